Context: an optimization exercise on an open-source flow, tuned for small area, a short achievable clock period and few clock cycles. The choices shown serve that exercise and are no tape-out recipe. RTL that was checked went through simulation tests only; none was proved equivalent to the original. Order is by start time. A run may have started before the one above it ended, and the first run may already hold edits. The series may have gaps, and a smaller design here may also do less where the tests do not look. Function not checked in runs 3 to 9 and 13: the RTL went through the layout flow alone. The clock cells of runs 14 to 26 come from the design's own scripts or RTL, not from TritonCTS. No driver is modelled on the clock port, so clock power and skew are understated where the tree is cut down; a real chip needs a root buffer or a tree.

==> design/flow/design.v <==
module Histogram(clk, dataIn, histAddr, reset, enable, histOut, resetm);
parameter numBins = 8;
input clk;
input reset, enable, resetm;
input [7:0] dataIn;
input [$clog2(numBins) - 1:0] histAddr;
output [15:0] histOut;
integer i;
reg [15:0] data [numBins - 1: 0];
localparam integer inc = 256 / numBins;
always @(posedge clk)
begin
	if (reset | resetm)
	begin
		for(i = 0; i < numBins; i = i + 1)
		begin
			data[i] <= 0;
		end
	end
	else if(enable)
	begin
		for(i = 0; i < numBins; i = i  + 1) begin
			if(dataIn >= (i * inc) && dataIn < ((i + 1) * inc)) begin
				data[i]  <= data[i] + 1;
			end
		end
	end
end
assign histOut = data[histAddr];
endmodule
module simd_histogram
#(parameter numLanes = 4)
(
	input             clk,
	input             rst_n,            
	input             img_ready,        
	output     [11:0] img_addr,         
	input      [31:0] img_data,         
	output            hist_we,          
	output      [2:0] hist_addr,        
	output     [15:0] hist_data,        
	output reg        hist_transmit     
);
parameter IDLE = 0;
parameter SEND_DATA_DISTRIBUTER = 5;
parameter PREPARE_HISTOGRAM = 6;
parameter COMPUTE_HIST_SUM = 8;
reg [3:0] currState;
reg [3:0] nextState;
reg [13:0] image_data_addr;
reg [13:0] next_image_data_addr;
reg histogram_write_enable;
reg next_histogram_write_enable;
reg resetm;
reg [numLanes:0] histSumCounter;
reg [numLanes:0] nextHistSumCounter;
wire [15:0] histOut [numLanes];
reg [15:0] histSum;
reg [15:0] nextHistSum;
reg [3:0] histAddr;
reg [3:0] nextHistAddr;
reg enable;
reg nextEnable;
assign img_addr  = image_data_addr[11:0];
assign hist_we   = histogram_write_enable;
assign hist_addr = histAddr[2:0];
assign hist_data = histSum;
genvar j;
generate
	for (j = 0; j < numLanes; j = j + 1) begin : HIST
		Histogram H(clk, img_data[(j + 1) * 8 - 1: j * 8], histAddr[2:0], ~rst_n, enable, histOut[j], resetm);
	end
endgenerate
always @ (posedge clk)
begin
if(~rst_n)
	begin
	currState <= IDLE;
	enable <= 0;
	histAddr <= 0;
	histogram_write_enable <= 0;
	image_data_addr <= 0;
	histSum <= 0;
	histSumCounter <= 0;
	end
else
	begin
	currState <= nextState;
	enable <= nextEnable;
	histAddr <= nextHistAddr;
	histogram_write_enable <= next_histogram_write_enable;
	image_data_addr <= next_image_data_addr;
	histSum <= nextHistSum;
	histSumCounter <= nextHistSumCounter;
	end
end
always @(*)
begin
nextState = currState;
nextHistAddr = histAddr;
nextEnable = enable;
next_histogram_write_enable = histogram_write_enable;
next_image_data_addr = image_data_addr;
nextHistSum = histSum;
nextHistSumCounter = histSumCounter;
hist_transmit = 0;
resetm = 0;
case(currState)
IDLE:
begin
	resetm = 1;
	nextEnable = 0;
	next_histogram_write_enable = 0;
	next_image_data_addr = 0;
	nextHistAddr = 0;
	nextHistSum = 0;
	nextHistSumCounter = 0;
	if(img_ready)
	begin
		nextState = SEND_DATA_DISTRIBUTER;
	end
end
SEND_DATA_DISTRIBUTER:
begin
	if(image_data_addr == 4096)
	begin
		nextState = COMPUTE_HIST_SUM;
		nextHistAddr = 0;
		next_histogram_write_enable = 0;
		nextEnable = 0;
		nextHistSum = 0;
		nextHistSumCounter = 0;
	end
	else begin
		nextEnable = 1;
		next_image_data_addr = image_data_addr + 1;
		nextState = SEND_DATA_DISTRIBUTER;
	end
end
PREPARE_HISTOGRAM:
begin
	nextEnable = 0;
	next_histogram_write_enable = 0;
	if(histAddr == 7)
	begin
		hist_transmit = 1;
		nextState = IDLE;
	end
	else begin
		nextHistSumCounter = 0;
		nextHistSum = 0;
		nextState = COMPUTE_HIST_SUM;
		nextHistAddr = histAddr + 1;
	end
end
COMPUTE_HIST_SUM:
begin
	if(histSumCounter < numLanes)
	begin
		nextHistSum = histSum + histOut[histSumCounter[1:0]];
		nextState = COMPUTE_HIST_SUM;
		nextHistSumCounter = histSumCounter + 1;
	end
	else
	begin
		nextState = PREPARE_HISTOGRAM;
		next_histogram_write_enable = 1;
	end
end
default: nextState = IDLE;
endcase
end
endmodule
==> design/flow/run.sh <==
#!/bin/bash
# synth_recipe.tcl (not shown) runs the flow's synth.tcl, then flattens the netlist and writes it again
# the make line also repeats each setting of config.mk as NAME=value (left out here)
make -C /OpenROAD-flow-scripts/flow DESIGN_CONFIG=/design/flow/config.mk WORK_HOME=/design/flow/orfs CLKGATE_MAP_FILE= SYNTH_SCRIPT=/design/flow/synth_recipe.tcl finish
==> design/flow/config.mk <==
export PLATFORM = sky130hd
export DESIGN_NAME = simd_histogram
export DESIGN_NICKNAME = simd_histogram
export VERILOG_FILES = /design/flow/design.v
export SDC_FILE = /design/flow/constraint.sdc
export NUM_CORES = 4
export LEC_CHECK = 0
export CAP_MARGIN = 20
export CORE_MARGIN = 2
export CORE_UTILIZATION = 40
export PLACE_DENSITY = 0.6
export SLEW_MARGIN = 20
==> design/flow/constraint.sdc <==
create_clock -name core_clock -period 6.0 [get_ports {clk}]
set_input_delay 1.2000 -clock core_clock [delete_from_list [all_inputs] [get_ports {clk}]]
set_output_delay 1.2000 -clock core_clock [all_outputs]
set_load 0.01 [all_outputs]
==> flow_summary.yaml, run 1 <==
outcome:
  status: "finished clean"
worst_setup_path:
  critical_path_class: "reg -> reg"
  cp_max_fo: 32
  critPathTopFamily: "compound AO/OA/AOI/OAI gates"
  critical_path_buf_inv_count: 4
  start_kind: "register"
  crit_slowest_cell: "and2_2"
  crit_chain: "inv_1 -> ha_1 -> buf_4 -> and2_2 -> buf_4 -> a222oi_1 -> nand3_1 -> a22o_1 -> a2111oi_0 -> buf_4 -> a21oi_1 -> ha_1 -> nand3b_1 -> a21oi_1 -> o211ai_1 -> a21oi_1 -> o21ai_0 -> o2bb2ai_1 -> o311a_1 -> a221oi_1"
  crit_path_max_incr_delay_ps: 470
  cp_data_arrival_time_ps: 5800
  endpoint_kind: "register"
  crit_required_ps: 6500
cts:
  cts-hold-fix-buffers: 0
  clock_latency_ps: 630
  post_cts_buffers: 0
  clock-sinks: 557
  ctsLongestPathBuffers: 3
  cts_tree: "yes"
  htreeDepth: 3
  clk_pin_slew_worst_paths_ps: 60
  cts_buffers: 66
  root_buffer: "clkbuf_16"
  cts_resized: 0
logic_synthesis:
  synth_top_family_by_area: "simple AND/OR/NAND/NOR gates"
  synth-simple-area-share_pct: 24.9
  post_synth_num_cell_types: 55
  syn_area_per_cell_um2: 8.50
  async_flop_share_pct: 0
  synth_area_leaders: "dfxtp_1 40%, xor2_1 11%, nor2_1 8.0%, nand2_1 4.3%, mux2_2 4.0%"
  synth_edf_count: 0
  synth_top_area_share_pct: 40.2
  synth_commonest_cells: "589 x nor2_1, 557 x dfxtp_1, 341 x xor2_1, 321 x nand2_1, 188 x nand3_1"
  synth_top_cell_by_area: "dfxtp_1"
  synth_xor_area_share_pct: 14.3
  synth_nets: 3365
  synthAdderAreaFrac_pct: 2.87
  synth.most_common_cell: "nor2_1"
  ys_seq_area_share_pct: 40.2
  synth_seq_cells: 557
  yosys_warnings: 3
  synth_top_flop_cell: "dfxtp_1"
  synth_compound_area_share_pct: 9.02
  synth_cells: 3267
  syn_area_um2: 27800
  synth_mux_area_share_pct: 5.38
timing:
  skew_ps: 33.5
  slew_violations: 0
  setup_tns_ps: 0
  slew-limit-headroom_pct: 31.8
  hold_violations: 0
  rsz0062_at_grt: "false"
  timing.final.crit_share_pct: 88.3
  whs_ps: 484
  timing.final.ws_setup_ps: 703
  tightest_slew_ps: 1010
  finalSetupViolCount: 0
  timing.fmax_mhz: 189
  post-route-min-period_ps: 5300
routing:
  wl_um: 73300
  drc: 0
  routed_wire_length_per_instance_um: 17.4
  vias_per_cell: 5.38
  vias: 22700
  drtIter0Drc: 1680
  drtPass1Iterations: 7
  drtAntennaViolNets: 0
final_layout:
  nets: 3333
  syn_to_final_growth_pct: 12.3
  layout-drive-gt1-share_pct: 7.59
  fin_util_pct: 45.4
  diodes: 0
place:
  pre_cts_slack_ps: 699
  port_buffers: 47
  post-dp-hpwl_um: 51400
  gp_congestion: 0.846
die:
  initial_utilization_pct: 40.4
  row_count: 96
  die_w_um: 267
  core_um2: 68700
  fp.dieArea_um2: 71500
  ios: 68
  die_y_um: 267
global_route:
  grt_max_degree: 106
  grt_usage_pct: 20.4
  grt_pass1_wl_um: 117000
  antenna_found_initial: 1
  overflow: 0
  grt_pass1_vias: 21100
job:
  cap_viol_max_count: 0
min_path:
  hold_path.class: "reg -> reg"
==> logic make-up after synthesis <==
logic type,after synthesis
AOI/OAI and AO/OA,341
adders and majority gates,63
DFF,557
and+or+nand+nor,1486
buffers and inverters,230
muxes,137
xor gates and xnor gates,453
==> worst register-to-register path, cell delays in order, from the launching register on <==
cell and delay (ps):
dfxtp_1 430, inv_1 120, ha_1 200, buf_4 180
and2_2 470, buf_4 350, a222oi_1 330, nand3_1 210
a22o_1 290, a2111oi_0 380, buf_4 210, a21oi_1 50
ha_1 370, nand3b_1 130, a21oi_1 200, o211ai_1 150
a21oi_1 170, o21ai_0 140, o2bb2ai_1 210, o311a_1 350
a221oi_1 240
==> layer usage <==
layer | GRT usage [%] | vias up | wire, µm
met4 | 6.48 | 0 | 2200
met1 | 28.7 | 10800 | 34800
met2 | 32.3 | 486 | 32700
met3 | 2.89 | 117 | 3590
met5 | 0 | - | 0
li1 | - | 11300 | -
==> cell type report <==
cell class                 instances  area [µm²]
fill                            6806       37500
multi-input combinational       2480       15700
sequential                       557       11200
clock buffer                      93        1910
tap                              931        1160
timing repair buffer              84         811
clock inverter                    19         265
inverter                          46         173
==> state kept, by name (all words and copies together) (netlist names) <==
register,flops
HIST.H.data,512
currState,4
enable,1
histAddr,4
histSum,16
histSumCounter,5
histogram_write_enable,1
image_data_addr,14
==> cells in the final DEF, fill, tap and decap left out, types with 6 or more instances in the layout <==
master,netlist,final
o211ai_1,6,6
and4_1,56,56
and3_1,93,93
xnor2_1,112,112
clkdlybuf4s50_1,0,47
and2_1,10,9
clkbuf_8,0,14
a2111oi_0,7,7
nor2b_1,11,10
nand2_1,321,320
xor2_1,341,341
ha_1,62,58
a22o_1,10,10
a221o_1,20,20
a21oi_1,85,85
or3_1,51,51
mux2_2,98,98
nor2_1,589,589
inv_1,45,45
nand2b_1,18,18
buf_4,15,32
clkbuf_16,0,67
dfxtp_1,557,556
a222oi_1,77,77
mux2i_1,39,39
nand4_1,108,108
nand3_1,188,188
clkinv_2,0,7
a221oi_1,24,24
clkbuf_1,139,12
nor3_1,25,25
a22oi_1,27,27
o21ai_0,60,60
==> final timing paths <==
path | from | end | slack (ps) | cells after the start
min | histSumCounter[4]$_SDFFE_PN0P_ | histSumCounter[4]$_SDFFE_PN0P_ | 480 | 2
max | histAddr[0]$_SDFFE_PN0P_ | histSum[14]$_SDFFE_PN0P_ | 700 | 20
min reg2reg | histSumCounter[4]$_SDFFE_PN0P_ | histSumCounter[4]$_SDFFE_PN0P_ | 480 | 2
max reg2reg | histAddr[0]$_SDFFE_PN0P_ | histSum[14]$_SDFFE_PN0P_ | 700 | 20
==> through the flow <==
step | cell area [µm²] | cells
floorplan | 27800 | 3267
global placement | 29000 | 4098
detailed placement | 29000 | 4098
CTS | 31200 | 4210
global route | 31200 | 4210
finish | 31200 | 4210
Testbench counts, summed over its fixed seeds: cycles 132,672.
Power of run 1 is not shown: the default activity estimate is doubtful for this run.
==> inputs of run 2 (changes only) <==
==> design/flow/design.v (replaced) <==
module Histogram (
	input         clk,
	input   [3:0] match,     
	input         shift,     
	input  [14:0] countIn,   
	output [14:0] count      
);
reg  [1:0]  lo;
reg         cy;
reg  [12:0] hi;
wire [2:0]  d   = match[0] + match[1] + match[2] + match[3];
wire [1:0]  sum = lo + d[1:0];
wire        c   = d[2] | (d[1] & d[0] & (lo != 2'd0)) | (d[1] & lo[1]) | (d[0] & lo[1] & lo[0]);
always @(posedge clk) begin
	lo <= shift ? countIn[1:0] : sum;
	cy <= c;
	hi <= (shift ? countIn[14:2] : hi) + cy;
end
assign count = {hi, lo};
endmodule
module simd_histogram (
	input             clk,
	input             rst_n,
	input             img_ready,
	output     [11:0] img_addr,
	input      [31:0] img_data,
	output            hist_we,
	output      [2:0] hist_addr,
	output     [15:0] hist_data,
	output reg        hist_transmit
);
reg        busy;       
reg        rd;         
reg [11:0] addr;
reg        v1;         
reg        v2;         
reg        v3;         
reg        clr;        
reg        ow;         
reg  [2:0] k;          
reg [11:0] px;         
wire go = (~busy & ~ow & ~clr & img_ready) | rd;
always @(posedge clk) begin
	px <= {img_data[31:29], img_data[23:21], img_data[15:13], img_data[7:5]};
	if (~rst_n) begin
		busy <= 1'b0;
		rd   <= 1'b0;
		addr <= 12'd0;
		v1   <= 1'b0;
		v2   <= 1'b0;
		v3   <= 1'b0;
		clr  <= 1'b1;
		ow   <= 1'b0;
		k    <= 3'd0;
		hist_transmit <= 1'b0;
	end else begin
		busy <= (busy & ~hist_transmit) | go;
		rd   <= go & (addr != 12'd4095);
		if (go) addr <= addr + 12'd1;
		v1   <= go;
		v2   <= v1;
		v3   <= v2;
		clr  <= 1'b0;
		ow   <= clr | (v3 & ~v2) | (ow & (k != 3'd7));
		if (ow) k <= k + 3'd1;
		hist_transmit <= busy & ow & (k == 3'd6);
	end
end
assign img_addr  = addr;
assign hist_we   = ow;
assign hist_addr = k;
wire [14:0] count [0:8];
assign count[8] = 15'd0;
genvar b, l;
generate
	for (b = 0; b < 8; b = b + 1) begin : HIST
		wire [3:0] match;
		for (l = 0; l < 4; l = l + 1) begin : PIX
			assign match[l] = v2 & (px[3*l+2:3*l] == b);
		end
		Histogram H (.clk(clk), .match(match), .shift(ow), .countIn(count[b+1]), .count(count[b]));
	end
endgenerate
assign hist_data = {1'b0, count[0]};
endmodule
==> flow_summary.yaml, run 2 <==
job:
  cap_viol_max_count: 0
final_layout:
  diodes: 0
  final_cell_mix: "162 x dfxtp_1, 71 x nand2_1, 67 x mux2i_1"
  biggestRegsByFlops: "HIST.H.hi (104), HIST.H.lo (16)"
  layout-drive-gt1-share_pct: 7.96
  syn_to_final_growth_pct: 15.0
  largest_register: "HIST.H.hi"
  fillers: 2034
  nets: 986
  largest_reg_flops: 104
  final_common_cell: "dfxtp_1"
logic_synthesis:
  syn_area_um2: 8430
  synth_top_area_share_pct: 38.7
  synth_area_leaders: "dfxtp_1 39%, mux2i_1 8.0%, ha_1 7.7%, xor2_1 6.4%, xnor2_1 5.7%"
  synth_nets: 950
  async_flop_share_pct: 0
  synth_seq_cells: 163
  synth_edf_count: 0
  ys_seq_area_share_pct: 38.7
  synth_top_flop_cell: "dfxtp_1"
  synth_cells: 855
  synth.most_common_cell: "dfxtp_1"
  synth_commonest_cells: "163 x dfxtp_1, 71 x nand2_1, 67 x mux2i_1, 62 x nor2_1, 62 x xor2_1"
  yosys_warnings: 2
  post_synth_num_cell_types: 57
  syn_area_per_cell_um2: 9.86
  synth_top_cell_by_area: "dfxtp_1"
routing:
  drtAntennaViolNets: 0
  vias_per_cell: 5.06
  drtIter0Drc: 267
  drc: 0
  drtPass1Iterations: 4
  vias: 5967
  routed_wire_length_per_instance_um: 13.0
  wl_um: 15400
outcome:
  status: "finished clean"
place:
  port_buffers: 46
  post-dp-hpwl_um: 10900
  gp_congestion: 0.826
cts:
  clk_pin_slew_worst_paths_ps: 70
  htreeDepth: 4
  post_cts_buffers: 0
  clock-sinks: 163
  clock_latency_ps: 420
  cts_tree: "yes"
  cts_resized: 0
  root_buffer: "clkbuf_16"
  ctsLongestPathBuffers: 2
  cts-hold-fix-buffers: 0
  cts_buffers: 17
worst_setup_path:
  crit_chain: "buf_4 -> clkdlybuf4s50_1"
  critical_path_buf_inv_count: 2
  crit_slowest_cell: "dfxtp_4"
  endpoint_kind: "primary output"
  start_kind: "register"
  crit_required_ps: 4800
  crit_path_max_incr_delay_ps: 710
  cp_data_arrival_time_ps: 2400
  cp_max_fo: 50
  critPathTopFamily: "buffers and inverters"
  critical_path_class: "reg -> out"
global_route:
  grt_usage_pct: 14.5
  grt_pass1_vias: 5684
  antenna_found_initial: 0
  overflow: 0
  grt_max_degree: 59
  grt_pass1_wl_um: 26600
timing:
  slew_violations: 0
  timing.final.crit_share_pct: 60.0
  post-route-min-period_ps: 3600
  finalSetupViolCount: 0
  setup_tns_ps: 0
  skew_ps: 9.71
  tightest_slew_ps: 694
  slew-limit-headroom_pct: 53.7
  rsz0062_at_grt: "false"
  timing.fmax_mhz: 278
  hold_violations: 0
die:
  ios: 68
  die_w_um: 149
  core_um2: 20800
  die_y_um: 149
  initial_utilization_pct: 40.5
  fp.dieArea_um2: 22200
  row_count: 53
min_path:
  hold_path.class: "reg -> reg"
[run 2: cell types whose count changed after synthesis, moves of 82 or more]
cell,delta
dfxtp_1,-394
nand2_1,-250
and3_1,-82
xor2_1,-279
nand4_1,-85
nor2_1,-527
clkbuf_1,-132
nand3_1,-142
[run 2: stage by stage]
| step | instances | setup WS (ps) | cell area [µm²] | util [%] | hold WS, ps |
|---|---|---|---|---|---|
| detailed placement | 1147 | 2830 | 9080 | 43.6 | 423 |
| finish | 1179 | 2400 | 9700 | 46.6 | 437 |
| global route | 1179 | 2250 | 9700 | 46.6 | 464 |
| CTS | 1179 | 2360 | 9700 | 46.6 | 441 |
| floorplan | 855 | 3140 | 8430 | - | 412 |
| global placement | 1147 | 2810 | 9080 | 43.6 | 421 |
[run 2: final cells by class]
class | instances | area (µm²) | share of cell area (%)
tap | 275 | 344 | 3.55
inverter | 8 | 30.0 | 0.310
timing repair buffer | 50 | 490 | 5.06
multi-input combinational | 651 | 4950 | 51.0
clock inverter | 15 | 191 | 1.97
clock buffer | 17 | 425 | 4.39
sequential | 163 | 3270 | 33.7
[run 2: worst register-to-register path: stages (launching register included)]
cell and delay, ps:
dfxtp_4 710, buf_4 640, mux2_2 280, ha_1 160, ha_1 210, nand4_1 140, a21oi_2 390, nand3_1 150
xor2_1 150, mux2i_1 80
[run 2: metal layers]
| layer | wire length [µm] | GRT usage (%) | vias up |
|---|---|---|---|
| met5 | 0 | 0 | - |
| met4 | 165 | 5.00 | 0 |
| met3 | 291 | 2.60 | 11 |
| met2 | 7050 | 22.7 | 53 |
| met1 | 7870 | 20.3 | 2798 |
| li1 | - | - | 3105 |
[run 2: kinds of logic (layout without fill, tap and decap cells)]
family | after synthesis | after routing | synth area share (%)
AND/OR/NAND/NOR | 298 | 298 | 18.6
flip-flops | 163 | 163 | 38.7
XOR/XNOR | 117 | 117 | 12.2
multiplexers | 94 | 94 | 11.6
AO/OA/AOI/OAI | 73 | 73 | 5.75
adder cells (fa/ha/maj) | 68 | 68 | 10.6
buffers and inverters | 41 | 90 | 2.58
other | 1 | 1 | 0.0445
[run 2: worst paths after layout]
path	startpoint	end	slack (ps)	cells after the start
hold / removal	v1$_SDFF_PN0_	v2$_SDFF_PN0_	440	1
setup / recovery	ow$_SDFF_PN0_	hist_we	2400	2
hold reg to reg	v1$_SDFF_PN0_	v2$_SDFF_PN0_	440	1
setup reg to reg	ow$_SDFF_PN0_	HIST[3].H.hi[10]$_DFF_P_	2970	9
Testbench counts for the RTL of run 2, summed over its fixed seeds: cycles 131,472.
Power of run 2 is not shown: the default activity estimate is doubtful for this run.
==> inputs of run 3 (changes only) <==
==> design/flow/design.v (replaced) <==
module Histogram #(parameter HA = 6, parameter HB = 7) (
	input              clk,
	input        [3:0] match,      
	input              clear,
	input  [HA+HB+3:0] stateIn,    
	output [HA+HB+3:0] stateOut    
);
reg  [1:0]    lo;
reg           cy;
reg  [HA-1:0] hiA;
reg           c2;
reg  [HB-1:0] hiB;
wire [1:0]    loI  = stateIn[1:0];
wire          cyI  = stateIn[2];
wire [HA-1:0] hiAI = stateIn[HA+2:3];
wire          c2I  = stateIn[HA+3];
wire [HB-1:0] hiBI = stateIn[HA+HB+3:HA+4];
wire [2:0]    d    = match[0] + match[1] + match[2] + match[3];
wire          c    = d[2] | (d[1] & d[0] & (loI != 2'd0)) | (d[1] & loI[1]) | (d[0] & loI[1] & loI[0]);
wire [HA:0]   sumA = hiAI + cyI;
always @(posedge clk) begin
	if (clear) begin
		lo  <= 2'd0;
		cy  <= 1'b0;
		hiA <= {HA{1'b0}};
		c2  <= 1'b0;
		hiB <= {HB{1'b0}};
	end else begin
		lo  <= loI + d[1:0];
		cy  <= c;
		hiA <= sumA[HA-1:0];
		c2  <= sumA[HA];
		hiB <= hiBI + c2I;
	end
end
assign stateOut = {hiB, c2, hiA, cy, lo};
endmodule
module simd_histogram (
	input             clk,
	input             rst_n,
	input             img_ready,
	output     [11:0] img_addr,
	input      [31:0] img_data,
	output            hist_we,
	output      [2:0] hist_addr,
	output     [15:0] hist_data,
	output reg        hist_transmit
);
localparam HA = 6, HB = 7, SW = HA + HB + 4;
localparam [2:0] U0 = 3'd5;
reg        busy;       
reg        rd;         
reg [11:0] addr;
reg        v1;         
reg        v2;         
reg        v3, v4;     
reg        ow;         
reg  [2:0] u;          
reg [11:0] px;         
wire go = (~busy & ~ow & img_ready) | rd;
wire [2:0] nu = 3'd2 - u;    
always @(posedge clk) begin
	px <= {img_data[31:29] + nu, img_data[23:21] + nu, img_data[15:13] + nu, img_data[7:5] + nu};
	if (~rst_n) begin
		busy <= 1'b0;
		rd   <= 1'b0;
		addr <= 12'd0;
		v1   <= 1'b0;
		v2   <= 1'b0;
		v3   <= 1'b0;
		v4   <= 1'b0;
		ow   <= 1'b1;
		u    <= U0;
		hist_transmit <= 1'b0;
	end else begin
		busy <= (busy & ~hist_transmit) | go;
		rd   <= go & (addr != 12'd4095);
		if (go) addr <= addr + 12'd1;
		v1   <= go;
		v2   <= v1;
		v3   <= v2;
		v4   <= v3;
		ow   <= (v4 & ~v3) | (ow & (u != U0 + 3'd1));
		u    <= (busy | ow) ? u - 3'd1 : 3'd0;
		hist_transmit <= busy & ow & (u == U0 + 3'd2);
	end
end
assign img_addr  = addr;
assign hist_we   = ow;
assign hist_addr = u;
wire [SW-1:0] st [0:7];
genvar s, l;
generate
	for (s = 0; s < 8; s = s + 1) begin : SLOT
		wire [3:0] match;
		for (l = 0; l < 4; l = l + 1) begin : PIX
			assign match[l] = v2 & (px[3*l+2:3*l] == s);
		end
		Histogram #(.HA(HA), .HB(HB)) H (
			.clk(clk), .match(match), .clear(s == 1 ? ow : 1'b0),
			.stateIn(st[(s + 7) % 8]), .stateOut(st[s]));
	end
endgenerate
assign hist_data = {1'b0, st[0][SW-1:HA+4], st[0][HA+2:3], st[0][1:0]};
endmodule
==> flow_summary.yaml, run 3 <==
logic_synthesis:
  synth_cells: 587
  synth_nets: 707
  synth_top_family_by_area: "adder cells"
  synth_seq_cells: 171
  synth_mux_area_share_pct: 0
  synth_edf_count: 0
  synth_commonest_cells: "171 x dfxtp_1, 73 x ha_1, 61 x xnor2_1, 47 x nand3_1, 43 x nor2_1"
  post_synth_num_cell_types: 38
  synth_top_cell_by_area: "dfxtp_1"
  syn_area_per_cell_um2: 11.5
  synth-simple-area-share_pct: 14.2
  synthAdderAreaFrac_pct: 18.3
  synth_top_flop_cell: "dfxtp_1"
  synth.most_common_cell: "dfxtp_1"
  synth_area_leaders: "dfxtp_1 51%, ha_1 14%, xnor2_1 7.9%, xor2_1 4.6%, fa_1 3.6%"
  yosys_warnings: 2
  async_flop_share_pct: 0
  syn_area_um2: 6720
  synth_xor_area_share_pct: 12.5
  synth_compound_area_share_pct: 3.42
  synth_top_area_share_pct: 50.9
  ys_seq_area_share_pct: 50.9
worst_setup_path:
  crit_required_ps: 4800
  r2r_start: "v2$_SDFF_PN0_"
  crit_path_max_incr_delay_ps: 920
  r2r_cells: 7
  cp_max_fo: 22
  crit_chain: "clkdlybuf4s50_1"
  r2r_end: "SLOT[0].H.cy$_DFF_P_"
  rrSetupSlack_ps: 3310
  start_kind: "register"
  endpoint_kind: "primary output"
  critical_path_buf_inv_count: 1
  cp_data_arrival_time_ps: 2050
  critical_path_class: "reg -> out"
  critPathTopFamily: "flip-flops"
  crit_slowest_cell: "dfxtp_1"
place:
  post-dp-hpwl_um: 8150
  port_buffers: 46
  gp_congestion: 0.853
min_path:
  hold_path.class: "reg -> reg"
  hold_path_end: "SLOT[3].H.hiB[6]$_DFF_P_"
  min_from: "SLOT[2].H.hiB[6]$_DFF_P_"
  whs_path_depth: 1
routing:
  drc: 0
  drtPass1Iterations: 5
  vias_per_cell: 4.66
  drtAntennaViolNets: 0
  wl_um: 11100
  drtIter0Drc: 215
  routed_wire_length_per_instance_um: 12.6
  vias: 4099
global_route:
  grt_max_degree: 23
  overflow: 0
  grt_pass1_vias: 4262
  antenna_found_initial: 0
  grt_usage_pct: 13.5
  grt_pass1_wl_um: 18900
timing:
  setup_tns_ps: 0
  timing.fmax_mhz: 308
  whs_ps: 422
  slew-limit-headroom_pct: 38.5
  post-route-min-period_ps: 3250
  skew_ps: 7.66
  finalSetupViolCount: 0
  hold_violations: 0
  slew_violations: 0
  timing.final.crit_share_pct: 54.1
  tightest_slew_ps: 921
  rsz0062_at_grt: "false"
die:
  initial_utilization_pct: 40.7
  row_count: 47
  core_um2: 16500
  die_y_um: 134
  ios: 68
  fp.dieArea_um2: 17900
  die_w_um: 134
final_layout:
  final_common_cell: "dfxtp_1"
  diodes: 0
  biggestRegsByFlops: "SLOT.H.hiB (56), SLOT.H.hiA (48), SLOT.H.lo (16)"
  syn_to_final_growth_pct: 19.4
  largest_register: "SLOT.H.hiB"
  layout-drive-gt1-share_pct: 5.77
  final_cell_mix: "171 x dfxtp_1, 73 x ha_1, 61 x xnor2_1"
  fin_util_pct: 48.6
  largest_reg_flops: 56
  fillers: 1448
  nets: 766
cts:
  ctsLongestPathBuffers: 2
  clock_latency_ps: 430
  cts_tree: "yes"
  root_buffer: "clkbuf_16"
  htreeDepth: 4
  clock-sinks: 171
  cts-hold-fix-buffers: 0
  cts_resized: 0
  cts_buffers: 17
  post_cts_buffers: 0
  clk_pin_slew_worst_paths_ps: 70
job:
  cap_viol_max_count: 0
outcome:
  status: "finished clean"
-- run 3: cell types whose count changed after synthesis, moves of 10 or more --
| cell | previous run | this run |
|---|---|---|
| a21oi_1 | 16 | 2 |
| and2_1 | 1 | 12 |
| and3_1 | 11 | 21 |
| buf_2 | 17 | 0 |
| ha_1 | 52 | 73 |
| mux2_2 | 27 | 0 |
| mux2i_1 | 67 | 0 |
| nand2_1 | 71 | 23 |
| nand3b_1 | 12 | 0 |
| nand4_1 | 23 | 0 |
| nand4b_1 | 10 | 0 |
| nor2_1 | 62 | 43 |
| o21ai_0 | 20 | 7 |
| xor2_1 | 62 | 35 |
-- run 3: metrics by stage --
step	worst slack (ps)	instances	instance area, µm²
finish	2750	879	8030
global route	2600	879	8030
global placement	3180	847	7430
floorplan	3640	587	6720
detailed placement	3130	847	7430
CTS	2700	879	8030
-- run 3: worst max-delay path by stage --
stage,end,from,slack [ps],cells past startpoint
after floorplan,SLOT[4].H.cy$_DFF_P_,v2$_SDFF_PN0_,3640,7
after global placement,addr[11]$_SDFFE_PN0P_,img_ready,3180,5
after detailed placement,addr[11]$_SDFFE_PN0P_,img_ready,3130,5
after CTS,hist_we,ow$_SDFF_PN1_,2700,1
after global routing,hist_we,ow$_SDFF_PN1_,2600,1
final,hist_we,ow$_SDFF_PN1_,2750,1
-- run 3: metal layers --
layer  share of wire, %  wire length [µm]  global-route usage [%]
met5                  0                 0                       0
met4                2.7               302                    6.97
met3                3.9               435                    4.11
met2                 48              5380                    22.9
met1                 45              4990                    15.4
-- run 3: kinds of logic after synthesis --
group,Yosys count
xor+xnor,96
fa+ha+maj,93
compound gates,32
flops,171
buf+inv,9
simple gates,185
other cells,1
-- run 3: area by class of cell --
type / instances / area (µm²) / area share [%]
Clock inverter: 15 / 166 / 2.07
Clock buffer: 17 / 425 / 5.30
Sequential cell: 171 / 3420 / 42.7
Timing Repair Buffer: 46 / 460 / 5.74
Tap cell: 220 / 275 / 3.43
Multi-Input combinational cell: 407 / 3260 / 40.7
Inverter: 3 / 11.3 / 0.140
Power of run 3 is not shown: the default activity estimate is doubtful for this run.
==> inputs of run 4 (changes only) <==
==> design/flow/design.v (replaced) <==
module Histogram #(parameter INC = 0) (
	input        clk,
	input  [3:0] match,     
	input        clear,
	input  [4:0] loIn,      
	input        pIn,
	input  [9:0] hiIn,
	output reg [4:0] lo,    
	output       p,
	output reg [9:0] hi
);
wire [2:0] d  = match[0] + match[1] + match[2] + match[3];
wire       c2 = d[2] | (d[1] & d[0] & (loIn[1:0] != 2'd0)) | (d[1] & loIn[1]) | (d[0] & loIn[1] & loIn[0]);
wire       ovf = c2 & (&loIn[4:2]);
always @(posedge clk) begin
	if (clear) lo <= 5'd0;
	else       lo <= loIn + d;
end
generate
	if (INC) begin : G_INC
		always @(posedge clk) hi <= hiIn + (pIn | ovf);
		assign p = 1'b0;
	end else begin : G_MOVE
		reg pr;
		always @(posedge clk) begin
			if (clear) begin
				pr <= 1'b0;
				hi <= 10'd0;
			end else begin
				pr <= pIn | ovf;
				hi <= hiIn;
			end
		end
		assign p = pr;
	end
endgenerate
endmodule
module simd_histogram (
	input             clk,
	input             rst_n,
	input             img_ready,
	output     [11:0] img_addr,
	input      [31:0] img_data,
	output reg        hist_we,
	output      [2:0] hist_addr,
	output     [15:0] hist_data,
	output reg        hist_transmit
);
localparam [2:0] U0 = 3'd7;
reg        busy;       
reg        rd;         
reg [11:0] addr;
reg        v1;         
reg        v2;         
reg        ow;         
reg  [2:0] u;          
reg [11:0] px;         
wire go    = (~busy & ~ow & img_ready) | rd;
wire start = v2 & ~v1;
wire [2:0] nu = 3'd2 - u;    
always @(posedge clk) begin
	px <= {img_data[31:29] + nu, img_data[23:21] + nu, img_data[15:13] + nu, img_data[7:5] + nu};
	if (~rst_n) begin
		busy <= 1'b0;
		rd   <= 1'b0;
		addr <= 12'd0;
		v1   <= 1'b0;
		v2   <= 1'b0;
		ow   <= 1'b1;
		hist_we <= 1'b0;
		u    <= U0;
		hist_transmit <= 1'b0;
	end else begin
		busy <= (busy & ~hist_transmit) | go;
		rd   <= go & (addr != 12'd4095);
		if (go) addr <= addr + 12'd1;
		v1   <= go;
		v2   <= v1;
		ow   <= start | (ow & (u != U0 + 3'd1));
		hist_we <= start | (hist_we & (u != U0 + 3'd1));
		u    <= (busy | ow) ? u - 3'd1 : 3'd0;
		hist_transmit <= busy & ow & (u == U0 + 3'd2);
	end
end
assign img_addr  = addr;
assign hist_addr = u;
wire [4:0] lo [0:7];
wire       p  [0:7];
wire [9:0] hi [0:7];
genvar s, l;
generate
	for (s = 0; s < 8; s = s + 1) begin : SLOT
		wire [3:0] match;
		for (l = 0; l < 4; l = l + 1) begin : PIX
			assign match[l] = v2 & (px[3*l+2:3*l] == s);
		end
		Histogram #(.INC(s == 0)) H (
			.clk(clk), .match(match), .clear(s == 1 ? ow : 1'b0),
			.loIn(lo[(s + 7) % 8]), .pIn(p[(s + 7) % 8]), .hiIn(hi[(s + 7) % 8]),
			.lo(lo[s]), .p(p[s]), .hi(hi[s]));
	end
endgenerate
assign hist_data = {1'b0, hi[0], lo[0]};
endmodule
==> flow_summary.yaml, run 4 <==
routing:
  vias_per_cell: 4.79
  drtIter0Drc: 101
  drc: 0
  drtPass1Iterations: 4
  vias: 3542
  wl_um: 10400
  routed_wire_length_per_instance_um: 14.0
  drtAntennaViolNets: 0
logic_synthesis:
  synthAdderAreaFrac_pct: 19.1
  syn_area_um2: 5860
  synth.most_common_cell: "dfxtp_1"
  synth_mux_area_share_pct: 0
  synth_xor_area_share_pct: 7.18
  synth_top_flop_cell: "dfxtp_1"
  ys_seq_area_share_pct: 55.0
  synth-simple-area-share_pct: 10.2
  synth_nets: 589
  synth_cells: 483
  synth_top_cell_by_area: "dfxtp_1"
  synth_compound_area_share_pct: 7.65
  syn_area_per_cell_um2: 12.1
  synth_seq_cells: 161
  yosys_warnings: 3
  synth_top_area_share_pct: 55.0
  async_flop_share_pct: 0
  synth_area_leaders: "dfxtp_1 55%, ha_1 11%, fa_1 6.8%, xnor2_1 4.5%, nor2_1 2.7%"
  synth_commonest_cells: "161 x dfxtp_1, 51 x ha_1, 42 x nor2_1, 30 x xnor2_1, 21 x nand2_1"
  post_synth_num_cell_types: 38
  synth_top_family_by_area: "adder cells"
  synth_edf_count: 0
timing:
  timing.final.crit_share_pct: 61.8
  post-route-min-period_ps: 3710
  tightest_slew_ps: 824
  setup_tns_ps: 0
  rsz0062_at_grt: "false"
  slew-limit-headroom_pct: 45.0
  slew_violations: 0
  skew_ps: 7.11
  hold_violations: 0
  finalSetupViolCount: 0
  timing.fmax_mhz: 270
global_route:
  antenna_found_initial: 0
  overflow: 0
  grt_usage_pct: 14.3
  grt_pass1_wl_um: 17500
  grt_max_degree: 21
  grt_pass1_vias: 3662
die:
  ios: 68
  fp.dieArea_um2: 15600
  initial_utilization_pct: 40.6
  die_y_um: 125
  die_w_um: 125
  core_um2: 14400
  row_count: 44
cts:
  cts_resized: 0
  htreeDepth: 4
  clk_pin_slew_worst_paths_ps: 60
  post_cts_buffers: 0
  root_buffer: "clkbuf_16"
  ctsLongestPathBuffers: 2
  clock-sinks: 161
  clock_latency_ps: 420
  cts_tree: "yes"
  cts_buffers: 17
  cts-hold-fix-buffers: 0
final_layout:
  syn_to_final_growth_pct: 21.3
  largest_register: "SLOT.H.hi"
  nets: 649
  biggestRegsByFlops: "SLOT.H.hi (80), SLOT.H.lo (40)"
  diodes: 0
  final_common_cell: "dfxtp_1"
  largest_reg_flops: 80
  final_cell_mix: "161 x dfxtp_1, 51 x ha_1, 46 x clkdlybuf4s50_1"
  layout-drive-gt1-share_pct: 5.94
worst_setup_path:
  start_kind: "register"
  critical_path_class: "reg -> reg"
  crit_required_ps: 6310
  endpoint_kind: "register"
  cp_max_fo: 9
  cp_data_arrival_time_ps: 4020
outcome:
  status: "finished clean"
place:
  port_buffers: 46
  gp_congestion: 0.807
  post-dp-hpwl_um: 7700
job:
  cap_viol_max_count: 0
min_path:
  hold_path.class: "reg -> reg"
## run 4: changes by cell type after synthesis, sizes merged, moves of 10 or more
cell   before  now
ha         73   51
xor2       35   18
a21oi       2   16
a21o        0   15
dfxtp     171  161
and2       12    1
and3       22    1
nand3      48    7
xnor2      61   30
## run 4: final timing paths
path	start	end	slack, ps	cells past startpoint
setup / recovery	v2$_SDFF_PN0_	SLOT[0].H.hi[6]$_DFF_P_	2290	13
setup reg to reg	v2$_SDFF_PN0_	SLOT[0].H.hi[6]$_DFF_P_	2290	13
hold reg to reg	SLOT[3].H.hi[0]$_DFF_P_	SLOT[4].H.hi[0]$_DFF_P_	320	0
hold / removal	SLOT[3].H.hi[0]$_DFF_P_	SLOT[4].H.hi[0]$_DFF_P_	320	0
## run 4: cell type report
cell class | count | area, µm²
clock buffer | 20 | 457
clock inverter | 12 | 120
fill | 1322 | 7320
inverter | 6 | 22.5
multi-input combinational | 311 | 2590
sequential | 161 | 3220
tap | 184 | 230
timing repair buffer | 46 | 460
## run 4: per-layer routing
metal	vias up	track usage (%)	part of all wire, %
li1	1784	-	-
met3	20	4.66	4.2
met5	-	0	0
met1	1681	16.7	44
met2	57	23.7	49
met4	0	7.25	2.1
## run 4: logic make-up (layout without fill, tap and decap cells)
family          count (synthesis)  count (layout)
compound gates                 63              63
xor+xnor                       48              48
fa+ha+maj                      79              79
buf+inv                        11              84
flops                         161             161
other cells                     1               1
simple gates                  120             120
## run 4: worst max-delay path, cell delays in order, from the launching register on
cell,delay (ps)
dfxtp_1,510
nand2b_1,170
nor3_1,180
ha_1,290
fa_1,410
ha_1,340
maj3_1,370
a211o_1,300
a41o_1,250
ha_1,220
ha_1,230
nand4_1,140
nor2_1,60
xor2_1,140
## run 4: per-stage QoR
stage,setup WS (ps),hold WS [ps],utilization (%),std cells,area (µm²)
after floorplan,2670,310,-,483,5860
after global placement,2350,310,45.2,708,6530
after detailed placement,2300,312,45.2,708,6530
after CTS,2290,324,49.2,740,7100
after global routing,2110,327,49.2,740,7100
final,2290,323,49.2,740,7100
Power of run 4 is not shown: the default activity estimate is doubtful for this run.
==> inputs of run 5 (changes only) <==
--- a/design/flow/config.mk
+++ b/design/flow/config.mk
@@ -9,4 +9,5 @@
 export CORE_MARGIN = 2
 export CORE_UTILIZATION = 40
 export PLACE_DENSITY = 0.6
+export SETUP_SLACK_MARGIN = 3.9
 export SLEW_MARGIN = 20
==> flow_summary.yaml, run 5 <==
cts:
  cts_tree: "yes"
  ctsLongestPathBuffers: 2
  htreeDepth: 4
  cts_buffers: 17
  clock_latency_ps: 420
  clock-sinks: 161
  root_buffer: "clkbuf_16"
  clk_pin_slew_worst_paths_ps: 70
timing:
  post-route-min-period_ps: 3030
  slew_violations: 0
  setup_tns_ps: 0
  rsz0062_at_grt: "true"
  skew_ps: 9.68
  tightest_slew_ps: 827
  timing.final.crit_share_pct: 50.5
  finalSetupViolCount: 0
  timing.fmax_mhz: 330
  slew-limit-headroom_pct: 44.8
  hold_violations: 0
die:
  row_count: 44
  initial_utilization_pct: 40.6
  ios: 68
  fp.dieArea_um2: 15600
  die_y_um: 125
  core_um2: 14400
  die_w_um: 125
global_route:
  grt_usage_pct: 15.8
  grt_pass1_vias: 3946
  overflow: 0
  grt_max_degree: 21
  antenna_found_initial: 0
  grt_pass1_wl_um: 19200
final_layout:
  fin_util_pct: 56.8
  biggestRegsByFlops: "SLOT.H.hi (80), SLOT.H.lo (40)"
  largest_reg_flops: 80
  final_cell_mix: "123 x dfxtp_1, 43 x buf_4, 35 x buf_6"
  largest_register: "SLOT.H.hi"
  nets: 696
  syn_to_final_growth_pct: 39.9
  final_common_cell: "dfxtp_1"
  layout-drive-gt1-share_pct: 41.0
  fillers: 1197
  diodes: 0
worst_setup_path:
  endpoint_kind: "register"
  cp_data_arrival_time_ps: 3340
  crit_required_ps: 6310
  critical_path_class: "reg -> reg"
  start_kind: "register"
  cp_max_fo: 2
logic_synthesis:
  ys_seq_area_share_pct: 55.0
  syn_area_um2: 5860
  synth_nets: 589
  synth_seq_cells: 161
  async_flop_share_pct: 0
  synth.most_common_cell: "dfxtp_1"
  synth_edf_count: 0
  synth_top_cell_by_area: "dfxtp_1"
  synth_top_area_share_pct: 55.0
  synth_top_flop_cell: "dfxtp_1"
  syn_area_per_cell_um2: 12.1
  synth_cells: 483
  synth_commonest_cells: "161 x dfxtp_1, 51 x ha_1, 42 x nor2_1, 30 x xnor2_1, 21 x nand2_1"
  synth_area_leaders: "dfxtp_1 55%, ha_1 11%, fa_1 6.8%, xnor2_1 4.5%, nor2_1 2.7%"
  yosys_warnings: 3
  post_synth_num_cell_types: 38
job:
  cap_viol_max_count: 0
routing:
  drtIter0Drc: 113
  wl_um: 11700
  drc: 0
  routed_wire_length_per_instance_um: 14.8
  drtAntennaViolNets: 0
  drtPass1Iterations: 4
  vias_per_cell: 4.75
  vias: 3736
min_path:
  hold_path.class: "reg -> reg"
place:
  port_buffers: 46
  post-dp-hpwl_um: 7770
  gp_congestion: 0.794
outcome:
  status: "finished clean"
## run 5: cell counts after synthesis
Identical to the previous run, type by type.
## run 5: routing by layer
layer / GRT usage (%) / share of wire, % / vias up
met5: 0 / 0 / -
met4: 5.29 / 1.2 / 0
met3: 5.09 / 3.7 / 12
met2: 26.9 / 50 / 58
met1: 18.9 / 45 / 1788
li1: - / - / 1878
## run 5: logic make-up (layout without fill, tap and decap cells)
logic type / Yosys count / in the layout / share of synthesized area [%]
AOI/OAI and AO/OA: 63 / 63 / 7.65
buffers and inverters: 11 / 131 / 0.769
xor gates and xnor gates: 48 / 48 / 7.18
other: 1 / 1 / 0.0640
and+or+nand+nor: 120 / 120 / 10.2
adders and majority gates: 79 / 79 / 19.1
DFF: 161 / 161 / 55.0
## run 5: area by class of cell
cell class | count | area, µm² | share of cell area [%]
clock inverters | 15 | 186 | 2.28
inverters | 6 | 26.3 | 0.321
multi-input cells | 311 | 3170 | 38.6
well taps | 184 | 230 | 2.81
clock buffers | 17 | 425 | 5.19
repair buffers | 93 | 862 | 10.5
flip-flops and latches | 161 | 3300 | 40.3
## run 5: timing repair
| item | 4_1_cts | 5_1_grt |
|---|---|---|
| pin swaps | 46 | 23 |
| hold endpoints to repair | 0 | 0 |
| gates cloned | 0 | 0 |
| setup buffers | 35 | 12 |
| setup endpoints to repair | 93 | 90 |
| hold buffers | 0 | 0 |
| gates resized for setup | 237 | 36 |
## run 5: critical path, cell delays in order (launching register included)
cell	delay [ps]
dfxtp_2	330
nand2b_4	150
nor3_4	110
ha_1	260
fa_2	400
ha_4	230
maj3_2	300
a211o_1	270
a41o_1	210
ha_4	180
ha_4	150
nand4_1	100
nor2_1	70
xor2_1	140
## run 5: path summary, 6_finish.rpt
path / start / end / slack [ps] / cells past startpoint
setup reg to reg: px[2]$_DFF_P_ / SLOT[0].H.hi[6]$_DFF_P_ / 2970 / 13
setup / recovery: px[2]$_DFF_P_ / SLOT[0].H.hi[6]$_DFF_P_ / 2970 / 13
hold reg to reg: SLOT[3].H.hi[2]$_DFF_P_ / SLOT[4].H.hi[2]$_DFF_P_ / 320 / 0
hold / removal: SLOT[3].H.hi[2]$_DFF_P_ / SLOT[4].H.hi[2]$_DFF_P_ / 320 / 0
## run 5: metrics by stage
stage | instances | setup WS, ps | hold slack (ps) | instance area [µm²]
floorplan | 483 | 3110 | 310 | 6140
global placement | 708 | 2900 | 310 | 6810
detailed placement | 708 | 2880 | 312 | 6810
CTS | 775 | 2920 | 326 | 7950
global route | 787 | 2870 | 331 | 8190
finish | 787 | 2970 | 322 | 8190
Power of run 5 is not shown: the default activity estimate is doubtful for this run.
==> inputs of run 6 (changes only) <==
==> design/flow/design.v (replaced) <==
module Histogram #(parameter INC = 0) (
	input        clk,
	input  [3:0] match,     
	input        clear,
	input  [4:0] loIn,      
	input        pIn,
	input  [9:0] hiIn,
	output reg [4:0] lo,    
	output       p,
	output reg [9:0] hi
);
wire s1 = match[0] ^ match[1] ^ match[2];
wire k1 = (match[0] & match[1]) | (match[2] & (match[0] | match[1]));
wire s0 = loIn[0] ^ match[3] ^ s1;
wire k2 = (loIn[0] & match[3]) | (s1 & (loIn[0] | match[3]));
wire s2 = loIn[1] ^ k1 ^ k2;
wire c2 = (k1 & k2) | (loIn[1] & (k1 | k2));    
wire [4:0] loN = {loIn[4] ^ (c2 & loIn[3] & loIn[2]), loIn[3] ^ (c2 & loIn[2]), loIn[2] ^ c2, s2, s0};
wire       ovf = c2 & loIn[4] & loIn[3] & loIn[2];
always @(posedge clk) begin
	if (clear) lo <= 5'd0;
	else       lo <= loN;
end
generate
	if (INC) begin : G_INC
		wire [9:0] ones;
		wire       inc = pIn | ovf;
		genvar i;
		assign ones[0] = 1'b1;
		for (i = 1; i < 10; i = i + 1) begin : ONES
			assign ones[i] = ones[i-1] & hiIn[i-1];
		end
		always @(posedge clk) hi <= hiIn ^ (ones & {10{inc}});
		assign p = 1'b0;
	end else begin : G_MOVE
		reg pr;
		always @(posedge clk) begin
			if (clear) begin
				pr <= 1'b0;
				hi <= 10'd0;
			end else begin
				pr <= pIn | ovf;
				hi <= hiIn;
			end
		end
		assign p = pr;
	end
endgenerate
endmodule
module simd_histogram (
	input             clk,
	input             rst_n,
	input             img_ready,
	output     [11:0] img_addr,
	input      [31:0] img_data,
	output            hist_we,
	output      [2:0] hist_addr,
	output     [15:0] hist_data,
	output reg        hist_transmit
);
localparam [2:0] U0 = 3'd7;
localparam [11:0] A_LAST = 12'h800;    
reg        busy;       
reg        rd;         
reg [11:0] addr;
reg        v1;         
reg        v2;         
reg        ow;         
reg  [2:0] u;          
reg [11:0] px;         
wire go    = rst_n & ((~busy & ~ow & img_ready) | rd);
wire start = v2 & ~v1;
wire [2:0] nu = 3'd2 - u;    
wire       fb = addr[11] ^ addr[5] ^ addr[3] ^ addr[0] ^ (addr[10:0] == 11'd0);
always @(posedge clk) begin
	px   <= v1 ? {img_data[31:29] + nu, img_data[23:21] + nu, img_data[15:13] + nu, img_data[7:5] + nu}
	           : 12'b001_001_001_001;
	addr <= go ? {addr[10:0], fb} : 12'd0;
	if (~rst_n) begin
		busy <= 1'b0;
		rd   <= 1'b0;
		v1   <= 1'b0;
		v2   <= 1'b0;
		ow   <= 1'b1;
		u    <= U0;
		hist_transmit <= 1'b0;
	end else begin
		busy <= (busy & ~hist_transmit) | go;
		rd   <= go & (addr != A_LAST);
		v1   <= go;
		v2   <= v1;
		ow   <= start | (ow & (u != U0 + 3'd1));
		u    <= (busy | ow) ? u - 3'd1 : 3'd0;
		hist_transmit <= busy & ow & (u == U0 + 3'd2);
	end
end
assign img_addr  = addr;
assign hist_we   = ow;
assign hist_addr = u;
wire [4:0] lo [0:7];
wire       p  [0:7];
wire [9:0] hi [0:7];
genvar s, l;
generate
	for (s = 0; s < 8; s = s + 1) begin : SLOT
		wire [3:0] match;
		for (l = 0; l < 4; l = l + 1) begin : PIX
			assign match[l] = (px[3*l+2:3*l] == s);
		end
		Histogram #(.INC(s == 0)) H (
			.clk(clk), .match(match), .clear(s == 1 ? ~v2 : 1'b0),
			.loIn(lo[(s + 7) % 8]), .pIn(p[(s + 7) % 8]), .hiIn(hi[(s + 7) % 8]),
			.lo(lo[s]), .p(p[s]), .hi(hi[s]));
	end
endgenerate
assign hist_data = {1'b0, hi[0], lo[0]};
endmodule
==> flow_summary.yaml, run 6 <==
timing:
  post-route-min-period_ps: 2650
  tightest_slew_ps: 578
  finalSetupViolCount: 0
  timing.final.crit_share_pct: 44.1
  timing.final.ws_setup_ps: 3350
  skew_ps: 12.8
  timing.fmax_mhz: 378
  hold_violations: 0
  setup_tns_ps: 0
  rsz0062_at_grt: "true"
  slew_violations: 0
  slew-limit-headroom_pct: 61.4
place:
  pre_cts_slack_ps: 3100
  post-dp-hpwl_um: 5950
  port_buffers: 46
  dpl-instance-area_um2: 6270
  gp_congestion: 0.787
logic_synthesis:
  synth_area_leaders: "dfxtp_1 59%, fa_1 10%, inv_1 4.0%, and2_1 3.9%, ha_1 3.9%"
  yosys_warnings: 3
  ys_seq_area_share_pct: 59.3
  synth_nets: 510
  synth_seq_cells: 160
  syn_area_per_cell_um2: 12.6
  synth_top_cell_by_area: "dfxtp_1"
  synth_top_area_share_pct: 59.3
  synth_top_flop_cell: "dfxtp_1"
  synth.most_common_cell: "dfxtp_1"
  synth_commonest_cells: "160 x dfxtp_1, 57 x inv_1, 34 x and2_1, 28 x fa_1"
  synth_cells: 430
  async_flop_share_pct: 0
  syn_area_um2: 5400
  post_synth_num_cell_types: 39
  synth_edf_count: 0
worst_setup_path:
  endpoint_kind: "register"
  crit_slowest_cell: "fa_1"
  rrSetupSlack_ps: 3350
  start_kind: "register"
  cp_max_fo: 8
  cp_common_cell: "fa_2"
  startpoint: "px[5]$_SDFF_PN0_"
  critPathCapture: "SLOT[0].H.hi[5]$_DFF_P_"
  r2r_start: "px[5]$_SDFF_PN0_"
  crit_required_ps: 6300
  r2r_cells: 9
  crit_path_max_incr_delay_ps: 500
  cp_data_arrival_time_ps: 2950
  critical_path_buf_inv_count: 1
  crit_chain: "nor3_4 -> fa_1 -> inv_1 -> fa_2 -> fa_2 -> and4b_2 -> o211a_4 -> nand3_2 -> xnor2_2"
  critPathTopFamily: "adder cells"
  r2r_end: "SLOT[0].H.hi[5]$_DFF_P_"
  cp.depth: 9
  critical_path_class: "reg -> reg"
final_layout:
  biggestRegsByFlops: "SLOT.H.hi (80), SLOT.H.lo (40)"
  diodes: 0
  final_cell_mix: "120 x dfxtp_1, 45 x inv_1, 33 x and2_1"
  final_common_cell: "dfxtp_1"
  finalInstanceArea_um2: 7370
  nets: 609
  largest_register: "SLOT.H.hi"
  largest_reg_flops: 80
  fillers: 1116
  layout-drive-gt1-share_pct: 41.9
  syn_to_final_growth_pct: 36.3
global_route:
  overflow: 0
  grt_pass1_vias: 3311
  grt_pass1_wl_um: 15600
  antenna_found_initial: 0
  grt_max_degree: 18
  grt_usage_pct: 14.2
cts:
  cts_tree: "yes"
  cts-hold-fix-buffers: 0
  htreeDepth: 4
  ctsLongestPathBuffers: 2
  root_buffer: "clkbuf_16"
  clk_pin_slew_worst_paths_ps: 60
  clock_latency_ps: 420
  cts_buffers: 17
  clock-sinks: 160
die:
  initial_utilization_pct: 40.8
  row_count: 42
  die_y_um: 120
  ios: 68
  fp.dieArea_um2: 14500
  die_w_um: 120
  core_um2: 13200
routing:
  drtAntennaViolNets: 0
  drtPass1Iterations: 4
  routed_wire_length_per_instance_um: 12.8
  vias: 3084
  wl_um: 9160
  vias_per_cell: 4.31
  drtIter0Drc: 72
  drc: 0
min_path:
  hold_path.class: "reg -> reg"
outcome:
  status: "finished clean"
job:
  cap_viol_max_count: 0
[run 6: kinds of logic after synthesis]
| kind of cell | count (synthesis) | share of synthesized area [%] |
|---|---|---|
| compound gates | 14 | 1.94 |
| xor+xnor | 39 | 6.74 |
| fa+ha+maj | 45 | 14.3 |
| buf+inv | 62 | 4.58 |
| flops | 160 | 59.3 |
| other cells | 1 | 0.0694 |
| simple gates | 109 | 13.1 |
[run 6: timing repair]
| item | 4_1_cts | 5_1_grt |
|---|---|---|
| resized for setup | 204 | 44 |
| pin swaps | 34 | 20 |
| endpoints found under the hold margin | 0 | 0 |
| buffers inserted | 25 | 14 |
| setup endpoints to repair | 87 | 94 |
[run 6: worst min path at each step]
| stage | from | end | slack (ps) | cells past startpoint |
|---|---|---|---|---|
| detailed placement | SLOT[5].H.hi[6]$_DFF_P_ | SLOT[6].H.hi[6]$_DFF_P_ | 310 | 0 |
| global placement | SLOT[6].H.hi[0]$_DFF_P_ | SLOT[7].H.hi[0]$_DFF_P_ | 310 | 0 |
| finish | SLOT[5].H.hi[9]$_DFF_P_ | SLOT[6].H.hi[9]$_DFF_P_ | 320 | 0 |
| floorplan | SLOT[1].H.hi[0]$_SDFF_PN0_ | SLOT[2].H.hi[0]$_DFF_P_ | 310 | 0 |
| global route | SLOT[2].H.hi[1]$_DFF_P_ | SLOT[3].H.hi[1]$_DFF_P_ | 330 | 0 |
| CTS | SLOT[4].H.hi[2]$_DFF_P_ | SLOT[5].H.hi[2]$_DFF_P_ | 330 | 0 |
[run 6: routing by layer]
| layer | routed length (µm) | GRT usage, % |
|---|---|---|
| met5 | 0 | 0 |
| met4 | 112 | 6.47 |
| met1 | 4020 | 16.8 |
| met3 | 404 | 4.62 |
| met2 | 4620 | 23.6 |
[run 6: area by class of cell]
| class | instances | area [µm²] | share of cell area [%] |
|---|---|---|---|
| Clock inverter | 10 | 101 | 1.38 |
| Inverter | 57 | 221 | 3.01 |
| Multi-Input combinational cell | 208 | 2310 | 31.3 |
| Tap cell | 176 | 220 | 2.99 |
| Sequential cell | 160 | 3290 | 44.6 |
| Timing Repair Buffer | 85 | 752 | 10.2 |
| Clock buffer | 20 | 478 | 6.49 |
[run 6: metrics by stage]
step                      instances  utilization [%]  hold WS [ps]
after global routing            716             55.6           328
after global placement          647             47.3           310
after detailed placement        647             47.3           312
after floorplan                 430                -           310
final                           716             55.6           322
after CTS                       702             53.8           326
[run 6: worst register-to-register path: stages (launching register included)]
cell and delay, ps:
dfxtp_4 380, nor3_4 50, fa_1 500, inv_1 50
fa_2 330, fa_2 360, and4b_2 310, o211a_4 270
nand3_2 120, xnor2_2 150
Power of run 6 is not shown: the default activity estimate is doubtful for this run.
==> inputs of run 7 (changes only) <==
--- a/design/flow/config.mk
+++ b/design/flow/config.mk
@@ -9,5 +9,4 @@
 export CORE_MARGIN = 2
 export CORE_UTILIZATION = 40
 export PLACE_DENSITY = 0.6
-export SETUP_SLACK_MARGIN = 3.9
 export SLEW_MARGIN = 20
==> flow_summary.yaml, run 7 <==
routing:
  vias_per_cell: 4.29
  drtAntennaViolNets: 0
  vias: 2913
  drtIter0Drc: 105
  wl_um: 8060
  drc: 0
  routed_wire_length_per_instance_um: 11.9
  drtPass1Iterations: 5
timing:
  setup_tns_ps: 0
  timing.final.ws_setup_ps: 2840
  slew_violations: 0
  rsz0062_at_grt: "false"
  timing.final.crit_share_pct: 52.7
  slew-limit-headroom_pct: 65.3
  tightest_slew_ps: 519
  hold_violations: 0
  finalSetupViolCount: 0
  timing.fmax_mhz: 316
  skew_ps: 5.68
  post-route-min-period_ps: 3160
global_route:
  met1_usage_pct: 16.0
  grtUsageMet2_pct: 19.7
  overflow: 0
  grt_pass1_vias: 3054
  grt_pass1_wl_um: 14100
  grt_usage_pct: 12.7
  top_usage_layer: "met2"
  grt_max_degree: 18
  antenna_found_initial: 0
  use_met3_pct: 5.05
logic_synthesis:
  synth.most_common_cell: "dfxtp_1"
  synth_commonest_cells: "160 x dfxtp_1, 57 x inv_1, 34 x and2_1, 28 x fa_1"
  syn_area_per_cell_um2: 12.6
  synth_nets: 510
  synth_top_area_share_pct: 59.3
  synth_top_cell_by_area: "dfxtp_1"
  async_flop_share_pct: 0
  ys_seq_area_share_pct: 59.3
  post_synth_num_cell_types: 39
  synth_area_leaders: "dfxtp_1 59%, fa_1 10%, inv_1 4.0%, and2_1 3.9%, ha_1 3.9%"
  synth_top_flop_cell: "dfxtp_1"
  synth_cells: 430
  yosys_warnings: 3
  synth_seq_cells: 160
  synth_edf_count: 0
  syn_area_um2: 5400
die:
  row_count: 42
  die_w_um: 120
  die_y_um: 120
  fp.dieArea_um2: 14500
  ios: 68
  initial_utilization_pct: 40.8
  core_um2: 13200
final_layout:
  diodes: 0
  fillers: 1208
  final_cell_mix: "160 x dfxtp_1, 57 x inv_1, 46 x clkdlybuf4s50_1"
  nets: 570
  finalNonFillerCells: 679
  biggestRegsByFlops: "SLOT.H.hi (80), SLOT.H.lo (40)"
  largest_register: "SLOT.H.hi"
  final_common_cell: "dfxtp_1"
  layout-drive-gt1-share_pct: 9.15
  largest_reg_flops: 80
  syn_to_final_growth_pct: 23.0
worst_setup_path:
  startpoint: "px[0]$_SDFF_PN1_"
  r2r_start: "px[0]$_SDFF_PN1_"
  crit_slowest_cell: "fa_1"
  crit_path_max_incr_delay_ps: 540
  critical_path_class: "reg -> reg"
  cp_data_arrival_time_ps: 3470
  crit_chain: "nor3_1 -> fa_1 -> inv_1 -> fa_1 -> fa_1 -> and4b_1 -> o211a_1 -> nand4_4 -> xnor2_2"
  crit_required_ps: 6310
  cp_max_fo: 8
  cp_common_cell: "fa_1"
  start_kind: "register"
  endpoint_kind: "register"
cts:
  root_buffer: "clkbuf_16"
  clock_latency_ps: 420
  cts-hold-fix-buffers: 0
  cts_resized: 0
  cts_tree: "yes"
  htreeDepth: 4
  clk_pin_slew_worst_paths_ps: 60
  clock-sinks: 160
  cts_buffers: 17
  post_cts_buffers: 0
  ctsLongestPathBuffers: 2
outcome:
  status: "finished clean"
job:
  cap_viol_max_count: 0
min_path:
  min_from: "SLOT[4].H.hi[8]$_DFF_P_"
  hold_path.class: "reg -> reg"
place:
  gp_congestion: 0.786
  post-dp-hpwl_um: 5580
  placed_cells: 647
  port_buffers: 46
  pre_cts_slack_ps: 2790
[run 7: cell types whose count changed in the layout (fill, tap and decap cells not counted), moves of 13 or more]
cell	before	now
buf_6	30	0
buf_4	31	0
dfxtp_2	27	0
clkdlybuf4s50_1	8	46
fa_2	20	0
dfxtp_4	13	0
fa_1	8	28
dfxtp_1	120	160
[run 7: cell families after synthesis]
kind of cell	count (synthesis)	share of synthesized area, %
other	1	0.0694
adders and majority gates	45	14.3
buffers and inverters	62	4.58
AOI/OAI and AO/OA	14	1.94
and+or+nand+nor	109	13.1
xor gates and xnor gates	39	6.74
DFF	160	59.3
[run 7: worst max-delay path, delay by kind of cell, from the launching register on]
kind,cells,cell delay (ps)
buffers and inverters,1,50
AOI/OAI and AO/OA,1,440
adders and majority gates,3,1410
xor gates and xnor gates,1,150
and+or+nand+nor,3,550
DFF,1,460
[run 7: layout make-up]
| type | instances | area [µm²] | area share [%] |
|---|---|---|---|
| Sequential cell | 160 | 3200 | 48.2 |
| Multi-Input combinational cell | 208 | 1950 | 29.4 |
| Timing Repair Buffer | 46 | 460 | 6.93 |
| Clock buffer | 19 | 443 | 6.66 |
| Tap cell | 176 | 220 | 3.31 |
| Inverter | 57 | 214 | 3.22 |
| Clock inverter | 13 | 154 | 2.32 |
[run 7: final timing paths]
check	to	slack, ps	cells past startpoint
max	SLOT[0].H.hi[9]$_DFF_P_	2840	9
max reg2reg	SLOT[0].H.hi[9]$_DFF_P_	2840	9
min	SLOT[5].H.hi[8]$_DFF_P_	320	0
min reg2reg	SLOT[5].H.hi[8]$_DFF_P_	320	0
[run 7: per-layer routing]
layer	vias up	wire length, µm
met5	-	0
met4	0	140
met3	11	369
met2	51	3830
met1	1395	3720
li1	1456	-
[run 7: stage by stage]
| stage | util [%] | cell area (µm²) | hold WS [ps] |
|---|---|---|---|
| 2_1_floorplan | - | 5400 | 310 |
| 3_3_place_gp | 45.7 | 6050 | 310 |
| 3_5_place_dp | 45.7 | 6050 | 312 |
| 4_1_cts | 50.2 | 6650 | 324 |
| 5_1_grt | 50.2 | 6650 | 329 |
| 6_report | 50.2 | 6650 | 323 |
Power of run 7 is not shown: the default activity estimate is doubtful for this run.
==> inputs of run 8 (changes only) <==
--- a/design/flow/design.v
+++ b/design/flow/design.v
@@ -3,9 +3,11 @@
 	input  [3:0] match,     
 	input        clear,
 	input  [4:0] loIn,      
+	input        cyIn,
 	input        pIn,
 	input  [9:0] hiIn,
 	output reg [4:0] lo,    
+	output       cy,
 	output       p,
 	output reg [9:0] hi
 );
@@ -14,13 +16,20 @@
 wire s0 = loIn[0] ^ match[3] ^ s1;
 wire k2 = (loIn[0] & match[3]) | (s1 & (loIn[0] | match[3]));
 wire s2 = loIn[1] ^ k1 ^ k2;
-wire c2 = (k1 & k2) | (loIn[1] & (k1 | k2));    
-wire [4:0] loN = {loIn[4] ^ (c2 & loIn[3] & loIn[2]), loIn[3] ^ (c2 & loIn[2]), loIn[2] ^ c2, s2, s0};
-wire       ovf = c2 & loIn[4] & loIn[3] & loIn[2];
+wire c2 = (k1 & k2) | (loIn[1] & (k1 | k2));
+wire [4:0] loN = {loIn[4] ^ (cyIn & loIn[3] & loIn[2]), loIn[3] ^ (cyIn & loIn[2]), loIn[2] ^ cyIn, s2, s0};
+wire       ovf = cyIn & loIn[4] & loIn[3] & loIn[2];
+reg cyr;
 always @(posedge clk) begin
-	if (clear) lo <= 5'd0;
-	else       lo <= loN;
+	if (clear) begin
+		lo  <= 5'd0;
+		cyr <= 1'b0;
+	end else begin
+		lo  <= loN;
+		cyr <= c2;
+	end
 end
+assign cy = cyr;
 generate
 	if (INC) begin : G_INC
 		wire [9:0] ones;
@@ -58,29 +67,30 @@
 	output     [15:0] hist_data,
 	output reg        hist_transmit
 );
-localparam [2:0] U0 = 3'd7;
+localparam [2:0] U0 = 3'd6;
 localparam [11:0] A_LAST = 12'h800;    
 reg        busy;       
 reg        rd;         
 reg [11:0] addr;
 reg        v1;         
 reg        v2;         
+reg        v3;         
 reg        ow;         
 reg  [2:0] u;          
 reg [11:0] px;         
 wire go    = rst_n & ((~busy & ~ow & img_ready) | rd);
-wire start = v2 & ~v1;
+wire start = v3 & ~v2;
 wire [2:0] nu = 3'd2 - u;    
 wire       fb = addr[11] ^ addr[5] ^ addr[3] ^ addr[0] ^ (addr[10:0] == 11'd0);
 always @(posedge clk) begin
-	px   <= v1 ? {img_data[31:29] + nu, img_data[23:21] + nu, img_data[15:13] + nu, img_data[7:5] + nu}
-	           : 12'b001_001_001_001;
+	px   <= {img_data[31:29] + nu, img_data[23:21] + nu, img_data[15:13] + nu, img_data[7:5] + nu};
 	addr <= go ? {addr[10:0], fb} : 12'd0;
 	if (~rst_n) begin
 		busy <= 1'b0;
 		rd   <= 1'b0;
 		v1   <= 1'b0;
 		v2   <= 1'b0;
+		v3   <= 1'b0;
 		ow   <= 1'b1;
 		u    <= U0;
 		hist_transmit <= 1'b0;
@@ -89,6 +99,7 @@
 		rd   <= go & (addr != A_LAST);
 		v1   <= go;
 		v2   <= v1;
+		v3   <= v2;
 		ow   <= start | (ow & (u != U0 + 3'd1));
 		u    <= (busy | ow) ? u - 3'd1 : 3'd0;
 		hist_transmit <= busy & ow & (u == U0 + 3'd2);
@@ -98,6 +109,7 @@
 assign hist_we   = ow;
 assign hist_addr = u;
 wire [4:0] lo [0:7];
+wire       cy [0:7];
 wire       p  [0:7];
 wire [9:0] hi [0:7];
 genvar s, l;
@@ -105,12 +117,12 @@
 	for (s = 0; s < 8; s = s + 1) begin : SLOT
 		wire [3:0] match;
 		for (l = 0; l < 4; l = l + 1) begin : PIX
-			assign match[l] = (px[3*l+2:3*l] == s);
+			assign match[l] = v2 & (px[3*l+2:3*l] == s);
 		end
 		Histogram #(.INC(s == 0)) H (
-			.clk(clk), .match(match), .clear(s == 1 ? ~v2 : 1'b0),
-			.loIn(lo[(s + 7) % 8]), .pIn(p[(s + 7) % 8]), .hiIn(hi[(s + 7) % 8]),
-			.lo(lo[s]), .p(p[s]), .hi(hi[s]));
+			.clk(clk), .match(match), .clear(s == 1 ? ow : 1'b0),
+			.loIn(lo[(s + 7) % 8]), .cyIn(cy[(s + 7) % 8]), .pIn(p[(s + 7) % 8]), .hiIn(hi[(s + 7) % 8]),
+			.lo(lo[s]), .cy(cy[s]), .p(p[s]), .hi(hi[s]));
 	end
 endgenerate
 assign hist_data = {1'b0, hi[0], lo[0]};
--- a/design/flow/config.mk
+++ b/design/flow/config.mk
@@ -9,4 +9,5 @@
 export CORE_MARGIN = 2
 export CORE_UTILIZATION = 40
 export PLACE_DENSITY = 0.6
+export SETUP_SLACK_MARGIN = 3.9
 export SLEW_MARGIN = 20
==> flow_summary.yaml, run 8 <==
logic_synthesis:
  synth-simple-area-share_pct: 11.3
  syn_area_um2: 5410
  synth_edf_count: 0
  synth_mux_area_share_pct: 0
  synth_xor_area_share_pct: 6.45
  synthAdderAreaFrac_pct: 14.3
  synth_top_family_by_area: "adder cells"
  synth_compound_area_share_pct: 1.87
  syn_area_per_cell_um2: 12.7
  synth_commonest_cells: "169 x dfxtp_1, 41 x inv_1, 28 x fa_1, 28 x nand3_1, 24 x xnor2_1"
  synth_area_leaders: "dfxtp_1 63%, fa_1 10%, ha_1 3.9%, xnor2_1 3.9%, inv_1 2.8%"
  post_synth_num_cell_types: 34
  synth_top_area_share_pct: 62.5
  synth_seq_cells: 169
  synth.most_common_cell: "dfxtp_1"
  async_flop_share_pct: 0
  synth_cells: 425
  synth_top_flop_cell: "dfxtp_1"
  ys_seq_area_share_pct: 62.5
  synth_nets: 505
  yosys_warnings: 3
  synth_top_cell_by_area: "dfxtp_1"
timing:
  slew-limit-headroom_pct: 64.6
  finalSetupViolCount: 0
  timing.final.crit_share_pct: 36.7
  tightest_slew_ps: 530
  hold_violations: 0
  skew_ps: 11.1
  setup_tns_ps: 0
  timing.fmax_mhz: 454
  slew_violations: 0
  rsz0062_at_grt: "true"
  post-route-min-period_ps: 2200
outcome:
  status: "finished clean"
final_layout:
  layout-drive-gt1-share_pct: 33.1
  syn_to_final_growth_pct: 30.5
  largest_reg_flops: 80
  fin_util_pct: 53.3
  nets: 584
  diodes: 0
  largest_register: "SLOT.H.hi"
  biggestRegsByFlops: "SLOT.H.hi (80), SLOT.H.lo (40)"
  final_cell_mix: "128 x dfxtp_1, 41 x inv_1, 32 x dfxtp_2"
  finalNonFillerCells: 693
  finalInstanceArea_um2: 7060
  final_common_cell: "dfxtp_1"
routing:
  drc: 0
  drtAntennaViolNets: 0
  routed_wire_length_per_instance_um: 12.8
  vias: 3030
  drtIter0Drc: 51
  wl_um: 8880
  vias_per_cell: 4.37
  drtPass1Iterations: 4
global_route:
  grt_usage_pct: 13.7
  overflow: 0
  grt_pass1_vias: 3162
  grt_max_degree: 17
  grt_pass1_wl_um: 14900
  antenna_found_initial: 0
die:
  die_w_um: 120
  initial_utilization_pct: 40.9
  die_y_um: 120
  row_count: 42
  core_um2: 13200
  fp.dieArea_um2: 14500
  ios: 68
place:
  post-dp-hpwl_um: 5770
  placed_cells: 641
  port_buffers: 46
  dpl-instance-area_um2: 6110
  gp_congestion: 0.851
cts:
  clock_latency_ps: 420
  clk_pin_slew_worst_paths_ps: 70
  ctsLongestPathBuffers: 2
  cts-hold-fix-buffers: 0
  clock-sinks: 169
  cts_buffers: 17
  htreeDepth: 4
  cts_tree: "yes"
  root_buffer: "clkbuf_16"
job:
  cap_viol_max_count: 0
worst_setup_path:
  crit_required_ps: 6310
  start_kind: "register"
  r2r_cells: 6
  endpoint_kind: "register"
  critPathCapture: "SLOT[5].H.lo[1]$_DFF_P_"
  cp_data_arrival_time_ps: 2520
  critical_path_class: "reg -> reg"
  cp_max_fo: 5
  startpoint: "px[2]$_DFF_P_"
  rrSetupSlack_ps: 3800
  r2r_end: "SLOT[5].H.lo[1]$_DFF_P_"
  r2r_start: "px[2]$_DFF_P_"
min_path:
  hold_path.class: "reg -> reg"
==> run 8: layout make-up <==
cell class,instances,area (µm²)
multi-input combinational,209,2020
clock inverter,13,144
fill,1172,6180
clock buffer,19,433
tap,176,220
inverter,41,154
timing repair buffer,66,634
sequential,169,3460
==> run 8: repair_timing <==
action / CTS / global route
pin swaps: 8 / 13
endpoints found under the hold margin: 0 / 0
gates cloned: 0 / 0
endpoints found under the setup margin: 56 / 48
buffers inserted: 15 / 5
gates resized for setup: 197 / 49
==> run 8: metal layers <==
metal | vias to the layer above | track usage, % | routed length [µm]
met5 | - | 0 | 0
li1 | 1498 | - | -
met3 | 16 | 4.91 | 448
met2 | 51 | 21.9 | 4260
met1 | 1465 | 16.3 | 3950
met4 | 0 | 6.98 | 217
==> run 8: cell families (layout without fill, tap and decap cells) <==
logic type               count (synthesis)  in the layout
AND/OR/NAND/NOR                        112            112
flip-flops                             169            169
buffers and inverters                   47            139
adder cells (fa/ha/maj)                 45             45
other                                    1              1
XOR/XNOR                                39             39
AO/OA/AOI/OAI                           12             12
==> run 8: worst min-delay path by stage <==
stage	depth (start not counted)	slack [ps]	to	from
2_1_floorplan	0	310	SLOT[2].H.hi[0]$_DFF_P_	SLOT[1].H.hi[0]$_SDFF_PP0_
3_3_place_gp	0	310	SLOT[7].H.hi[4]$_DFF_P_	SLOT[6].H.hi[4]$_DFF_P_
3_5_place_dp	0	310	SLOT[2].H.hi[0]$_DFF_P_	SLOT[1].H.hi[0]$_SDFF_PP0_
4_1_cts	0	320	SLOT[6].H.hi[2]$_DFF_P_	SLOT[5].H.hi[2]$_DFF_P_
5_1_grt	0	330	SLOT[7].H.hi[2]$_DFF_P_	SLOT[6].H.hi[2]$_DFF_P_
6_report	0	320	SLOT[7].H.hi[2]$_DFF_P_	SLOT[6].H.hi[2]$_DFF_P_
==> run 8: per-stage QoR <==
| step | hold slack (ps) | setup slack [ps] |
|---|---|---|
| 6_report | 320 | 3800 |
| 5_1_grt | 330 | 3700 |
| 4_1_cts | 324 | 3800 |
| 3_5_place_dp | 312 | 3180 |
| 3_3_place_gp | 310 | 3170 |
| 2_1_floorplan | 310 | 3840 |
==> run 8: critical path: stages, from the launching register on <==
cell and delay (ps):
dfxtp_2 400, nor2b_1 210, nand3_1 120, fa_1 480, fa_2 360, fa_1 500
inv_1 40
Power of run 8 is not shown: the default activity estimate is doubtful for this run.
==> inputs of run 9 (changes only) <==
--- a/design/flow/config.mk
+++ b/design/flow/config.mk
@@ -8,6 +8,8 @@
 export CAP_MARGIN = 20
 export CORE_MARGIN = 2
 export CORE_UTILIZATION = 40
+export CTS_BUF_LIST = sky130_fd_sc_hd__clkbuf_8
+export CTS_CLUSTER_SIZE = 40
 export PLACE_DENSITY = 0.6
 export SETUP_SLACK_MARGIN = 3.9
 export SLEW_MARGIN = 20
==> flow_summary.yaml, run 9 <==
timing:
  skew_ps: 15.1
  setup_tns_ps: 0
  timing.fmax_mhz: 450
  timing.final.crit_share_pct: 37.0
  rsz0062_at_grt: "true"
  finalSetupViolCount: 0
  whs_ps: 323
  post-route-min-period_ps: 2220
  hold_violations: 0
  slew-limit-headroom_pct: 64.6
  tightest_slew_ps: 530
  slew_violations: 0
die:
  core_um2: 13200
  die_y_um: 120
  row_count: 42
  ios: 68
  fp.dieArea_um2: 14500
  die_w_um: 120
  initial_utilization_pct: 40.9
worst_setup_path:
  endpoint_kind: "register"
  crit_path_max_incr_delay_ps: 540
  crit_slowest_cell: "fa_2"
  crit_required_ps: 6340
  cp_data_arrival_time_ps: 2560
  r2r_end: "SLOT[7].H.lo[1]$_DFF_P_"
  critical_path_buf_inv_count: 2
  startpoint: "v2$_SDFF_PN0_"
  rrSetupSlack_ps: 3780
  critPathTopFamily: "adder cells"
  critical_path_class: "reg -> reg"
  r2r_start: "v2$_SDFF_PN0_"
  r2r_cells: 6
  cp_common_cell: "fa_2"
  crit_chain: "buf_4 -> nand4_1 -> fa_1 -> fa_2 -> fa_2 -> inv_1"
  start_kind: "register"
  cp_max_fo: 6
place:
  gp_congestion: 0.851
  port_buffers: 46
  post-dp-hpwl_um: 5770
logic_synthesis:
  synth_area_leaders: "dfxtp_1 63%, fa_1 10%, ha_1 3.9%, xnor2_1 3.9%, inv_1 2.8%"
  synth.most_common_cell: "dfxtp_1"
  synth_commonest_cells: "169 x dfxtp_1, 41 x inv_1, 28 x fa_1, 28 x nand3_1, 24 x xnor2_1"
  syn_area_per_cell_um2: 12.7
  ys_seq_area_share_pct: 62.5
  async_flop_share_pct: 0
  synth_nets: 505
  synth_top_cell_by_area: "dfxtp_1"
  syn_area_um2: 5410
  synth_top_area_share_pct: 62.5
  synth_cells: 425
  post_synth_num_cell_types: 34
  synth_top_flop_cell: "dfxtp_1"
  yosys_warnings: 3
  synth_edf_count: 0
  synth_seq_cells: 169
routing:
  drtPass1Iterations: 4
  routed_wire_length_per_instance_um: 12.6
  drtAntennaViolNets: 0
  wl_um: 8760
  vias: 3031
  drtIter0Drc: 67
  drc: 0
  vias_per_cell: 4.34
job:
  cap_viol_max_count: 0
min_path:
  hold_path.class: "reg -> reg"
  hold_path_end: "SLOT[6].H.hi[2]$_DFF_P_"
  whs_path_depth: 0
  min_from: "SLOT[5].H.hi[2]$_DFF_P_"
final_layout:
  diodes: 0
  fillers: 1197
  largest_register: "SLOT.H.hi"
  final_cell_mix: "127 x dfxtp_1, 43 x inv_1, 36 x dfxtp_2"
  layout-drive-gt1-share_pct: 32.4
  nets: 589
  final_common_cell: "dfxtp_1"
  biggestRegsByFlops: "SLOT.H.hi (80), SLOT.H.lo (40)"
  syn_to_final_growth_pct: 27.1
  largest_reg_flops: 80
outcome:
  status: "finished clean"
cts:
  clock_latency_ps: 440
  cts_buffers: 17
  cts_tree: "yes"
  clk_pin_slew_worst_paths_ps: 80
  htreeDepth: 4
  root_buffer: "clkbuf_8"
  ctsLongestPathBuffers: 2
  clock-sinks: 169
  cts-hold-fix-buffers: 0
global_route:
  antenna_found_initial: 0
  overflow: 0
  grt_max_degree: 17
  grt_pass1_vias: 3215
  grt_pass1_wl_um: 15000
  grt_usage_pct: 13.8
==> run 9: how the worst max path moves through the flow <==
stage / cells after the start / endpoint / slack (ps)
2_1_floorplan: 7 / SLOT[3].H.lo[1]$_DFF_P_ / 3840
3_3_place_gp: 1 / hist_we / 3170
5_1_grt: 6 / SLOT[7].H.lo[1]$_DFF_P_ / 3710
4_1_cts: 6 / SLOT[0].H.lo[1]$_DFF_P_ / 3780
6_report: 6 / SLOT[7].H.lo[1]$_DFF_P_ / 3780
3_5_place_dp: 1 / hist_we / 3180
==> run 9: cell families (layout without fill, tap and decap cells) <==
group | after synthesis | count (layout) | synth area share (%)
other | 1 | 1 | 0.0693
DFF | 169 | 169 | 62.5
buffers and inverters | 47 | 144 | 3.45
AOI/OAI and AO/OA | 12 | 12 | 1.87
adders and majority gates | 45 | 45 | 14.3
and+or+nand+nor | 112 | 112 | 11.3
xor gates and xnor gates | 39 | 39 | 6.45
==> run 9: metal layers <==
metal	share of wire [%]	vias up	GRT usage, %	wire [µm]
met4	1.4	0	5.38	121
met1	46	1474	16.4	4010
met2	48	45	22.0	4250
met5	0	-	0	0
met3	4.4	11	5.85	389
li1	-	1501	-	-
==> run 9: timing repair <==
| action | CTS | global route |
|---|---|---|
| setup buffers | 24 | 1 |
| gates cloned | 0 | 0 |
| setup endpoints to repair | 52 | 52 |
| pin swaps | 5 | 5 |
| resized for setup | 212 | 21 |
==> run 9: final cells by class <==
type                       instances  area, µm²  area share, %
clock buffer                      17        234           3.40
clock inverter                    15        151           2.20
inverter                          41        154           2.24
multi-input combinational        209       1970           28.6
sequential                       169       3450           50.2
tap                              176        220           3.20
timing repair buffer              71        698           10.2
==> run 9: worst reg2reg max path: stages, from the launching register on <==
cell,delay (ps)
dfxtp_4,390
buf_4,150
nand4_1,140
fa_1,500
fa_2,370
fa_2,540
inv_1,30
==> run 9: through the flow <==
step	setup WS, ps	util (%)	instance area [µm²]	instances
after floorplan	3840	-	5490	425
after global placement	3170	46.2	6110	641
after detailed placement	3180	46.2	6110	641
after CTS	3780	51.3	6800	697
after global routing	3710	51.9	6870	698
final	3780	51.9	6870	698
Power of run 9 is not shown: the default activity estimate is doubtful for this run.
==> inputs of run 10 (changes only) <==
--- a/design/flow/design.v
+++ b/design/flow/design.v
@@ -1,6 +1,8 @@
 module Histogram #(parameter INC = 0) (
 	input        clk,
 	input  [3:0] match,     
+	input  [1:0] eq,        
+	input  [1:0] ne,        
 	input        clear,
 	input  [4:0] loIn,      
 	input        cyIn,
@@ -11,12 +13,16 @@
 	output       p,
 	output reg [9:0] hi
 );
-wire s1 = match[0] ^ match[1] ^ match[2];
-wire k1 = (match[0] & match[1]) | (match[2] & (match[0] | match[1]));
-wire s0 = loIn[0] ^ match[3] ^ s1;
-wire k2 = (loIn[0] & match[3]) | (s1 & (loIn[0] | match[3]));
-wire s2 = loIn[1] ^ k1 ^ k2;
-wire c2 = (k1 & k2) | (loIn[1] & (k1 | k2));
+wire a1 = match[0] & eq[0];
+wire a0 = (match[0] | match[1]) & ne[0];
+wire b1 = match[2] & eq[1];
+wire b0 = (match[2] | match[3]) & ne[1];
+wire s0 = loIn[0] ^ a0 ^ b0;
+wire k0 = (loIn[0] & a0) | (b0 & (loIn[0] | a0));
+wire t1 = loIn[1] ^ a1 ^ b1;
+wire k1 = (loIn[1] & a1) | (b1 & (loIn[1] | a1));
+wire s2 = t1 ^ k0;
+wire c2 = k1 | (t1 & k0);
 wire [4:0] loN = {loIn[4] ^ (cyIn & loIn[3] & loIn[2]), loIn[3] ^ (cyIn & loIn[2]), loIn[2] ^ cyIn, s2, s0};
 wire       ovf = cyIn & loIn[4] & loIn[3] & loIn[2];
 reg cyr;
@@ -78,12 +84,17 @@
 reg        ow;         
 reg  [2:0] u;          
 reg [11:0] px;         
+reg  [1:0] eq, ne;     
 wire go    = rst_n & ((~busy & ~ow & img_ready) | rd);
 wire start = v3 & ~v2;
 wire [2:0] nu = 3'd2 - u;    
 wire       fb = addr[11] ^ addr[5] ^ addr[3] ^ addr[0] ^ (addr[10:0] == 11'd0);
 always @(posedge clk) begin
 	px   <= {img_data[31:29] + nu, img_data[23:21] + nu, img_data[15:13] + nu, img_data[7:5] + nu};
+	eq[0] <= v1 & (img_data[15:13] == img_data[7:5]);
+	ne[0] <= v1 & (img_data[15:13] != img_data[7:5]);
+	eq[1] <= v1 & (img_data[31:29] == img_data[23:21]);
+	ne[1] <= v1 & (img_data[31:29] != img_data[23:21]);
 	addr <= go ? {addr[10:0], fb} : 12'd0;
 	if (~rst_n) begin
 		busy <= 1'b0;
@@ -117,10 +128,10 @@
 	for (s = 0; s < 8; s = s + 1) begin : SLOT
 		wire [3:0] match;
 		for (l = 0; l < 4; l = l + 1) begin : PIX
-			assign match[l] = v2 & (px[3*l+2:3*l] == s);
+			assign match[l] = (px[3*l+2:3*l] == s);
 		end
 		Histogram #(.INC(s == 0)) H (
-			.clk(clk), .match(match), .clear(s == 1 ? ow : 1'b0),
+			.clk(clk), .match(match), .eq(eq), .ne(ne), .clear(s == 1 ? ow : 1'b0),
 			.loIn(lo[(s + 7) % 8]), .cyIn(cy[(s + 7) % 8]), .pIn(p[(s + 7) % 8]), .hiIn(hi[(s + 7) % 8]),
 			.lo(lo[s]), .cy(cy[s]), .p(p[s]), .hi(hi[s]));
 	end
==> flow_summary.yaml, run 10 <==
outcome:
  status: "finished clean"
routing:
  vias_per_cell: 4.48
  drtAntennaViolNets: 0
  drtPass1Iterations: 4
  drtIter0Drc: 118
  vias: 3371
  routed_wire_length_per_instance_um: 12.5
  drc: 0
  wl_um: 9400
worst_setup_path:
  cp_max_fo: 2
  crit_slowest_cell: "dfxtp_4"
  critical_path_class: "reg -> out"
  rrSetupSlack_ps: 4030
  critPathTopFamily: "flip-flops"
  crit_path_max_incr_delay_ps: 360
  start_kind: "register"
  endpoint_kind: "primary output"
  critical_path_buf_inv_count: 1
  crit_required_ps: 4800
  cp_data_arrival_time_ps: 920
  crit_chain: "buf_6"
logic_synthesis:
  syn_area_per_cell_um2: 11.9
  synth_commonest_cells: "173 x dfxtp_1, 49 x inv_1, 31 x xnor2_1, 30 x nand2_1, 26 x nand3_1"
  synth_seq_cells: 173
  ys_seq_area_share_pct: 60.4
  synth_top_cell_by_area: "dfxtp_1"
  synth_cells: 482
  async_flop_share_pct: 0
  synth_area_leaders: "dfxtp_1 60%, fa_1 7.0%, ha_1 5.5%, xnor2_1 4.7%, inv_1 3.2%"
  synth_top_area_share_pct: 60.4
  synth_top_flop_cell: "dfxtp_1"
  synth_nets: 562
  post_synth_num_cell_types: 33
  yosys_warnings: 3
  syn_area_um2: 5730
  synth.most_common_cell: "dfxtp_1"
  synth_edf_count: 0
global_route:
  overflow: 0
  met1_usage_pct: 17.5
  use_met3_pct: 5.27
  grt_usage_pct: 13.8
  top_usage_layer: "met2"
  grt_pass1_wl_um: 15700
  antenna_found_initial: 0
  grt_max_degree: 17
  grtUsageMet2_pct: 20.6
  grt_pass1_vias: 3419
timing:
  tightest_slew_ps: 497
  slew_violations: 0
  whs_ps: 324
  setup_tns_ps: 0
  post-route-min-period_ps: 2120
  timing.final.crit_share_pct: 35.3
  skew_ps: 11.7
  rsz0062_at_grt: "true"
  finalSetupViolCount: 0
  timing.fmax_mhz: 473
  slew-limit-headroom_pct: 66.8
  hold_violations: 0
die:
  row_count: 43
  ios: 68
  initial_utilization_pct: 41.1
  fp.dieArea_um2: 15300
  die_y_um: 124
  core_um2: 13900
  die_w_um: 124
cts:
  ctsLongestPathBuffers: 2
  clock-sinks: 173
  cts_buffers: 17
  clk_pin_slew_worst_paths_ps: 90
  root_buffer: "clkbuf_8"
  cts_tree: "yes"
  clock_latency_ps: 450
  htreeDepth: 4
final_layout:
  largest_reg_flops: 80
  final_cell_mix: "141 x dfxtp_1, 49 x inv_1, 32 x buf_6"
  fin_util_pct: 50.7
  syn_to_final_growth_pct: 23.4
  final_common_cell: "dfxtp_1"
  diodes: 0
  largest_register: "SLOT.H.hi"
  nets: 641
  layout-drive-gt1-share_pct: 23.0
  fillers: 1256
  biggestRegsByFlops: "SLOT.H.hi (80), SLOT.H.lo (40)"
  finalNonFillerCells: 753
job:
  cap_viol_max_count: 0
place:
  port_buffers: 46
  gp_congestion: 0.846
  placed_cells: 701
  post-dp-hpwl_um: 6460
min_path:
  hold_path.class: "reg -> reg"
[run 10: changes by cell type after synthesis, sizes merged, moves of 2 or more]
cell,before,now
a31oi,0,2
a32o,0,4
and3,2,0
dfxtp,169,173
fa,28,20
ha,17,25
inv,41,49
nand2,19,30
nand2b,1,8
nor3,2,10
o21ai,2,10
o32ai,0,2
xnor2,24,31
[run 10: layout make-up]
class | instances | area [µm²] | area share [%]
inverters | 50 | 201 | 2.85
clock inverters | 13 | 133 | 1.88
repair buffers | 67 | 668 | 9.45
multi-input cells | 252 | 2080 | 29.5
well taps | 180 | 225 | 3.19
clock buffers | 18 | 248 | 3.50
flip-flops and latches | 173 | 3510 | 49.7
[run 10: repair_timing]
| action | 4_1_cts | 5_1_grt |
|---|---|---|
| setup buffers | 20 | 1 |
| cloned | 0 | 0 |
| endpoints found under the setup margin | 51 | 50 |
| hold buffers | 0 | 0 |
| pin swaps | 0 | 3 |
| endpoints found under the hold margin | 0 | 0 |
| gates resized for setup | 200 | 9 |
[run 10: cells by family (layout without fill, tap and decap cells)]
| kind of cell | Yosys count | count (layout) | synth area share [%] |
|---|---|---|---|
| buf+inv | 57 | 148 | 4.08 |
| xor+xnor | 45 | 45 | 6.88 |
| flops | 173 | 173 | 60.4 |
| simple gates | 132 | 132 | 12.4 |
| other cells | 1 | 1 | 0.0654 |
| fa+ha+maj | 45 | 45 | 12.4 |
| compound gates | 29 | 29 | 3.75 |
[run 10: metrics by stage]
stage / cell area (µm²) / setup slack [ps]
after floorplan: 5740 / 3900
after global placement: 6390 / 3230
after detailed placement: 6390 / 3210
after CTS: 7020 / 3830
after global routing: 7070 / 3830
final: 7070 / 3880
[run 10: final timing paths]
check	startpoint	end	depth (start not counted)
max	u[0]$_SDFF_PN0_	hist_addr[0]	1
max reg2reg	px[2]$_DFF_P_	SLOT[5].H.cyr$_DFF_P_	6
min reg2reg	SLOT[5].H.hi[9]$_DFF_P_	SLOT[6].H.hi[9]$_DFF_P_	0
min	SLOT[5].H.hi[9]$_DFF_P_	SLOT[6].H.hi[9]$_DFF_P_	0
[run 10: per-layer routing]
| metal | vias to the layer above | routed length, µm |
|---|---|---|
| li1 | 1697 | - |
| met1 | 1580 | 4400 |
| met2 | 72 | 4280 |
| met3 | 22 | 518 |
| met4 | 0 | 211 |
| met5 | - | 0 |
Testbench counts for the RTL of run 10, summed over its fixed seeds: cycles 131,464.
Power of run 10 is not shown: the default activity estimate is doubtful for this run.
==> inputs of run 11 (changes only) <==
--- a/design/flow/config.mk
+++ b/design/flow/config.mk
@@ -11,5 +11,5 @@
 export CTS_BUF_LIST = sky130_fd_sc_hd__clkbuf_8
 export CTS_CLUSTER_SIZE = 40
 export PLACE_DENSITY = 0.6
-export SETUP_SLACK_MARGIN = 3.9
+export SETUP_SLACK_MARGIN = 3.85
 export SLEW_MARGIN = 20
==> flow_summary.yaml, run 11 <==
outcome:
  status: "finished clean"
final_layout:
  layout-drive-gt1-share_pct: 22.5
  nets: 642
  largest_reg_flops: 80
  syn_to_final_growth_pct: 23.5
  biggestRegsByFlops: "SLOT.H.hi (80), SLOT.H.lo (40)"
  final_cell_mix: "141 x dfxtp_1, 49 x inv_1, 32 x buf_6"
  finalNonFillerCells: 754
  largest_register: "SLOT.H.hi"
  final_common_cell: "dfxtp_1"
  diodes: 0
  fillers: 1224
logic_synthesis:
  synth_nets: 562
  synth_top_cell_by_area: "dfxtp_1"
  synth_mux_area_share_pct: 0
  synth-simple-area-share_pct: 12.4
  synth.most_common_cell: "dfxtp_1"
  post_synth_num_cell_types: 33
  synth_area_leaders: "dfxtp_1 60%, fa_1 7.0%, ha_1 5.5%, xnor2_1 4.7%, inv_1 3.2%"
  synth_top_flop_cell: "dfxtp_1"
  synth_top_area_share_pct: 60.4
  synth_seq_cells: 173
  synth_commonest_cells: "173 x dfxtp_1, 49 x inv_1, 31 x xnor2_1, 30 x nand2_1, 26 x nand3_1"
  yosys_warnings: 3
  async_flop_share_pct: 0
  synthAdderAreaFrac_pct: 12.4
  synth_xor_area_share_pct: 6.88
  synth_compound_area_share_pct: 3.75
  synth_top_family_by_area: "adder cells"
  synth_edf_count: 0
  ys_seq_area_share_pct: 60.4
  synth_cells: 482
  syn_area_um2: 5730
  syn_area_per_cell_um2: 11.9
die:
  fp.dieArea_um2: 15300
  initial_utilization_pct: 41.1
  row_count: 43
  die_w_um: 124
  ios: 68
  core_um2: 13900
  die_y_um: 124
worst_setup_path:
  crit_required_ps: 6320
  endpoint_kind: "register"
  r2r_start: "px[1]$_DFF_P_"
  crit_slowest_cell: "clkdlybuf4s50_1"
  crit_path_max_incr_delay_ps: 440
  r2r_cells: 6
  cp_data_arrival_time_ps: 2450
  rrSetupSlack_ps: 4020
  crit_chain: "clkdlybuf4s50_1 -> ha_2 -> fa_2 -> xnor2_1 -> xnor2_1"
  critical_path_class: "in -> reg"
  r2r_end: "SLOT[3].H.cyr$_DFF_P_"
  cp_max_fo: 2
  cp_common_cell: "xnor2_1"
  start_kind: "input pin"
timing:
  setup_tns_ps: 0
  timing.fmax_mhz: 471
  finalSetupViolCount: 0
  slew_violations: 0
  post-route-min-period_ps: 2120
  hold_violations: 0
  timing.final.crit_share_pct: 35.4
  rsz0062_at_grt: "true"
  skew_ps: 8.35
min_path:
  hold_path.class: "reg -> reg"
  whs_path_depth: 0
  hold_path_end: "SLOT[3].H.hi[6]$_DFF_P_"
  min_from: "SLOT[2].H.hi[6]$_DFF_P_"
place:
  port_buffers: 46
  placed_cells: 701
  gp_congestion: 0.849
  post-dp-hpwl_um: 6420
global_route:
  grt_pass1_vias: 3540
  top_usage_layer: "met2"
  grtUsageMet2_pct: 22.3
  met1_usage_pct: 17.0
  grt_pass1_wl_um: 16100
  grt_usage_pct: 14.2
  antenna_found_initial: 0
  use_met3_pct: 5.77
  overflow: 0
  grt_max_degree: 17
routing:
  vias_per_cell: 4.44
  wl_um: 9540
  vias: 3346
  drtIter0Drc: 104
  drc: 0
  drtAntennaViolNets: 0
  drtPass1Iterations: 4
  routed_wire_length_per_instance_um: 12.6
cts:
  cts-hold-fix-buffers: 0
  cts_buffers: 17
  clock-sinks: 173
  clock_latency_ps: 450
  cts_tree: "yes"
  ctsLongestPathBuffers: 2
  clk_pin_slew_worst_paths_ps: 90
  htreeDepth: 4
  root_buffer: "clkbuf_8"
job:
  cap_viol_max_count: 0
## run 11: logic make-up (layout without fill, tap and decap cells)
family,after synthesis,after routing
XOR/XNOR,45,45
other,1,1
AND/OR/NAND/NOR,132,132
buffers and inverters,57,149
adder cells (fa/ha/maj),45,45
AO/OA/AOI/OAI,29,29
flip-flops,173,173
## run 11: layout make-up
cell class / count / area, µm² / area share [%]
clock buffers: 18 / 248 / 3.50
inverters: 50 / 201 / 2.85
multi-input cells: 252 / 2060 / 29.2
flip-flops and latches: 173 / 3510 / 49.6
well taps: 180 / 225 / 3.18
repair buffers: 68 / 669 / 9.46
clock inverters: 13 / 159 / 2.25
## run 11: metrics by stage
step	utilization, %	area (µm²)	setup slack, ps	hold WS [ps]
after floorplan	-	5730	3860	310
after global placement	45.8	6380	3230	310
after detailed placement	45.8	6380	3230	312
after CTS	50.2	7000	3730	328
after global routing	50.8	7080	3820	342
final	50.8	7080	3880	330
## run 11: how the worst max path moves through the flow
stage | startpoint | to | slack, ps | depth (start not counted)
final | img_data[13] | px[5]$_DFF_P_ | 3880 | 5
after global routing | u[2]$_SDFF_PN1_ | hist_addr[2] | 3820 | 1
after CTS | ow$_SDFF_PN1_ | hist_we | 3730 | 1
after detailed placement | ow$_SDFF_PN1_ | hist_we | 3230 | 1
after global placement | ow$_SDFF_PN1_ | hist_we | 3230 | 1
after floorplan | img_data[29] | px[11]$_DFF_P_ | 3860 | 4
## run 11: routing by layer
metal,vias up,wire length (µm)
met3,16,536
li1,1698,-
met1,1570,4490
met5,-,0
met4,0,160
met2,62,4350
## run 11: timing repair
action                     CTS  global route
gates resized for setup    191            17
setup endpoints to repair   50            41
pin swaps                    2             2
setup buffers               21             1
## run 11: worst max-delay path: cells and delay by family
kind	cells	cell delay, ps
buffers and inverters	1	440
XOR/XNOR	2	270
adder cells (fa/ha/maj)	2	540
Power of run 11 is not shown: the default activity estimate is doubtful for this run.
==> inputs of run 12 (changes only) <==
--- a/design/flow/config.mk
+++ b/design/flow/config.mk
@@ -8,8 +8,9 @@
 export CAP_MARGIN = 20
 export CORE_MARGIN = 2
 export CORE_UTILIZATION = 40
-export CTS_BUF_LIST = sky130_fd_sc_hd__clkbuf_8
-export CTS_CLUSTER_SIZE = 40
+export CTS_BUF_LIST = sky130_fd_sc_hd__clkbuf_16
+export CTS_CLUSTER_DIAMETER = 150
+export CTS_CLUSTER_SIZE = 60
 export PLACE_DENSITY = 0.6
 export SETUP_SLACK_MARGIN = 3.85
 export SLEW_MARGIN = 20
==> flow_summary.yaml, run 12 <==
final_layout:
  final_common_cell: "dfxtp_1"
  biggestRegsByFlops: "SLOT.H.hi (80), SLOT.H.lo (40)"
  diodes: 0
  layout-drive-gt1-share_pct: 19.9
  layout.area.seq_um2: 3500
  syn_to_final_growth_pct: 21.7
  largest_reg_flops: 80
  fillers: 1246
  multi_input_area_um2: 2070
  final_cell_mix: "147 x dfxtp_1, 49 x inv_1, 30 x nand2_1, 30 x buf_2, 29 x xnor2_1"
  largest_register: "SLOT.H.hi"
  nets: 631
  fin_util_pct: 50.1
  finalInstanceArea_um2: 6980
timing:
  setup_tns_ps: 0
  skew_ps: 15.3
  hold_violations: 0
  timing.final.ws_setup_ps: 3900
  rsz0062_at_grt: "false"
  timing.final.crit_share_pct: 35.0
  finalSetupViolCount: 0
  slew_violations: 0
  timing.fmax_mhz: 476
  post-route-min-period_ps: 2100
cts:
  clock_latency_ps: 430
  cts_buffers: 17
  clock-sinks: 173
  cts-hold-fix-buffers: 0
  htreeDepth: 4
  root_buffer: "clkbuf_16"
  ctsLongestPathBuffers: 2
  cts_tree: "yes"
  clk_pin_slew_worst_paths_ps: 60
place:
  port_buffers: 46
  gp_congestion: 0.849
  pre_cts_slack_ps: 3230
  post-dp-hpwl_um: 6420
  dpl-instance-area_um2: 6380
worst_setup_path:
  critical_path_buf_inv_count: 1
  cp.depth: 1
  cp_max_fo: 3
  r2r_cells: 6
  cp_data_arrival_time_ps: 900
  crit_slowest_cell: "dfxtp_2"
  crit_path_max_incr_delay_ps: 350
  crit_chain: "buf_2"
  start_kind: "register"
  critical_path_class: "reg -> out"
  crit_required_ps: 4800
  endpoint_kind: "primary output"
  critPathTopFamily: "flip-flops"
global_route:
  grt_max_degree: 17
  grt_pass1_vias: 3443
  antenna_found_initial: 0
  overflow: 0
  grt_usage_pct: 13.7
  grt_pass1_wl_um: 15500
outcome:
  status: "finished clean"
logic_synthesis:
  synth_commonest_cells: "173 x dfxtp_1, 49 x inv_1, 31 x xnor2_1, 30 x nand2_1, 26 x nand3_1"
  yosys_warnings: 3
  synth_top_area_share_pct: 60.4
  synth_edf_count: 0
  async_flop_share_pct: 0
  synth_top_flop_cell: "dfxtp_1"
  synth_top_cell_by_area: "dfxtp_1"
  syn_area_per_cell_um2: 11.9
  ys_seq_area_share_pct: 60.4
  synth_area_leaders: "dfxtp_1 60%, fa_1 7.0%, ha_1 5.5%, xnor2_1 4.7%, inv_1 3.2%"
  post_synth_num_cell_types: 33
  syn_area_um2: 5730
  synth_cells: 482
  synth_nets: 562
  synth.most_common_cell: "dfxtp_1"
  synth_seq_cells: 173
min_path:
  hold_path.class: "reg -> reg"
  whs_path_depth: 0
routing:
  routed_wire_length_per_instance_um: 12.5
  wl_um: 9320
  drc: 0
  vias: 3318
  drtAntennaViolNets: 0
  drtPass1Iterations: 4
  drtIter0Drc: 133
  vias_per_cell: 4.47
die:
  ios: 68
  die_y_um: 124
  row_count: 43
  fp.dieArea_um2: 15300
  core_um2: 13900
  initial_utilization_pct: 41.1
  die_w_um: 124
job:
  cap_viol_max_count: 0
==> run 12: cell types whose count changed in the layout (fill, tap and decap cells not counted), moves of 6 or more <==
cell | before | now
dfxtp_2 | 29 | 23
buf_4 | 22 | 12
clkbuf_16 | 0 | 17
buf_6 | 32 | 0
buf_2 | 0 | 30
clkbuf_8 | 18 | 0
dfxtp_1 | 141 | 147
==> run 12: through the flow <==
step	std cells	hold WS, ps
after floorplan	482	310
after global placement	701	310
after detailed placement	701	312
after CTS	743	325
after global routing	743	335
final	743	323
==> run 12: logic make-up after synthesis <==
family / share of synthesized area (%)
compound gates: 3.75
xor+xnor: 6.88
simple gates: 12.4
buf+inv: 4.08
flops: 60.4
fa+ha+maj: 12.4
other cells: 0.0654
==> run 12: path summary, 6_finish.rpt <==
| check | startpoint | to | slack, ps |
|---|---|---|---|
| hold reg to reg | SLOT[1].H.hi[1]$_SDFF_PP0_ | SLOT[2].H.hi[1]$_DFF_P_ | 320 |
| setup reg to reg | px[1]$_DFF_P_ | SLOT[3].H.cyr$_DFF_P_ | 4020 |
| setup / recovery | addr[2]$_SDFF_PN0_ | img_addr[2] | 3900 |
| hold / removal | SLOT[1].H.hi[1]$_SDFF_PP0_ | SLOT[2].H.hi[1]$_DFF_P_ | 320 |
==> run 12: timing repair <==
item,in CTS,in global routing
resized for setup,160,11
endpoints found under the hold margin,0,0
pin swaps,1,3
buffers inserted,11,0
setup endpoints to repair,51,20
==> run 12: per-layer routing <==
metal | vias up | part of all wire [%] | GRT usage (%)
met1 | 1550 | 47 | 16.5
li1 | 1680 | - | -
met5 | - | 0 | 0
met3 | 20 | 5.3 | 4.99
met4 | 0 | 2.6 | 7.67
met2 | 68 | 45 | 21.2
==> run 12: area by class of cell <==
cell class                 count  share of cell area, %
inverter                      50                   2.89
clock inverter                14                   2.33
tap                          180                   3.23
multi-input combinational    252                   29.7
timing repair buffer          57                   5.56
sequential                   173                   50.2
clock buffer                  17                   6.10
Power of run 12 is not shown: the default activity estimate is doubtful for this run.
==> inputs of run 13 (changes only) <==
--- a/design/flow/design.v
+++ b/design/flow/design.v
@@ -5,11 +5,9 @@
 	input  [1:0] ne,        
 	input        clear,
 	input  [4:0] loIn,      
-	input        cyIn,
 	input        pIn,
 	input  [9:0] hiIn,
 	output reg [4:0] lo,    
-	output       cy,
 	output       p,
 	output reg [9:0] hi
 );
@@ -23,19 +21,12 @@
 wire k1 = (loIn[1] & a1) | (b1 & (loIn[1] | a1));
 wire s2 = t1 ^ k0;
 wire c2 = k1 | (t1 & k0);
-wire [4:0] loN = {loIn[4] ^ (cyIn & loIn[3] & loIn[2]), loIn[3] ^ (cyIn & loIn[2]), loIn[2] ^ cyIn, s2, s0};
-wire       ovf = cyIn & loIn[4] & loIn[3] & loIn[2];
-reg cyr;
+wire [4:0] loN = {loIn[4] ^ (c2 & loIn[3] & loIn[2]), loIn[3] ^ (c2 & loIn[2]), loIn[2] ^ c2, s2, s0};
+wire       ovf = c2 & loIn[4] & loIn[3] & loIn[2];
 always @(posedge clk) begin
-	if (clear) begin
-		lo  <= 5'd0;
-		cyr <= 1'b0;
-	end else begin
-		lo  <= loN;
-		cyr <= c2;
-	end
+	if (clear) lo <= 5'd0;
+	else       lo <= loN;
 end
-assign cy = cyr;
 generate
 	if (INC) begin : G_INC
 		wire [9:0] ones;
@@ -73,20 +64,19 @@
 	output     [15:0] hist_data,
 	output reg        hist_transmit
 );
-localparam [2:0] U0 = 3'd6;
+localparam [2:0] U0 = 3'd7;
 localparam [11:0] A_LAST = 12'h800;    
 reg        busy;       
 reg        rd;         
 reg [11:0] addr;
 reg        v1;         
 reg        v2;         
-reg        v3;         
 reg        ow;         
 reg  [2:0] u;          
 reg [11:0] px;         
 reg  [1:0] eq, ne;     
 wire go    = rst_n & ((~busy & ~ow & img_ready) | rd);
-wire start = v3 & ~v2;
+wire start = v2 & ~v1;
 wire [2:0] nu = 3'd2 - u;    
 wire       fb = addr[11] ^ addr[5] ^ addr[3] ^ addr[0] ^ (addr[10:0] == 11'd0);
 always @(posedge clk) begin
@@ -101,7 +91,6 @@
 		rd   <= 1'b0;
 		v1   <= 1'b0;
 		v2   <= 1'b0;
-		v3   <= 1'b0;
 		ow   <= 1'b1;
 		u    <= U0;
 		hist_transmit <= 1'b0;
@@ -110,7 +99,6 @@
 		rd   <= go & (addr != A_LAST);
 		v1   <= go;
 		v2   <= v1;
-		v3   <= v2;
 		ow   <= start | (ow & (u != U0 + 3'd1));
 		u    <= (busy | ow) ? u - 3'd1 : 3'd0;
 		hist_transmit <= busy & ow & (u == U0 + 3'd2);
@@ -120,7 +108,6 @@
 assign hist_we   = ow;
 assign hist_addr = u;
 wire [4:0] lo [0:7];
-wire       cy [0:7];
 wire       p  [0:7];
 wire [9:0] hi [0:7];
 genvar s, l;
@@ -132,8 +119,8 @@
 		end
 		Histogram #(.INC(s == 0)) H (
 			.clk(clk), .match(match), .eq(eq), .ne(ne), .clear(s == 1 ? ow : 1'b0),
-			.loIn(lo[(s + 7) % 8]), .cyIn(cy[(s + 7) % 8]), .pIn(p[(s + 7) % 8]), .hiIn(hi[(s + 7) % 8]),
-			.lo(lo[s]), .cy(cy[s]), .p(p[s]), .hi(hi[s]));
+			.loIn(lo[(s + 7) % 8]), .pIn(p[(s + 7) % 8]), .hiIn(hi[(s + 7) % 8]),
+			.lo(lo[s]), .p(p[s]), .hi(hi[s]));
 	end
 endgenerate
 assign hist_data = {1'b0, hi[0], lo[0]};
==> flow_summary.yaml, run 13 <==
logic_synthesis:
  synth_commonest_cells: "164 x dfxtp_1, 45 x inv_1, 31 x nand2_1, 26 x xnor2_1, 25 x ha_1"
  synth_top_area_share_pct: 59.3
  synth_nets: 553
  synth_top_flop_cell: "dfxtp_1"
  synth_top_cell_by_area: "dfxtp_1"
  synth_edf_count: 0
  synth_cells: 473
  post_synth_num_cell_types: 40
  async_flop_share_pct: 0
  synth.most_common_cell: "dfxtp_1"
  ys_seq_area_share_pct: 59.3
  synth_area_leaders: "dfxtp_1 59%, fa_1 7.2%, ha_1 5.6%, xnor2_1 4.1%, inv_1 3.0%"
  syn_area_per_cell_um2: 11.7
  yosys_warnings: 3
  syn_area_um2: 5540
  synth_seq_cells: 164
worst_setup_path:
  critPathCapture: "SLOT[0].H.hi[6]$_DFF_P_"
  cp_max_fo: 8
  startpoint: "px[3]$_DFF_P_"
  start_kind: "register"
  cp_data_arrival_time_ps: 2500
  crit_required_ps: 6300
  r2r_start: "px[3]$_DFF_P_"
  cp.depth: 9
  r2r_end: "SLOT[0].H.hi[6]$_DFF_P_"
  critPathTopFamily: "adder cells"
  critical_path_buf_inv_count: 1
  crit_path_max_incr_delay_ps: 410
  crit_chain: "nor3_1 -> o21ai_2 -> fa_2 -> inv_1 -> ha_2 -> nand2b_4 -> a41o_4 -> nand3_1 -> xnor2_2"
  critical_path_class: "reg -> reg"
  rrSetupSlack_ps: 3790
  crit_slowest_cell: "fa_2"
  r2r_cells: 9
  endpoint_kind: "register"
timing:
  timing.final.crit_share_pct: 36.8
  post-route-min-period_ps: 2210
  finalSetupViolCount: 0
  slew-limit-headroom_pct: 65.0
  skew_ps: 9.26
  rsz0062_at_grt: "true"
  setup_tns_ps: 0
  slew_violations: 0
  tightest_slew_ps: 523
  hold_violations: 0
  timing.fmax_mhz: 453
cts:
  cts_buffers: 17
  root_buffer: "clkbuf_16"
  htreeDepth: 4
  cts_tree: "yes"
  ctsLongestPathBuffers: 2
  clock_latency_ps: 420
  clk_pin_slew_worst_paths_ps: 60
  clock-sinks: 164
routing:
  drtAntennaViolNets: 0
  wl_um: 10200
  routed_wire_length_per_instance_um: 13.7
  drc: 0
  drtPass1Iterations: 6
  vias: 3343
  vias_per_cell: 4.50
  drtIter0Drc: 107
global_route:
  grt_max_degree: 20
  overflow: 0
  grt_pass1_wl_um: 17000
  grt_usage_pct: 15.2
  antenna_found_initial: 0
  grt_pass1_vias: 3491
die:
  row_count: 42
  die_w_um: 122
  die_y_um: 122
  initial_utilization_pct: 41.3
  ios: 68
  fp.dieArea_um2: 14800
  core_um2: 13400
min_path:
  hold_path.class: "reg -> reg"
final_layout:
  biggestRegsByFlops: "SLOT.H.hi (80), SLOT.H.lo (40)"
  diodes: 0
  fillers: 1149
  nets: 635
  final_common_cell: "dfxtp_1"
  largest_reg_flops: 80
  layout-drive-gt1-share_pct: 32.6
  final_cell_mix: "129 x dfxtp_1, 45 x inv_1, 30 x buf_2"
  largest_register: "SLOT.H.hi"
  syn_to_final_growth_pct: 29.6
job:
  cap_viol_max_count: 0
outcome:
  status: "finished clean"
place:
  post-dp-hpwl_um: 6630
  port_buffers: 46
  gp_congestion: 0.780
==> run 13: cells by family (layout without fill, tap and decap cells) <==
family,after synthesis,count (layout),share of synthesized area (%)
other,1,1,0.0677
AND/OR/NAND/NOR,134,134,13.1
buffers and inverters,52,146,3.75
adder cells (fa/ha/maj),45,45,12.9
AO/OA/AOI/OAI,32,32,3.84
XOR/XNOR,45,45,7.12
flip-flops,164,164,59.3
==> run 13: area by class of cell <==
class                           count  area, µm²  share of cell area (%)
Sequential cell                   164       3350                    46.7
Multi-Input combinational cell    257       2400                    33.4
Timing Repair Buffer               70        495                    6.90
Clock buffer                       17        425                    5.93
Inverter                           45        169                    2.35
Tap cell                          176        220                    3.07
Clock inverter                     14        114                    1.59
==> run 13: worst min-delay path by stage <==
stage	start	to	slack [ps]	depth (start not counted)
after detailed placement	SLOT[4].H.hi[2]$_DFF_P_	SLOT[5].H.hi[2]$_DFF_P_	310	0
after floorplan	SLOT[1].H.hi[0]$_SDFF_PP0_	SLOT[2].H.hi[0]$_DFF_P_	310	0
after CTS	SLOT[4].H.hi[0]$_DFF_P_	SLOT[5].H.hi[0]$_DFF_P_	320	0
after global routing	SLOT[6].H.hi[1]$_DFF_P_	SLOT[7].H.hi[1]$_DFF_P_	330	0
final	SLOT[1].H.hi[6]$_SDFF_PP0_	SLOT[2].H.hi[6]$_DFF_P_	320	0
after global placement	SLOT[5].H.hi[1]$_DFF_P_	SLOT[6].H.hi[1]$_DFF_P_	310	0
==> run 13: through the flow <==
stage	cells	hold slack, ps	area (µm²)	util (%)	setup slack (ps)
CTS	737	325	6890	51.4	3780
detailed placement	689	312	6210	46.4	3300
finish	743	325	7180	53.6	3790
global placement	689	311	6210	46.4	3340
floorplan	473	310	5570	-	3840
global route	743	329	7180	53.6	3710
==> run 13: per-layer routing <==
metal	vias up	GRT usage (%)	routed length, µm
met4	0	5.75	148
met1	1608	19.4	4720
met3	13	5.38	458
li1	1668	-	-
met5	-	0	0
met2	54	23.7	4820
==> run 13: timing repair <==
| item | in CTS | in global routing |
|---|---|---|
| pin swaps | 4 | 18 |
| setup endpoints to repair | 76 | 55 |
| setup buffers | 17 | 6 |
| gates resized for setup | 199 | 60 |
| hold endpoints to repair | 0 | 0 |
| hold buffers | 0 | 0 |
Power of run 13 is not shown: the default activity estimate is doubtful for this run.
==> inputs of run 14 (changes only) <==
==> design/flow/design.v: back to that of run 10 <==
==> design/flow/flow/run.sh (new file) <==
#!/bin/bash
# The standard layout (standard.sh), except that the clock tree is built
# by flow/cts_hook.tcl, run by ORFS's CTS step as its PRE_CTS_TCL hook,
# instead of by TritonCTS. make's full output goes to flow_make.log; each
# ORFS step keeps its own log under orfs/logs/.
set -euo pipefail
export PRE_CTS_TCL="$(pwd)/flow/cts_hook.tcl"
bash standard.sh finish > flow_make.log 2>&1
==> design/flow/flow/cts_hook.tcl (new file) <==
# Clock tree for ORFS's CTS step (sourced as PRE_CTS_TCL). The clock port
# drives one root buffer, which drives leaf buffers placed at the centres of
# groups of nearby flip-flops (k-means on their placed locations), about 22
# flip-flops per leaf. TritonCTS is then skipped: its H-tree for this design
# has 16 leaves of about 11 flip-flops, with more buffer area and a longer
# insertion delay. Every flip-flop sees the same two buffer levels.
proc mycts_build { nleaf rootm leafm } {
  set db [ord::get_db]
  set block [ord::get_db_block]
  set clknet [$block findNet clk]
  set sinks {}
  foreach it [$clknet getITerms] {
    if { [$it isInputSignal] } { lappend sinks $it }
  }
  set pts {}
  foreach it $sinks {
    set inst [$it getInst]
    set b [$inst getBBox]
    lappend pts [list [expr {([$b xMin] + [$b xMax]) / 2.0}] [expr {([$b yMin] + [$b yMax]) / 2.0}]]
  }
  set n [llength $pts]
  # k-means, seeded by points spread along the sorted x order
  set order [lsort -real -index 0 $pts]
  set cs {}
  for {set k 0} {$k < $nleaf} {incr k} {
    lappend cs [lindex $order [expr {int(($k + 0.5) * $n / $nleaf)}]]
  }
  for {set iter 0} {$iter < 50} {incr iter} {
    set asg {}
    foreach p $pts {
      set best 0; set bd 1e30
      for {set k 0} {$k < $nleaf} {incr k} {
        set c [lindex $cs $k]
        set d [expr {abs([lindex $p 0] - [lindex $c 0]) + abs([lindex $p 1] - [lindex $c 1])}]
        if {$d < $bd} { set bd $d; set best $k }
      }
      lappend asg $best
    }
    set ncs {}
    for {set k 0} {$k < $nleaf} {incr k} {
      set sx 0; set sy 0; set m 0
      foreach p $pts a $asg { if {$a == $k} { set sx [expr {$sx + [lindex $p 0]}]; set sy [expr {$sy + [lindex $p 1]}]; incr m } }
      if {$m > 0} { lappend ncs [list [expr {$sx / $m}] [expr {$sy / $m}]] } else { lappend ncs [lindex $cs $k] }
    }
    set cs $ncs
  }
  set rootmaster [$db findMaster $rootm]
  set leafmaster [$db findMaster $leafm]
  set rootnet [odb::dbNet_create $block "clknet_root"]
  $rootnet setSigType CLOCK
  set root [odb::dbInst_create $block $rootmaster "clkbuf_root"]
  [$root findITerm A] connect $clknet
  [$root findITerm X] connect $rootnet
  set rx 0; set ry 0
  foreach c $cs { set rx [expr {$rx + [lindex $c 0]}]; set ry [expr {$ry + [lindex $c 1]}] }
  $root setLocation [expr {int($rx / $nleaf)}] [expr {int($ry / $nleaf)}]
  $root setPlacementStatus PLACED
  set leafnets {}
  for {set k 0} {$k < $nleaf} {incr k} {
    set net [odb::dbNet_create $block "clknet_leaf_$k"]
    $net setSigType CLOCK
    set inst [odb::dbInst_create $block $leafmaster "clkbuf_leaf_$k"]
    [$inst findITerm A] connect $rootnet
    [$inst findITerm X] connect $net
    set c [lindex $cs $k]
    $inst setLocation [expr {int([lindex $c 0])}] [expr {int([lindex $c 1])}]
    $inst setPlacementStatus PLACED
    lappend leafnets $net
  }
  foreach it $sinks a $asg {
    $it disconnect
    $it connect [lindex $leafnets $a]
  }
  set counts {}
  for {set k 0} {$k < $nleaf} {incr k} { lappend counts [llength [lsearch -all $asg $k]] }
  puts "MYCTS sinks $n leaves $nleaf fanouts $counts"
}

set mycts_nsinks [llength [all_registers -clock_pins]]
mycts_build [expr {max(1, ($mycts_nsinks + 21) / 22)}] sky130_fd_sc_hd__clkbuf_16 sky130_fd_sc_hd__clkbuf_16
global_connect
set_propagated_clock [all_clocks]
rename clock_tree_synthesis tritoncts_clock_tree_synthesis
proc clock_tree_synthesis { args } {
  puts "cts_hook.tcl: clock tree already built, TritonCTS skipped"
}
==> design/flow/standard.sh (new file) <==
#!/bin/bash
# synth_recipe.tcl (not shown) runs the flow's synth.tcl, then flattens the netlist and writes it again
# the make line also repeats each setting of config.mk as NAME=value (left out here)
make -C /OpenROAD-flow-scripts/flow DESIGN_CONFIG=/design/flow/config.mk WORK_HOME=/design/flow/orfs CLKGATE_MAP_FILE= SYNTH_SCRIPT=/design/flow/synth_recipe.tcl "${@:-finish}"
--- a/design/flow/config.mk
+++ b/design/flow/config.mk
@@ -8,9 +8,6 @@
 export CAP_MARGIN = 20
 export CORE_MARGIN = 2
 export CORE_UTILIZATION = 40
-export CTS_BUF_LIST = sky130_fd_sc_hd__clkbuf_16
-export CTS_CLUSTER_DIAMETER = 150
-export CTS_CLUSTER_SIZE = 60
 export PLACE_DENSITY = 0.6
 export SETUP_SLACK_MARGIN = 3.85
 export SLEW_MARGIN = 20
removed: design/flow/run.sh
==> flow_summary.yaml, run 14 <==
outcome:
  status: "finished clean"
logic_synthesis:
  synth_nets: 562
  synth_seq_cells: 173
  synth_top_cell_by_area: "dfxtp_1"
  synth_cells: 482
  syn_area_um2: 5730
  synth_top_area_share_pct: 60.4
  ys_seq_area_share_pct: 60.4
  synth.most_common_cell: "dfxtp_1"
  synth_top_flop_cell: "dfxtp_1"
  async_flop_share_pct: 0
  yosys_warnings: 3
  post_synth_num_cell_types: 33
  synth_area_leaders: "dfxtp_1 60%, fa_1 7.0%, ha_1 5.5%, xnor2_1 4.7%, inv_1 3.2%"
  synth_commonest_cells: "173 x dfxtp_1, 49 x inv_1, 31 x xnor2_1, 30 x nand2_1, 26 x nand3_1"
  syn_area_per_cell_um2: 11.9
  synth_edf_count: 0
global_route:
  grt_usage_pct: 12.2
  overflow: 0
  grt_pass1_vias: 3344
  grt_max_degree: 29
  antenna_found_initial: 0
  grt_pass1_wl_um: 15200
worst_setup_path:
  crit_chain: "clkdlybuf4s15_2"
  crit_required_ps: 4800
  critical_path_class: "reg -> out"
  critPathTopFamily: "flip-flops"
  crit_slowest_cell: "dfxtp_2"
  start_kind: "register"
  cp_max_fo: 2
  critical_path_buf_inv_count: 1
  crit_path_max_incr_delay_ps: 330
  endpoint_kind: "primary output"
  cp.depth: 1
  cp_data_arrival_time_ps: 900
  r2r_cells: 6
place:
  gp_congestion: 0.849
  port_buffers: 46
  pre_cts_slack_ps: 3230
  post-dp-hpwl_um: 6420
  dpl-instance-area_um2: 6380
routing:
  drtPass1Iterations: 4
  vias: 3271
  wl_um: 9020
  wl_met1_um: 4260
  routed_wire_length_per_instance_um: 12.4
  wl_met3_um: 529
  drtIter0Drc: 122
  drtAntennaViolNets: 0
  drc: 0
  vias_per_cell: 4.51
  wl_met2_um: 4080
  routed.top_layer: "met4"
final_layout:
  nets: 628
  final_common_cell: "dfxtp_1"
  layout-drive-gt1-share_pct: 17.4
  syn_to_final_growth_pct: 16.1
  largest_reg_flops: 80
  diodes: 0
  largest_register: "SLOT.H.hi"
  biggestRegsByFlops: "SLOT.H.hi (80), SLOT.H.lo (40)"
  final_cell_mix: "146 x dfxtp_1, 49 x inv_1, 30 x nand2_1, 30 x xnor2_1"
  finalInstanceArea_um2: 6660
min_path:
  hold_path.class: "reg -> reg"
  whs_path_depth: 0
timing:
  skew_ps: 23.6
  setup_tns_ps: 0
  finalSetupViolCount: 0
  slew_violations: 0
  timing.final.ws_setup_ps: 3900
  hold_violations: 0
  timing.final.crit_share_pct: 35.0
  whs_ps: 322
  timing.fmax_mhz: 476
  post-route-min-period_ps: 2100
  rsz0062_at_grt: "false"
die:
  initial_utilization_pct: 41.1
  core_um2: 13900
  die_w_um: 124
  row_count: 43
  fp.dieArea_um2: 15300
  die_y_um: 124
  ios: 68
cts:
  clock_latency_ps: 370
  cts-hold-fix-buffers: 0
  clk_pin_slew_worst_paths_ps: 90
job:
  cap_viol_max_count: 0
==> run 14: final timing paths <==
path | slack (ps) | to | start
worst min register to register | 320 | SLOT[2].H.hi[7]$_DFF_P_ | SLOT[1].H.hi[7]$_SDFF_PP0_
worst min-delay path | 320 | SLOT[2].H.hi[7]$_DFF_P_ | SLOT[1].H.hi[7]$_SDFF_PP0_
worst max-delay path | 3900 | hist_data[10] | SLOT[0].H.hi[5]$_DFF_P_
worst max register to register | 4040 | SLOT[3].H.cyr$_DFF_P_ | px[1]$_DFF_P_
==> run 14: per-stage QoR <==
step                util, %  cells
floorplan                 -    482
global placement       45.8    701
detailed placement     45.8    701
CTS                    48.5    722
global route           47.8    726
finish                 47.8    726
==> run 14: kinds of logic (layout without fill, tap and decap cells) <==
family,Yosys count,in the layout,share of synthesized area (%)
simple gates,132,132,12.4
xor+xnor,45,45,6.88
flops,173,173,60.4
other cells,1,1,0.0654
fa+ha+maj,45,45,12.4
buf+inv,57,121,4.08
compound gates,29,29,3.75
==> run 14: repair_timing <==
action	in CTS	in global routing
endpoints found under the setup margin	51	46
buffers inserted	12	4
gates resized for setup	134	33
pin swaps	1	1
cloned	0	0
==> run 14: cell type report <==
type                       instances  area, µm²
buffer                             9        225
sequential                       173       3500
timing repair buffer              62        438
fill                            1280       7280
inverter                          50        201
tap                              180        225
multi-input combinational        252       2060
==> run 14: routing by layer <==
layer / vias to the layer above / global-route usage, %
li1: 1657 / -
met1: 1541 / 16.1
met2: 59 / 21.4
met3: 14 / 2.20
met4: 0 / 1.78
met5: - / 0
Testbench counts for the RTL of run 14, summed over its fixed seeds: cycles 131,464.
Power of run 14 is not shown: the default activity estimate is doubtful for this run.
==> inputs of run 15 (changes only) <==
--- a/design/flow/config.mk
+++ b/design/flow/config.mk
@@ -9,5 +9,5 @@
 export CORE_MARGIN = 2
 export CORE_UTILIZATION = 40
 export PLACE_DENSITY = 0.6
-export SETUP_SLACK_MARGIN = 3.85
+export SETUP_SLACK_MARGIN = 4.0
 export SLEW_MARGIN = 20
==> flow_summary.yaml, run 15 <==
routing:
  drtAntennaViolNets: 0
  routed_wire_length_per_instance_um: 12.5
  wl_um: 9180
  drtIter0Drc: 132
  drc: 0
  vias_per_cell: 4.51
  drtPass1Iterations: 4
  vias: 3307
place:
  gp_congestion: 0.852
  pre_cts_slack_ps: 3190
  port_buffers: 46
  post-dp-hpwl_um: 6360
timing:
  timing.fmax_mhz: 493
  hold_violations: 0
  setup_tns_ps: 0
  skew_ps: 27.6
  post-route-min-period_ps: 2030
  timing.final.crit_share_pct: 33.8
  rsz0062_at_grt: "true"
  slew_violations: 0
  timing.final.ws_setup_ps: 3970
  finalSetupViolCount: 0
logic_synthesis:
  synthAdderAreaFrac_pct: 12.4
  synth_top_flop_cell: "dfxtp_1"
  syn_area_um2: 5730
  post_synth_num_cell_types: 33
  synth_nets: 562
  synth_mux_area_share_pct: 0
  synth_area_leaders: "dfxtp_1 60%, fa_1 7.0%, ha_1 5.5%, xnor2_1 4.7%, inv_1 3.2%"
  syn_area_per_cell_um2: 11.9
  ys_seq_area_share_pct: 60.4
  synth_top_family_by_area: "adder cells"
  synth_top_cell_by_area: "dfxtp_1"
  synth_seq_cells: 173
  synth_top_area_share_pct: 60.4
  synth-simple-area-share_pct: 12.4
  async_flop_share_pct: 0
  synth.most_common_cell: "dfxtp_1"
  synth_compound_area_share_pct: 3.75
  synth_edf_count: 0
  yosys_warnings: 3
  synth_cells: 482
  synth_xor_area_share_pct: 6.88
  synth_commonest_cells: "173 x dfxtp_1, 49 x inv_1, 31 x xnor2_1, 30 x nand2_1, 26 x nand3_1"
global_route:
  grt_usage_pct: 12.4
  grt_pass1_wl_um: 15500
  grt_pass1_vias: 3352
  antenna_found_initial: 0
  grt_max_degree: 28
  overflow: 0
final_layout:
  largest_register: "SLOT.H.hi"
  final_common_cell: "dfxtp_1"
  syn_to_final_growth_pct: 21.2
  fillers: 1239
  diodes: 0
  largest_reg_flops: 80
  multi_input_area_um2: 2130
  layout.area.seq_um2: 3510
  final_cell_mix: "140 x dfxtp_1, 48 x inv_1, 32 x buf_6"
  nets: 635
  layout-drive-gt1-share_pct: 22.8
  biggestRegsByFlops: "SLOT.H.hi (80), SLOT.H.lo (40)"
worst_setup_path:
  cp_max_fo: 2
  crit_required_ps: 4800
  critical_path_class: "reg -> out"
  crit_path_max_incr_delay_ps: 360
  cp_data_arrival_time_ps: 830
  crit_slowest_cell: "dfxtp_4"
  crit_chain: "buf_6"
  critPathTopFamily: "flip-flops"
  start_kind: "register"
  critical_path_buf_inv_count: 1
  endpoint_kind: "primary output"
cts:
  clock_latency_ps: 370
  cts-hold-fix-buffers: 0
  clk_pin_slew_worst_paths_ps: 90
die:
  die_w_um: 124
  row_count: 43
  core_um2: 13900
  fp.dieArea_um2: 15300
  initial_utilization_pct: 41.1
  die_y_um: 124
  ios: 68
job:
  cap_viol_max_count: 0
outcome:
  status: "finished clean"
min_path:
  hold_path.class: "reg -> reg"
[run 15: cell counts after synthesis]
Identical to the previous run, type by type.
[run 15: path summary, 6_finish.rpt]
path	start	to	slack, ps	depth (start not counted)
max reg2reg	px[2]$_DFF_P_	SLOT[5].H.cyr$_DFF_P_	4070	6
min	SLOT[1].H.hi[8]$_SDFF_PP0_	SLOT[2].H.hi[8]$_DFF_P_	320	0
max	ow$_SDFF_PN1_	hist_we	3970	1
min reg2reg	SLOT[1].H.hi[8]$_SDFF_PP0_	SLOT[2].H.hi[8]$_DFF_P_	320	0
[run 15: kinds of logic (layout without fill, tap and decap cells)]
| group | Yosys count | after routing |
|---|---|---|
| buffers and inverters | 57 | 127 |
| adder cells (fa/ha/maj) | 45 | 45 |
| XOR/XNOR | 45 | 45 |
| other | 1 | 1 |
| AND/OR/NAND/NOR | 132 | 133 |
| AO/OA/AOI/OAI | 29 | 29 |
| flip-flops | 173 | 173 |
[run 15: cell type report]
cell class | count | area share (%)
Buffer | 9 | 3.24
Inverter | 50 | 2.90
Multi-Input combinational cell | 253 | 30.7
Sequential cell | 173 | 50.6
Tap cell | 180 | 3.24
Timing Repair Buffer | 68 | 9.31
[run 15: layer usage]
layer | up-vias | share of wire (%) | GRT usage (%)
li1 | 1677 | - | -
met1 | 1563 | 48 | 17.3
met2 | 55 | 45 | 20.6
met3 | 12 | 5.3 | 2.20
met4 | 0 | 1.6 | 1.78
met5 | - | 0 | 0
[run 15: metrics by stage]
stage	hold slack (ps)	cells	util, %	area (µm²)
floorplan	310	482	-	5740
global placement	310	701	45.9	6390
detailed placement	312	701	45.9	6390
CTS	325	731	49.4	6890
global route	339	733	49.8	6950
finish	324	733	49.8	6950
[run 15: what timing repair did]
action | 4_1_cts | 5_1_grt
gates resized for setup | 217 | 17
setup endpoints to repair | 55 | 59
pin swaps | 5 | 6
setup buffers | 21 | 1
cloned | 0 | 1
Power of run 15 is not shown: the default activity estimate is doubtful for this run.
==> inputs of run 16 (changes only) <==
--- a/design/flow/config.mk
+++ b/design/flow/config.mk
@@ -9,5 +9,5 @@
 export CORE_MARGIN = 2
 export CORE_UTILIZATION = 40
 export PLACE_DENSITY = 0.6
-export SETUP_SLACK_MARGIN = 4.0
+export SETUP_SLACK_MARGIN = 3.7
 export SLEW_MARGIN = 20
==> flow_summary.yaml, run 16 <==
logic_synthesis:
  ys_seq_area_share_pct: 60.4
  post_synth_num_cell_types: 33
  synth_commonest_cells: "173 x dfxtp_1, 49 x inv_1, 31 x xnor2_1, 30 x nand2_1, 26 x nand3_1"
  synth.most_common_cell: "dfxtp_1"
  synth_edf_count: 0
  synth_top_area_share_pct: 60.4
  synth_seq_cells: 173
  synth_top_flop_cell: "dfxtp_1"
  async_flop_share_pct: 0
  yosys_warnings: 3
  synth_cells: 482
  syn_area_um2: 5730
  synth_nets: 562
  syn_area_per_cell_um2: 11.9
  synth_top_cell_by_area: "dfxtp_1"
  synth_area_leaders: "dfxtp_1 60%, fa_1 7.0%, ha_1 5.5%, xnor2_1 4.7%, inv_1 3.2%"
die:
  ios: 68
  die_w_um: 124
  die_y_um: 124
  initial_utilization_pct: 41.1
  core_um2: 13900
  fp.dieArea_um2: 15300
  row_count: 43
timing:
  finalSetupViolCount: 0
  slew_violations: 0
  post-route-min-period_ps: 2280
  setup_tns_ps: 0
  rsz0062_at_grt: "false"
  skew_ps: 21.4
  hold_violations: 0
  timing.final.crit_share_pct: 38.0
  timing.fmax_mhz: 439
routing:
  drtIter0Drc: 141
  drc: 0
  drtAntennaViolNets: 0
  vias_per_cell: 4.48
  wl_um: 8820
  vias: 3190
  routed_wire_length_per_instance_um: 12.4
  drtPass1Iterations: 4
global_route:
  grt_pass1_vias: 3278
  overflow: 0
  antenna_found_initial: 0
  grt_usage_pct: 11.9
  grt_pass1_wl_um: 14900
  grt_max_degree: 29
final_layout:
  diodes: 0
  nets: 614
  layout-drive-gt1-share_pct: 5.45
  largest_register: "SLOT.H.hi"
  fillers: 1279
  layout.area.seq_um2: 3480
  final_cell_mix: "166 x dfxtp_1, 49 x inv_1, 30 x nand2_1"
  multi_input_area_um2: 2060
  final_common_cell: "dfxtp_1"
  fin_util_pct: 47.6
  biggestRegsByFlops: "SLOT.H.hi (80), SLOT.H.lo (40)"
  syn_to_final_growth_pct: 15.7
  largest_reg_flops: 80
cts:
  clock_latency_ps: 370
  cts-hold-fix-buffers: 0
  clk_pin_slew_worst_paths_ps: 90
place:
  gp_congestion: 0.849
  post-dp-hpwl_um: 6420
  port_buffers: 46
worst_setup_path:
  endpoint_kind: "register"
  crit_chain: "clkdlybuf4s50_1 -> ha_1 -> fa_1 -> xnor2_1 -> xnor2_1"
  crit_path_max_incr_delay_ps: 450
  cp_data_arrival_time_ps: 2520
  critPathTopFamily: "adder cells"
  critical_path_class: "in -> reg"
  critical_path_buf_inv_count: 1
  crit_required_ps: 6240
  crit_slowest_cell: "clkdlybuf4s50_1"
  cp_max_fo: 2
  start_kind: "input pin"
  cp_common_cell: "xnor2_1"
job:
  cap_viol_max_count: 0
min_path:
  hold_path.class: "reg -> reg"
outcome:
  status: "finished clean"
==> run 16: cell types whose count changed in the layout (fill, tap and decap cells not counted), sizes merged <==
cell | before | now
buf | 55 | 2
clkbuf | 11 | 9
clkdlybuf4s15 | 1 | 2
clkdlybuf4s50 | 6 | 14
dlygate4sd2 | 4 | 29
dlymetal6s2s | 0 | 1
nor2b | 24 | 23
==> run 16: cells by family after synthesis <==
logic type	after synthesis	synth area share (%)
flip-flops	173	60.4
AND/OR/NAND/NOR	132	12.4
buffers and inverters	57	4.08
XOR/XNOR	45	6.88
adder cells (fa/ha/maj)	45	12.4
AO/OA/AOI/OAI	29	3.75
other	1	0.0654
==> run 16: timing repair <==
action,4_1_cts,5_1_grt
gates cloned,0,0
buffers inserted,2,0
hold endpoints to repair,0,0
resized for setup,39,11
pin swaps,0,0
setup endpoints to repair,46,8
==> run 16: area by class of cell <==
class,count,share of cell area [%]
Tap cell,180,3.40
Sequential cell,173,52.4
Timing Repair Buffer,48,6.66
Inverter,50,3.04
Buffer,9,3.40
Multi-Input combinational cell,252,31.1
==> run 16: worst reg2reg max path: cells and delay by family, from the launching register on <==
kind	cells	cell delay, ps
and+or+nand+nor	3	620
DFF	1	490
adders and majority gates	2	730
buffers and inverters	1	40
==> run 16: layer usage <==
layer	routed length, µm	track usage, %
met1	4240	15.7
met3	513	2.29
met4	148	1.78
met2	3930	20.8
met5	0	0
==> run 16: final timing paths <==
path                               from                 endpoint  slack [ps]  cells past startpoint
max                        img_data[29]           px[11]$_DFF_P_        3720                      5
min reg2reg  SLOT[1].H.hi[7]$_SDFF_PP0_  SLOT[2].H.hi[7]$_DFF_P_         330                      0
max reg2reg               px[1]$_DFF_P_    SLOT[3].H.cyr$_DFF_P_        4040                      6
min          SLOT[1].H.hi[7]$_SDFF_PP0_  SLOT[2].H.hi[7]$_DFF_P_         330                      0
==> run 16: through the flow <==
step	setup slack, ps	cell area [µm²]	hold WS (ps)	instances
final	3720	6630	327	712
after global routing	3700	6630	330	712
after CTS	3510	6600	321	712
after detailed placement	3230	6380	312	701
after global placement	3230	6380	310	701
after floorplan	3860	5730	310	482
Power of run 16 is not shown: the default activity estimate is doubtful for this run.
==> inputs of run 17 (changes only) <==
--- a/design/flow/design.v
+++ b/design/flow/design.v
@@ -8,7 +8,7 @@
 	input        cyIn,
 	input        pIn,
 	input  [9:0] hiIn,
-	output reg [4:0] lo,    
+	output [4:0] lo,        
 	output       cy,
 	output       p,
 	output reg [9:0] hi
@@ -26,15 +26,20 @@
 wire [4:0] loN = {loIn[4] ^ (cyIn & loIn[3] & loIn[2]), loIn[3] ^ (cyIn & loIn[2]), loIn[2] ^ cyIn, s2, s0};
 wire       ovf = cyIn & loIn[4] & loIn[3] & loIn[2];
 reg cyr;
+reg [1:0] xlo;
+reg [4:2] lor;
 always @(posedge clk) begin
 	if (clear) begin
-		lo  <= 5'd0;
+		xlo <= 2'b11;
+		lor <= 3'd0;
 		cyr <= 1'b0;
 	end else begin
-		lo  <= loN;
+		xlo <= loN[1:0] ^ 2'b11;
+		lor <= loN[4:2];
 		cyr <= c2;
 	end
 end
+assign lo = {lor, xlo ^ 2'b11};
 assign cy = cyr;
 generate
 	if (INC) begin : G_INC
--- a/design/flow/config.mk
+++ b/design/flow/config.mk
@@ -9,5 +9,5 @@
 export CORE_MARGIN = 2
 export CORE_UTILIZATION = 40
 export PLACE_DENSITY = 0.6
-export SETUP_SLACK_MARGIN = 3.7
+export SETUP_SLACK_MARGIN = 3.85
 export SLEW_MARGIN = 20
==> flow_summary.yaml, run 17 <==
outcome:
  status: "finished clean"
timing:
  slew-limit-headroom_pct: 65.5
  skew_ps: 36.9
  setup_tns_ps: 0
  hold_violations: 0
  rsz0062_at_grt: "false"
  finalSetupViolCount: 0
  timing.final.ws_setup_ps: 3870
  post-route-min-period_ps: 2130
  timing.final.crit_share_pct: 35.5
  tightest_slew_ps: 516
  slew_violations: 0
  timing.fmax_mhz: 470
worst_setup_path:
  cp_max_fo: 2
  endpoint_kind: "register"
  critPathTopFamily: "buffers and inverters"
  cp_data_arrival_time_ps: 2360
  crit_chain: "clkdlybuf4s50_1 -> fa_2 -> xnor2_1 -> xnor2_1"
  critical_path_buf_inv_count: 1
  critical_path_class: "in -> reg"
  crit_path_max_incr_delay_ps: 480
  crit_required_ps: 6230
  crit_slowest_cell: "clkdlybuf4s50_1"
  start_kind: "input pin"
  cp_common_cell: "xnor2_1"
global_route:
  use_met3_pct: 1.29
  grt_pass1_vias: 3157
  grt_max_degree: 33
  met1_usage_pct: 16.6
  grtUsageMet2_pct: 20.6
  top_usage_layer: "met2"
  overflow: 0
  grt_pass1_wl_um: 14800
  antenna_found_initial: 0
  grt_usage_pct: 12.0
routing:
  drtPass1Iterations: 4
  wl_um: 8950
  drc: 0
  vias: 3250
  vias_per_cell: 4.53
  drtAntennaViolNets: 0
  drtIter0Drc: 144
  routed_wire_length_per_instance_um: 12.5
logic_synthesis:
  syn_area_um2: 5670
  synth_top_cell_by_area: "dfxtp_1"
  synth_edf_count: 0
  ys_seq_area_share_pct: 61.1
  syn_area_per_cell_um2: 12.2
  synth_cells: 466
  synth_commonest_cells: "173 x dfxtp_1, 33 x inv_1, 30 x nand2_1, 27 x xnor2_1, 25 x ha_1"
  post_synth_num_cell_types: 36
  synth.most_common_cell: "dfxtp_1"
  yosys_warnings: 3
  synth_nets: 546
  async_flop_share_pct: 0
  synth_seq_cells: 173
  synth_top_area_share_pct: 61.1
  synth_top_flop_cell: "dfxtp_1"
  synth_area_leaders: "dfxtp_1 61%, fa_1 7.1%, ha_1 5.5%, xnor2_1 4.2%, xor2_1 2.6%"
die:
  ios: 68
  fp.dieArea_um2: 15100
  initial_utilization_pct: 40.8
  die_y_um: 123
  core_um2: 13900
  row_count: 43
  die_w_um: 123
place:
  post-dp-hpwl_um: 6420
  dpl-instance-area_um2: 6320
  gp_congestion: 0.826
  port_buffers: 46
  pre_cts_slack_ps: 3300
final_layout:
  largest_reg_flops: 80
  largest_register: "SLOT.H.hi"
  nets: 619
  final_common_cell: "dfxtp_1"
  syn_to_final_growth_pct: 17.0
  final_cell_mix: "141 x dfxtp_1, 32 x inv_1, 30 x nand2_1"
  finalInstanceArea_um2: 6630
  fillers: 1292
  multi_input_area_um2: 2060
  biggestRegsByFlops: "SLOT.H.hi (80), SLOT.H.lor (24), SLOT.H.xlo (16)"
  layout-drive-gt1-share_pct: 20.5
  diodes: 0
  layout.area.seq_um2: 3510
cts:
  clk_pin_slew_worst_paths_ps: 110
  clock_latency_ps: 370
  cts-hold-fix-buffers: 0
job:
  cap_viol_max_count: 0
min_path:
  hold_path.class: "reg -> reg"
-- run 17: cell types whose count changed in the layout (fill, tap and decap cells not counted), moves of 3 or more --
cell,delta
o21ai_1,-5
buf_2,+29
dfxtp_1,-25
dlygate4sd2_1,-24
xor2_1,+3
clkdlybuf4s50_1,-7
dfxtp_2,+24
inv_1,-17
buf_4,+20
o21ai_0,+8
xnor2_1,-3
-- run 17: final cells by class --
cell class	count	area share, %
multi-input cells	253	31.1
well taps	180	3.40
repair buffers	68	7.19
plain buffers	9	3.40
flip-flops and latches	173	53.0
inverters	34	1.92
-- run 17: worst paths after layout --
| path | startpoint | endpoint | slack [ps] | depth (start not counted) |
|---|---|---|---|---|
| setup / recovery | img_data[6] | px[2]$_DFF_P_ | 3870 | 4 |
| hold / removal | SLOT[3].H.hi[0]$_DFF_P_ | SLOT[4].H.hi[0]$_DFF_P_ | 320 | 0 |
| setup reg to reg | px[0]$_DFF_P_ | SLOT[1].H.xlo[0]$_SDFF_PP1_ | 4000 | 5 |
| hold reg to reg | SLOT[3].H.hi[0]$_DFF_P_ | SLOT[4].H.hi[0]$_DFF_P_ | 320 | 0 |
-- run 17: layer usage --
layer | wire [µm] | share of wire, %
met5 | 0 | 0
met4 | 158 | 1.8
met3 | 406 | 4.5
met2 | 4070 | 46
met1 | 4310 | 48
-- run 17: cells by family after synthesis --
kind of cell | share of synthesized area (%)
buffers and inverters | 2.78
XOR/XNOR | 7.09
flip-flops | 61.1
AND/OR/NAND/NOR | 12.6
adder cells (fa/ha/maj) | 12.6
AO/OA/AOI/OAI | 3.71
other | 0.0662
-- run 17: through the flow --
stage / util, % / hold slack [ps] / cells
global placement: 45.5 / 310 / 686
global route: 47.8 / 329 / 717
finish: 47.8 / 319 / 717
floorplan: - / 310 / 466
detailed placement: 45.5 / 312 / 686
CTS: 48.1 / 323 / 714
-- run 17: repair_timing --
action	CTS	global route
gates resized for setup	155	19
buffers inserted	19	3
setup endpoints to repair	36	17
pin swaps	0	0
Testbench counts for the RTL of run 17, summed over its fixed seeds: cycles 131,464.
Power of run 17 is not shown: the default activity estimate is doubtful for this run.
==> inputs of run 18 (changes only) <==
==> design/flow/flow/run.sh (replaced) <==
#!/bin/bash
# The standard layout (standard.sh), except that the clock tree is built
# by flow/cts_hook.tcl, run by ORFS's CTS step as its PRE_CTS_TCL hook,
# instead of by TritonCTS, and the port buffers are inserted as buf_1 cells
# (buffer_ports otherwise picks a delay cell, clkdlybuf4s50_1, larger and
# slower; the timing repair resizes any that need more drive). make's full output goes to flow_make.log; each
# ORFS step keeps its own log under orfs/logs/.
set -euo pipefail
export PRE_CTS_TCL="$(pwd)/flow/cts_hook.tcl"
export BUFFER_PORTS_ARGS="-buffer_cell sky130_fd_sc_hd__buf_1"
bash standard.sh finish > flow_make.log 2>&1
==> flow_summary.yaml, run 18 <==
die:
  fp.dieArea_um2: 15100
  ios: 68
  initial_utilization_pct: 40.8
  row_count: 43
  die_y_um: 123
  die_w_um: 123
  core_um2: 13900
final_layout:
  layout.area.seq_um2: 3480
  final_common_cell: "dfxtp_1"
  layout-drive-gt1-share_pct: 9.27
  final_cell_mix: "160 x dfxtp_1, 33 x inv_1, 32 x buf_1"
  largest_register: "SLOT.H.hi"
  nets: 600
  biggestRegsByFlops: "SLOT.H.hi (80), SLOT.H.lor (24), SLOT.H.xlo (16)"
  largest_reg_flops: 80
  fillers: 1306
  diodes: 0
  multi_input_area_um2: 2050
  syn_to_final_growth_pct: 11.6
outcome:
  status: "finished clean"
global_route:
  grt_usage_pct: 11.8
  grt_pass1_wl_um: 14500
  grt_max_degree: 30
  grt_pass1_vias: 3073
  overflow: 0
  antenna_found_initial: 0
logic_synthesis:
  synth_top_area_share_pct: 61.1
  syn_area_per_cell_um2: 12.2
  ys_seq_area_share_pct: 61.1
  synth_top_cell_by_area: "dfxtp_1"
  synth_top_flop_cell: "dfxtp_1"
  async_flop_share_pct: 0
  syn_area_um2: 5670
  synth_seq_cells: 173
  synth_nets: 546
  synth_area_leaders: "dfxtp_1 61%, fa_1 7.1%, ha_1 5.5%, xnor2_1 4.2%, xor2_1 2.6%"
  post_synth_num_cell_types: 36
  synth_commonest_cells: "173 x dfxtp_1, 33 x inv_1, 30 x nand2_1, 27 x xnor2_1, 25 x ha_1"
  synth_edf_count: 0
  yosys_warnings: 3
  synth.most_common_cell: "dfxtp_1"
  synth_cells: 466
worst_setup_path:
  crit_required_ps: 4800
  critPathTopFamily: "flip-flops"
  endpoint_kind: "primary output"
  cp_data_arrival_time_ps: 900
  critical_path_buf_inv_count: 1
  crit_chain: "buf_1"
  critical_path_class: "reg -> out"
  crit_slowest_cell: "dfxtp_1"
  start_kind: "register"
  cp_max_fo: 2
  crit_path_max_incr_delay_ps: 360
timing:
  finalSetupViolCount: 0
  timing.fmax_mhz: 477
  skew_ps: 29.6
  setup_tns_ps: 0
  hold_violations: 0
  rsz0062_at_grt: "false"
  timing.final.crit_share_pct: 34.9
  post-route-min-period_ps: 2100
  slew_violations: 0
routing:
  vias: 3111
  vias_per_cell: 4.46
  drtAntennaViolNets: 0
  drtPass1Iterations: 5
  wl_um: 8710
  drtIter0Drc: 207
  drc: 0
  routed_wire_length_per_instance_um: 12.5
place:
  port_buffers: 46
  post-dp-hpwl_um: 6380
  gp_congestion: 0.801
cts:
  clock_latency_ps: 380
  clk_pin_slew_worst_paths_ps: 100
min_path:
  hold_path.class: "reg -> reg"
job:
  cap_viol_max_count: 0
run 18: cell counts after synthesis:
No cell type changed its count.
run 18: kinds of logic (layout without fill, tap and decap cells):
logic type,after synthesis,in the layout,synth area share [%]
AOI/OAI and AO/OA,29,29,3.71
xor gates and xnor gates,45,45,7.09
adders and majority gates,45,45,12.6
buffers and inverters,40,92,2.78
DFF,173,173,61.1
other,1,1,0.0662
and+or+nand+nor,133,133,12.6
run 18: timing repair:
action                     4_1_cts  5_1_grt
hold endpoints to repair         0        0
gates resized for setup          9       21
hold buffers                     0        0
setup buffers                    1        2
setup endpoints to repair        6       18
run 18: stage by stage:
stage | hold slack (ps) | setup WS (ps) | utilization, % | std cells | cell area, µm²
final | 326 | 3900 | 45.5 | 698 | 6320
after global routing | 338 | 3850 | 45.5 | 698 | 6320
after CTS | 331 | 3820 | 45.2 | 696 | 6280
after detailed placement | 312 | 3670 | 43.5 | 686 | 6030
after global placement | 310 | 3700 | 43.5 | 686 | 6030
after floorplan | 310 | 3860 | - | 466 | 5670
run 18: path summary, 6_finish.rpt:
path              depth (start not counted)               startpoint                      end  slack, ps
hold reg to reg                           0  SLOT[4].H.hi[7]$_DFF_P_  SLOT[5].H.hi[7]$_DFF_P_        330
setup / recovery                          1  SLOT[0].H.hi[6]$_DFF_P_            hist_data[11]       3900
setup reg to reg                          6            px[2]$_DFF_P_    SLOT[6].H.cyr$_DFF_P_       4010
hold / removal                            0  SLOT[4].H.hi[7]$_DFF_P_  SLOT[5].H.hi[7]$_DFF_P_        330
run 18: per-layer routing:
layer  wire length [µm]  part of all wire (%)  global-route usage (%)  up-vias
met5                  0                     0                       0        -
met2               3970                    46                    20.0       54
met1               4200                    48                    16.3     1439
met3                390                   4.5                    1.43       10
li1                   -                     -                       -     1608
met4                152                   1.7                    2.20        0
run 18: layout make-up:
class	count	area share, %
multi-input cells	253	32.4
plain buffers	9	3.56
inverters	34	2.02
repair buffers	49	3.36
well taps	180	3.56
flip-flops and latches	173	55.1
run 18: worst reg2reg max path, stage by stage (launching register included):
cell      delay [ps]
dfxtp_1          490
nor2b_1          330
nand3_1          170
fa_1             570
inv_1             40
ha_1             170
nand2b_1         130
Power of run 18 is not shown: the default activity estimate is doubtful for this run.
==> inputs of run 19 (changes only) <==
--- a/design/flow/design.v
+++ b/design/flow/design.v
@@ -79,9 +79,7 @@
 	output reg        hist_transmit
 );
 localparam [2:0] U0 = 3'd6;
-localparam [11:0] A_LAST = 12'h800;    
 reg        busy;       
-reg        rd;         
 reg [11:0] addr;
 reg        v1;         
 reg        v2;         
@@ -89,21 +87,21 @@
 reg        ow;         
 reg  [2:0] u;          
 reg [11:0] px;         
-reg  [1:0] eq, ne;     
+reg  [1:0] eq;         
+wire a0    = (addr[10:0] == 11'd0);    
+wire rd    = busy & ~(a0 & ~addr[11]);
 wire go    = rst_n & ((~busy & ~ow & img_ready) | rd);
 wire start = v3 & ~v2;
+wire [1:0] ne = {2{v2}} & ~eq;    
 wire [2:0] nu = 3'd2 - u;    
-wire       fb = addr[11] ^ addr[5] ^ addr[3] ^ addr[0] ^ (addr[10:0] == 11'd0);
+wire       fb = addr[11] ^ addr[5] ^ addr[3] ^ addr[0] ^ a0;
 always @(posedge clk) begin
 	px   <= {img_data[31:29] + nu, img_data[23:21] + nu, img_data[15:13] + nu, img_data[7:5] + nu};
 	eq[0] <= v1 & (img_data[15:13] == img_data[7:5]);
-	ne[0] <= v1 & (img_data[15:13] != img_data[7:5]);
 	eq[1] <= v1 & (img_data[31:29] == img_data[23:21]);
-	ne[1] <= v1 & (img_data[31:29] != img_data[23:21]);
 	addr <= go ? {addr[10:0], fb} : 12'd0;
 	if (~rst_n) begin
 		busy <= 1'b0;
-		rd   <= 1'b0;
 		v1   <= 1'b0;
 		v2   <= 1'b0;
 		v3   <= 1'b0;
@@ -112,7 +110,6 @@
 		hist_transmit <= 1'b0;
 	end else begin
 		busy <= (busy & ~hist_transmit) | go;
-		rd   <= go & (addr != A_LAST);
 		v1   <= go;
 		v2   <= v1;
 		v3   <= v2;
--- a/design/flow/config.mk
+++ b/design/flow/config.mk
@@ -7,7 +7,7 @@
 export LEC_CHECK = 0
 export CAP_MARGIN = 20
 export CORE_MARGIN = 2
-export CORE_UTILIZATION = 40
-export PLACE_DENSITY = 0.6
+export CORE_UTILIZATION = 25
+export PLACE_DENSITY = 0.5
 export SETUP_SLACK_MARGIN = 3.85
 export SLEW_MARGIN = 20
==> flow_summary.yaml, run 19 <==
final_layout:
  multi_input_area_um2: 2060
  biggestRegsByFlops: "SLOT.H.hi (80), SLOT.H.lor (24), SLOT.H.xlo (16)"
  largest_reg_flops: 80
  diodes: 0
  fillers: 2288
  layout.area.seq_um2: 3440
  largest_register: "SLOT.H.hi"
  layout-drive-gt1-share_pct: 10.4
  final_cell_mix: "154 x dfxtp_1, 32 x inv_1, 31 x nand2_1"
  final_common_cell: "dfxtp_1"
  syn_to_final_growth_pct: 14.3
  finalInstanceArea_um2: 6410
  nets: 601
worst_setup_path:
  start_kind: "register"
  cp_data_arrival_time_ps: 910
  crit_path_max_incr_delay_ps: 380
  cp_max_fo: 2
  crit_required_ps: 4800
  crit_chain: "inv_1 -> clkbuf_2"
  critical_path_buf_inv_count: 2
  critical_path_class: "reg -> out"
  crit_slowest_cell: "dfxtp_2"
  endpoint_kind: "primary output"
  critPathTopFamily: "flip-flops"
timing:
  timing.final.crit_share_pct: 35.1
  hold_violations: 0
  post-route-min-period_ps: 2110
  rsz0062_at_grt: "true"
  slew-limit-headroom_pct: 64.6
  setup_tns_ps: 0
  tightest_slew_ps: 529
  timing.fmax_mhz: 475
  timing.final.ws_setup_ps: 3890
  skew_ps: 33.3
  slew_violations: 0
  finalSetupViolCount: 0
logic_synthesis:
  yosys_warnings: 3
  synth_top_flop_cell: "dfxtp_1"
  post_synth_num_cell_types: 34
  synth_seq_cells: 170
  synth_top_area_share_pct: 60.7
  synth.most_common_cell: "dfxtp_1"
  syn_area_um2: 5610
  synth_cells: 468
  synth_area_leaders: "dfxtp_1 61%, fa_1 7.1%, ha_1 5.6%, xnor2_1 3.6%, xor2_1 3.0%"
  synth_nets: 548
  synth_commonest_cells: "170 x dfxtp_1, 32 x inv_1, 31 x nand2_1, 25 x ha_1, 24 x nor2b_1"
  synth_top_cell_by_area: "dfxtp_1"
  ys_seq_area_share_pct: 60.7
  synth_edf_count: 0
  syn_area_per_cell_um2: 12.0
  async_flop_share_pct: 0
global_route:
  grt_usage_pct: 8.20
  grt_max_degree: 31
  antenna_found_initial: 0
  overflow: 0
  grt_pass1_vias: 3381
  grt_pass1_wl_um: 16500
job:
  cap_viol_max_count: 0
die:
  die_y_um: 154
  initial_utilization_pct: 25.6
  fp.dieArea_um2: 23700
  core_um2: 21900
  row_count: 54
  die_w_um: 154
  ios: 68
place:
  gp_congestion: 0.860
  port_buffers: 46
  dpl-instance-area_um2: 6100
  post-dp-hpwl_um: 7150
  pre_cts_slack_ps: 3590
cts:
  clock_latency_ps: 380
  clk_pin_slew_worst_paths_ps: 100
routing:
  routed_wire_length_per_instance_um: 12.2
  drtIter0Drc: 104
  vias_per_cell: 4.01
  drtAntennaViolNets: 0
  drc: 0
  vias: 3205
  drtPass1Iterations: 4
  wl_um: 9760
outcome:
  status: "finished clean"
min_path:
  hold_path.class: "reg -> reg"
[run 19: cell count changes in the layout (fill, tap and decap cells not counted), moves of 3 or more]
cell,previous run,this run
buf_1,32,26
buf_2,1,9
dfxtp_1,160,154
dfxtp_4,2,5
nand3_1,24,21
o21ai_0,13,16
xnor2_1,27,23
[run 19: path summary, 6_finish.rpt]
check / slack, ps / cells past startpoint / end / from
min reg2reg: 310 / 0 / SLOT[3].H.hi[5]$_DFF_P_ / SLOT[2].H.hi[5]$_DFF_P_
max: 3890 / 2 / hist_data[1] / SLOT[0].H.xlo[1]$_DFF_P_
max reg2reg: 3990 / 6 / SLOT[6].H.cyr$_DFF_P_ / px[7]$_DFF_P_
min: 310 / 0 / SLOT[3].H.hi[5]$_DFF_P_ / SLOT[2].H.hi[5]$_DFF_P_
[run 19: worst register-to-register path: cells and delay by family (launching register included)]
| family | cells | cell delay, ps |
|---|---|---|
| fa+ha+maj | 2 | 720 |
| flops | 1 | 500 |
| buf+inv | 1 | 40 |
| simple gates | 3 | 640 |
[run 19: repair_timing]
action / 4_1_cts / 5_1_grt
resized for setup: 19 / 24
buffers inserted: 2 / 1
hold buffers: 0 / 0
setup endpoints to repair: 15 / 25
gates cloned: 0 / 0
[run 19: logic make-up after synthesis]
| group | share of synthesized area [%] |
|---|---|
| DFF | 60.7 |
| and+or+nand+nor | 13.5 |
| adders and majority gates | 12.7 |
| xor gates and xnor gates | 6.98 |
| buffers and inverters | 2.68 |
| AOI/OAI and AO/OA | 3.39 |
| other | 0.0669 |
[run 19: per-stage QoR]
stage	hold slack (ps)	utilization, %	cells
finish	307	29.3	799
global route	319	29.3	799
CTS	310	29.1	798
detailed placement	312	27.9	787
global placement	311	27.9	787
floorplan	310	-	468
[run 19: area by class of cell]
class                           instances  area share (%)
Inverter                               32            1.87
Timing Repair Buffer                   49            3.43
Tap cell                              280            5.46
Multi-Input combinational cell        259            32.1
Buffer                                  9            3.51
Sequential cell                       170            53.6
[run 19: routing by layer]
layer	GRT usage [%]	up-vias	part of all wire, %
li1	-	1614	-
met1	11.3	1515	50
met2	13.6	55	44
met3	0.930	21	3.5
met4	2.32	0	3.3
met5	0	-	0
Testbench counts for the RTL of run 19, summed over its fixed seeds: cycles 131,464.
Power of run 19 is not shown: the default activity estimate is doubtful for this run.
==> inputs of run 20 (changes only) <==
--- a/design/flow/config.mk
+++ b/design/flow/config.mk
@@ -7,7 +7,7 @@
 export LEC_CHECK = 0
 export CAP_MARGIN = 20
 export CORE_MARGIN = 2
-export CORE_UTILIZATION = 25
-export PLACE_DENSITY = 0.5
+export CORE_UTILIZATION = 60
+export PLACE_DENSITY = 0.75
 export SETUP_SLACK_MARGIN = 3.85
 export SLEW_MARGIN = 20
==> flow_summary.yaml, run 20 <==
global_route:
  grt_usage_pct: 16.7
  overflow: 0
  grt_pass1_wl_um: 13800
  antenna_found_initial: 0
  grt_pass1_vias: 3066
  grt_max_degree: 28
worst_setup_path:
  start_kind: "register"
  crit_slowest_cell: "dfxtp_1"
  crit_path_max_incr_delay_ps: 410
  cp_data_arrival_time_ps: 920
  crit_chain: "clkbuf_2"
  endpoint_kind: "primary output"
  critical_path_class: "reg -> out"
  critPathTopFamily: "flip-flops"
  cp_max_fo: 3
  critical_path_buf_inv_count: 1
  crit_required_ps: 4800
min_path:
  hold_path.class: "reg -> reg"
routing:
  drtPass1Iterations: 4
  drtIter0Drc: 147
  wl_um: 8490
  vias: 3156
  drc: 0
  drtAntennaViolNets: 0
  vias_per_cell: 5.01
  routed_wire_length_per_instance_um: 13.5
die:
  die_w_um: 101
  fp.dieArea_um2: 10100
  core_um2: 9150
  ios: 68
  row_count: 35
  die_y_um: 101
  initial_utilization_pct: 61.3
logic_synthesis:
  synth_top_cell_by_area: "dfxtp_1"
  synth_top_flop_cell: "dfxtp_1"
  post_synth_num_cell_types: 34
  yosys_warnings: 3
  async_flop_share_pct: 0
  synth_nets: 548
  syn_area_per_cell_um2: 12.0
  synth.most_common_cell: "dfxtp_1"
  synth_top_area_share_pct: 60.7
  ys_seq_area_share_pct: 60.7
  syn_area_um2: 5610
  synth_area_leaders: "dfxtp_1 61%, fa_1 7.1%, ha_1 5.6%, xnor2_1 3.6%, xor2_1 3.0%"
  synth_commonest_cells: "170 x dfxtp_1, 32 x inv_1, 31 x nand2_1, 25 x ha_1, 24 x nor2b_1"
  synth_seq_cells: 170
  synth_edf_count: 0
  synth_cells: 468
timing:
  timing.final.ws_setup_ps: 3880
  rsz0062_at_grt: "false"
  timing.final.crit_share_pct: 35.3
  post-route-min-period_ps: 2120
  timing.fmax_mhz: 472
  setup_tns_ps: 0
  skew_ps: 24.1
  slew_violations: 0
  tightest_slew_ps: 503
  slew-limit-headroom_pct: 66.4
  hold_violations: 0
  finalSetupViolCount: 0
final_layout:
  nets: 601
  layout-drive-gt1-share_pct: 6.36
  biggestRegsByFlops: "SLOT.H.hi (80), SLOT.H.lor (24), SLOT.H.xlo (16)"
  largest_register: "SLOT.H.hi"
  final_common_cell: "dfxtp_1"
  diodes: 0
  largest_reg_flops: 80
  final_cell_mix: "162 x dfxtp_1, 38 x buf_1, 32 x inv_1"
  syn_to_final_growth_pct: 9.93
place:
  post-dp-hpwl_um: 5970
  gp_congestion: 0.891
  port_buffers: 46
  pre_cts_slack_ps: 3670
job:
  cap_viol_max_count: 0
cts:
  clk_pin_slew_worst_paths_ps: 90
  clock_latency_ps: 370
outcome:
  status: "finished clean"
run 20: metrics by stage:
| stage | hold WS (ps) | util, % | std cells | instance area (µm²) |
|---|---|---|---|---|
| final | 316 | 67.4 | 630 | 6170 |
| after CTS | 322 | 67.1 | 628 | 6140 |
| after global placement | 311 | 64.4 | 618 | 5890 |
| after detailed placement | 313 | 64.4 | 618 | 5890 |
| after floorplan | 310 | - | 468 | 5610 |
| after global routing | 332 | 67.4 | 630 | 6170 |
run 20: cell families after synthesis:
group	share of synthesized area, %
AOI/OAI and AO/OA	3.39
xor gates and xnor gates	6.98
adders and majority gates	12.7
buffers and inverters	2.68
DFF	60.7
other	0.0669
and+or+nand+nor	13.5
run 20: cell type report:
| cell class | count | area (µm²) |
|---|---|---|
| inverters | 32 | 120 |
| flip-flops and latches | 170 | 3420 |
| plain buffers | 9 | 225 |
| repair buffers | 49 | 205 |
| multi-input cells | 259 | 2060 |
| fillers | 677 | 2990 |
| well taps | 111 | 139 |
run 20: final timing paths:
| path | from | to | slack [ps] | cells past startpoint |
|---|---|---|---|---|
| setup / recovery | SLOT[0].H.lor[3]$_DFF_P_ | hist_data[3] | 3880 | 1 |
| hold / removal | SLOT[4].H.hi[6]$_DFF_P_ | SLOT[5].H.hi[6]$_DFF_P_ | 320 | 0 |
| setup reg to reg | px[6]$_DFF_P_ | SLOT[1].H.cyr$_SDFF_PP0_ | 4020 | 8 |
| hold reg to reg | SLOT[4].H.hi[6]$_DFF_P_ | SLOT[5].H.hi[6]$_DFF_P_ | 320 | 0 |
run 20: layer usage:
metal | vias to the layer above | routed length, µm | part of all wire, % | GRT usage [%]
met2 | 57 | 4070 | 48 | 30.0
met3 | 12 | 345 | 4.1 | 1.94
li1 | 1606 | - | - | -
met1 | 1481 | 3950 | 47 | 22.4
met4 | 0 | 128 | 1.5 | 2.21
met5 | - | 0 | 0 | 0
run 20: repair_timing:
action,4_1_cts,5_1_grt
setup endpoints to repair,6,9
endpoints found under the hold margin,0,0
hold buffers,0,0
buffers inserted,1,2
gates resized for setup,10,9
run 20: worst register-to-register path: stages, from the launching register on:
cell and delay (ps):
dfxtp_1 490, nor2b_1 330, nor2b_1 170, o21ai_0 130, fa_1 420, inv_1 60, ha_1 130, inv_1 40
a21oi_1 150
Power of run 20 is not shown: the default activity estimate is doubtful for this run.
==> inputs of run 21 (changes only) <==
--- a/design/flow/config.mk
+++ b/design/flow/config.mk
@@ -7,7 +7,7 @@
 export LEC_CHECK = 0
 export CAP_MARGIN = 20
 export CORE_MARGIN = 2
-export CORE_UTILIZATION = 60
-export PLACE_DENSITY = 0.75
-export SETUP_SLACK_MARGIN = 3.85
+export CORE_UTILIZATION = 40
+export PLACE_DENSITY = 0.6
+export SETUP_SLACK_MARGIN = 3.95
 export SLEW_MARGIN = 20
==> flow_summary.yaml, run 21 <==
routing:
  wl_um: 9150
  drtIter0Drc: 171
  drtAntennaViolNets: 0
  drtPass1Iterations: 4
  routed_wire_length_per_instance_um: 12.8
  vias_per_cell: 4.54
  drc: 0
  vias: 3254
timing:
  finalSetupViolCount: 0
  hold_violations: 0
  skew_ps: 38.5
  timing.fmax_mhz: 484
  post-route-min-period_ps: 2070
  timing.final.crit_share_pct: 34.4
  rsz0062_at_grt: "true"
  slew_violations: 0
  slew-limit-headroom_pct: 63.1
  setup_tns_ps: 0
  tightest_slew_ps: 552
final_layout:
  diodes: 0
  largest_register: "SLOT.H.hi"
  final_cell_mix: "138 x dfxtp_1, 31 x nand2_1, 30 x inv_1"
  largest_reg_flops: 80
  syn_to_final_growth_pct: 18.2
  layout-drive-gt1-share_pct: 20.3
  final_common_cell: "dfxtp_1"
  biggestRegsByFlops: "SLOT.H.hi (80), SLOT.H.lor (24), SLOT.H.xlo (16)"
  fin_util_pct: 48.2
  nets: 618
place:
  port_buffers: 46
  post-dp-hpwl_um: 6400
  gp_congestion: 0.870
logic_synthesis:
  yosys_warnings: 3
  synth_area_leaders: "dfxtp_1 61%, fa_1 7.1%, ha_1 5.6%, xnor2_1 3.6%, xor2_1 3.0%"
  synth_commonest_cells: "170 x dfxtp_1, 32 x inv_1, 31 x nand2_1, 25 x ha_1, 24 x nor2b_1"
  syn_area_um2: 5610
  synth_nets: 548
  synth_top_cell_by_area: "dfxtp_1"
  synth.most_common_cell: "dfxtp_1"
  syn_area_per_cell_um2: 12.0
  synth_edf_count: 0
  synth_seq_cells: 170
  synth_top_area_share_pct: 60.7
  post_synth_num_cell_types: 34
  ys_seq_area_share_pct: 60.7
  synth_cells: 468
  async_flop_share_pct: 0
  synth_top_flop_cell: "dfxtp_1"
job:
  cap_viol_max_count: 0
die:
  initial_utilization_pct: 40.7
  core_um2: 13800
  ios: 68
  die_w_um: 122
  die_y_um: 122
  fp.dieArea_um2: 15000
  row_count: 43
cts:
  cts-hold-fix-buffers: 0
  clk_pin_slew_worst_paths_ps: 110
  clock_latency_ps: 390
worst_setup_path:
  rrSetupSlack_ps: 4100
  startpoint: "SLOT[0].H.xlo[1]$_DFF_P_"
  cp_max_fo: 2
  endpoint_kind: "primary output"
  crit_required_ps: 4800
  critical_path_class: "reg -> out"
  start_kind: "register"
  r2r_end: "SLOT[5].H.cyr$_DFF_P_"
  cp_data_arrival_time_ps: 870
  r2r_cells: 6
  r2r_start: "px[6]$_DFF_P_"
  critPathCapture: "hist_data[1]"
global_route:
  overflow: 0
  grt_pass1_wl_um: 14600
  grt_usage_pct: 12.0
  antenna_found_initial: 0
  grt_max_degree: 34
  grt_pass1_vias: 3062
outcome:
  status: "finished clean"
min_path:
  hold_path.class: "reg -> reg"
  min_from: "SLOT[2].H.hi[5]$_DFF_P_"
[run 21: changes by cell type in the layout (fill, tap and decap cells not counted), moves of 3 or more]
cell,previous run,this run
dfxtp_1,162,138
buf_4,3,20
fa_2,0,4
fa_1,20,16
buf_6,0,26
dfxtp_4,2,5
nor2b_1,23,18
buf_1,38,14
dfxtp_2,6,27
buf_2,2,6
clkbuf_2,6,0
nor2b_2,1,6
[run 21: how the worst min path moves through the flow]
| stage | endpoint | slack, ps | cells after the start |
|---|---|---|---|
| 3_3_place_gp | SLOT[7].H.hi[7]$_DFF_P_ | 310 | 0 |
| 4_1_cts | SLOT[3].H.hi[5]$_DFF_P_ | 320 | 0 |
| 5_1_grt | SLOT[6].H.hi[3]$_DFF_P_ | 330 | 0 |
| 6_report | SLOT[3].H.hi[5]$_DFF_P_ | 310 | 0 |
| 2_1_floorplan | SLOT[2].H.hi[0]$_DFF_P_ | 310 | 0 |
| 3_5_place_dp | SLOT[2].H.hi[1]$_DFF_P_ | 310 | 0 |
[run 21: timing repair]
action / in CTS / in global routing
cloned: 0 / 0
endpoints found under the setup margin: 32 / 36
endpoints found under the hold margin: 0 / 0
setup buffers: 19 / 1
gates resized for setup: 82 / 22
[run 21: logic make-up after synthesis]
kind of cell,count (synthesis),synth area share [%]
AOI/OAI and AO/OA,29,3.39
adders and majority gates,45,12.7
xor gates and xnor gates,43,6.98
buffers and inverters,39,2.68
DFF,170,60.7
other,1,0.0669
and+or+nand+nor,141,13.5
[run 21: metal layers]
| metal | vias up | track usage, % | share of wire, % |
|---|---|---|---|
| li1 | 1639 | - | - |
| met1 | 1528 | 17.0 | 47 |
| met2 | 73 | 20.3 | 46 |
| met3 | 14 | 1.16 | 4.7 |
| met4 | 0 | 1.94 | 2.0 |
| met5 | - | 0 | 0 |
[run 21: worst max-delay path, cell delays in order (launching register included)]
cell and delay [ps]:
dfxtp_2 340, inv_2 40, buf_6 110
[run 21: final cells by class]
type                    count  area, µm²
fillers                  1270       7140
flip-flops and latches    170       3460
multi-input cells         259       2080
repair buffers             66        526
plain buffers               9        225
well taps                 180        225
inverters                  32        120
[run 21: through the flow]
step / area, µm² / std cells / worst slack [ps] / hold WS, ps
finish: 6630 / 716 / 3930 / 314
floorplan: 5620 / 468 / 3900 / 310
CTS: 6530 / 715 / 3910 / 321
global route: 6630 / 716 / 3900 / 326
global placement: 5990 / 687 / 3680 / 311
detailed placement: 5990 / 687 / 3690 / 312
Power of run 21 is not shown: the default activity estimate is doubtful for this run.
==> inputs of run 22 (changes only) <==
--- a/design/flow/config.mk
+++ b/design/flow/config.mk
@@ -9,5 +9,5 @@
 export CORE_MARGIN = 2
 export CORE_UTILIZATION = 40
 export PLACE_DENSITY = 0.6
-export SETUP_SLACK_MARGIN = 3.95
+export SETUP_SLACK_MARGIN = 3.85
 export SLEW_MARGIN = 20
==> flow_summary.yaml, run 22 <==
outcome:
  status: "finished clean"
final_layout:
  largest_register: "SLOT.H.hi"
  nets: 602
  fillers: 1312
  diodes: 0
  layout-drive-gt1-share_pct: 8.46
  final_cell_mix: "156 x dfxtp_1, 34 x buf_1, 32 x inv_1"
  finalNonFillerCells: 700
  finalInstanceArea_um2: 6280
  syn_to_final_growth_pct: 11.9
  largest_reg_flops: 80
  biggestRegsByFlops: "SLOT.H.hi (80), SLOT.H.lor (24), SLOT.H.xlo (16)"
  final_common_cell: "dfxtp_1"
min_path:
  hold_path.class: "reg -> reg"
  whs_path_depth: 0
  min_from: "SLOT[6].H.hi[0]$_DFF_P_"
  hold_path_end: "SLOT[7].H.hi[0]$_DFF_P_"
global_route:
  grt_usage_pct: 11.8
  overflow: 0
  grt_pass1_vias: 3089
  top_usage_layer: "met2"
  grt_max_degree: 28
  antenna_found_initial: 0
  grt_pass1_wl_um: 14500
  use_met3_pct: 1.58
  grtUsageMet2_pct: 20.5
  met1_usage_pct: 16.2
worst_setup_path:
  cp_max_fo: 5
  rrSetupSlack_ps: 4010
  crit_slowest_cell: "dfxtp_2"
  crit_path_max_incr_delay_ps: 380
  critPathTopFamily: "flip-flops"
  crit_required_ps: 4800
  cp_data_arrival_time_ps: 900
  crit_chain: "buf_1"
  start_kind: "register"
  endpoint_kind: "primary output"
  critical_path_class: "reg -> out"
  r2r_start: "v2$_SDFF_PN0_"
  critical_path_buf_inv_count: 1
  r2r_end: "SLOT[0].H.xlo[1]$_DFF_P_"
  r2r_cells: 6
timing:
  timing.final.crit_share_pct: 35.0
  finalSetupViolCount: 0
  post-route-min-period_ps: 2100
  timing.fmax_mhz: 476
  slew_violations: 0
  hold_violations: 0
  timing.final.ws_setup_ps: 3900
  skew_ps: 24.3
  rsz0062_at_grt: "false"
  tightest_slew_ps: 518
  setup_tns_ps: 0
  slew-limit-headroom_pct: 65.3
place:
  post-dp-hpwl_um: 6250
  gp_congestion: 0.829
  dpl-instance-area_um2: 5980
  pre_cts_slack_ps: 3650
  port_buffers: 46
  placed_cells: 687
die:
  fp.dieArea_um2: 15000
  initial_utilization_pct: 40.7
  die_w_um: 122
  ios: 68
  die_y_um: 122
  row_count: 43
  core_um2: 13800
logic_synthesis:
  synth_seq_cells: 170
  async_flop_share_pct: 0
  ys_seq_area_share_pct: 60.7
  synth_cells: 468
  post_synth_num_cell_types: 34
  synth.most_common_cell: "dfxtp_1"
  synth_area_leaders: "dfxtp_1 61%, fa_1 7.1%, ha_1 5.6%, xnor2_1 3.6%, xor2_1 3.0%"
  synth_top_cell_by_area: "dfxtp_1"
  syn_area_per_cell_um2: 12.0
  synth_top_flop_cell: "dfxtp_1"
  synth_nets: 548
  synth_commonest_cells: "170 x dfxtp_1, 32 x inv_1, 31 x nand2_1, 25 x ha_1, 24 x nor2b_1"
  synth_top_area_share_pct: 60.7
  syn_area_um2: 5610
  yosys_warnings: 3
  synth_edf_count: 0
routing:
  drtAntennaViolNets: 0
  drtIter0Drc: 105
  drtPass1Iterations: 4
  drc: 0
  vias_per_cell: 4.49
  vias: 3141
  routed_wire_length_per_instance_um: 12.5
  wl_um: 8730
cts:
  clock_latency_ps: 370
  clk_pin_slew_worst_paths_ps: 80
  cts-hold-fix-buffers: 0
job:
  cap_viol_max_count: 0
## run 22: cell counts after synthesis
Identical to the previous run, type by type.
## run 22: final cells by class
cell class | instances | area (µm²) | area share [%]
Tap cell | 180 | 225 | 3.59
Inverter | 32 | 120 | 1.91
Multi-Input combinational cell | 259 | 2060 | 32.8
Buffer | 9 | 225 | 3.59
Sequential cell | 170 | 3430 | 54.6
Timing Repair Buffer | 50 | 221 | 3.53
## run 22: cells by family after synthesis
family | synth area share, %
flops | 60.7
simple gates | 13.5
fa+ha+maj | 12.7
xor+xnor | 6.98
buf+inv | 2.68
compound gates | 3.39
other cells | 0.0669
## run 22: repair_timing
item	CTS	global route
gates resized for setup	10	19
buffers inserted	2	2
endpoints found under the setup margin	7	17
cloned	0	0
pin swaps	0	0
## run 22: metal layers
metal / wire length (µm) / part of all wire, %
met4: 117 / 1.3
met5: 0 / 0
met3: 381 / 4.4
met2: 3990 / 46
met1: 4240 / 49
## run 22: metrics by stage
stage          utilization [%]  hold slack (ps)
4_1_cts                   45.3              326
3_3_place_gp              43.4              311
2_1_floorplan                -              310
3_5_place_dp              43.4              312
6_report                  45.6              324
5_1_grt                   45.6              327
## run 22: worst max path at each step
stage / depth (start not counted) / to / start / slack, ps
finish: 1 / img_addr[5] / addr[5]$_SDFF_PN0_ / 3900
global route: 1 / img_addr[10] / addr[10]$_SDFF_PN0_ / 3850
detailed placement: 5 / px[5]$_DFF_P_ / img_data[13] / 3650
CTS: 1 / hist_addr[1] / u[1]$_SDFF_PN1_ / 3860
floorplan: 4 / px[11]$_DFF_P_ / img_data[29] / 3860
global placement: 1 / hist_we / ow$_SDFF_PN1_ / 3680
Power of run 22 is not shown: the default activity estimate is doubtful for this run.
==> inputs of run 23 (changes only) <==
--- a/design/flow/flow/run.sh
+++ b/design/flow/flow/run.sh
@@ -8,4 +8,5 @@
 set -euo pipefail
 export PRE_CTS_TCL="$(pwd)/flow/cts_hook.tcl"
 export BUFFER_PORTS_ARGS="-buffer_cell sky130_fd_sc_hd__buf_1"
+export RECOVER_POWER=100
 bash standard.sh finish > flow_make.log 2>&1
==> flow_summary.yaml, run 23 <==
timing:
  finalSetupViolCount: 0
  tightest_slew_ps: 650
  rsz0062_at_grt: "false"
  timing.fmax_mhz: 459
  skew_ps: 24.2
  slew-limit-headroom_pct: 56.7
  hold_violations: 0
  setup_tns_ps: 0
  post-route-min-period_ps: 2180
  slew_violations: 0
  timing.final.crit_share_pct: 36.3
cts:
  clk_pin_slew_worst_paths_ps: 80
  clock_latency_ps: 370
worst_setup_path:
  critical_path_class: "reg -> out"
  crit_chain: "clkbuf_2"
  critical_path_buf_inv_count: 1
  start_kind: "register"
  cp_data_arrival_time_ps: 980
  critPathTopFamily: "flip-flops"
  crit_path_max_incr_delay_ps: 440
  crit_slowest_cell: "dfxtp_1"
  endpoint_kind: "primary output"
  crit_required_ps: 4800
  cp_max_fo: 5
logic_synthesis:
  synth_compound_area_share_pct: 3.39
  synth_edf_count: 0
  synth_commonest_cells: "170 x dfxtp_1, 32 x inv_1, 31 x nand2_1, 25 x ha_1, 24 x nor2b_1"
  yosys_warnings: 3
  syn_area_per_cell_um2: 12.0
  syn_area_um2: 5610
  synth.most_common_cell: "dfxtp_1"
  synth_top_family_by_area: "simple AND/OR/NAND/NOR gates"
  synth_top_area_share_pct: 60.7
  synthAdderAreaFrac_pct: 12.7
  synth_top_flop_cell: "dfxtp_1"
  synth-simple-area-share_pct: 13.5
  synth_nets: 548
  synth_top_cell_by_area: "dfxtp_1"
  synth_xor_area_share_pct: 6.98
  synth_mux_area_share_pct: 0
  synth_area_leaders: "dfxtp_1 61%, fa_1 7.1%, ha_1 5.6%, xnor2_1 3.6%, xor2_1 3.0%"
  synth_cells: 468
  synth_seq_cells: 170
  post_synth_num_cell_types: 34
  ys_seq_area_share_pct: 60.7
  async_flop_share_pct: 0
place:
  gp_congestion: 0.829
  port_buffers: 46
  placed_cells: 687
  post-dp-hpwl_um: 6250
routing:
  vias: 3142
  vias_per_cell: 4.49
  drtIter0Drc: 105
  drc: 0
  routed_wire_length_per_instance_um: 12.5
  drtPass1Iterations: 4
  wl_um: 8740
  drtAntennaViolNets: 0
final_layout:
  fillers: 1327
  diodes: 0
  layout-drive-gt1-share_pct: 4.23
  final_cell_mix: "170 x dfxtp_1, 33 x buf_1, 32 x inv_1"
  biggestRegsByFlops: "SLOT.H.hi (80), SLOT.H.lor (24), SLOT.H.xlo (16)"
  largest_reg_flops: 80
  finalNonFillerCells: 700
  syn_to_final_growth_pct: 11.0
  nets: 602
  largest_register: "SLOT.H.hi"
  final_common_cell: "dfxtp_1"
die:
  die_y_um: 122
  row_count: 43
  fp.dieArea_um2: 15000
  initial_utilization_pct: 40.7
  ios: 68
  die_w_um: 122
  core_um2: 13800
outcome:
  status: "finished clean"
global_route:
  overflow: 0
  grt_usage_pct: 11.8
  grt_pass1_vias: 3089
  grt_pass1_wl_um: 14500
  grt_max_degree: 28
  antenna_found_initial: 0
job:
  cap_viol_max_count: 0
min_path:
  hold_path.class: "reg -> reg"
==> run 23: cell counts after synthesis <==
Identical to the previous run, type by type.
==> run 23: worst reg2reg max path: cells and delay by family, from the launching register on <==
family / cells / cell delay, ps
AO/OA/AOI/OAI: 2 / 250
adder cells (fa/ha/maj): 2 / 610
flip-flops: 1 / 490
AND/OR/NAND/NOR: 2 / 510
buffers and inverters: 2 / 100
==> run 23: through the flow <==
step / setup slack, ps / utilization [%] / cell area, µm² / hold WS, ps
floorplan: 3860 / - / 5610 / 310
global placement: 3680 / 43.4 / 5980 / 311
detailed placement: 3650 / 43.4 / 5980 / 312
CTS: 3860 / 45.3 / 6240 / 326
global route: 3770 / 45.2 / 6230 / 327
finish: 3820 / 45.2 / 6230 / 324
==> run 23: repair_timing <==
| action | in CTS | in global routing |
|---|---|---|
| gates resized for setup | 10 | 19 |
| endpoints found under the setup margin | 7 | 17 |
| hold buffers | 0 | 0 |
| setup buffers | 2 | 2 |
==> run 23: worst paths after layout <==
| check | start | slack, ps | endpoint | cells after the start |
|---|---|---|---|---|
| setup / recovery | u[2]$_SDFF_PN1_ | 3820 | hist_addr[2] | 1 |
| hold / removal | SLOT[6].H.hi[0]$_DFF_P_ | 320 | SLOT[7].H.hi[0]$_DFF_P_ | 0 |
| setup reg to reg | px[0]$_DFF_P_ | 3970 | SLOT[1].H.cyr$_SDFF_PP0_ | 8 |
| hold reg to reg | SLOT[6].H.hi[0]$_DFF_P_ | 320 | SLOT[7].H.hi[0]$_DFF_P_ | 0 |
==> run 23: per-layer routing <==
metal | routed length (µm) | part of all wire (%) | global-route usage (%) | vias to the layer above
met4 | 116 | 1.3 | 1.51 | 0
met1 | 4240 | 49 | 16.2 | 1473
met5 | 0 | 0 | 0 | -
li1 | - | - | - | 1610
met2 | 3990 | 46 | 20.5 | 49
met3 | 388 | 4.4 | 1.58 | 10
==> run 23: layout make-up <==
type | count | area [µm²] | area share [%]
flip-flops and latches | 170 | 3400 | 54.6
multi-input cells | 259 | 2050 | 32.9
plain buffers | 9 | 225 | 3.62
well taps | 180 | 225 | 3.62
repair buffers | 50 | 206 | 3.31
inverters | 32 | 120 | 1.93
==> run 23: cells by family after synthesis <==
kind of cell | Yosys count
other | 1
AO/OA/AOI/OAI | 29
buffers and inverters | 39
adder cells (fa/ha/maj) | 45
XOR/XNOR | 43
AND/OR/NAND/NOR | 141
flip-flops | 170
Power of run 23 is not shown: the default activity estimate is doubtful for this run.
==> inputs of run 24 (changes only) <==
--- a/design/flow/flow/run.sh
+++ b/design/flow/flow/run.sh
@@ -8,5 +8,4 @@
 set -euo pipefail
 export PRE_CTS_TCL="$(pwd)/flow/cts_hook.tcl"
 export BUFFER_PORTS_ARGS="-buffer_cell sky130_fd_sc_hd__buf_1"
-export RECOVER_POWER=100
 bash standard.sh finish > flow_make.log 2>&1
--- a/design/flow/config.mk
+++ b/design/flow/config.mk
@@ -8,6 +8,7 @@
 export CAP_MARGIN = 20
 export CORE_MARGIN = 2
 export CORE_UTILIZATION = 40
+export GPL_TIMING_DRIVEN = 0
 export PLACE_DENSITY = 0.6
 export SETUP_SLACK_MARGIN = 3.85
 export SLEW_MARGIN = 20
==> flow_summary.yaml, run 24 <==
logic_synthesis:
  synth_top_area_share_pct: 60.7
  synth_top_flop_cell: "dfxtp_1"
  synth_area_leaders: "dfxtp_1 61%, fa_1 7.1%, ha_1 5.6%, xnor2_1 3.6%, xor2_1 3.0%"
  synth_commonest_cells: "170 x dfxtp_1, 32 x inv_1, 31 x nand2_1, 25 x ha_1, 24 x nor2b_1"
  synth_edf_count: 0
  synth_compound_area_share_pct: 3.39
  synth.most_common_cell: "dfxtp_1"
  synth_nets: 548
  synth-simple-area-share_pct: 13.5
  async_flop_share_pct: 0
  synth_seq_cells: 170
  syn_area_um2: 5610
  synth_top_cell_by_area: "dfxtp_1"
  synth_cells: 468
  synthAdderAreaFrac_pct: 12.7
  ys_seq_area_share_pct: 60.7
  syn_area_per_cell_um2: 12.0
  synth_top_family_by_area: "simple AND/OR/NAND/NOR gates"
  post_synth_num_cell_types: 34
  synth_xor_area_share_pct: 6.98
  synth_mux_area_share_pct: 0
  yosys_warnings: 3
worst_setup_path:
  crit_slowest_cell: "dfxtp_4"
  cp_data_arrival_time_ps: 920
  r2r_end: "SLOT[7].H.cyr$_DFF_P_"
  start_kind: "register"
  crit_path_max_incr_delay_ps: 410
  critPathTopFamily: "flip-flops"
  r2r_cells: 6
  r2r_start: "px[1]$_DFF_P_"
  critical_path_buf_inv_count: 1
  cp_max_fo: 9
  critical_path_class: "reg -> out"
  crit_required_ps: 4800
  rrSetupSlack_ps: 4000
  startpoint: "u[0]$_SDFF_PN0_"
  critPathCapture: "hist_addr[0]"
  crit_chain: "clkbuf_2"
  endpoint_kind: "primary output"
  cp.depth: 1
cts:
  clk_pin_slew_worst_paths_ps: 90
  cts-hold-fix-buffers: 0
  post_cts_buffers: 0
  clock_latency_ps: 370
min_path:
  hold_path.class: "reg -> reg"
  whs_path_depth: 0
  min_from: "SLOT[1].H.hi[3]$_SDFF_PP0_"
timing:
  skew_ps: 26.7
  timing.final.crit_share_pct: 35.3
  rsz0062_at_grt: "true"
  slew-limit-headroom_pct: 60.2
  timing.fmax_mhz: 472
  slew_violations: 0
  post-route-min-period_ps: 2120
  setup_tns_ps: 0
  finalSetupViolCount: 0
  tightest_slew_ps: 596
  hold_violations: 0
global_route:
  antenna_found_initial: 0
  grt_pass1_vias: 3120
  grt_pass1_wl_um: 14400
  overflow: 0
  grt_usage_pct: 11.7
  grt_max_degree: 27
final_layout:
  nets: 605
  final_common_cell: "dfxtp_1"
  largest_reg_flops: 80
  syn_to_final_growth_pct: 11.8
  largest_register: "SLOT.H.hi"
  layout-drive-gt1-share_pct: 7.46
  diodes: 0
  finalNonFillerCells: 703
  final_cell_mix: "161 x dfxtp_1, 33 x buf_1, 31 x inv_1, 31 x nand2_1, 25 x ha_1"
  biggestRegsByFlops: "SLOT.H.hi (80), SLOT.H.lor (24), SLOT.H.xlo (16)"
  finalInstanceArea_um2: 6270
routing:
  drc: 0
  drtPass1Iterations: 4
  drtAntennaViolNets: 0
  routed_wire_length_per_instance_um: 12.3
  vias: 3149
  drtIter0Drc: 198
  vias_per_cell: 4.48
  wl_um: 8640
die:
  row_count: 43
  fp.dieArea_um2: 15000
  initial_utilization_pct: 40.7
  ios: 68
  die_w_um: 122
  core_um2: 13800
  die_y_um: 122
place:
  dpl-instance-area_um2: 6010
  gp_congestion: 0.846
  post-dp-hpwl_um: 6370
  port_buffers: 46
  placed_cells: 694
job:
  cap_viol_max_count: 0
outcome:
  status: "finished clean"
## run 24: metrics by stage
| step | utilization, % | hold slack (ps) | setup WS, ps |
|---|---|---|---|
| 4_1_cts | 45.3 | 309 | 3800 |
| 3_5_place_dp | 43.6 | 312 | 3680 |
| 5_1_grt | 45.5 | 310 | 3830 |
| 2_1_floorplan | - | 310 | 3860 |
| 3_3_place_gp | 43.6 | 311 | 3710 |
| 6_report | 45.5 | 302 | 3880 |
## run 24: area by class of cell
type                    instances  area, µm²
well taps                     180        225
multi-input cells             259       2060
flip-flops and latches        170       3420
repair buffers                 46        189
inverters                      32        120
fillers                      1334       7500
plain buffers                  16        255
## run 24: metal layers
| metal | up-vias | track usage (%) | wire (µm) |
|---|---|---|---|
| li1 | 1617 | - | - |
| met1 | 1452 | 16.2 | 4220 |
| met2 | 70 | 19.5 | 3840 |
| met3 | 10 | 2.00 | 443 |
| met4 | 0 | 1.72 | 131 |
| met5 | - | 0 | 0 |
## run 24: worst min-delay path by stage
| stage | end |
|---|---|
| 2_1_floorplan | SLOT[2].H.hi[0]$_DFF_P_ |
| 4_1_cts | SLOT[2].H.hi[3]$_DFF_P_ |
| 3_5_place_dp | SLOT[3].H.hi[9]$_DFF_P_ |
| 5_1_grt | SLOT[2].H.hi[3]$_DFF_P_ |
| 3_3_place_gp | SLOT[2].H.hi[4]$_DFF_P_ |
| 6_report | SLOT[2].H.hi[3]$_DFF_P_ |
## run 24: cells by family after synthesis
family,count (synthesis)
adder cells (fa/ha/maj),45
XOR/XNOR,43
flip-flops,170
AO/OA/AOI/OAI,29
other,1
AND/OR/NAND/NOR,141
buffers and inverters,39
## run 24: repair_timing
action	in CTS	in global routing
endpoints found under the setup margin	5	16
gates resized for setup	5	24
pin swaps	0	0
Power of run 24 is not shown: the default activity estimate is doubtful for this run.
==> inputs of run 25 (changes only) <==
--- a/design/flow/config.mk
+++ b/design/flow/config.mk
@@ -8,7 +8,6 @@
 export CAP_MARGIN = 20
 export CORE_MARGIN = 2
 export CORE_UTILIZATION = 40
-export GPL_TIMING_DRIVEN = 0
 export PLACE_DENSITY = 0.6
-export SETUP_SLACK_MARGIN = 3.85
+export SETUP_SLACK_MARGIN = 3.9
 export SLEW_MARGIN = 20
==> flow_summary.yaml, run 25 <==
logic_synthesis:
  synth_nets: 548
  post_synth_num_cell_types: 34
  synth_top_cell_by_area: "dfxtp_1"
  syn_area_um2: 5610
  synth_commonest_cells: "170 x dfxtp_1, 32 x inv_1, 31 x nand2_1, 25 x ha_1, 24 x nor2b_1"
  yosys_warnings: 3
  synth_top_area_share_pct: 60.7
  synth_cells: 468
  synth_edf_count: 0
  async_flop_share_pct: 0
  synth_seq_cells: 170
  syn_area_per_cell_um2: 12.0
  synth_area_leaders: "dfxtp_1 61%, fa_1 7.1%, ha_1 5.6%, xnor2_1 3.6%, xor2_1 3.0%"
  synth_top_flop_cell: "dfxtp_1"
  synth.most_common_cell: "dfxtp_1"
  ys_seq_area_share_pct: 60.7
global_route:
  grt_pass1_vias: 3192
  grt_pass1_wl_um: 14700
  grt_max_degree: 32
  antenna_found_initial: 0
  overflow: 0
  grt_usage_pct: 11.8
die:
  fp.dieArea_um2: 15000
  core_um2: 13800
  die_y_um: 122
  row_count: 43
  ios: 68
  initial_utilization_pct: 40.7
  die_w_um: 122
worst_setup_path:
  cp_max_fo: 2
  critical_path_class: "reg -> out"
  start_kind: "register"
  endpoint_kind: "primary output"
  rrSetupSlack_ps: 4010
  crit_required_ps: 4800
  cp_data_arrival_time_ps: 900
routing:
  vias_per_cell: 4.52
  drtPass1Iterations: 4
  wl_um: 8870
  drtIter0Drc: 127
  vias: 3210
  drc: 0
  drtAntennaViolNets: 0
  routed_wire_length_per_instance_um: 12.5
place:
  placed_cells: 687
  post-dp-hpwl_um: 6280
  port_buffers: 46
  pre_cts_slack_ps: 3670
  gp_congestion: 0.860
timing:
  finalSetupViolCount: 0
  timing.final.ws_setup_ps: 3900
  timing.fmax_mhz: 476
  post-route-min-period_ps: 2100
  setup_tns_ps: 0
  timing.final.crit_share_pct: 35.0
  skew_ps: 43.2
  hold_violations: 0
  slew_violations: 0
  rsz0062_at_grt: "true"
final_layout:
  syn_to_final_growth_pct: 15.1
  fin_util_pct: 46.9
  nets: 612
  final_common_cell: "dfxtp_1"
  layout-drive-gt1-share_pct: 17.9
  final_cell_mix: "142 x dfxtp_1, 31 x nand2_1, 30 x inv_1"
  largest_register: "SLOT.H.hi"
  largest_reg_flops: 80
  biggestRegsByFlops: "SLOT.H.hi (80), SLOT.H.lor (24), SLOT.H.xlo (16)"
  diodes: 0
  finalNonFillerCells: 710
cts:
  clock_latency_ps: 380
  cts-hold-fix-buffers: 0
  clk_pin_slew_worst_paths_ps: 100
outcome:
  status: "finished clean"
job:
  cap_viol_max_count: 0
min_path:
  hold_path.class: "reg -> reg"
## run 25: cell counts after synthesis
No cell type changed its count.
## run 25: layout make-up
cell class | count | area (µm²)
sequential | 170 | 3450
multi-input combinational | 259 | 2070
tap | 180 | 225
fill | 1301 | 7310
buffer | 9 | 225
timing repair buffer | 60 | 367
inverter | 32 | 120
## run 25: layer usage
metal,global-route usage [%],share of wire [%],up-vias
met5,0,0,-
met4,2.16,2.1,0
met3,1.25,3.9,14
met2,19.9,45,47
met1,16.7,49,1520
li1,-,-,1629
## run 25: through the flow
stage	instance area, µm²	hold slack (ps)
5_1_grt	6460	333
6_report	6460	327
4_1_cts	6370	331
3_5_place_dp	5990	312
2_1_floorplan	5620	310
3_3_place_gp	5990	311
## run 25: timing repair
action,CTS,global route
endpoints found under the setup margin,29,24
buffers inserted,10,4
resized for setup,57,20
## run 25: worst max-delay path, stage by stage (launching register included)
cell     delay, ps
dfxtp_2        370
inv_2           50
buf_6          110
## run 25: logic make-up after synthesis
| kind of cell | Yosys count | synth area share, % |
|---|---|---|
| flops | 170 | 60.7 |
| simple gates | 141 | 13.5 |
| fa+ha+maj | 45 | 12.7 |
| xor+xnor | 43 | 6.98 |
| buf+inv | 39 | 2.68 |
| compound gates | 29 | 3.39 |
| other cells | 1 | 0.0669 |
## run 25: path summary, 6_finish.rpt
check                                start                  endpoint  depth (start not counted)
setup / recovery  SLOT[0].H.xlo[1]$_DFF_P_              hist_data[1]                          2
hold / removal     SLOT[4].H.hi[0]$_DFF_P_   SLOT[5].H.hi[0]$_DFF_P_                          0
setup reg to reg             px[6]$_DFF_P_  SLOT[5].H.xlo[1]$_DFF_P_                          6
hold reg to reg    SLOT[4].H.hi[0]$_DFF_P_   SLOT[5].H.hi[0]$_DFF_P_                          0
Power of run 25 is not shown: the default activity estimate is doubtful for this run.
==> inputs of run 26 (changes only) <==
--- a/design/flow/config.mk
+++ b/design/flow/config.mk
@@ -9,5 +9,5 @@
 export CORE_MARGIN = 2
 export CORE_UTILIZATION = 40
 export PLACE_DENSITY = 0.6
-export SETUP_SLACK_MARGIN = 3.9
+export SETUP_SLACK_MARGIN = 3.8
 export SLEW_MARGIN = 20
==> flow_summary.yaml, run 26 <==
die:
  fp.dieArea_um2: 15000
  ios: 68
  die_w_um: 122
  row_count: 43
  die_y_um: 122
  core_um2: 13800
  initial_utilization_pct: 40.7
final_layout:
  syn_to_final_growth_pct: 11.3
  multi_input_area_um2: 2060
  layout-drive-gt1-share_pct: 4.43
  diodes: 0
  largest_register: "SLOT.H.hi"
  largest_reg_flops: 80
  nets: 601
  final_cell_mix: "163 x dfxtp_1, 46 x buf_1, 32 x inv_1"
  fillers: 1316
  biggestRegsByFlops: "SLOT.H.hi (80), SLOT.H.lor (24), SLOT.H.xlo (16)"
  layout.area.seq_um2: 3420
  finalNonFillerCells: 699
  final_common_cell: "dfxtp_1"
worst_setup_path:
  r2r_start: "px[0]$_DFF_P_"
  cp_data_arrival_time_ps: 960
  start_kind: "register"
  critical_path_class: "reg -> out"
  crit_required_ps: 4800
  crit_chain: "buf_1"
  endpoint_kind: "primary output"
  cp_max_fo: 5
  r2r_end: "SLOT[1].H.xlo[0]$_SDFF_PP1_"
  crit_slowest_cell: "dfxtp_1"
  crit_path_max_incr_delay_ps: 420
  critical_path_buf_inv_count: 1
  critPathTopFamily: "flip-flops"
  startpoint: "addr[5]$_SDFF_PN0_"
  rrSetupSlack_ps: 4010
  r2r_cells: 5
logic_synthesis:
  syn_area_per_cell_um2: 12.0
  synth_cells: 468
  synth_top_flop_cell: "dfxtp_1"
  synth_top_cell_by_area: "dfxtp_1"
  synth_edf_count: 0
  yosys_warnings: 3
  synth_area_leaders: "dfxtp_1 61%, fa_1 7.1%, ha_1 5.6%, xnor2_1 3.6%, xor2_1 3.0%"
  async_flop_share_pct: 0
  post_synth_num_cell_types: 34
  synth_commonest_cells: "170 x dfxtp_1, 32 x inv_1, 31 x nand2_1, 25 x ha_1, 24 x nor2b_1"
  syn_area_um2: 5610
  synth.most_common_cell: "dfxtp_1"
  ys_seq_area_share_pct: 60.7
  synth_nets: 548
  synth_top_area_share_pct: 60.7
  synth_seq_cells: 170
timing:
  skew_ps: 24.2
  timing.final.crit_share_pct: 36.0
  tightest_slew_ps: 522
  slew-limit-headroom_pct: 65.1
  finalSetupViolCount: 0
  timing.final.ws_setup_ps: 3840
  rsz0062_at_grt: "false"
  hold_violations: 0
  post-route-min-period_ps: 2160
  timing.fmax_mhz: 464
  setup_tns_ps: 0
  slew_violations: 0
global_route:
  grt_max_degree: 28
  overflow: 0
  grt_pass1_wl_um: 14300
  grt_pass1_vias: 3079
  antenna_found_initial: 0
  grt_usage_pct: 11.7
min_path:
  hold_path.class: "reg -> reg"
  min_from: "SLOT[6].H.hi[0]$_DFF_P_"
  whs_path_depth: 0
  hold_path_end: "SLOT[7].H.hi[0]$_DFF_P_"
place:
  post-dp-hpwl_um: 6250
  port_buffers: 46
  placed_cells: 687
  pre_cts_slack_ps: 3650
  gp_congestion: 0.829
job:
  cap_viol_max_count: 0
routing:
  vias: 3132
  routed_wire_length_per_instance_um: 12.5
  drc: 0
  drtPass1Iterations: 4
  drtIter0Drc: 107
  drtAntennaViolNets: 0
  wl_um: 8710
  vias_per_cell: 4.48
outcome:
  status: "finished clean"
cts:
  clk_pin_slew_worst_paths_ps: 80
  clock_latency_ps: 370
==> run 26: changes by cell type in the layout (fill, tap and decap cells not counted), moves of 4 or more <==
cell,delta
buf_2,-21
buf_4,-12
buf_6,-7
fa_1,+4
dfxtp_1,+21
buf_1,+31
dfxtp_2,-19
fa_2,-4
==> run 26: kinds of logic after synthesis <==
kind of cell	after synthesis	synth area share, %
other	1	0.0669
XOR/XNOR	43	6.98
adder cells (fa/ha/maj)	45	12.7
AND/OR/NAND/NOR	141	13.5
AO/OA/AOI/OAI	29	3.39
flip-flops	170	60.7
buffers and inverters	39	2.68
==> run 26: worst register-to-register path, delay by kind of cell (launching register included) <==
kind                     cells  cell delay (ps)
adder cells (fa/ha/maj)      1              510
AO/OA/AOI/OAI                1              150
flip-flops                   1              480
AND/OR/NAND/NOR              3              760
==> run 26: how the worst max path moves through the flow <==
| stage | to | slack (ps) | cells after the start |
|---|---|---|---|
| final | img_addr[5] | 3840 | 1 |
| after global routing | img_addr[5] | 3800 | 1 |
| after CTS | hist_we | 3690 | 1 |
| after detailed placement | px[5]$_DFF_P_ | 3650 | 5 |
| after global placement | hist_we | 3680 | 1 |
| after floorplan | px[11]$_DFF_P_ | 3860 | 4 |
==> run 26: repair_timing <==
action	in CTS	in global routing
buffers inserted	0	3
hold buffers	0	0
pin swaps	0	0
endpoints found under the setup margin	3	6
gates resized for setup	4	5
==> run 26: layer usage <==
layer  vias up  part of all wire [%]  track usage [%]
li1       1609                     -                -
met1      1462                    48             16.1
met2        51                    46             20.1
met3        10                   4.7             1.58
met4         0                   1.3             1.51
met5         -                     0                0
==> run 26: per-stage QoR <==
| stage | hold slack, ps | area, µm² | utilization, % |
|---|---|---|---|
| 2_1_floorplan | 310 | 5610 | - |
| 3_3_place_gp | 311 | 5980 | 43.4 |
| 3_5_place_dp | 312 | 5980 | 43.4 |
| 4_1_cts | 326 | 6210 | 45.1 |
| 5_1_grt | 327 | 6240 | 45.3 |
| 6_report | 324 | 6240 | 45.3 |
==> run 26: final cells by class <==
cell class                      count  share of cell area [%]
Multi-Input combinational cell    259                    32.9
Timing Repair Buffer               49                    3.19
Inverter                           32                    1.92
Buffer                              9                    3.61
Sequential cell                   170                    54.7
Tap cell                          180                    3.61
Power of run 26 is not shown: the default activity estimate is doubtful for this run.

-- re-timing with driven ports --
In the flow no input, the clock included, has a driving cell. The finished layouts below were timed again as built, in two steps. Step 1 assumes that a clkbuf_16 drives the clock port and a buf_2 every other input. Step 2, shift: input delay + t, output delay - t, t = (earliest + latest rising clock arrival at the registers) / 2. This alone moves slack from input paths to output paths. Three values: ideal ports, drivers, drivers and shift; two values: the first two.
run | t, ns | setup WS [ns] | worst data-port slew with drivers (ns)
run 1 | 0.669 | 0.703 / 0.703 / 0.703 | 0.06
run 2 | 0.463 | 2.402 / 2.357 / 2.820 | 0.04
run 3 | 0.467 | 2.754 / 2.713 / 3.130 | 0.03
run 4 | 0.461 | 2.294 / 2.294 / 2.294 | 0.05
run 5 | 0.465 | 2.971 / 2.971 / 2.971 | 0.04
run 6 | 0.449 | 3.351 / 3.351 / 3.351 | 0.05
run 7 | 0.452 | 2.837 / 2.837 / 2.837 | 0.04
run 8 | 0.455 | 3.796 / 3.796 / 3.574 | 0.04
run 9 | 0.466 | 3.777 / 3.777 / 3.456 | 0.04
run 10 | 0.477 | 3.885 / 3.851 / 3.493 | 0.03
run 11 | 0.480 | 3.876 / 3.842 / 3.409 | 0.03
run 12 | 0.464 | 3.897 / 3.855 / 3.466 | 0.03
run 13 | 0.456 | 3.794 / 3.794 / 3.460 | 0.04
run 14 | 0.394 | 3.901 / 3.863 / 3.545 | 0.04
run 15 | 0.391 | 3.970 / 3.932 / 3.660 | 0.03
run 16 | 0.394 | 3.723 / 3.725 / 3.344 | 0.04
run 17 | 0.394 | 3.871 / 3.859 / 3.492 | 0.03
run 18 | 0.405 | 3.904 / 3.865 / 3.691 | 0.03
run 19 | 0.408 | 3.894 / 3.848 / 3.668 | 0.03
run 20 | 0.394 | 3.881 / 3.844 / 3.672 | 0.03
run 21 | 0.406 | 3.935 / 3.895 / 3.714 | 0.03
run 22 | 0.396 | 3.899 / 3.865 / 3.660 | 0.03
run 23 | 0.398 | 3.821 / 3.786 / 3.614 | 0.03
run 24 | 0.388 | 3.883 / 3.847 / 3.686 | 0.03
run 25 | 0.401 | 3.897 / 3.860 / 3.705 | 0.03
run 26 | 0.397 | 3.843 / 3.808 / 3.659 | 0.03
After both steps setup and hold are still met in every run listed. The setup slack of run 11, which loses most, moves by -0.034 ns with the drivers and by -0.467 ns with both steps.
